Context: an optimization exercise on an open-source flow, tuned for small area and a short achievable clock period. The choices shown serve that exercise and are no tape-out recipe. At most, simulation tests tie the RTL to the original design; equivalence was not proved. The runs stand in the order in which they began. Some may have run side by side, so a run need not build on the results above it, and the first need not be the original design. Some runs may be left out. An edit can pass the tests and still lose a function that they never use. No functional check of the RTL was part of runs 4, 5 and 7.

[config.mk]
export PLATFORM = sky130hd
export DESIGN_NAME = cpu_z80
export DESIGN_NICKNAME = cpu_z80
export VERILOG_FILES = /design/flow/design.v
export SDC_FILE = /design/flow/constraint.sdc
export NUM_CORES = 4
export LEC_CHECK = 0
export CAP_MARGIN = 30
export CORE_MARGIN = 2
export CORE_UTILIZATION = 40
export SLEW_MARGIN = 30
[design.v]
module tv80_reg ( 
  DOBH, DOAL, DOCL, DOBL, DOCH, DOAH, 
  AddrC, AddrA, AddrB, DIH, DIL, clk, CEN, WEH, WEL
  );
    input  [2:0] AddrC;
    output [7:0] DOBH;
    input  [2:0] AddrA;
    input  [2:0] AddrB;
    input  [7:0] DIH;
    output [7:0] DOAL;
    output [7:0] DOCL;
    input  [7:0] DIL;
    output [7:0] DOBL;
    output [7:0] DOCH;
    output [7:0] DOAH;
    input  clk, CEN, WEH, WEL;
  reg [7:0] RegsH [0:7];
  reg [7:0] RegsL [0:7];
  always @(posedge clk)
    begin
      if (CEN)
        begin
          if (WEH) RegsH[AddrA] <= DIH;
          if (WEL) RegsL[AddrA] <= DIL;
        end
    end
  assign DOAH = RegsH[AddrA];
  assign DOAL = RegsL[AddrA];
  assign DOBH = RegsH[AddrB];
  assign DOBL = RegsL[AddrB];
  assign DOCH = RegsH[AddrC];
  assign DOCL = RegsL[AddrC];
  wire [7:0] B = RegsH[0];
  wire [7:0] C = RegsL[0];
  wire [7:0] D = RegsH[1];
  wire [7:0] E = RegsL[1];
  wire [7:0] H = RegsH[2];
  wire [7:0] L = RegsL[2];
  wire [15:0] IX = { RegsH[3], RegsL[3] };
  wire [15:0] IY = { RegsH[7], RegsL[7] };
endmodule
module tv80_alu ( 
  Q, F_Out, 
  Arith16, Z16, ALU_Op, IR, ISet, BusA, BusB, F_In
  );
  parameter		Mode   = 0;
  parameter		Flag_C = 0;
  parameter		Flag_N = 1;
  parameter		Flag_P = 2;
  parameter		Flag_X = 3;
  parameter		Flag_H = 4;
  parameter		Flag_Y = 5;
  parameter		Flag_Z = 6;
  parameter		Flag_S = 7;
  input 		Arith16;
  input 		Z16;
  input [3:0]           ALU_Op ;
  input [5:0]           IR;
  input [1:0]           ISet;
  input [7:0]           BusA;
  input [7:0]           BusB;
  input [7:0]           F_In;
  output [7:0]          Q;
  output [7:0]          F_Out;
  reg [7:0]             Q;
  reg [7:0]             F_Out;
  function [4:0] AddSub4;
    input [3:0] A;
    input [3:0] B;
    input Sub;
    input Carry_In;
    begin
      AddSub4 = { 1'b0, A } + { 1'b0, (Sub)?~B:B } + {4'h0,Carry_In};
    end
  endfunction  
  function [3:0] AddSub3;
    input [2:0] A;
    input [2:0] B;
    input Sub;
    input Carry_In;
    begin
      AddSub3 = { 1'b0, A } + { 1'b0, (Sub)?~B:B } + {3'h0,Carry_In};
    end
  endfunction  
  function [1:0] AddSub1;
    input A;
    input B;
    input Sub;
    input Carry_In;
    begin
      AddSub1 = { 1'b0, A } + { 1'b0, (Sub)?~B:B } + {1'h0,Carry_In};
    end
  endfunction  
  reg UseCarry;
  reg Carry7_v;
  reg OverFlow_v;
  reg HalfCarry_v;
  reg Carry_v;
  reg [7:0] Q_v;
  reg [7:0] BitMask;
  always @( ALU_Op or BusA or BusB or F_In or IR)
    begin
      case (IR[5:3])
        3'b000 : BitMask = 8'b00000001;
        3'b001 : BitMask = 8'b00000010;
        3'b010 : BitMask = 8'b00000100; 
        3'b011 : BitMask = 8'b00001000; 
        3'b100 : BitMask = 8'b00010000; 
        3'b101 : BitMask = 8'b00100000; 
        3'b110 : BitMask = 8'b01000000; 
        default: BitMask = 8'b10000000; 
      endcase  
      UseCarry = ~ ALU_Op[2] && ALU_Op[0];
      { HalfCarry_v, Q_v[3:0] } = AddSub4(BusA[3:0], BusB[3:0], ALU_Op[1], ALU_Op[1] ^ (UseCarry && F_In[Flag_C]) );
      { Carry7_v, Q_v[6:4]  } = AddSub3(BusA[6:4], BusB[6:4], ALU_Op[1], HalfCarry_v);
      { Carry_v, Q_v[7] } = AddSub1(BusA[7], BusB[7], ALU_Op[1], Carry7_v);
      OverFlow_v = Carry_v ^ Carry7_v;
    end  
  reg [7:0] Q_t;
  reg [8:0] DAA_Q;
  always @ ( ALU_Op or Arith16 or BitMask or BusA or BusB
	    or Carry_v or F_In or HalfCarry_v or IR or ISet
	    or OverFlow_v or Q_v or Z16)
    begin
      Q_t = 8'hxx;
      DAA_Q = {9{1'bx}};
      F_Out = F_In;
      case (ALU_Op)
	4'b0000, 4'b0001,  4'b0010, 4'b0011, 4'b0100, 4'b0101, 4'b0110, 4'b0111 :
          begin
	    F_Out[Flag_N] = 1'b0;
	    F_Out[Flag_C] = 1'b0;
	    case (ALU_Op[2:0])
	      3'b000, 3'b001 :  
                begin
		  Q_t = Q_v;
		  F_Out[Flag_C] = Carry_v;
		  F_Out[Flag_H] = HalfCarry_v;
		  F_Out[Flag_P] = OverFlow_v;
                end
	      3'b010, 3'b011, 3'b111 :  
                begin
		  Q_t = Q_v;
		  F_Out[Flag_N] = 1'b1;
		  F_Out[Flag_C] = ~ Carry_v;
		  F_Out[Flag_H] = ~ HalfCarry_v;
		  F_Out[Flag_P] = OverFlow_v;
                end
	      3'b100 :  
                begin
		  Q_t[7:0] = BusA & BusB;
		  F_Out[Flag_H] = 1'b1;
                end
	      3'b101 :  
                begin
		  Q_t[7:0] = BusA ^ BusB;
		  F_Out[Flag_H] = 1'b0;
                end
	      default :  
                begin
		  Q_t[7:0] = BusA | BusB;
		  F_Out[Flag_H] = 1'b0;
                end
	    endcase  
	    if (ALU_Op[2:0] == 3'b111 ) 
              begin  
		F_Out[Flag_X] = BusB[3];
		F_Out[Flag_Y] = BusB[5];
	      end 
            else 
              begin
		F_Out[Flag_X] = Q_t[3];
		F_Out[Flag_Y] = Q_t[5];
	      end
	    if (Q_t[7:0] == 8'b00000000 ) 
              begin
		F_Out[Flag_Z] = 1'b1;
		if (Z16 == 1'b1 ) 
                  begin
		    F_Out[Flag_Z] = F_In[Flag_Z];	 
		  end
	      end 
            else 
              begin
		F_Out[Flag_Z] = 1'b0;
	      end  
	    F_Out[Flag_S] = Q_t[7];
	    case (ALU_Op[2:0])
	      3'b000, 3'b001, 3'b010, 3'b011, 3'b111 :  
                ;
	      default :
	        F_Out[Flag_P] = ~(^Q_t);                    
	    endcase  
	    if (Arith16 == 1'b1 ) 
              begin
		F_Out[Flag_S] = F_In[Flag_S];
		F_Out[Flag_Z] = F_In[Flag_Z];
		F_Out[Flag_P] = F_In[Flag_P];
	      end
          end  
	4'b1100 :
          begin
	    F_Out[Flag_H] = F_In[Flag_H];
	    F_Out[Flag_C] = F_In[Flag_C];
	    DAA_Q[7:0] = BusA;
	    DAA_Q[8] = 1'b0;
	    if (F_In[Flag_N] == 1'b0 ) 
              begin
		if (DAA_Q[3:0] > 9 || F_In[Flag_H] == 1'b1 ) 
                  begin
		    if ((DAA_Q[3:0] > 9) ) 
                      begin
			F_Out[Flag_H] = 1'b1;
		      end 
                    else 
                      begin
			F_Out[Flag_H] = 1'b0;
		      end
		    DAA_Q = DAA_Q + 6;
		  end  
		if (DAA_Q[8:4] > 9 || F_In[Flag_C] == 1'b1 ) 
                  begin
		    DAA_Q = DAA_Q + 96;  
		  end
	      end 
            else 
              begin
		if (DAA_Q[3:0] > 9 || F_In[Flag_H] == 1'b1 ) 
                  begin
		    if (DAA_Q[3:0] > 5 ) 
                      begin
			F_Out[Flag_H] = 1'b0;
		      end
		    DAA_Q[7:0] = DAA_Q[7:0] - 6;
		  end
		if (BusA > 153 || F_In[Flag_C] == 1'b1 ) 
                  begin
		    DAA_Q = DAA_Q - 352;  
		  end
	      end  
	    F_Out[Flag_X] = DAA_Q[3];
	    F_Out[Flag_Y] = DAA_Q[5];
	    F_Out[Flag_C] = F_In[Flag_C] || DAA_Q[8];
	    Q_t = DAA_Q[7:0];
	    if (DAA_Q[7:0] == 8'b00000000 ) 
              begin
		F_Out[Flag_Z] = 1'b1;
	      end 
            else 
              begin
		F_Out[Flag_Z] = 1'b0;
	      end
	    F_Out[Flag_S] = DAA_Q[7];
	    F_Out[Flag_P] = ~ (^DAA_Q);
          end  
	4'b1101, 4'b1110 :
          begin
	    Q_t[7:4] = BusA[7:4];
	    if (ALU_Op[0] == 1'b1 ) 
              begin
		Q_t[3:0] = BusB[7:4];
	      end 
            else 
              begin
		Q_t[3:0] = BusB[3:0];
	      end
	    F_Out[Flag_H] = 1'b0;
	    F_Out[Flag_N] = 1'b0;
	    F_Out[Flag_X] = Q_t[3];
	    F_Out[Flag_Y] = Q_t[5];
	    if (Q_t[7:0] == 8'b00000000 ) 
              begin
		F_Out[Flag_Z] = 1'b1;
	      end 
            else 
              begin
		F_Out[Flag_Z] = 1'b0;
	      end
	    F_Out[Flag_S] = Q_t[7];
            F_Out[Flag_P] = ~(^Q_t);
          end  
	4'b1001 :
          begin
	    Q_t[7:0] = BusB & BitMask;
	    F_Out[Flag_S] = Q_t[7];
	    if (Q_t[7:0] == 8'b00000000 ) 
              begin
		F_Out[Flag_Z] = 1'b1;
		F_Out[Flag_P] = 1'b1;
	      end 
            else 
              begin
		F_Out[Flag_Z] = 1'b0;
		F_Out[Flag_P] = 1'b0;
	      end
	    F_Out[Flag_H] = 1'b1;
	    F_Out[Flag_N] = 1'b0;
	    F_Out[Flag_X] = 1'b0;
	    F_Out[Flag_Y] = 1'b0;
	    if (IR[2:0] != 3'b110 ) 
              begin
		F_Out[Flag_X] = BusB[3];
		F_Out[Flag_Y] = BusB[5];
	      end
          end  
	4'b1010 :
	  Q_t[7:0] = BusB | BitMask;
	4'b1011 :
	  Q_t[7:0] = BusB & ~ BitMask;
	4'b1000 :
          begin
	    case (IR[5:3])
	      3'b000 :  
                begin
		  Q_t[7:1] = BusA[6:0];
		  Q_t[0] = BusA[7];
		  F_Out[Flag_C] = BusA[7];
                end
	      3'b010 :  
                begin
		  Q_t[7:1] = BusA[6:0];
		  Q_t[0] = F_In[Flag_C];
		  F_Out[Flag_C] = BusA[7];
                end
	      3'b001 :  
                begin
		  Q_t[6:0] = BusA[7:1];
		  Q_t[7] = BusA[0];
		  F_Out[Flag_C] = BusA[0];
                end
	      3'b011 :  
                begin                        
		  Q_t[6:0] = BusA[7:1];
		  Q_t[7] = F_In[Flag_C];
		  F_Out[Flag_C] = BusA[0];
                end
	      3'b100 :  
                begin
		  Q_t[7:1] = BusA[6:0];
		  Q_t[0] = 1'b0;
		  F_Out[Flag_C] = BusA[7];
                end
	      3'b110 :  
                begin
		  if (Mode == 3 ) 
                    begin
		      Q_t[7:4] = BusA[3:0];
		      Q_t[3:0] = BusA[7:4];
		      F_Out[Flag_C] = 1'b0;                            
		    end 
                  else 
                    begin
		      Q_t[7:1] = BusA[6:0];
		      Q_t[0] = 1'b1;
		      F_Out[Flag_C] = BusA[7];
		    end  
                end  
	      3'b101 :  
                begin
		  Q_t[6:0] = BusA[7:1];
		  Q_t[7] = BusA[7];
		  F_Out[Flag_C] = BusA[0];
                end
	      default :  
                begin
		  Q_t[6:0] = BusA[7:1];
		  Q_t[7] = 1'b0;
		  F_Out[Flag_C] = BusA[0];
                end
	    endcase  
	    F_Out[Flag_H] = 1'b0;
	    F_Out[Flag_N] = 1'b0;
	    F_Out[Flag_X] = Q_t[3];
	    F_Out[Flag_Y] = Q_t[5];
	    F_Out[Flag_S] = Q_t[7];
	    if (Q_t[7:0] == 8'b00000000 ) 
              begin
		F_Out[Flag_Z] = 1'b1;
	      end 
            else 
              begin
		F_Out[Flag_Z] = 1'b0;
	      end
            F_Out[Flag_P] = ~(^Q_t);
	    if (ISet == 2'b00 ) 
              begin
		F_Out[Flag_P] = F_In[Flag_P];
		F_Out[Flag_S] = F_In[Flag_S];
		F_Out[Flag_Z] = F_In[Flag_Z];
	      end
          end  
	default :
	  ;
      endcase  
      Q = Q_t;
    end  
endmodule  
module tv80_mcode 
  ( 
  MCycles, TStates, Prefix, Inc_PC, Inc_WZ, IncDec_16, Read_To_Reg, 
  Read_To_Acc, Set_BusA_To, Set_BusB_To, ALU_Op, Save_ALU, PreserveC, 
  Arith16, Set_Addr_To, IORQ, Jump, JumpE, JumpXY, Call, RstP, LDZ, 
  LDW, LDSPHL, Special_LD, ExchangeDH, ExchangeRp, ExchangeAF, 
  ExchangeRS, I_DJNZ, I_CPL, I_CCF, I_SCF, I_RETN, I_BT, I_BC, I_BTR, 
  I_RLD, I_RRD, I_INRC, SetDI, SetEI, IMode, Halt, NoRead, Write, 
  IR, ISet, MCycle, F, NMICycle, IntCycle
  );
  parameter             Mode   = 0;
  parameter             Flag_C = 0;
  parameter             Flag_N = 1;
  parameter             Flag_P = 2;
  parameter             Flag_X = 3;
  parameter             Flag_H = 4;
  parameter             Flag_Y = 5;
  parameter             Flag_Z = 6;
  parameter             Flag_S = 7;
  input [7:0]           IR;
  input [1:0]           ISet                    ;
  input [6:0]           MCycle                  ;
  input [7:0]           F                       ;
  input                 NMICycle                ;
  input                 IntCycle                ;
  output [2:0]          MCycles                 ;
  output [2:0]          TStates                 ;
  output [1:0]          Prefix                  ;  
  output                Inc_PC                  ;
  output                Inc_WZ                  ;
  output [3:0]          IncDec_16               ;  
  output                Read_To_Reg             ;
  output                Read_To_Acc             ;
  output [3:0]          Set_BusA_To     ;  
  output [3:0]          Set_BusB_To     ;  
  output [3:0]          ALU_Op                  ;
  output                Save_ALU                ;
  output                PreserveC               ;
  output                Arith16                 ;
  output [2:0]          Set_Addr_To             ;  
  output                IORQ                    ;
  output                Jump                    ;
  output                JumpE                   ;
  output                JumpXY                  ;
  output                Call                    ;
  output                RstP                    ;
  output                LDZ                     ;
  output                LDW                     ;
  output                LDSPHL                  ;
  output [2:0]          Special_LD              ;  
  output                ExchangeDH              ;
  output                ExchangeRp              ;
  output                ExchangeAF              ;
  output                ExchangeRS              ;
  output                I_DJNZ                  ;
  output                I_CPL                   ;
  output                I_CCF                   ;
  output                I_SCF                   ;
  output                I_RETN                  ;
  output                I_BT                    ;
  output                I_BC                    ;
  output                I_BTR                   ;
  output                I_RLD                   ;
  output                I_RRD                   ;
  output                I_INRC                  ;
  output                SetDI                   ;
  output                SetEI                   ;
  output [1:0]          IMode                   ;
  output                Halt                    ;
  output                NoRead                  ;
  output                Write   ;                
  reg [2:0]             MCycles                 ;
  reg [2:0]             TStates                 ;
  reg [1:0]             Prefix                  ;  
  reg                   Inc_PC                  ;
  reg                   Inc_WZ                  ;
  reg [3:0]             IncDec_16               ;  
  reg                   Read_To_Reg             ;
  reg                   Read_To_Acc             ;
  reg [3:0]             Set_BusA_To     ;  
  reg [3:0]             Set_BusB_To     ;  
  reg [3:0]             ALU_Op                  ;
  reg                   Save_ALU                ;
  reg                   PreserveC               ;
  reg                   Arith16                 ;
  reg [2:0]             Set_Addr_To             ;  
  reg                   IORQ                    ;
  reg                   Jump                    ;
  reg                   JumpE                   ;
  reg                   JumpXY                  ;
  reg                   Call                    ;
  reg                   RstP                    ;
  reg                   LDZ                     ;
  reg                   LDW                     ;
  reg                   LDSPHL                  ;
  reg [2:0]             Special_LD              ;  
  reg                   ExchangeDH              ;
  reg                   ExchangeRp              ;
  reg                   ExchangeAF              ;
  reg                   ExchangeRS              ;
  reg                   I_DJNZ                  ;
  reg                   I_CPL                   ;
  reg                   I_CCF                   ;
  reg                   I_SCF                   ;
  reg                   I_RETN                  ;
  reg                   I_BT                    ;
  reg                   I_BC                    ;
  reg                   I_BTR                   ;
  reg                   I_RLD                   ;
  reg                   I_RRD                   ;
  reg                   I_INRC                  ;
  reg                   SetDI                   ;
  reg                   SetEI                   ;
  reg [1:0]             IMode                   ;
  reg                   Halt                    ;
  reg                   NoRead                  ;
  reg                   Write   ;                
  parameter             aNone   = 3'b111;
  parameter             aBC     = 3'b000;
  parameter             aDE     = 3'b001;
  parameter             aXY     = 3'b010;
  parameter             aIOA    = 3'b100;
  parameter             aSP     = 3'b101;
  parameter             aZI     = 3'b110;
  function is_cc_true;
    input [7:0] FF;
    input [2:0] cc;
    begin
      if (Mode == 3 ) 
        begin
          case (cc)
            3'b000  : is_cc_true = FF[7] == 1'b0;  
            3'b001  : is_cc_true = FF[7] == 1'b1;  
            3'b010  : is_cc_true = FF[4] == 1'b0;  
            3'b011  : is_cc_true = FF[4] == 1'b1;  
            3'b100  : is_cc_true = 0;
            3'b101  : is_cc_true = 0;
            3'b110  : is_cc_true = 0;
            3'b111  : is_cc_true = 0;
          endcase
        end 
      else 
        begin
          case (cc)
            3'b000  : is_cc_true = FF[6] == 1'b0;  
            3'b001  : is_cc_true = FF[6] == 1'b1;  
            3'b010  : is_cc_true = FF[0] == 1'b0;  
            3'b011  : is_cc_true = FF[0] == 1'b1;  
            3'b100  : is_cc_true = FF[2] == 1'b0;  
            3'b101  : is_cc_true = FF[2] == 1'b1;  
            3'b110  : is_cc_true = FF[7] == 1'b0;  
            3'b111  : is_cc_true = FF[7] == 1'b1;  
          endcase
        end
    end
  endfunction  
  reg [2:0] DDD;
  reg [2:0] SSS;
  reg [1:0] DPAIR;
  always @ ( F or IR or ISet or IntCycle or MCycle
            or NMICycle)
    begin
      DDD = IR[5:3];
      SSS = IR[2:0];
      DPAIR = IR[5:4];
      MCycles = 3'b001;
      if (MCycle[0] ) 
        begin
          TStates = 3'b100;
        end 
      else 
        begin
          TStates = 3'b011;
        end
      Prefix = 2'b00;
      Inc_PC = 1'b0;
      Inc_WZ = 1'b0;
      IncDec_16 = 4'b0000;
      Read_To_Acc = 1'b0;
      Read_To_Reg = 1'b0;
      Set_BusB_To = 4'b0000;
      Set_BusA_To = 4'b0000;
      ALU_Op = { 1'b0, IR[5:3] };
      Save_ALU = 1'b0;
      PreserveC = 1'b0;
      Arith16 = 1'b0;
      IORQ = 1'b0;
      Set_Addr_To = aNone;
      Jump = 1'b0;
      JumpE = 1'b0;
      JumpXY = 1'b0;
      Call = 1'b0;
      RstP = 1'b0;
      LDZ = 1'b0;
      LDW = 1'b0;
      LDSPHL = 1'b0;
      Special_LD = 3'b000;
      ExchangeDH = 1'b0;
      ExchangeRp = 1'b0;
      ExchangeAF = 1'b0;
      ExchangeRS = 1'b0;
      I_DJNZ = 1'b0;
      I_CPL = 1'b0;
      I_CCF = 1'b0;
      I_SCF = 1'b0;
      I_RETN = 1'b0;
      I_BT = 1'b0;
      I_BC = 1'b0;
      I_BTR = 1'b0;
      I_RLD = 1'b0;
      I_RRD = 1'b0;
      I_INRC = 1'b0;
      SetDI = 1'b0;
      SetEI = 1'b0;
      IMode = 2'b11;
      Halt = 1'b0;
      NoRead = 1'b0;
      Write = 1'b0;
      case (ISet)
        2'b00  :
          begin
            casez (IR)
              8'b01zzzzzz :
                begin
                  if (IR[5:0] == 6'b110110)
                    Halt = 1'b1;
                  else if (IR[2:0] == 3'b110)
                    begin
                      MCycles = 3'b010;
                      if (MCycle[0])
                        Set_Addr_To = aXY;
                      if (MCycle[1])
                        begin
                          Set_BusA_To[2:0] = DDD;
                          Read_To_Reg = 1'b1;
                        end
                    end  
                  else if (IR[5:3] == 3'b110)
                    begin
                      MCycles = 3'b010;
                      if (MCycle[0])
                        begin
                          Set_Addr_To = aXY;
                          Set_BusB_To[2:0] = SSS;
                          Set_BusB_To[3] = 1'b0;
                        end
                      if (MCycle[1])
                        Write = 1'b1;
                    end  
                  else
                    begin
                      Set_BusB_To[2:0] = SSS;
                      ExchangeRp = 1'b1;
                      Set_BusA_To[2:0] = DDD;
                      Read_To_Reg = 1'b1;
                    end  
                end  
              8'b00zzz110 :
                begin
                  if (IR[5:3] == 3'b110)
                    begin
                      MCycles = 3'b011;
                      if (MCycle[1])
                        begin
                          Inc_PC = 1'b1;
                          Set_Addr_To = aXY;
                          Set_BusB_To[2:0] = SSS;
                          Set_BusB_To[3] = 1'b0;
                        end
                      if (MCycle[2])
                        Write = 1'b1;
                    end  
                  else
                    begin
                      MCycles = 3'b010;
                      if (MCycle[1])
                        begin
                          Inc_PC = 1'b1;
                          Set_BusA_To[2:0] = DDD;
                          Read_To_Reg = 1'b1;
                        end
                    end
                end
              8'b00001010  :
                begin
                  MCycles = 3'b010;
                  if (MCycle[0])
                    Set_Addr_To = aBC;
                  if (MCycle[1])
                    Read_To_Acc = 1'b1;
                end  
              8'b00011010  :
                begin
                  MCycles = 3'b010;
                  if (MCycle[0])
                    Set_Addr_To = aDE;
                  if (MCycle[1])
                    Read_To_Acc = 1'b1;
                end  
              8'b00111010  :
                begin
                  if (Mode == 3 ) 
                    begin
                      MCycles = 3'b010;
                      if (MCycle[0])
                        Set_Addr_To = aXY;
                      if (MCycle[1])
                        begin
                          Read_To_Acc = 1'b1;
                          IncDec_16 = 4'b1110;
                        end
                    end 
                  else 
                    begin
                      MCycles = 3'b100;
                      if (MCycle[1])
                        begin
                          Inc_PC = 1'b1;
                          LDZ = 1'b1;
                        end
                      if (MCycle[2])
                        begin
                          Set_Addr_To = aZI;
                          Inc_PC = 1'b1;
                        end
                      if (MCycle[3])
                        begin
                          Read_To_Acc = 1'b1;
                        end
                    end  
                end  
              8'b00000010  :
                begin
                  MCycles = 3'b010;
                  if (MCycle[0])
                    begin
                      Set_Addr_To = aBC;
                      Set_BusB_To = 4'b0111;
                    end
                  if (MCycle[1])
                    begin
                      Write = 1'b1;
                    end
                end  
              8'b00010010  :
                begin
                  MCycles = 3'b010;
                  case (1'b1)  
                    MCycle[0] :
                      begin
                        Set_Addr_To = aDE;
                        Set_BusB_To = 4'b0111;
                      end
                    MCycle[1] :
                      Write = 1'b1;
                    default :;
                  endcase  
                end  
              8'b00110010  :
                begin
                  if (Mode == 3 ) 
                    begin
                      MCycles = 3'b010;
                      case (1'b1)  
                        MCycle[0] :
                          begin
                            Set_Addr_To = aXY;
                            Set_BusB_To = 4'b0111;
                          end
                        MCycle[1] :
                          begin
                            Write = 1'b1;
                            IncDec_16 = 4'b1110;
                          end
                        default :;
                      endcase  
                    end 
                  else 
                    begin
                      MCycles = 3'b100;
                      case (1'b1)  
                        MCycle[1] :
                          begin
                            Inc_PC = 1'b1;
                            LDZ = 1'b1;
                          end
                        MCycle[2] :
                          begin
                            Set_Addr_To = aZI;
                            Inc_PC = 1'b1;
                            Set_BusB_To = 4'b0111;
                          end
                        MCycle[3] :
                          begin
                            Write = 1'b1;
                          end
                        default :;
                      endcase
                    end  
                end  
              8'b00000001,8'b00010001,8'b00100001,8'b00110001  :
                begin
                  MCycles = 3'b011;
                  case (1'b1)  
                    MCycle[1] :
                      begin
                        Inc_PC = 1'b1;
                        Read_To_Reg = 1'b1;
                        if (DPAIR == 2'b11 ) 
                          begin
                            Set_BusA_To[3:0] = 4'b1000;
                          end 
                        else 
                          begin
                            Set_BusA_To[2:1] = DPAIR;
                            Set_BusA_To[0] = 1'b1;
                          end
                      end  
                    MCycle[2] :
                      begin
                        Inc_PC = 1'b1;
                        Read_To_Reg = 1'b1;
                        if (DPAIR == 2'b11 ) 
                          begin
                            Set_BusA_To[3:0] = 4'b1001;
                          end 
                        else 
                          begin
                            Set_BusA_To[2:1] = DPAIR;
                            Set_BusA_To[0] = 1'b0;
                          end
                      end  
                    default :;
                  endcase  
                end  
              8'b00101010  :
                begin
                  if (Mode == 3 ) 
                    begin
                      MCycles = 3'b010;
                      case (1'b1)  
                        MCycle[0] :
                          Set_Addr_To = aXY;
                        MCycle[1] :
                          begin
                            Read_To_Acc = 1'b1;
                            IncDec_16 = 4'b0110;
                          end
                        default :;
                      endcase
                    end 
                  else 
                    begin
                      MCycles = 3'b101;
                      case (1'b1)  
                        MCycle[1] :
                          begin
                            Inc_PC = 1'b1;
                            LDZ = 1'b1;
                          end
                        MCycle[2] :
                          begin
                            Set_Addr_To = aZI;
                            Inc_PC = 1'b1;
                            LDW = 1'b1;
                          end
                        MCycle[3] :
                          begin
                            Set_BusA_To[2:0] = 3'b101;  
                            Read_To_Reg = 1'b1;
                            Inc_WZ = 1'b1;
                            Set_Addr_To = aZI;
                          end
                        MCycle[4] :
                          begin
                            Set_BusA_To[2:0] = 3'b100;  
                            Read_To_Reg = 1'b1;
                          end
                        default :;
                      endcase
                    end  
                end  
              8'b00100010  :
                begin
                  if (Mode == 3 ) 
                    begin
                      MCycles = 3'b010;
                      case (1'b1)  
                        MCycle[0] :
                          begin
                            Set_Addr_To = aXY;
                            Set_BusB_To = 4'b0111;
                          end
                        MCycle[1] :
                          begin
                            Write = 1'b1;
                            IncDec_16 = 4'b0110;
                          end
                        default :;
                      endcase
                    end 
                  else 
                    begin
                      MCycles = 3'b101;
                      case (1'b1)  
                        MCycle[1] :
                          begin
                            Inc_PC = 1'b1;
                            LDZ = 1'b1;
                          end
                        MCycle[2] :
                          begin
                            Set_Addr_To = aZI;
                            Inc_PC = 1'b1;
                            LDW = 1'b1;
                            Set_BusB_To = 4'b0101;  
                          end
                        MCycle[3] :
                          begin
                            Inc_WZ = 1'b1;
                            Set_Addr_To = aZI;
                            Write = 1'b1;
                            Set_BusB_To = 4'b0100;  
                          end
                        MCycle[4] :                          
                          Write = 1'b1;
                        default :;
                      endcase
                    end  
                end  
              8'b11111001  :
                begin
                  TStates = 3'b110;
                  LDSPHL = 1'b1;
                end
              8'b11zz0101 :
                begin
                  MCycles = 3'b011;
                  case (1'b1)  
                    MCycle[0] :
                      begin
                        TStates = 3'b101;
                        IncDec_16 = 4'b1111;
                        Set_Addr_To = aSP;
                        if (DPAIR == 2'b11 ) 
                          begin
                            Set_BusB_To = 4'b0111;
                          end 
                        else
                          begin
                            Set_BusB_To[2:1] = DPAIR;
                            Set_BusB_To[0] = 1'b0;
                            Set_BusB_To[3] = 1'b0;
                          end
                      end  
                    MCycle[1] :
                      begin
                        IncDec_16 = 4'b1111;
                        Set_Addr_To = aSP;
                        if (DPAIR == 2'b11 ) 
                          begin
                            Set_BusB_To = 4'b1011;
                          end 
                        else 
                          begin
                            Set_BusB_To[2:1] = DPAIR;
                            Set_BusB_To[0] = 1'b1;
                            Set_BusB_To[3] = 1'b0;
                          end
                        Write = 1'b1;
                      end  
                    MCycle[2] :
                      Write = 1'b1;
                    default :;
                  endcase  
                end  
              8'b11zz0001 :
                begin
                  MCycles = 3'b011;
                  case (1'b1)  
                    MCycle[0] :
                      Set_Addr_To = aSP;
                    MCycle[1] :
                      begin
                        IncDec_16 = 4'b0111;
                        Set_Addr_To = aSP;
                        Read_To_Reg = 1'b1;
                        if (DPAIR == 2'b11 ) 
                          begin
                            Set_BusA_To[3:0] = 4'b1011;
                          end 
                        else 
                          begin
                            Set_BusA_To[2:1] = DPAIR;
                            Set_BusA_To[0] = 1'b1;
                          end
                      end  
                    MCycle[2] :
                      begin
                        IncDec_16 = 4'b0111;
                        Read_To_Reg = 1'b1;
                        if (DPAIR == 2'b11 ) 
                          begin
                            Set_BusA_To[3:0] = 4'b0111;
                          end 
                        else 
                          begin
                            Set_BusA_To[2:1] = DPAIR;
                            Set_BusA_To[0] = 1'b0;
                          end
                      end  
                    default :;
                  endcase  
                end  
              8'b11101011  :
                begin
                  if (Mode != 3 ) 
                    begin
                      ExchangeDH = 1'b1;
                    end
                end
              8'b00001000  :
                begin
                  if (Mode == 3 ) 
                    begin
                      MCycles = 3'b101;
                      case (1'b1)  
                        MCycle[1] :
                          begin
                            Inc_PC = 1'b1;
                            LDZ = 1'b1;
                          end
                        MCycle[2] :
                          begin
                            Set_Addr_To = aZI;
                            Inc_PC = 1'b1;
                            LDW = 1'b1;
                            Set_BusB_To = 4'b1000;
                          end
                        MCycle[3] :
                          begin
                            Inc_WZ = 1'b1;
                            Set_Addr_To = aZI;
                            Write = 1'b1;
                            Set_BusB_To = 4'b1001;
                          end
                        MCycle[4] :
                          Write = 1'b1;
                        default :;
                      endcase
                    end 
                  else if (Mode < 2 ) 
                    begin
                      ExchangeAF = 1'b1;
                    end
                end  
              8'b11011001  :
                begin
                  if (Mode == 3 ) 
                    begin
                      MCycles = 3'b011;
                      case (1'b1)  
                        MCycle[0] :
                          Set_Addr_To = aSP;
                        MCycle[1] :
                          begin
                            IncDec_16 = 4'b0111;
                            Set_Addr_To = aSP;
                            LDZ = 1'b1;
                          end
                        MCycle[2] :
                          begin
                            Jump = 1'b1;
                            IncDec_16 = 4'b0111;
                            I_RETN = 1'b1;
                            SetEI = 1'b1;
                          end
                        default :;
                      endcase
                    end 
                  else if (Mode < 2 ) 
                    begin
                      ExchangeRS = 1'b1;
                    end
                end  
              8'b11100011  :
                begin
                  if (Mode != 3 ) 
                    begin
                      MCycles = 3'b101;
                      case (1'b1)  
                        MCycle[0] :
                          Set_Addr_To = aSP;
                        MCycle[1] :
                          begin
                            Read_To_Reg = 1'b1;
                            Set_BusA_To = 4'b0101;
                            Set_BusB_To = 4'b0101;
                            Set_Addr_To = aSP;
                          end
                        MCycle[2] :
                          begin
                            IncDec_16 = 4'b0111;
                            Set_Addr_To = aSP;
                            TStates = 3'b100;
                            Write = 1'b1;
                          end
                        MCycle[3] :
                          begin
                            Read_To_Reg = 1'b1;
                            Set_BusA_To = 4'b0100;
                            Set_BusB_To = 4'b0100;
                            Set_Addr_To = aSP;
                          end
                        MCycle[4] :
                          begin
                            IncDec_16 = 4'b1111;
                            TStates = 3'b101;
                            Write = 1'b1;
                          end
                        default :;
                      endcase
                    end  
                end  
              8'b10zzzzzz :
                begin
                  if (IR[2:0] == 3'b110)
                    begin
                      MCycles = 3'b010;
                      case (1'b1)  
                        MCycle[0] :
                          Set_Addr_To = aXY;
                        MCycle[1] :
                          begin
                            Read_To_Reg = 1'b1;
                            Save_ALU = 1'b1;
                            Set_BusB_To[2:0] = SSS;
                            Set_BusA_To[2:0] = 3'b111;
                          end
                        default :;
                      endcase  
                    end  
                  else
                    begin
                      Set_BusB_To[2:0] = SSS;
                      Set_BusA_To[2:0] = 3'b111;
                      Read_To_Reg = 1'b1;
                      Save_ALU = 1'b1;
                    end  
                end  
              8'b11zzz110 :
                begin
                  MCycles = 3'b010;
                  if (MCycle[1] ) 
                    begin
                      Inc_PC = 1'b1;
                      Read_To_Reg = 1'b1;
                      Save_ALU = 1'b1;
                      Set_BusB_To[2:0] = SSS;
                      Set_BusA_To[2:0] = 3'b111;
                    end
                end
              8'b00zzz100 :
                begin
                  if (IR[5:3] == 3'b110)
                    begin
                      MCycles = 3'b011;
                      case (1'b1)  
                        MCycle[0] :
                          Set_Addr_To = aXY;
                        MCycle[1] :
                          begin
                            TStates = 3'b100;
                            Set_Addr_To = aXY;
                            Read_To_Reg = 1'b1;
                            Save_ALU = 1'b1;
                            PreserveC = 1'b1;
                            ALU_Op = 4'b0000;
                            Set_BusB_To = 4'b1010;
                            Set_BusA_To[2:0] = DDD;
                          end  
                        MCycle[2] :
                          Write = 1'b1;
                        default :;
                      endcase  
                    end  
                  else
                    begin
                      Set_BusB_To = 4'b1010;
                      Set_BusA_To[2:0] = DDD;
                      Read_To_Reg = 1'b1;
                      Save_ALU = 1'b1;
                      PreserveC = 1'b1;
                      ALU_Op = 4'b0000;
                    end
                end
              8'b00zzz101 :
                begin               
                  if (IR[5:3] == 3'b110)
                    begin
                      MCycles = 3'b011;
                      case (1'b1)  
                        MCycle[0] :
                          Set_Addr_To = aXY;
                        MCycle[1] :
                          begin
                            TStates = 3'b100;
                            Set_Addr_To = aXY;
                            ALU_Op = 4'b0010;
                            Read_To_Reg = 1'b1;
                            Save_ALU = 1'b1;
                            PreserveC = 1'b1;
                            Set_BusB_To = 4'b1010;
                            Set_BusA_To[2:0] = DDD;
                          end  
                        MCycle[2] :
                          Write = 1'b1;
                        default :;
                      endcase  
                    end
                  else
                    begin
                      Set_BusB_To = 4'b1010;
                      Set_BusA_To[2:0] = DDD;
                      Read_To_Reg = 1'b1;
                      Save_ALU = 1'b1;
                      PreserveC = 1'b1;
                      ALU_Op = 4'b0010;
                    end
                end
              8'b00100111  :
                begin
                  Set_BusA_To[2:0] = 3'b111;
                  Read_To_Reg = 1'b1;
                  ALU_Op = 4'b1100;
                  Save_ALU = 1'b1;
                end
              8'b00101111  :
                I_CPL = 1'b1;
              8'b00111111  :
                I_CCF = 1'b1;
              8'b00110111  :
                I_SCF = 1'b1;
              8'b00000000  :
                begin
                  if (NMICycle == 1'b1 ) 
                    begin
                      MCycles = 3'b011;
                      case (1'b1)  
                        MCycle[0] :
                          begin
                            TStates = 3'b101;
                            IncDec_16 = 4'b1111;
                            Set_Addr_To = aSP;
                            Set_BusB_To = 4'b1101;
                          end
                        MCycle[1] :
                          begin
                            TStates = 3'b100;
                            Write = 1'b1;
                            IncDec_16 = 4'b1111;
                            Set_Addr_To = aSP;
                            Set_BusB_To = 4'b1100;
                          end
                        MCycle[2] :
                          begin
                            TStates = 3'b100;
                            Write = 1'b1;
                          end
                        default :;
                      endcase  
                    end 
                  else if (IntCycle == 1'b1 ) 
                    begin
                      MCycles = 3'b101;
                      case (1'b1)  
                        MCycle[0] :
                          begin
                            LDZ = 1'b1;
                            TStates = 3'b101;
                            IncDec_16 = 4'b1111;
                            Set_Addr_To = aSP;
                            Set_BusB_To = 4'b1101;
                          end
                        MCycle[1] :
                          begin
                            TStates = 3'b100;
                            Write = 1'b1;
                            IncDec_16 = 4'b1111;
                            Set_Addr_To = aSP;
                            Set_BusB_To = 4'b1100;
                          end
                        MCycle[2] :
                          begin
                            TStates = 3'b100;
                            Write = 1'b1;
                          end
                        MCycle[3] :
                          begin
                            Inc_PC = 1'b1;
                            LDZ = 1'b1;
                          end
                        MCycle[4] :
                          Jump = 1'b1;
                        default :;
                      endcase
                    end
                end  
              8'b11110011  :
                SetDI = 1'b1;
              8'b11111011  :
                SetEI = 1'b1;
              8'b00zz1001  :
                begin
                  MCycles = 3'b011;
                  case (1'b1)  
                    MCycle[1] :
                      begin
                        NoRead = 1'b1;
                        ALU_Op = 4'b0000;
                        Read_To_Reg = 1'b1;
                        Save_ALU = 1'b1;
                        Set_BusA_To[2:0] = 3'b101;
                        case (IR[5:4])
                          0,1,2  :
                            begin
                              Set_BusB_To[2:1] = IR[5:4];
                              Set_BusB_To[0] = 1'b1;
                            end
                          default :
                            Set_BusB_To = 4'b1000;
                        endcase  
                        TStates = 3'b100;
                        Arith16 = 1'b1;
                      end  
                    MCycle[2] :
                      begin
                        NoRead = 1'b1;
                        Read_To_Reg = 1'b1;
                        Save_ALU = 1'b1;
                        ALU_Op = 4'b0001;
                        Set_BusA_To[2:0] = 3'b100;
                        case (IR[5:4])
                          0,1,2  :
                            Set_BusB_To[2:1] = IR[5:4];
                          default :
                            Set_BusB_To = 4'b1001;
                        endcase
                        Arith16 = 1'b1;
                      end  
                    default :;
                  endcase  
                end  
              8'b00zz0011 :
                begin
                  TStates = 3'b110;
                  IncDec_16[3:2] = 2'b01;
                  IncDec_16[1:0] = DPAIR;
                end
              8'b00zz1011 :
                begin
                  TStates = 3'b110;
                  IncDec_16[3:2] = 2'b11;
                  IncDec_16[1:0] = DPAIR;
                end
              8'b00000111,
                  8'b00010111,
                  8'b00001111,
                  8'b00011111 :
                    begin
                      Set_BusA_To[2:0] = 3'b111;
                      ALU_Op = 4'b1000;
                      Read_To_Reg = 1'b1;
                      Save_ALU = 1'b1;
                    end  
              8'b11000011  :
                begin
                  MCycles = 3'b011;
                  if (MCycle[1])
                    begin
                      Inc_PC = 1'b1;
                      LDZ = 1'b1;
                    end
                  if (MCycle[2])
                    begin
                      Inc_PC = 1'b1;
                      Jump = 1'b1;
                    end
                end  
              8'b11zzz010  :
                begin
                  if (IR[5] == 1'b1 && Mode == 3 ) 
                    begin
                      case (IR[4:3])
                        2'b00  :
                          begin
                            MCycles = 3'b010;
                            case (1'b1)  
                              MCycle[0] :
                                begin
                                  Set_Addr_To = aBC;
                                  Set_BusB_To   = 4'b0111;
                                end
                              MCycle[1] :
                                begin
                                  Write = 1'b1;
                                  IORQ = 1'b1;
                                end
                              default :;
                            endcase  
                          end  
                        2'b01  :
                          begin
                            MCycles = 3'b100;
                            case (1'b1)  
                              MCycle[1] :
                                begin
                                  Inc_PC = 1'b1;
                                  LDZ = 1'b1;
                                end
                              MCycle[2] :
                                begin
                                  Set_Addr_To = aZI;
                                  Inc_PC = 1'b1;
                                  Set_BusB_To = 4'b0111;
                                end
                              MCycle[3] :
                                Write = 1'b1;
                              default :;
                            endcase  
                          end  
                        2'b10  :
                          begin
                            MCycles = 3'b010;
                            case (1'b1)  
                              MCycle[0] :
                                Set_Addr_To = aBC;
                              MCycle[1] :
                                begin
                                  Read_To_Acc = 1'b1;
                                  IORQ = 1'b1;
                                end
                              default :;
                            endcase  
                          end  
                        2'b11  :
                          begin
                            MCycles = 3'b100;
                            case (1'b1)  
                              MCycle[1] :
                                begin
                                  Inc_PC = 1'b1;
                                  LDZ = 1'b1;
                                end
                              MCycle[2] :
                                begin
                                  Set_Addr_To = aZI;
                                  Inc_PC = 1'b1;
                                end
                              MCycle[3] :
                                Read_To_Acc = 1'b1;
                              default :;
                            endcase  
                          end
                      endcase
                    end 
                  else 
                    begin
                      MCycles = 3'b011;
                      case (1'b1)  
                        MCycle[1] :
                          begin
                            Inc_PC = 1'b1;
                            LDZ = 1'b1;
                          end
                        MCycle[2] :
                          begin
                            Inc_PC = 1'b1;
                            if (is_cc_true(F, IR[5:3]) ) 
                              begin
                                Jump = 1'b1;
                              end
                          end
                        default :;
                      endcase
                    end  
                end  
              8'b00011000  :
                begin
                  if (Mode != 2 ) 
                    begin
                      MCycles = 3'b011;
                      case (1'b1)  
                        MCycle[1] :
                          Inc_PC = 1'b1;
                        MCycle[2] :
                          begin
                            NoRead = 1'b1;
                            JumpE = 1'b1;
                            TStates = 3'b101;
                          end
                        default :;
                      endcase
                    end  
                end  
              8'b001zz000  :
                begin
                  if (Mode != 2 ) 
                    begin
                      MCycles = 3'd3;
                      case (1'b1)  
                        MCycle[1] :
                          begin
                            Inc_PC = 1'b1;
                            case (IR[4:3])
                              0 : MCycles = (F[Flag_Z]) ? 3'd2 : 3'd3;
                              1 : MCycles = (!F[Flag_Z]) ? 3'd2 : 3'd3;
                              2 : MCycles = (F[Flag_C]) ? 3'd2 : 3'd3;
                              3 : MCycles = (!F[Flag_C]) ? 3'd2 : 3'd3;
                            endcase
                          end
                        MCycle[2] :
                          begin
                            NoRead = 1'b1;
                            JumpE = 1'b1;
                            TStates = 3'd5;
                          end
                        default :;
                      endcase
                    end  
                end  
              8'b11101001  :
                JumpXY = 1'b1;
              8'b00010000  :
                begin
                  if (Mode == 3 ) 
                    begin
                      I_DJNZ = 1'b1;
                    end 
                  else if (Mode < 2 ) 
                    begin
                      MCycles = 3'b011;
                      case (1'b1)  
                        MCycle[0] :
                          begin
                            TStates = 3'b101;
                            I_DJNZ = 1'b1;
                            Set_BusB_To = 4'b1010;
                            Set_BusA_To[2:0] = 3'b000;
                            Read_To_Reg = 1'b1;
                            Save_ALU = 1'b1;
                            ALU_Op = 4'b0010;
                          end
                        MCycle[1] :
                          begin
                            I_DJNZ = 1'b1;
                            Inc_PC = 1'b1;
                          end
                        MCycle[2] :
                          begin
                            NoRead = 1'b1;
                            JumpE = 1'b1;
                            TStates = 3'b101;
                          end
                        default :;
                      endcase
                    end  
                end  
              8'b11001101  :
                begin
                  MCycles = 3'b101;
                  case (1'b1)  
                    MCycle[1] :
                      begin
                        Inc_PC = 1'b1;
                        LDZ = 1'b1;
                      end
                    MCycle[2] :
                      begin
                        IncDec_16 = 4'b1111;
                        Inc_PC = 1'b1;
                        TStates = 3'b100;
                        Set_Addr_To = aSP;
                        LDW = 1'b1;
                        Set_BusB_To = 4'b1101;
                      end
                    MCycle[3] :
                      begin
                        Write = 1'b1;
                        IncDec_16 = 4'b1111;
                        Set_Addr_To = aSP;
                        Set_BusB_To = 4'b1100;
                      end
                    MCycle[4] :
                      begin
                        Write = 1'b1;
                        Call = 1'b1;
                      end
                    default :;
                  endcase  
                end  
              8'b11zzz100  :
                begin
                  if (IR[5] == 1'b0 || Mode != 3 ) 
                    begin
                      MCycles = 3'b101;
                      case (1'b1)  
                        MCycle[1] :
                          begin
                            Inc_PC = 1'b1;
                            LDZ = 1'b1;
                          end
                        MCycle[2] :
                          begin
                            Inc_PC = 1'b1;
                            LDW = 1'b1;
                            if (is_cc_true(F, IR[5:3]) ) 
                              begin
                                IncDec_16 = 4'b1111;
                                Set_Addr_To = aSP;
                                TStates = 3'b100;
                                Set_BusB_To = 4'b1101;
                              end 
                            else 
                              begin
                                MCycles = 3'b011;
                              end  
                          end  
                        MCycle[3] :
                          begin
                            Write = 1'b1;
                            IncDec_16 = 4'b1111;
                            Set_Addr_To = aSP;
                            Set_BusB_To = 4'b1100;
                          end
                        MCycle[4] :
                          begin
                            Write = 1'b1;
                            Call = 1'b1;
                          end
                        default :;
                      endcase
                    end  
                end  
              8'b11001001  :
                begin
                  MCycles = 3'b011;
                  case (1'b1)  
                    MCycle[0] :
                      begin
                        TStates = 3'b101;
                        Set_Addr_To = aSP;
                      end
                    MCycle[1] :
                      begin
                        IncDec_16 = 4'b0111;
                        Set_Addr_To = aSP;
                        LDZ = 1'b1;
                      end
                    MCycle[2] :
                      begin
                        Jump = 1'b1;
                        IncDec_16 = 4'b0111;
                      end
                    default :;
                  endcase  
                end  
              8'b11000000,8'b11001000,8'b11010000,8'b11011000,8'b11100000,8'b11101000,8'b11110000,8'b11111000  :
                begin                  
                  if (IR[5] == 1'b1 && Mode == 3 ) 
                    begin
                      case (IR[4:3])
                        2'b00  :
                          begin
                            MCycles = 3'b011;
                            case (1'b1)  
                              MCycle[1] :
                                begin
                                  Inc_PC = 1'b1;
                                  Set_Addr_To = aIOA;
                                  Set_BusB_To   = 4'b0111;
                                end
                              MCycle[2] :
                                Write = 1'b1;
                              default :;
                            endcase  
                          end  
                        2'b01  :
                          begin
                            MCycles = 3'b011;
                            case (1'b1)  
                              MCycle[1] :
                                begin
                                  ALU_Op = 4'b0000;
                                  Inc_PC = 1'b1;
                                  Read_To_Reg = 1'b1;
                                  Save_ALU = 1'b1;
                                  Set_BusA_To = 4'b1000;
                                  Set_BusB_To = 4'b0110;
                                end
                              MCycle[2] :
                                begin
                                  NoRead = 1'b1;
                                  Read_To_Reg = 1'b1;
                                  Save_ALU = 1'b1;
                                  ALU_Op = 4'b0001;
                                  Set_BusA_To = 4'b1001;
                                  Set_BusB_To = 4'b1110;         
                                end
                              default :;
                            endcase  
                          end  
                        2'b10  :
                          begin
                            MCycles = 3'b011;
                            case (1'b1)  
                              MCycle[1] :
                                begin
                                  Inc_PC = 1'b1;
                                  Set_Addr_To = aIOA;
                                end
                              MCycle[2] :
                                Read_To_Acc = 1'b1;
                              default :;
                            endcase  
                          end  
                        2'b11  :
                          begin
                            MCycles = 3'b101;
                            case (1'b1)  
                              MCycle[1] :
                                begin
                                  Inc_PC = 1'b1;
                                  LDZ = 1'b1;
                                end
                              MCycle[2] :
                                begin
                                  Set_Addr_To = aZI;
                                  Inc_PC = 1'b1;
                                  LDW = 1'b1;
                                end
                              MCycle[3] :
                                begin
                                  Set_BusA_To[2:0] = 3'b101;  
                                  Read_To_Reg = 1'b1;
                                  Inc_WZ = 1'b1;
                                  Set_Addr_To = aZI;
                                end
                              MCycle[4] :
                                begin
                                  Set_BusA_To[2:0] = 3'b100;  
                                  Read_To_Reg = 1'b1;
                                end
                              default :;
                            endcase  
                          end  
                      endcase  
                    end 
                  else 
                    begin
                      MCycles = 3'b011;
                      case (1'b1)  
                        MCycle[0] :
                          begin
                            if (is_cc_true(F, IR[5:3]) )                              
                              begin
                                Set_Addr_To = aSP;
                              end 
                            else 
                              begin
                                MCycles = 3'b001;
                              end
                            TStates = 3'b101;
                          end  
                        MCycle[1] :
                          begin
                            IncDec_16 = 4'b0111;
                            Set_Addr_To = aSP;
                            LDZ = 1'b1;
                          end
                        MCycle[2] :
                          begin
                            Jump = 1'b1;
                            IncDec_16 = 4'b0111;
                          end
                        default :;
                      endcase
                    end  
                end  
              8'b11000111,8'b11001111,8'b11010111,8'b11011111,8'b11100111,8'b11101111,8'b11110111,8'b11111111  :
                begin
                  MCycles = 3'b011;
                  case (1'b1)  
                    MCycle[0] :
                      begin
                        TStates = 3'b101;
                        IncDec_16 = 4'b1111;
                        Set_Addr_To = aSP;
                        Set_BusB_To = 4'b1101;
                      end
                    MCycle[1] :
                      begin
                        Write = 1'b1;
                        IncDec_16 = 4'b1111;
                        Set_Addr_To = aSP;
                        Set_BusB_To = 4'b1100;
                      end
                    MCycle[2] :
                      begin
                        Write = 1'b1;
                        RstP = 1'b1;
                      end
                    default :;
                  endcase  
                end  
              8'b11011011  :
                begin
                  if (Mode != 3 ) 
                    begin
                      MCycles = 3'b011;
                      case (1'b1)  
                        MCycle[1] :
                          begin
                            Inc_PC = 1'b1;
                            Set_Addr_To = aIOA;
                          end
                        MCycle[2] :
                          begin
                            Read_To_Acc = 1'b1;
                            IORQ = 1'b1;
                          end
                        default :;
                      endcase
                    end  
                end  
              8'b11010011  :
                begin
                  if (Mode != 3 ) 
                    begin
                      MCycles = 3'b011;
                      case (1'b1)  
                        MCycle[1] :
                          begin
                            Inc_PC = 1'b1;
                            Set_Addr_To = aIOA;
                            Set_BusB_To = 4'b0111;
                          end
                        MCycle[2] :
                          begin
                            Write = 1'b1;
                            IORQ = 1'b1;
                          end
                        default :;
                      endcase
                    end  
                end  
              8'b11001011  :
                begin
                  if (Mode != 2 ) 
                    begin
                      Prefix = 2'b01;
                    end
                end              
              8'b11101101  :
                begin
                  if (Mode < 2 ) 
                    begin
                      Prefix = 2'b10;
                    end
                end
              8'b11011101,8'b11111101  :
                begin
                  if (Mode < 2 ) 
                    begin
                      Prefix = 2'b11;
                    end
                end
            endcase  
          end  
        2'b01  :
          begin
            Set_BusA_To[2:0] = IR[2:0];
            Set_BusB_To[2:0] = IR[2:0];
            casez (IR)
              8'b00000000,8'b00000001,8'b00000010,8'b00000011,8'b00000100,8'b00000101,8'b00000111,
              8'b00010000,8'b00010001,8'b00010010,8'b00010011,8'b00010100,8'b00010101,8'b00010111,
              8'b00001000,8'b00001001,8'b00001010,8'b00001011,8'b00001100,8'b00001101,8'b00001111,
              8'b00011000,8'b00011001,8'b00011010,8'b00011011,8'b00011100,8'b00011101,8'b00011111,
              8'b00100000,8'b00100001,8'b00100010,8'b00100011,8'b00100100,8'b00100101,8'b00100111,
              8'b00101000,8'b00101001,8'b00101010,8'b00101011,8'b00101100,8'b00101101,8'b00101111,
              8'b00110000,8'b00110001,8'b00110010,8'b00110011,8'b00110100,8'b00110101,8'b00110111,
              8'b00111000,8'b00111001,8'b00111010,8'b00111011,8'b00111100,8'b00111101,8'b00111111 :
                begin
                  if (MCycle[0] ) begin
                    ALU_Op = 4'b1000;
                    Read_To_Reg = 1'b1;
                    Save_ALU = 1'b1;
                  end
                end  
              8'b00zzz110  :
                begin
                  MCycles = 3'b011;
                  case (1'b1)  
                    MCycle[0], MCycle[6] :
                      Set_Addr_To = aXY;
                    MCycle[1] :
                      begin
                        ALU_Op = 4'b1000;
                        Read_To_Reg = 1'b1;
                        Save_ALU = 1'b1;
                        Set_Addr_To = aXY;
                        TStates = 3'b100;
                      end
                    MCycle[2] :
                      Write = 1'b1;
                    default :;
                  endcase  
                end  
              8'b01000000,8'b01000001,8'b01000010,8'b01000011,8'b01000100,8'b01000101,8'b01000111,
                  8'b01001000,8'b01001001,8'b01001010,8'b01001011,8'b01001100,8'b01001101,8'b01001111,
                  8'b01010000,8'b01010001,8'b01010010,8'b01010011,8'b01010100,8'b01010101,8'b01010111,
                  8'b01011000,8'b01011001,8'b01011010,8'b01011011,8'b01011100,8'b01011101,8'b01011111,
                  8'b01100000,8'b01100001,8'b01100010,8'b01100011,8'b01100100,8'b01100101,8'b01100111,
                  8'b01101000,8'b01101001,8'b01101010,8'b01101011,8'b01101100,8'b01101101,8'b01101111,
                  8'b01110000,8'b01110001,8'b01110010,8'b01110011,8'b01110100,8'b01110101,8'b01110111,
                  8'b01111000,8'b01111001,8'b01111010,8'b01111011,8'b01111100,8'b01111101,8'b01111111 :
                    begin
                      if (MCycle[0] )
                        begin
                          Set_BusB_To[2:0] = IR[2:0];
                          ALU_Op = 4'b1001;
                        end
                    end  
              8'b01000110,8'b01001110,8'b01010110,8'b01011110,8'b01100110,8'b01101110,8'b01110110,8'b01111110  :
                begin
                  MCycles = 3'b010;
                  case (1'b1)  
                    MCycle[0], MCycle[6] :
                      Set_Addr_To = aXY;
                    MCycle[1] :
                      begin
                        ALU_Op = 4'b1001;
                        TStates = 3'b100;
                      end
                    default :;
                  endcase  
                end  
              8'b11000000,8'b11000001,8'b11000010,8'b11000011,8'b11000100,8'b11000101,8'b11000111,
                  8'b11001000,8'b11001001,8'b11001010,8'b11001011,8'b11001100,8'b11001101,8'b11001111,
                  8'b11010000,8'b11010001,8'b11010010,8'b11010011,8'b11010100,8'b11010101,8'b11010111,
                  8'b11011000,8'b11011001,8'b11011010,8'b11011011,8'b11011100,8'b11011101,8'b11011111,
                  8'b11100000,8'b11100001,8'b11100010,8'b11100011,8'b11100100,8'b11100101,8'b11100111,
                  8'b11101000,8'b11101001,8'b11101010,8'b11101011,8'b11101100,8'b11101101,8'b11101111,
                  8'b11110000,8'b11110001,8'b11110010,8'b11110011,8'b11110100,8'b11110101,8'b11110111,
                  8'b11111000,8'b11111001,8'b11111010,8'b11111011,8'b11111100,8'b11111101,8'b11111111 :
                    begin
                      if (MCycle[0] ) 
                        begin
                          ALU_Op = 4'b1010;
                          Read_To_Reg = 1'b1;
                          Save_ALU = 1'b1;
                        end
                    end  
              8'b11000110,8'b11001110,8'b11010110,8'b11011110,8'b11100110,8'b11101110,8'b11110110,8'b11111110  :
                begin
                  MCycles = 3'b011;
                  case (1'b1)  
                    MCycle[0], MCycle[6] :
                      Set_Addr_To = aXY;
                    MCycle[1] :
                      begin
                        ALU_Op = 4'b1010;
                        Read_To_Reg = 1'b1;
                        Save_ALU = 1'b1;
                        Set_Addr_To = aXY;
                        TStates = 3'b100;
                      end
                    MCycle[2] :
                      Write = 1'b1;
                    default :;
                  endcase  
                end  
              8'b10000000,8'b10000001,8'b10000010,8'b10000011,8'b10000100,8'b10000101,8'b10000111,
                  8'b10001000,8'b10001001,8'b10001010,8'b10001011,8'b10001100,8'b10001101,8'b10001111,
                  8'b10010000,8'b10010001,8'b10010010,8'b10010011,8'b10010100,8'b10010101,8'b10010111,
                  8'b10011000,8'b10011001,8'b10011010,8'b10011011,8'b10011100,8'b10011101,8'b10011111,
                  8'b10100000,8'b10100001,8'b10100010,8'b10100011,8'b10100100,8'b10100101,8'b10100111,
                  8'b10101000,8'b10101001,8'b10101010,8'b10101011,8'b10101100,8'b10101101,8'b10101111,
                  8'b10110000,8'b10110001,8'b10110010,8'b10110011,8'b10110100,8'b10110101,8'b10110111,
                  8'b10111000,8'b10111001,8'b10111010,8'b10111011,8'b10111100,8'b10111101,8'b10111111 :
                    begin
                      if (MCycle[0] ) 
                        begin
                          ALU_Op = 4'b1011;
                          Read_To_Reg = 1'b1;
                          Save_ALU = 1'b1;
                        end
                    end  
              8'b10000110,8'b10001110,8'b10010110,8'b10011110,8'b10100110,8'b10101110,8'b10110110,8'b10111110  :
                begin
                  MCycles = 3'b011;
                  case (1'b1)  
                    MCycle[0], MCycle[6] :
                      Set_Addr_To = aXY;
                    MCycle[1] :
                      begin
                        ALU_Op = 4'b1011;
                        Read_To_Reg = 1'b1;
                        Save_ALU = 1'b1;
                        Set_Addr_To = aXY;
                        TStates = 3'b100;
                      end
                    MCycle[2] :
                      Write = 1'b1;
                    default :;
                  endcase  
                end  
            endcase  
          end  
        default :
          begin : default_ed_block
            casez (IR)
              8'b01010111  :
                begin
                  Special_LD = 3'b100;
                  TStates = 3'b101;
                end
              8'b01011111  :
                begin
                  Special_LD = 3'b101;
                  TStates = 3'b101;
                end
              8'b01000111  :
                begin
                  Special_LD = 3'b110;
                  TStates = 3'b101;
                end
              8'b01001111  :
                begin
                  Special_LD = 3'b111;
                  TStates = 3'b101;
                end
              8'b01001011,8'b01011011,8'b01101011,8'b01111011  :
                begin
                  MCycles = 3'b101;
                  case (1'b1)  
                    MCycle[1] :
                      begin
                        Inc_PC = 1'b1;
                        LDZ = 1'b1;
                      end
                    MCycle[2] :
                      begin
                        Set_Addr_To = aZI;
                        Inc_PC = 1'b1;
                        LDW = 1'b1;
                      end
                    MCycle[3] :
                      begin
                        Read_To_Reg = 1'b1;
                        if (IR[5:4] == 2'b11 ) 
                          begin
                            Set_BusA_To = 4'b1000;
                          end 
                        else 
                          begin
                            Set_BusA_To[2:1] = IR[5:4];
                            Set_BusA_To[0] = 1'b1;
                          end
                        Inc_WZ = 1'b1;
                        Set_Addr_To = aZI;
                      end  
                    MCycle[4] :
                      begin
                        Read_To_Reg = 1'b1;
                        if (IR[5:4] == 2'b11 ) 
                          begin
                            Set_BusA_To = 4'b1001;
                          end 
                        else 
                          begin
                            Set_BusA_To[2:1] = IR[5:4];
                            Set_BusA_To[0] = 1'b0;
                          end
                      end  
                    default :;
                  endcase  
                end  
              8'b01000011,8'b01010011,8'b01100011,8'b01110011  :
                begin
                  MCycles = 3'b101;
                  case (1'b1)  
                    MCycle[1] :
                      begin
                        Inc_PC = 1'b1;
                        LDZ = 1'b1;
                      end
                    MCycle[2] :
                      begin
                        Set_Addr_To = aZI;
                        Inc_PC = 1'b1;
                        LDW = 1'b1;
                        if (IR[5:4] == 2'b11 ) 
                          begin
                            Set_BusB_To = 4'b1000;
                          end 
                        else 
                          begin
                            Set_BusB_To[2:1] = IR[5:4];
                            Set_BusB_To[0] = 1'b1;
                            Set_BusB_To[3] = 1'b0;
                          end
                      end  
                    MCycle[3] :
                      begin
                        Inc_WZ = 1'b1;
                        Set_Addr_To = aZI;
                        Write = 1'b1;
                        if (IR[5:4] == 2'b11 ) 
                          begin
                            Set_BusB_To = 4'b1001;
                          end 
                        else 
                          begin
                            Set_BusB_To[2:1] = IR[5:4];
                            Set_BusB_To[0] = 1'b0;
                            Set_BusB_To[3] = 1'b0;
                          end
                      end  
                    MCycle[4] :
                      begin
                        Write = 1'b1;
                      end
                    default :;
                  endcase  
                end  
              8'b10100000 , 8'b10101000 , 8'b10110000 , 8'b10111000  :
                begin
                  MCycles = 3'b100;
                  case (1'b1)  
                    MCycle[0] :
                      begin
                        Set_Addr_To = aXY;
                        IncDec_16 = 4'b1100;  
                      end
                    MCycle[1] :
                      begin
                        Set_BusB_To = 4'b0110;
                        Set_BusA_To[2:0] = 3'b111;
                        ALU_Op = 4'b0000;
                        Set_Addr_To = aDE;
                        if (IR[3] == 1'b0 ) 
                          begin
                            IncDec_16 = 4'b0110;  
                          end 
                        else 
                          begin
                            IncDec_16 = 4'b1110;
                          end
                      end  
                    MCycle[2] :
                      begin
                        I_BT = 1'b1;
                        TStates = 3'b101;
                        Write = 1'b1;
                        if (IR[3] == 1'b0 ) 
                          begin
                            IncDec_16 = 4'b0101;  
                          end 
                        else 
                          begin
                            IncDec_16 = 4'b1101;
                          end
                      end  
                    MCycle[3] :
                      begin
                        NoRead = 1'b1;
                        TStates = 3'b101;
                      end
                    default :;
                  endcase  
                end  
              8'b10100001 , 8'b10101001 , 8'b10110001 , 8'b10111001  :
                begin
                  MCycles = 3'b100;
                  case (1'b1)  
                    MCycle[0] :
                      begin
                        Set_Addr_To = aXY;
                        IncDec_16 = 4'b1100;  
                      end
                    MCycle[1] :
                      begin
                        Set_BusB_To = 4'b0110;
                        Set_BusA_To[2:0] = 3'b111;
                        ALU_Op = 4'b0111;
                        Save_ALU = 1'b1;
                        PreserveC = 1'b1;
                        if (IR[3] == 1'b0 ) 
                          begin
                            IncDec_16 = 4'b0110;
                          end 
                        else 
                          begin
                            IncDec_16 = 4'b1110;
                          end
                      end  
                    MCycle[2] :
                      begin
                        NoRead = 1'b1;
                        I_BC = 1'b1;
                        TStates = 3'b101;
                      end
                    MCycle[3] :
                      begin
                        NoRead = 1'b1;
                        TStates = 3'b101;
                      end
                    default :;
                  endcase  
                end  
              8'b01000100,8'b01001100,8'b01010100,8'b01011100,8'b01100100,8'b01101100,8'b01110100,8'b01111100  :
                begin
                  ALU_Op = 4'b0010;
                  Set_BusB_To = 4'b0111;
                  Set_BusA_To = 4'b1010;
                  Read_To_Acc = 1'b1;
                  Save_ALU = 1'b1;
                end
              8'b01000110,8'b01001110,8'b01100110,8'b01101110  :
                begin
                  IMode = 2'b00;
                end
              8'b01010110,8'b01110110  :
                IMode = 2'b01;
              8'b01011110,8'b01110111  :
                IMode = 2'b10;
              8'b01001010,8'b01011010,8'b01101010,8'b01111010  :
                begin
                  MCycles = 3'b011;
                  case (1'b1)  
                    MCycle[1] :
                      begin
                        NoRead = 1'b1;
                        ALU_Op = 4'b0001;
                        Read_To_Reg = 1'b1;
                        Save_ALU = 1'b1;
                        Set_BusA_To[2:0] = 3'b101;
                        case (IR[5:4])
                          0,1,2  :
                            begin
                              Set_BusB_To[2:1] = IR[5:4];
                              Set_BusB_To[0] = 1'b1;
                            end
                          default :
                            Set_BusB_To = 4'b1000;
                        endcase
                        TStates = 3'b100;
                      end  
                    MCycle[2] :
                      begin
                        NoRead = 1'b1;
                        Read_To_Reg = 1'b1;
                        Save_ALU = 1'b1;
                        ALU_Op = 4'b0001;
                        Set_BusA_To[2:0] = 3'b100;
                        case (IR[5:4])
                          0,1,2  :
                            begin
                              Set_BusB_To[2:1] = IR[5:4];
                              Set_BusB_To[0] = 1'b0;
                            end
                          default :
                            Set_BusB_To = 4'b1001;
                        endcase  
                      end  
                    default :;
                  endcase  
                end  
              8'b01000010,8'b01010010,8'b01100010,8'b01110010  :
                begin
                  MCycles = 3'b011;
                  case (1'b1)  
                    MCycle[1] :
                      begin
                        NoRead = 1'b1;
                        ALU_Op = 4'b0011;
                        Read_To_Reg = 1'b1;
                        Save_ALU = 1'b1;
                        Set_BusA_To[2:0] = 3'b101;
                        case (IR[5:4])
                          0,1,2  :
                            begin
                              Set_BusB_To[2:1] = IR[5:4];
                              Set_BusB_To[0] = 1'b1;
                            end
                          default :
                            Set_BusB_To = 4'b1000;
                        endcase
                        TStates = 3'b100;
                      end  
                    MCycle[2] :
                      begin
                        NoRead = 1'b1;
                        ALU_Op = 4'b0011;
                        Read_To_Reg = 1'b1;
                        Save_ALU = 1'b1;
                        Set_BusA_To[2:0] = 3'b100;
                        case (IR[5:4])
                          0,1,2  :
                            Set_BusB_To[2:1] = IR[5:4];
                          default :
                            Set_BusB_To = 4'b1001;
                        endcase
                      end  
                    default :;
                  endcase  
                end  
              8'b01101111  :
                begin
                  MCycles = 3'b100;
                  case (1'b1)  
                    MCycle[1] :
                      begin
                        NoRead = 1'b1;
                        Set_Addr_To = aXY;
                      end
                    MCycle[2] :
                      begin
                        Read_To_Reg = 1'b1;
                        Set_BusB_To[2:0] = 3'b110;
                        Set_BusA_To[2:0] = 3'b111;
                        ALU_Op = 4'b1101;
                        TStates = 3'b100;
                        Set_Addr_To = aXY;
                        Save_ALU = 1'b1;
                      end
                    MCycle[3] :
                      begin
                        I_RLD = 1'b1;
                        Write = 1'b1;
                      end
                    default :;
                  endcase  
                end  
              8'b01100111  :
                begin
                  MCycles = 3'b100;
                  case (1'b1)  
                    MCycle[1] :
                      Set_Addr_To = aXY;
                    MCycle[2] :
                      begin
                        Read_To_Reg = 1'b1;
                        Set_BusB_To[2:0] = 3'b110;
                        Set_BusA_To[2:0] = 3'b111;
                        ALU_Op = 4'b1110;
                        TStates = 3'b100;
                        Set_Addr_To = aXY;
                        Save_ALU = 1'b1;
                      end
                    MCycle[3] :
                      begin
                        I_RRD = 1'b1;
                        Write = 1'b1;
                      end
                    default :;
                  endcase  
                end  
              8'b01000101,8'b01001101,8'b01010101,8'b01011101,8'b01100101,8'b01101101,8'b01110101,8'b01111101  :
                begin
                  MCycles = 3'b011;
                  case (1'b1)  
                    MCycle[0] :
                      Set_Addr_To = aSP;
                    MCycle[1] :
                      begin
                        IncDec_16 = 4'b0111;
                        Set_Addr_To = aSP;
                        LDZ = 1'b1;
                      end
                    MCycle[2] :
                      begin
                        Jump = 1'b1;
                        IncDec_16 = 4'b0111;
                        I_RETN = 1'b1;
                      end
                    default :;
                  endcase  
                end  
              8'b01000000,8'b01001000,8'b01010000,8'b01011000,8'b01100000,8'b01101000,8'b01110000,8'b01111000  :
                begin
                  MCycles = 3'b010;
                  case (1'b1)  
                    MCycle[0] :
                      Set_Addr_To = aBC;
                    MCycle[1] :
                      begin
                        IORQ = 1'b1;
                        if (IR[5:3] != 3'b110 ) 
                          begin
                            Read_To_Reg = 1'b1;
                            Set_BusA_To[2:0] = IR[5:3];
                          end
                        I_INRC = 1'b1;
                      end
                    default :;
                  endcase  
                end  
              8'b01000001,8'b01001001,8'b01010001,8'b01011001,8'b01100001,8'b01101001,8'b01110001,8'b01111001  :
                begin
                  MCycles = 3'b010;
                  case (1'b1)  
                    MCycle[0] :
                      begin
                        Set_Addr_To = aBC;
                        Set_BusB_To[2:0]        = IR[5:3];
                        if (IR[5:3] == 3'b110 ) 
                          begin
                            Set_BusB_To[3] = 1'b1;
                          end
                      end
                    MCycle[1] :
                      begin
                        Write = 1'b1;
                        IORQ = 1'b1;
                      end
                    default :;
                  endcase  
                end  
              8'b10100010 , 8'b10101010 , 8'b10110010 , 8'b10111010  :
                begin
                  MCycles = 3'b100;
                  case (1'b1)  
                    MCycle[0] :
                      begin
                        Set_Addr_To = aBC;
                        Set_BusB_To = 4'b1010;
                        Set_BusA_To = 4'b0000;
                        Read_To_Reg = 1'b1;
                        Save_ALU = 1'b1;
                        ALU_Op = 4'b0010;
                      end
                    MCycle[1] :
                      begin
                        IORQ = 1'b1;
                        Set_BusB_To = 4'b0110;
                        Set_Addr_To = aXY;
                      end
                    MCycle[2] :
                      begin
                        if (IR[3] == 1'b0 ) 
                          begin
			    IncDec_16 = 4'b0110;
                          end 
                        else 
                          begin
			    IncDec_16 = 4'b1110;
                          end
                        TStates = 3'b100;
                        Write = 1'b1;
                        I_BTR = 1'b1;
                      end  
                    MCycle[3] :
                      begin
                        NoRead = 1'b1;
                        TStates = 3'b101;
                      end
                    default :;
                  endcase  
                end  
              8'b10100011 , 8'b10101011 , 8'b10110011 , 8'b10111011  :
                begin
                  MCycles = 3'b100;
                  case (1'b1)  
                    MCycle[0] :
                      begin
                        TStates = 3'b101;
                        Set_Addr_To = aXY;
                        Set_BusB_To = 4'b1010;
                        Set_BusA_To = 4'b0000;
                        Read_To_Reg = 1'b1;
                        Save_ALU = 1'b1;
                        ALU_Op = 4'b0010;
                      end
                    MCycle[1] :
                      begin
                        Set_BusB_To = 4'b0110;
                        Set_Addr_To = aBC;
                        if (IR[3] == 1'b0 ) 
                          begin
                            IncDec_16 = 4'b0110;
                          end 
                        else 
                          begin
                            IncDec_16 = 4'b1110;
                          end
                      end
                    MCycle[2] :
                      begin
                        if (IR[3] == 1'b0 ) 
                          begin
                            IncDec_16 = 4'b0010;
                          end 
                        else 
                          begin
                            IncDec_16 = 4'b1010;
                          end
                        IORQ = 1'b1;
                        Write = 1'b1;
                        I_BTR = 1'b1;
                      end  
                    MCycle[3] :
                      begin
                        NoRead = 1'b1;
                        TStates = 3'b101;
                      end
                    default :;
                  endcase  
                end  
              default : ;
            endcase  
          end  
      endcase  
      if (Mode == 1 ) 
        begin
          if (MCycle[0] ) 
            begin
            end 
          else 
            begin
              TStates = 3'b011;
            end
        end
      if (Mode == 3 ) 
        begin
          if (MCycle[0] ) 
            begin
            end 
          else 
            begin
              TStates = 3'b100;
            end
        end
      if (Mode < 2 ) 
        begin
          if (MCycle[5] ) 
            begin
              Inc_PC = 1'b1;
              if (Mode == 1 ) 
                begin
                  Set_Addr_To = aXY;
                  TStates = 3'b100;
                  Set_BusB_To[2:0] = SSS;
                  Set_BusB_To[3] = 1'b0;
                end
              if (IR == 8'b00110110 || IR == 8'b11001011 ) 
                begin
                  Set_Addr_To = aNone;
                end
            end
          if (MCycle[6] ) 
            begin
              if (Mode == 0 ) 
                begin
                  TStates = 3'b101;
                end
              if (ISet != 2'b01 ) 
                begin
                  Set_Addr_To = aXY;
                end
              Set_BusB_To[2:0] = SSS;
              Set_BusB_To[3] = 1'b0;
              if (IR == 8'b00110110 || ISet == 2'b01 ) 
                begin
                  Inc_PC = 1'b1;
                end 
              else 
                begin
                  NoRead = 1'b1;
                end
            end
        end  
    end  
endmodule  
module tv80_core ( 
  m1_n, iorq, no_read, write, rfsh_n, halt_n, busak_n, A, dout, mc,
  ts, intcycle_n, IntE, stop,
  reset_n, clk, cen, wait_n, int_n, nmi_n, busrq_n, dinst, di
  );
  parameter Mode = 0;    
  parameter IOWait = 1;  
  parameter Flag_C = 0;
  parameter Flag_N = 1;
  parameter Flag_P = 2;
  parameter Flag_X = 3;
  parameter Flag_H = 4;
  parameter Flag_Y = 5;
  parameter Flag_Z = 6;
  parameter Flag_S = 7;
  input     reset_n;            
  input     clk;                
  input     cen;                
  input     wait_n;             
  input     int_n;              
  input     nmi_n;              
  input     busrq_n;            
  output    m1_n;               
  output    iorq;               
  output    no_read;            
  output    write;
  output    rfsh_n;
  output    halt_n;
  output    busak_n;
  output [15:0] A;
  input [7:0]   dinst;
  input [7:0]   di;
  output [7:0]  dout;
  output [6:0]  mc;
  output [6:0]  ts;
  output        intcycle_n;     
  output        IntE;           
  output        stop;           
  reg    m1_n;          
  reg    iorq; 
  reg    halt_n;                
  reg    busak_n;               
  reg [15:0] A; 
  reg [7:0]  dout;        
  reg [6:0]  mc;        
  reg [6:0]  ts;        
  reg   intcycle_n;     
  reg   IntE;           
  reg   stop;           
  parameter     aNone    = 3'b111;
  parameter     aBC      = 3'b000;
  parameter     aDE      = 3'b001;
  parameter     aXY      = 3'b010;
  parameter     aIOA     = 3'b100;
  parameter     aSP      = 3'b101;
  parameter     aZI      = 3'b110;
  reg [7:0]     ACC, F;
  reg [7:0]     Ap, Fp;
  reg [7:0]     I;
  reg [15:0]    SP, PC;
  reg [7:0]     RegDIH;
  reg [7:0]     RegDIL;
  wire [15:0]   RegBusA;
  wire [15:0]   RegBusB;
  wire [15:0]   RegBusC;
  reg [2:0]     RegAddrA_r;
  reg [2:0]     RegAddrA;
  reg [2:0]     RegAddrB_r;
  reg [2:0]     RegAddrB;
  reg [2:0]     RegAddrC;
  reg           RegWEH;
  reg           RegWEL;
  reg           Alternate;
  reg [15:0]    TmpAddr;         
  reg [7:0]     IR;              
  reg [1:0]     ISet;            
  reg [15:0]    RegBusA_r;
  reg [15:0]    ID16;
  reg [7:0]     Save_Mux;
  reg [6:0]     tstate;
  reg [6:0]     mcycle;
  reg           last_mcycle, last_tstate;
  reg           IntE_FF1;
  reg           IntE_FF2;
  reg           Halt_FF;
  reg           BusReq_s;
  reg           BusAck;
  reg           ClkEn;
  reg           NMI_s;
  reg           INT_s;
  reg [1:0]     IStatus;
  reg [7:0]     DI_Reg;
  reg           T_Res;
  reg [1:0]     XY_State;
  reg [2:0]     Pre_XY_F_M;
  reg           NextIs_XY_Fetch;
  reg           XY_Ind;
  reg           No_BTR;
  reg           BTR_r;
  reg           Auto_Wait;
  reg           Auto_Wait_t1;
  reg           Auto_Wait_t2;
  reg           IncDecZ;
  reg [7:0]     BusB;
  reg [7:0]     BusA;
  wire [7:0]    ALU_Q;
  wire [7:0]    F_Out;
  reg [4:0]     Read_To_Reg_r;
  reg           Arith16_r;
  reg           Z16_r;
  reg [3:0]     ALU_Op_r;
  reg           Save_ALU_r;
  reg           PreserveC_r;
  reg [2:0]     mcycles;
  wire [2:0]    mcycles_d;
  wire [2:0]    tstates;
  reg           IntCycle;
  reg           NMICycle;
  wire          Inc_PC;
  wire          Inc_WZ;
  wire [3:0]    IncDec_16;
  wire [1:0]    Prefix;
  wire          Read_To_Acc;
  wire          Read_To_Reg;
  wire [3:0]     Set_BusB_To;
  wire [3:0]     Set_BusA_To;
  wire [3:0]     ALU_Op;
  wire           Save_ALU;
  wire           PreserveC;
  wire           Arith16;
  wire [2:0]     Set_Addr_To;
  wire           Jump;
  wire           JumpE;
  wire           JumpXY;
  wire           Call;
  wire           RstP;
  wire           LDZ;
  wire           LDW;
  wire           LDSPHL;
  wire           iorq_i;
  wire [2:0]     Special_LD;
  wire           ExchangeDH;
  wire           ExchangeRp;
  wire           ExchangeAF;
  wire           ExchangeRS;
  wire           I_DJNZ;
  wire           I_CPL;
  wire           I_CCF;
  wire           I_SCF;
  wire           I_RETN;
  wire           I_BT;
  wire           I_BC;
  wire           I_BTR;
  wire           I_RLD;
  wire           I_RRD;
  wire           I_INRC;
  wire           SetDI;
  wire           SetEI;
  wire [1:0]     IMode;
  wire           Halt;
  reg [15:0]     PC16;
  reg [15:0]     PC16_B;
  reg [15:0]     SP16, SP16_A, SP16_B;
  reg [15:0]     ID16_B;
  reg            Oldnmi_n;
  tv80_mcode #(Mode, Flag_C, Flag_N, Flag_P, Flag_X, Flag_H, Flag_Y, Flag_Z, Flag_S) i_mcode
    (
     .IR                   (IR),
     .ISet                 (ISet),
     .MCycle               (mcycle),
     .F                    (F),
     .NMICycle             (NMICycle),
     .IntCycle             (IntCycle),
     .MCycles              (mcycles_d),
     .TStates              (tstates),
     .Prefix               (Prefix),
     .Inc_PC               (Inc_PC),
     .Inc_WZ               (Inc_WZ),
     .IncDec_16            (IncDec_16),
     .Read_To_Acc          (Read_To_Acc),
     .Read_To_Reg          (Read_To_Reg),
     .Set_BusB_To          (Set_BusB_To),
     .Set_BusA_To          (Set_BusA_To),
     .ALU_Op               (ALU_Op),
     .Save_ALU             (Save_ALU),
     .PreserveC            (PreserveC),
     .Arith16              (Arith16),
     .Set_Addr_To          (Set_Addr_To),
     .IORQ                 (iorq_i),
     .Jump                 (Jump),
     .JumpE                (JumpE),
     .JumpXY               (JumpXY),
     .Call                 (Call),
     .RstP                 (RstP),
     .LDZ                  (LDZ),
     .LDW                  (LDW),
     .LDSPHL               (LDSPHL),
     .Special_LD           (Special_LD),
     .ExchangeDH           (ExchangeDH),
     .ExchangeRp           (ExchangeRp),
     .ExchangeAF           (ExchangeAF),
     .ExchangeRS           (ExchangeRS),
     .I_DJNZ               (I_DJNZ),
     .I_CPL                (I_CPL),
     .I_CCF                (I_CCF),
     .I_SCF                (I_SCF),
     .I_RETN               (I_RETN),
     .I_BT                 (I_BT),
     .I_BC                 (I_BC),
     .I_BTR                (I_BTR),
     .I_RLD                (I_RLD),
     .I_RRD                (I_RRD),
     .I_INRC               (I_INRC),
     .SetDI                (SetDI),
     .SetEI                (SetEI),
     .IMode                (IMode),
     .Halt                 (Halt),
     .NoRead               (no_read),
     .Write                (write)
     );
  tv80_alu #(Mode, Flag_C, Flag_N, Flag_P, Flag_X, Flag_H, Flag_Y, Flag_Z, Flag_S) i_alu
    (
     .Arith16              (Arith16_r),
     .Z16                  (Z16_r),
     .ALU_Op               (ALU_Op_r),
     .IR                   (IR[5:0]),
     .ISet                 (ISet),
     .BusA                 (BusA),
     .BusB                 (BusB),
     .F_In                 (F),
     .Q                    (ALU_Q),
     .F_Out                (F_Out)
     );
  function [6:0] number_to_bitvec;
    input [2:0] num;
    begin
      case (num)
        1 : number_to_bitvec = 7'b0000001;
        2 : number_to_bitvec = 7'b0000010;
        3 : number_to_bitvec = 7'b0000100;
        4 : number_to_bitvec = 7'b0001000;
        5 : number_to_bitvec = 7'b0010000;
        6 : number_to_bitvec = 7'b0100000;
        7 : number_to_bitvec = 7'b1000000;
        default : number_to_bitvec = 7'bx;
      endcase  
    end
  endfunction  
  function [2:0] mcyc_to_number;
    input [6:0] mcyc;
    begin
      casez (mcyc)
        7'b1zzzzzz : mcyc_to_number = 3'h7;
        7'b01zzzzz : mcyc_to_number = 3'h6;
        7'b001zzzz : mcyc_to_number = 3'h5;
        7'b0001zzz : mcyc_to_number = 3'h4;
        7'b00001zz : mcyc_to_number = 3'h3;
        7'b000001z : mcyc_to_number = 3'h2;
        7'b0000001 : mcyc_to_number = 3'h1;
        default : mcyc_to_number = 3'h1;
      endcase
    end
  endfunction
  always @( mcycle or mcycles or tstate or tstates)
    begin
      case (mcycles)
        1 : last_mcycle = mcycle[0];
        2 : last_mcycle = mcycle[1];
        3 : last_mcycle = mcycle[2];
        4 : last_mcycle = mcycle[3];
        5 : last_mcycle = mcycle[4];
        6 : last_mcycle = mcycle[5];
        7 : last_mcycle = mcycle[6];
        default : last_mcycle = 1'bx;
      endcase  
      case (tstates)
        0 : last_tstate = tstate[0];
        1 : last_tstate = tstate[1];
        2 : last_tstate = tstate[2];
        3 : last_tstate = tstate[3];
        4 : last_tstate = tstate[4];
        5 : last_tstate = tstate[5];
        6 : last_tstate = tstate[6];
        default : last_tstate = 1'bx;
      endcase
    end  
  always @( ALU_Q or BusAck or BusB or DI_Reg
	   or ExchangeRp or IR or Save_ALU_r or Set_Addr_To or XY_Ind
	   or XY_State or cen or last_tstate or mcycle)
    begin
      ClkEn = cen && ~ BusAck;
      if (last_tstate)
        T_Res = 1'b1;
      else T_Res = 1'b0;
      if (XY_State != 2'b00 && XY_Ind == 1'b0 &&
          ((Set_Addr_To == aXY) ||
           (mcycle[0] && IR == 8'b11001011) ||
           (mcycle[0] && IR == 8'b00110110)))
        NextIs_XY_Fetch = 1'b1;
      else 
        NextIs_XY_Fetch = 1'b0;
      if (ExchangeRp)
        Save_Mux = BusB;
      else if (!Save_ALU_r)
        Save_Mux = DI_Reg;
      else
        Save_Mux = ALU_Q;
    end  
  always @ (posedge clk or negedge reset_n)
    begin
      if (reset_n == 1'b0 ) 
        begin
          PC <= 0;   
          A <= 0;
          TmpAddr <= 0;
          IR <= 8'b00000000;
          ISet <= 2'b00;
          XY_State <= 2'b00;
          IStatus <= 2'b00;
          mcycles <= 3'b000;
          dout <= 8'b00000000;
          ACC <= 8'hFF;
          F <= 8'hFF;
          Ap <= 8'hFF;
          Fp <= 8'hFF;
          I <= 0;
          SP <= 16'hFFFF;
          Alternate <= 1'b0;
          Read_To_Reg_r <= 5'b00000;
          Arith16_r <= 1'b0;
          BTR_r <= 1'b0;
          Z16_r <= 1'b0;
          ALU_Op_r <= 4'b0000;
          Save_ALU_r <= 1'b0;
          PreserveC_r <= 1'b0;
          XY_Ind <= 1'b0;
        end 
      else 
        begin
          if (ClkEn == 1'b1 ) 
            begin
              ALU_Op_r <= 4'b0000;
              Save_ALU_r <= 1'b0;
              Read_To_Reg_r <= 5'b00000;
              mcycles <= mcycles_d;
              if (IMode != 2'b11 ) 
                begin
                  IStatus <= IMode;
                end
              Arith16_r <= Arith16;
              PreserveC_r <= PreserveC;
              if (ISet == 2'b10 && ALU_Op[2] == 1'b0 && ALU_Op[0] == 1'b1 && mcycle[2] ) 
                begin
                  Z16_r <= 1'b1;
                end 
              else 
                begin
                  Z16_r <= 1'b0;
                end
              if (mcycle[0] && (tstate[1] | tstate[2] | tstate[3] )) 
                begin
                  if (tstate[2] && wait_n == 1'b1 ) 
                    begin
                      if (Jump == 1'b0 && Call == 1'b0 && NMICycle == 1'b0 && IntCycle == 1'b0 && ~ (Halt_FF == 1'b1 || Halt == 1'b1) ) 
                        begin
                          PC <= PC16;
                        end
                      if (IntCycle == 1'b1 && IStatus == 2'b01 ) 
                        begin
                          IR <= 8'b11111111;
                        end 
                      else if (Halt_FF == 1'b1 || (IntCycle == 1'b1 && IStatus == 2'b10) || NMICycle == 1'b1 ) 
                        begin
                          IR <= 8'b00000000;
			  TmpAddr[7:0] <= dinst;  
                        end 
                      else 
                        begin
                          IR <= dinst;
                        end
                      ISet <= 2'b00;
                      if (Prefix != 2'b00 ) 
                        begin
                          if (Prefix == 2'b11 ) 
                            begin
                              if (IR[5] == 1'b1 ) 
                                begin
                                  XY_State <= 2'b10;
                                end 
                              else 
                                begin
                                  XY_State <= 2'b01;
                                end
                            end 
                          else 
                            begin
                              if (Prefix == 2'b10 ) 
                                begin
                                  XY_State <= 2'b00;
                                  XY_Ind <= 1'b0;
                                end
                              ISet <= Prefix;
                            end
                        end 
                      else 
                        begin
                          XY_State <= 2'b00;
                          XY_Ind <= 1'b0;
                        end
                    end  
                end 
              else 
                begin
                  if (mcycle[5] ) 
                    begin
                      XY_Ind <= 1'b1;
                      if (Prefix == 2'b01 ) 
                        begin
                          ISet <= 2'b01;
                        end
                    end
                  if (T_Res == 1'b1 ) 
                    begin
                      BTR_r <= (I_BT || I_BC || I_BTR) && ~ No_BTR;
                      if (Jump == 1'b1 ) 
                        begin
                          A[15:8] <= DI_Reg;
                          A[7:0] <= TmpAddr[7:0];
                          PC[15:8] <= DI_Reg;
                          PC[7:0] <= TmpAddr[7:0];
                        end 
                      else if (JumpXY == 1'b1 ) 
                        begin
                          A <= RegBusC;
                          PC <= RegBusC;
                        end else if (Call == 1'b1 || RstP == 1'b1 ) 
                          begin
                            A <= TmpAddr;
                            PC <= TmpAddr;
                          end 
                        else if (last_mcycle && NMICycle == 1'b1 ) 
                          begin
                            A <= 16'b0000000001100110;
                            PC <= 16'b0000000001100110;
                          end 
                        else if (mcycle[2] && IntCycle == 1'b1 && IStatus == 2'b10 ) 
                          begin
                            A[15:8] <= I;
                            A[7:0] <= TmpAddr[7:0];
                            PC[15:8] <= I;
                            PC[7:0] <= TmpAddr[7:0];
                          end 
                        else 
                          begin
                            case (Set_Addr_To)
                              aXY :
                                begin
                                  if (XY_State == 2'b00 ) 
                                    begin
                                      A <= RegBusC;
                                    end 
                                  else 
                                    begin
                                      if (NextIs_XY_Fetch == 1'b1 )
                                        begin
                                          A <= PC;
                                        end 
                                      else 
                                        begin
                                          A <= TmpAddr;
                                        end
                                    end  
                                end  
                              aIOA :
                                begin
                                  if (Mode == 3 ) 
                                    begin
                                      A[15:8] <= 8'hFF;
                                    end 
                                  else if (Mode == 2 ) 
                                    begin
                                      A[15:8] <= DI_Reg;
                                    end 
                                  else 
                                    begin
                                      A[15:8] <= ACC;
                                    end
                                  A[7:0] <= DI_Reg;
                                end  
                              aSP :
                                begin
                                  A <= SP;
                                end
                              aBC :
                                begin
                                  if (Mode == 3 && iorq_i == 1'b1 ) 
                                    begin
                                      A[15:8] <= 8'hFF;
                                      A[7:0] <= RegBusC[7:0];
                                    end 
                                  else 
                                    begin
                                      A <= RegBusC;
                                    end
                                end  
                              aDE :
                                begin
                                  A <= RegBusC;
                                end
                              aZI :
                                begin                                  
                                  if (Inc_WZ == 1'b1 ) 
                                    begin
                                      A <= TmpAddr + 1;
                                    end 
                                  else 
                                    begin
                                      A[15:8] <= DI_Reg;
                                      A[7:0] <= TmpAddr[7:0];
                                    end
                                end  
                              default   :
                                begin                                    
                                  A <= PC;
                                end
                            endcase  
                          end  
                      Save_ALU_r <= Save_ALU;
                      ALU_Op_r <= ALU_Op;
                      if (I_CPL == 1'b1 ) 
                        begin
                          ACC <= ~ ACC;
                          F[Flag_Y] <= ~ ACC[5];
                          F[Flag_H] <= 1'b1;
                          F[Flag_X] <= ~ ACC[3];
                          F[Flag_N] <= 1'b1;
                        end
                      if (I_CCF == 1'b1 ) 
                        begin
                          F[Flag_C] <= ~ F[Flag_C];
                          F[Flag_Y] <= ACC[5];
                          F[Flag_H] <= F[Flag_C];
                          F[Flag_X] <= ACC[3];
                          F[Flag_N] <= 1'b0;
                        end
                      if (I_SCF == 1'b1 ) 
                        begin
                          F[Flag_C] <= 1'b1;
                          F[Flag_Y] <= ACC[5];
                          F[Flag_H] <= 1'b0;
                          F[Flag_X] <= ACC[3];
                          F[Flag_N] <= 1'b0;
                        end
                    end  
                  if (tstate[2] && wait_n == 1'b1 ) 
                    begin
                      if (ISet == 2'b01 && mcycle[6] ) 
                        begin
                          IR <= dinst;
                        end
                      if (JumpE == 1'b1 ) 
                        begin
                          PC <= PC16;
                        end 
                      else if (Inc_PC == 1'b1 ) 
                        begin
                          PC <= PC16;
                        end
                      if (BTR_r == 1'b1 ) 
                        begin
                          PC <= PC16;
                        end
                      if (RstP == 1'b1 ) 
                        begin
                          TmpAddr <= { 10'h0, IR[5:3], 3'h0 };
                        end
                    end
                  if (tstate[3] && mcycle[5] ) 
                    begin
                      TmpAddr <= SP16;
                    end
                  if ((tstate[2] && wait_n == 1'b1) || (tstate[4] && mcycle[0]) ) 
                    begin
                      if (IncDec_16[2:0] == 3'b111 ) 
                        begin
                          SP <= SP16;
                        end
                    end
                  if (LDSPHL == 1'b1 ) 
                    begin
                      SP <= RegBusC;
                    end
                  if (ExchangeAF == 1'b1 ) 
                    begin
                      Ap <= ACC;
                      ACC <= Ap;
                      Fp <= F;
                      F <= Fp;
                    end
                  if (ExchangeRS == 1'b1 ) 
                    begin
                      Alternate <= ~ Alternate;
                    end
                end  
              if (tstate[3] ) 
                begin
                  if (LDZ == 1'b1 ) 
                    begin
                      TmpAddr[7:0] <= DI_Reg;
                    end
                  if (LDW == 1'b1 ) 
                    begin
                      TmpAddr[15:8] <= DI_Reg;
                    end
                  if (Special_LD[2] == 1'b1 ) 
                    begin
                      case (Special_LD[1:0])
                        2'b00 :
                          begin
                            ACC <= I;
                            F[Flag_P] <= IntE_FF2;
			    F[Flag_Z] <= (I == 0);
			    F[Flag_S] <= I[7];
			    F[Flag_H] <= 0;
			    F[Flag_N] <= 0; 
                          end
                        2'b01 :
                          begin
                            ACC <= 0;
                            F[Flag_P] <= IntE_FF2;
			    F[Flag_Z] <= (I == 0);
			    F[Flag_S] <= I[7];
			    F[Flag_H] <= 0;
			    F[Flag_N] <= 0; 
                          end
                        2'b10 :
                          I <= ACC;
                        default : ;
                      endcase
                    end
                end  
              if ((I_DJNZ == 1'b0 && Save_ALU_r == 1'b1) || ALU_Op_r == 4'b1001 ) 
                begin
                  if (Mode == 3 ) 
                    begin
                      F[6] <= F_Out[6];
                      F[5] <= F_Out[5];
                      F[7] <= F_Out[7];
                      if (PreserveC_r == 1'b0 ) 
                        begin
                          F[4] <= F_Out[4];
                        end
                    end 
                  else 
                    begin
                      F[7:1] <= F_Out[7:1];
                      if (PreserveC_r == 1'b0 ) 
                        begin
                          F[Flag_C] <= F_Out[0];
                        end
                    end
                end  
              if (T_Res == 1'b1 && I_INRC == 1'b1 ) 
                begin
                  F[Flag_H] <= 1'b0;
                  F[Flag_N] <= 1'b0;
                  if (DI_Reg[7:0] == 8'b00000000 ) 
                    begin
                      F[Flag_Z] <= 1'b1;
                    end 
                  else 
                    begin
                      F[Flag_Z] <= 1'b0;
                    end
                  F[Flag_S] <= DI_Reg[7];
                  F[Flag_P] <= ~ (^DI_Reg[7:0]);
                end  
              if (tstate[1] && Auto_Wait_t1 == 1'b0 ) 
                begin
                  dout <= BusB;
                  if (I_RLD == 1'b1 ) 
                    begin
                      dout[3:0] <= BusA[3:0];
                      dout[7:4] <= BusB[3:0];
                    end
                  if (I_RRD == 1'b1 ) 
                    begin
                      dout[3:0] <= BusB[7:4];
                      dout[7:4] <= BusA[3:0];
                    end
                end
              if (T_Res == 1'b1 ) 
                begin
                  Read_To_Reg_r[3:0] <= Set_BusA_To;
                  Read_To_Reg_r[4] <= Read_To_Reg;
                  if (Read_To_Acc == 1'b1 ) 
                    begin
                      Read_To_Reg_r[3:0] <= 4'b0111;
                      Read_To_Reg_r[4] <= 1'b1;
                    end
                end
              if (tstate[1] && I_BT == 1'b1 ) 
                begin
                  F[Flag_X] <= ALU_Q[3];
                  F[Flag_Y] <= ALU_Q[1];
                  F[Flag_H] <= 1'b0;
                  F[Flag_N] <= 1'b0;
                end
              if (I_BC == 1'b1 || I_BT == 1'b1 ) 
                begin
                  F[Flag_P] <= IncDecZ;
                end
              if ((tstate[1] && Save_ALU_r == 1'b0 && Auto_Wait_t1 == 1'b0) ||
                  (Save_ALU_r == 1'b1 && ALU_Op_r != 4'b0111) ) 
                begin
                  case (Read_To_Reg_r)
                    5'b10111 :
                      ACC <= Save_Mux;
                    5'b10110 :
                      dout <= Save_Mux;
                    5'b11000 :
                      SP[7:0] <= Save_Mux;
                    5'b11001 :
                      SP[15:8] <= Save_Mux;
                    5'b11011 :
                      F <= Save_Mux;
                    default : ;
                  endcase
                end  
            end  
        end  
    end
  always @ (posedge clk)
    begin
      if (ClkEn == 1'b1 ) 
        begin
          RegAddrA_r <=  { Alternate, Set_BusA_To[2:1] };
          if (XY_Ind == 1'b0 && XY_State != 2'b00 && Set_BusA_To[2:1] == 2'b10 ) 
            begin
              RegAddrA_r <= { XY_State[1],  2'b11 };
            end
          RegAddrB_r <= { Alternate, Set_BusB_To[2:1] };
          if (XY_Ind == 1'b0 && XY_State != 2'b00 && Set_BusB_To[2:1] == 2'b10 ) 
            begin
              RegAddrB_r <= { XY_State[1],  2'b11 };
            end
          RegAddrC <= { Alternate,  Set_Addr_To[1:0] };
          if ((JumpXY == 1'b1 || LDSPHL == 1'b1) ) 
            begin
              RegAddrC <= { Alternate, 2'b10 };
            end
          if (((JumpXY == 1'b1 || LDSPHL == 1'b1) && XY_State != 2'b00) || (mcycle[5]) ) 
            begin
              RegAddrC <= { XY_State[1],  2'b11 };
            end
          if (I_DJNZ == 1'b1 && Save_ALU_r == 1'b1 && Mode < 2 ) 
            begin
              IncDecZ <= F_Out[Flag_Z];
            end
          if ((tstate[2] || (tstate[3] && mcycle[0])) && IncDec_16[2:0] == 3'b100 ) 
            begin
              if (ID16 == 0 ) 
                begin
                  IncDecZ <= 1'b0;
                end 
              else 
                begin
                  IncDecZ <= 1'b1;
                end
            end
          RegBusA_r <= RegBusA;
        end
    end  
  always @( Alternate or ExchangeDH or IncDec_16
	   or RegAddrA_r or RegAddrB_r or XY_State or mcycle or tstate)
    begin
      if ((tstate[2] || (tstate[3] && mcycle[0] && IncDec_16[2] == 1'b1)) && XY_State == 2'b00)
        RegAddrA = { Alternate, IncDec_16[1:0] };
      else if ((tstate[2] || (tstate[3] && mcycle[0] && IncDec_16[2] == 1'b1)) && IncDec_16[1:0] == 2'b10)
        RegAddrA = { XY_State[1], 2'b11 };
      else if (ExchangeDH == 1'b1 && tstate[3])
        RegAddrA = { Alternate, 2'b10 };
      else if (ExchangeDH == 1'b1 && tstate[4])
        RegAddrA = { Alternate, 2'b01 };
      else
        RegAddrA = RegAddrA_r;
      if (ExchangeDH == 1'b1 && tstate[3])
        RegAddrB = { Alternate, 2'b01 };
      else
        RegAddrB = RegAddrB_r;
    end  
  always @( ALU_Op_r or Auto_Wait_t1 or ExchangeDH
	   or IncDec_16 or Read_To_Reg_r or Save_ALU_r or mcycle
	   or tstate or wait_n)
    begin
      RegWEH = 1'b0;
      RegWEL = 1'b0;
      if ((tstate[1] && ~Save_ALU_r && ~Auto_Wait_t1) ||
          (Save_ALU_r && (ALU_Op_r != 4'b0111)) ) 
        begin
          case (Read_To_Reg_r)
            5'b10000 , 5'b10001 , 5'b10010 , 5'b10011 , 5'b10100 , 5'b10101 :
              begin
                RegWEH = ~ Read_To_Reg_r[0];
                RegWEL = Read_To_Reg_r[0];
              end  
            default : ;
          endcase  
        end  
      if (ExchangeDH && (tstate[3] || tstate[4]) ) 
        begin
          RegWEH = 1'b1;
          RegWEL = 1'b1;
        end
      if (IncDec_16[2] && ((tstate[2] && wait_n && ~mcycle[0]) || (tstate[3] && mcycle[0])) ) 
        begin
          case (IncDec_16[1:0])
            2'b00 , 2'b01 , 2'b10 :
              begin
                RegWEH = 1'b1;
                RegWEL = 1'b1;
              end  
            default : ;
          endcase
        end
    end  
  always @( ExchangeDH or ID16 or IncDec_16 or RegBusA_r
	   or RegBusB or Save_Mux or mcycle or tstate)
    begin
      RegDIH = Save_Mux;
      RegDIL = Save_Mux;
      if (ExchangeDH == 1'b1 && tstate[3] ) 
        begin
          RegDIH = RegBusB[15:8];
          RegDIL = RegBusB[7:0];
        end
      else if (ExchangeDH == 1'b1 && tstate[4] ) 
        begin
          RegDIH = RegBusA_r[15:8];
          RegDIL = RegBusA_r[7:0];
        end
      else if (IncDec_16[2] == 1'b1 && ((tstate[2] && ~mcycle[0]) || (tstate[3] && mcycle[0])) ) 
        begin
          RegDIH = ID16[15:8];
          RegDIL = ID16[7:0];
        end
    end
  tv80_reg i_reg
    (
     .clk                  (clk),
     .CEN                  (ClkEn),
     .WEH                  (RegWEH),
     .WEL                  (RegWEL),
     .AddrA                (RegAddrA),
     .AddrB                (RegAddrB),
     .AddrC                (RegAddrC),
     .DIH                  (RegDIH),
     .DIL                  (RegDIL),
     .DOAH                 (RegBusA[15:8]),
     .DOAL                 (RegBusA[7:0]),
     .DOBH                 (RegBusB[15:8]),
     .DOBL                 (RegBusB[7:0]),
     .DOCH                 (RegBusC[15:8]),
     .DOCL                 (RegBusC[7:0])
     );
  always @ (posedge clk)
    begin
      if (ClkEn == 1'b1 ) 
        begin
          case (Set_BusB_To)
            4'b0111 :
              BusB <= ACC;
            4'b0000 , 4'b0001 , 4'b0010 , 4'b0011 , 4'b0100 , 4'b0101 :
              begin
                if (Set_BusB_To[0] == 1'b1 ) 
                  begin
                    BusB <= RegBusB[7:0];
                  end 
                else 
                  begin
                    BusB <= RegBusB[15:8];
                  end
              end
            4'b0110 :
              BusB <= DI_Reg;
            4'b1000 :
              BusB <= SP[7:0];
            4'b1001 :
              BusB <= SP[15:8];
            4'b1010 :
              BusB <= 8'b00000001;
            4'b1011 :
              BusB <= F;
            4'b1100 :
              BusB <= PC[7:0];
            4'b1101 :
              BusB <= PC[15:8];
            4'b1110 :
              BusB <= 8'b00000000;
            default :
              BusB <= 8'h0;
          endcase
          case (Set_BusA_To)
            4'b0111 :
              BusA <= ACC;
            4'b0000 , 4'b0001 , 4'b0010 , 4'b0011 , 4'b0100 , 4'b0101 :
              begin
                if (Set_BusA_To[0] == 1'b1 )
                  begin
                    BusA <= RegBusA[7:0];
                  end 
                else 
                  begin
                    BusA <= RegBusA[15:8];
                  end
              end
            4'b0110 :
              BusA <= DI_Reg;
            4'b1000 :
              BusA <= SP[7:0];
            4'b1001 :
              BusA <= SP[15:8];
            4'b1010 :
              BusA <= 8'b00000000;
            default :
              BusA <=  8'h0;
          endcase
        end
    end
  assign rfsh_n = 1'b1;
  always @( BusAck or Halt_FF or I_DJNZ or IntCycle
	   or IntE_FF1 or di or iorq_i or mcycle or tstate)
    begin
      mc = mcycle;
      ts = tstate;
      DI_Reg = di;
      halt_n = ~ Halt_FF;
      busak_n = ~ BusAck;
      intcycle_n = ~ IntCycle;
      IntE = IntE_FF1;
      iorq = iorq_i;
      stop = I_DJNZ;
    end
  always @ (posedge clk or negedge reset_n)
    begin : sync_inputs
      if (~reset_n) 
        begin
          BusReq_s <= 1'b0;
          INT_s <= 1'b0;
          NMI_s <= 1'b0;
          Oldnmi_n <= 1'b0;
        end 
      else
        begin
          if (cen == 1'b1 ) 
            begin
              BusReq_s <= ~ busrq_n;
              INT_s <= ~ int_n;
              if (NMICycle == 1'b1 ) 
                begin
                  NMI_s <= 1'b0;
                end 
              else if (nmi_n == 1'b0 && Oldnmi_n == 1'b1 ) 
                begin
                  NMI_s <= 1'b1;
                end
              Oldnmi_n <= nmi_n;
            end
        end
    end
  always @ (posedge clk or negedge reset_n)
    begin
      if (reset_n == 1'b0 ) 
        begin
          mcycle <= 7'b0000001;
          tstate <= 7'b0000001;
          Pre_XY_F_M <= 3'b000;
          Halt_FF <= 1'b0;
          BusAck <= 1'b0;
          NMICycle <= 1'b0;
          IntCycle <= 1'b0;
          IntE_FF1 <= 1'b0;
          IntE_FF2 <= 1'b0;
          No_BTR <= 1'b0;
          Auto_Wait_t1 <= 1'b0;
          Auto_Wait_t2 <= 1'b0;
          m1_n <= 1'b1;
        end 
      else
        begin
          if (cen == 1'b1 ) 
            begin
              if (T_Res == 1'b1 ) 
                begin
                  Auto_Wait_t1 <= 1'b0;
                end 
              else 
                begin
		  Auto_Wait_t1 <= Auto_Wait || (iorq_i & ~Auto_Wait_t2);
                end
              Auto_Wait_t2 <= Auto_Wait_t1 & !T_Res;
              No_BTR <= (I_BT && (~ IR[4] || ~ F[Flag_P])) ||
                        (I_BC && (~ IR[4] || F[Flag_Z] || ~ F[Flag_P])) ||
                        (I_BTR && (~ IR[4] || F[Flag_Z]));
              if (tstate[2] ) 
                begin
                  if (SetEI == 1'b1 ) 
                    begin
                      if (!NMICycle)
                        IntE_FF1 <= 1'b1;
                      IntE_FF2 <= 1'b1;
                    end
                  if (I_RETN == 1'b1 ) 
                    begin
                      IntE_FF1 <= IntE_FF2;
                    end
                end
              if (tstate[3] ) 
                begin
                  if (SetDI == 1'b1 ) 
                    begin
                      IntE_FF1 <= 1'b0;
                      IntE_FF2 <= 1'b0;
                    end
                end
              if (IntCycle == 1'b1 || NMICycle == 1'b1 ) 
                begin
                  Halt_FF <= 1'b0;
                end
              if (mcycle[0] && tstate[2] && wait_n == 1'b1 ) 
                begin
                  m1_n <= 1'b1;
                end
              if (BusReq_s == 1'b1 && BusAck == 1'b1 ) 
                begin
                end 
              else 
                begin
                  BusAck <= 1'b0;
                  if (tstate[2] && wait_n == 1'b0 ) 
                    begin
                    end 
                  else if (T_Res == 1'b1 ) 
                    begin
                      if (Halt == 1'b1 ) 
                        begin
                          Halt_FF <= 1'b1;
                        end
                      if (BusReq_s == 1'b1 ) 
                        begin
                          BusAck <= 1'b1;
                        end 
                      else 
                        begin
                          tstate <= 7'b0000010;
                          if (NextIs_XY_Fetch == 1'b1 ) 
                            begin
                              mcycle <= 7'b0100000;
                              Pre_XY_F_M <= mcyc_to_number(mcycle);
                              if (IR == 8'b00110110 && Mode == 0 ) 
                                begin
                                  Pre_XY_F_M <= 3'b010;
                                end
                            end 
                          else if ((mcycle[6]) || (mcycle[5] && Mode == 1 && ISet != 2'b01) ) 
                            begin
                              mcycle <= number_to_bitvec(Pre_XY_F_M + 1);
                            end 
                          else if ((last_mcycle) ||
                                   No_BTR == 1'b1 ||
                                   (mcycle[1] && I_DJNZ == 1'b1 && IncDecZ == 1'b1) ) 
                            begin
                              m1_n <= 1'b0;
                              mcycle <= 7'b0000001;
                              IntCycle <= 1'b0;
                              NMICycle <= 1'b0;
                              if (NMI_s == 1'b1 && Prefix == 2'b00 ) 
                                begin
                                  NMICycle <= 1'b1;
                                  IntE_FF1 <= 1'b0;
                                end 
                              else if ((IntE_FF1 == 1'b1 && INT_s == 1'b1) && Prefix == 2'b00 && SetEI == 1'b0 ) 
                                begin
                                  IntCycle <= 1'b1;
                                  IntE_FF1 <= 1'b0;
                                  IntE_FF2 <= 1'b0;
                                end
                            end 
                          else 
                            begin
                              mcycle <= { mcycle[5:0], mcycle[6] };
                            end
                        end
                    end 
                  else 
                    begin    
                      if ( ~(Auto_Wait == 1'b1 && Auto_Wait_t2 == 1'b0) &&
                           ~(IOWait == 1 && iorq_i == 1'b1 && Auto_Wait_t1 == 1'b0) ) 
                        begin
                          tstate <= { tstate[5:0], tstate[6] };
                        end
                    end
                end
              if (tstate[0]) 
                begin
                  m1_n <= 1'b0;
                end
            end
        end
    end
  always @( BTR_r or DI_Reg or IncDec_16 or JumpE or PC
	   or RegBusA or RegBusC or SP or tstate)
    begin
      if (JumpE == 1'b1 ) 
        begin
          PC16_B = { {8{DI_Reg[7]}}, DI_Reg };
        end 
      else if (BTR_r == 1'b1 ) 
        begin
          PC16_B = -2;
        end
      else
        begin
          PC16_B = 1;
        end
      if (tstate[3])
        begin
          SP16_A = RegBusC;
          SP16_B = { {8{DI_Reg[7]}}, DI_Reg };
        end
      else
        begin
          SP16_A = SP;
          if (IncDec_16[3] == 1'b1)
            SP16_B = -1;
          else
            SP16_B = 1;
        end
      if (IncDec_16[3])  
        ID16_B = -1;
      else
        ID16_B = 1;
      ID16 = RegBusA + ID16_B;
      PC16 = PC + PC16_B;
      SP16 = SP16_A + SP16_B;
    end  
  always @( IntCycle or NMICycle or mcycle)
    begin
      Auto_Wait = 1'b0;
      if (IntCycle == 1'b1 || NMICycle == 1'b1 ) 
        begin
          if (mcycle[0] ) 
            begin
              Auto_Wait = 1'b1;
            end
        end
    end  
endmodule  
module cpu_z80(
	input CLK,
	input nRESET,
	input wire [7:0] DATA_IN,
	output wire [7:0] DATA_OUT,
	output [15:0] ADDRESS,
	output reg nIORQ, nMREQ,
	output reg nRD, nWR,
	input nINT, nNMI
);
	reg [7:0] DATA_IN_REG;
	wire [6:0] T_STATE;
	wire [6:0] M_CYCLE;
	wire nINTCYCLE;
	wire NO_READ;
	wire WRITE;
	wire IORQ;
	tv80_core TV80( , IORQ, NO_READ, WRITE, , , , ADDRESS, DATA_OUT, M_CYCLE,
							T_STATE, nINTCYCLE, , , nRESET, CLK, 1'b1, 1'b1,
							nINT, nNMI, 1'b1, DATA_IN, DATA_IN_REG);
	always @(posedge CLK)
	begin
		if (!nRESET)
		begin
			nRD <= 1'b1;
			nWR <= 1'b1;
			nIORQ <= 1'b1;
			nMREQ <= 1'b1;
			DATA_IN_REG <= 8'b00000000;
		end
		else
		begin
			nRD <= 1'b1;
			nWR <= 1'b1;
			nIORQ <= 1'b1;
			nMREQ <= 1'b1;
			if (M_CYCLE[0])
			begin
				if (T_STATE[1])
				begin
					nRD <= ~nINTCYCLE;
					nMREQ <= ~nINTCYCLE;
					nIORQ <= nINTCYCLE;
				end
			end
			else
			begin
				if ((T_STATE[1]) && NO_READ == 1'b0 && WRITE == 1'b0)
				begin
					nRD <= 1'b0;
					nIORQ <= ~IORQ;
					nMREQ <= IORQ;
				end
				if ((T_STATE[1]) && WRITE == 1'b1)
				begin
					nWR <= 1'b0;
					nIORQ <= ~IORQ;
					nMREQ <= IORQ;
				end
			end
			if (T_STATE[2]) DATA_IN_REG <= DATA_IN;
		end
	end
endmodule
[constraint.sdc]
create_clock -name core_clock -period 11.0 [get_ports {CLK}]
set_input_delay 2.2000 -clock core_clock [delete_from_list [all_inputs] [get_ports {CLK}]]
set_output_delay 2.2000 -clock core_clock [all_outputs]
set_load 0.01 [all_outputs]
[run.sh]
#!/bin/bash
# synth_recipe.tcl (not shown) runs the flow's synth.tcl, then flattens the netlist and writes it again
# the make line also repeats each setting of config.mk as NAME=value (left out here)
make -C /OpenROAD-flow-scripts/flow DESIGN_CONFIG=/design/flow/config.mk WORK_HOME=/design/flow/orfs CLKGATE_MAP_FILE= SYNTH_SCRIPT=/design/flow/synth_recipe.tcl finish
==> results of run 1 <==
-- worst min-delay path by stage --
stage	slack, ps	end	from
2_1_floorplan	450	TV80.Pre_XY_F_M[2]$_DFFE_PN0P_	TV80.Pre_XY_F_M[2]$_DFFE_PN0P_
3_3_place_gp	470	TV80.Ap[5]$_DFFE_PN1P_	TV80.Ap[5]$_DFFE_PN1P_
3_5_place_dp	470	TV80.Ap[5]$_DFFE_PN1P_	TV80.Ap[5]$_DFFE_PN1P_
4_1_cts	480	TV80.Ap[5]$_DFFE_PN1P_	TV80.Ap[5]$_DFFE_PN1P_
5_1_grt	490	TV80.Ap[5]$_DFFE_PN1P_	TV80.Ap[5]$_DFFE_PN1P_
6_report	480	TV80.Ap[5]$_DFFE_PN1P_	TV80.Ap[5]$_DFFE_PN1P_
-- worst min-delay path, delay by kind of cell, from the launching register on --
| kind | cells | cell delay (ps) |
|---|---|---|
| DFF | 1 | 370 |
| AOI/OAI and AO/OA | 1 | 70 |
| and+or+nand+nor | 1 | 40 |
-- registers in the layout (all words and copies together) (netlist names), 4 cells and up --
name	flops
TV80.i_reg.RegsH	64
TV80.mcycle	7
TV80.I	8
TV80.BusB	8
TV80.Read_To_Reg_r	5
TV80.ALU_Op_r	4
TV80.TmpAddr	16
TV80.i_reg.RegsL	64
TV80.RegBusA_r	16
TV80.Ap	8
TV80.tstate	7
TV80.IR	8
TV80.SP	16
TV80.ACC	8
TV80.A	16
TV80.F	8
TV80.PC	16
TV80.dout	8
DATA_IN_REG	8
TV80.BusA	8
TV80.Fp	8
-- through the flow --
stage | instance area, sq um | utilization [%]
CTS | 37300 | 44.5
finish | 37300 | 44.6
detailed placement | 35800 | 42.8
floorplan | 33800 | -
global placement | 35700 | 42.7
global route | 37300 | 44.6
-- routing by layer --
layer	wire, microns	track usage (%)
met5	93	0
met2	75900	59.5
met1	74800	56.3
met4	10600	19.1
met3	28000	16.8
-- logic make-up (layout without fill, tap and decap cells) --
| kind of cell | count (synthesis) | count (layout) | share of synthesized area, % |
|---|---|---|---|
| AOI/OAI and AO/OA | 1460 | 1460 | 28.4 |
| and+or+nand+nor | 1610 | 1610 | 23.1 |
| xor gates and xnor gates | 104 | 104 | 2.69 |
| adders and majority gates | 110 | 110 | 4.25 |
| DFF | 355 | 355 | 27.6 |
| muxes | 222 | 222 | 8.11 |
| buffers and inverters | 488 | 440 | 5.80 |
| other | 0 | 7 | 0 |
-- cell type report --
class                   instances  area [sq um]
fillers                      8374         46400
multi-input cells            3506         22800
flip-flops and latches        355          9340
repair buffers                226          1800
well taps                    1134          1420
clock buffers                  50          1110
inverters                     137           514
clock inverters                27           355
diodes                          7          17.5
-- Yosys cell counts (50+ instances only) --
cell type	number
clkbuf_1	272
ha_1	102
o21ai_0	312
xnor2_1	79
nand2_1	471
nor3_1	110
mux2i_1	139
a31oi_1	54
inv_1	132
nand3_1	141
a21oi_1	393
dfxtp_1	53
dfstp_2	50
a211oi_1	89
edfxtp_1	129
dfrtp_1	123
nor2_1	456
a22oi_1	61
nor2b_1	57
o22ai_1	65
==> impl_metrics.tcl, run 1 <==
set metrics [dict create \
    rsz0062_at_grt "no" \
    ys_seq_elements 355 \
    layout.nets 4390 \
    syn_inst 4349 \
    core_area_sq_um 83700 \
    rows 106 \
    min_period_ps 9010 \
    wl_microns 189000 \
    drcViolationCount 0 \
    clock_latency_ps 630 \
    die_h_microns 295 \
    ys_seq_area_share_pct 27.6 \
    dpl.hpwl_microns 142000 \
    crit_top_cell "nand2_1" \
    max_slew.worst_pin.slew_ps 1170 \
    antenna_found_initial 14 \
    cp_top_family "compound AO/OA/AOI/OAI gates" \
    drv_cap 0 \
    yosysWarnings 5 \
    rr_worst_depth 23 \
    cp.required_ps 11280 \
    drt_iter0_drc 6314 \
    first_pass_iters 9 \
    critical_path_depth 23 \
    cts_sinks 355 \
    via_per_inst 7.11 \
    critPathBufInv 2 \
    grt_pass1_wl_microns 266000 \
    slew_headroom_pct 21.1 \
    synth_edf_count 129 \
    wire_per_inst_microns 34.8 \
    timing.rr.end "TV80.i_reg.RegsH[5][5]$_DFFE_PP_" \
    clockRootBuffer "clkbuf_16" \
    cts_max_level 2 \
    cpPeakStageDelay_ps 790 \
    synth_top_area_share_pct 11.5 \
    final_common_cell "nand2_1" \
    portBuffers 39 \
    grtUsageTotal_pct 42.2 \
    skew_ps 52.6 \
    cts_tree "yes" \
    syn_area_sq_um 33800 \
    cp.arrival_ps 9290 \
    io_pins 40 \
    path_cells "buf_4 > nand2_1 > nor3_1 > a211o_1 > nor4_4 > a221oi_1 > a2bb2oi_1 > nand2_1 > nand2_1 > nor2_1 > a22oi_1 > o22ai_1 > a21oi_1 > inv_1 > ha_1 > nand4_1 > nand2_1 > o2111ai_1 > nand3_1 > a2111oi_0 > nor3_1 > o21a_1 > o21ai_0" \
    vias 38671 \
    start_util_pct 40.4 \
    place_ws_ps 2260 \
    synth.distinct_cells 109 \
    r2r_slack_ps 1990 \
    drive_gt1_share_pct 12.0 \
    start_kind "register" \
    final_cells 5442 \
    report.final.slew_viol_count 0 \
    finalSetupViolCount 0 \
    crit_path_end "TV80.i_reg.RegsH[5][5]$_DFFE_PP_" \
    yosysTopAreaCell "edfxtp_1" \
    ys_top_cells_by_area "edfxtp_1 (11%), dfrtp_1 (9.1%), a21oi_1 (5.8%), nand2_1 (5.2%), nor2_1 (5.1%)" \
    syn2layout_area_growth_pct 10.4 \
    layout_common_cells "nand2_1 (471), nor2_1 (439), a21oi_1 (390), o21ai_0 (308), buf_4 (186)" \
    critPathLaunch "TV80.IR[0]$_DFFE_PN0P_" \
    r2r-start "TV80.IR[0]$_DFFE_PN0P_" \
    hold_ws_ps 482 \
    tns_ps 0 \
    final_hold_viol_count 0 \
    cts_setup_buffers 0 \
    cts_buffer_depth 3 \
    fin_crit_sh_pct 81.9 \
    numCtsBuffers 42 \
    dp.cells 5357 \
    synth_async_sr_flop_share_pct 48.7 \
    mappedNetlistNets 4471 \
    ys.flop_type "edfxtp_1" \
    grt_remaining_overflow 0 \
    setup.worst_path.end_class "register" \
    avgSynthCellArea_sq_um 7.77 \
    die_area_sq_um 86800 \
    status "timing/DRC/antenna clean" \
    grt_pass1_vias 35320 \
    fmax_mhz 111 \
    fin_ws_ps 1990 \
    clk_pin_slew_worst_paths_ps 60 \
    path_class "reg2reg" \
    hold_depth 2 \
    critical_path.max_fanout 44 \
    fp.dieW_microns 295 \
    finalWeightedCongestion 1.10 \
    hp-class "reg2reg" \
    grt_max_degree 80 \
    postCtsHoldBufs 0 \
    slowest_stage "nor3_1" \
    ant_nets 0 \
    cts_resized 0 \
]
Power of run 1 is not shown: the default activity estimate is doubtful for this run.
==> run 2, diff against run 1 <==
--- a/config.mk
+++ b/config.mk
@@ -5,6 +5,7 @@
 export SDC_FILE = /design/flow/constraint.sdc
 export NUM_CORES = 4
 export LEC_CHECK = 0
+export ABC_AREA = 1
 export CAP_MARGIN = 30
 export CORE_MARGIN = 2
 export CORE_UTILIZATION = 40
==> run 2 against run 1 <==
  * Clock-buffer cell count grew 7
  * Register-to-register slack gained 20 ps
  * Synthesized cell count grew 18%
  * Worst hold slack gained 6.4 ps
  * Critical path depth grew 7
  * Global-route usage grew 3.4 points
  * Critical endpoint unchanged
  * Largest cell class unchanged
  * Highest routed layer unchanged
==> impl_metrics.tcl, run 2 <==
set metrics [dict create \
    status "timing/DRC/antenna clean" \
    synthAdderAreaFrac_pct 4.31 \
    cts_setup_buffers 0 \
    synth_async_sr_flop_share_pct 48.7 \
    cp_top_family "simple AND/OR/NAND/NOR gates" \
    cts_sinks 355 \
    drive_gt1_share_pct 7.40 \
    yosysTopAreaCell "nand2_1" \
    numCtsBuffers 45 \
    layout.nets 5232 \
    fin_crit_sh_pct 81.7 \
    max_slew.worst_pin.slew_ps 1120 \
    ys_seq_area_share_pct 28.0 \
    first_pass_iters 7 \
    final_hold_viol_count 0 \
    grt_use_met1_pct 59.2 \
    ys_seq_elements 355 \
    finalSetupViolCount 0 \
    skew_ps 49.1 \
    cp.arrival_ps 9290 \
    die_area_sq_um 85600 \
    cts_max_level 2 \
    ys_top_cells_by_area "nand2_1 (12%), edfxtp_1 (12%), dfrtp_1 (9.2%), o21ai_0 (7.8%), inv_1 (6.6%)" \
    syn_area_sq_um 33300 \
    synth_most_common_cell "nand2_1" \
    grt_pass1_vias 38387 \
    largest_registers "TV80.i_reg.RegsH: 64 flops, TV80.i_reg.RegsL: 64 flops" \
    fp.dieW_microns 293 \
    min_period_ps 8990 \
    avgSynthCellArea_sq_um 6.47 \
    cts_buffer_depth 3 \
    grtUsageTotal_pct 45.7 \
    start_kind "register" \
    fillerInstances 8739 \
    postCtsHoldBufs 0 \
    drcViolationCount 0 \
    slew_headroom_pct 25.1 \
    synth_edf_count 129 \
    io_pins 40 \
    hp-class "reg2reg" \
    grt_busiest_layer "met2" \
    synth.distinct_cells 80 \
    vias 41169 \
    wire_per_inst_microns 32.3 \
    via_per_inst 6.62 \
    grt_max_degree 88 \
    dpl.hpwl_microns 158000 \
    start_util_pct 40.5 \
    die_h_microns 293 \
    cts_tree "yes" \
    mappedNetlistNets 5272 \
    synth_top_area_share_pct 12.1 \
    critical_path.max_fanout 23 \
    clockRootBuffer "clkbuf_16" \
    met2_usage_pct 67.5 \
    finalWeightedCongestion 1.07 \
    path_class "reg2reg" \
    yosysWarnings 5 \
    core_area_sq_um 82200 \
    antenna_found_initial 12 \
    layout_common_cells "nand2_1 (1,073), inv_1 (582), nor2_1 (560), o21ai_0 (518), a21oi_1 (349)" \
    drt_iter0_drc 6589 \
    synthMuxAreaShare_pct 0.124 \
    grt_pass1_wl_microns 284000 \
    setup.worst_path.end_class "register" \
    drv_cap 0 \
    slowest_stage "nand2_1" \
    ant_nets 0 \
    critPathBufInv 5 \
    clock_latency_ps 640 \
    grt_remaining_overflow 0 \
    rsz0062_at_grt "no" \
    syn2layout_area_growth_pct 9.59 \
    cpPeakStageDelay_ps 640 \
    yosys-top-cells-count "nand2_1 (1,074), inv_1 (585), nor2_1 (578), o21ai_0 (520), a21oi_1 (350)" \
    yosys.area_share.simple_pct 29.5 \
    clk_pin_slew_worst_paths_ps 60 \
    cp.required_ps 11310 \
    final_common_cell "nand2_1" \
    rows 105 \
    fmax_mhz 111 \
    cts_resized 0 \
    wl_microns 201000 \
    portBuffers 39 \
    synth_top_family_by_area "simple AND/OR/NAND/NOR gates" \
    syn_inst 5150 \
    crit_top_cell "nand2_1" \
    tns_ps 0 \
    synth-xor-area-share_pct 2.05 \
    ys.flop_type "edfxtp_1" \
    synth-compound-area-share_pct 26.1 \
    gr-usage-met3_pct 13.4 \
    report.final.slew_viol_count 0 \
]
## run 2: changes by cell type after synthesis, moves of 122 or more
| cell | before | now |
|---|---|---|
| nand2_1 | 471 | 1074 |
| inv_1 | 132 | 585 |
| nand3_1 | 141 | 313 |
| mux2i_1 | 139 | 3 |
| nor2_1 | 456 | 578 |
| o21ai_0 | 312 | 520 |
## run 2: tightest hold or removal path: stages, from the launching register on
cell and delay [ps]:
dfrtp_1 340, nand2_1 50, o21ai_1 60
## run 2: layer usage
| metal | routed length (microns) | part of all wire, % |
|---|---|---|
| met5 | 82 | 0.041 |
| met3 | 26200 | 13 |
| met4 | 13800 | 6.9 |
| met2 | 83400 | 42 |
| met1 | 77200 | 38 |
## run 2: cell type report
class	instances	area [sq um]	share of cell area [%]
tap	1070	1340	3.67
antenna	4	10.0	0.0274
timing repair buffer	134	1120	3.06
multi-input combinational	3924	20800	57.0
clock inverter	27	294	0.805
sequential	355	9330	25.6
clock buffer	57	1180	3.24
inverter	650	2440	6.69
## run 2: final timing paths
path	cells past startpoint	start	slack (ps)	to
min in group asynchronous	1	nRESET	1620	TV80.dout[2]$_DFF_PN0_
worst min register to register	2	TV80.A[3]$_DFFE_PN0P_	490	TV80.A[3]$_DFFE_PN0P_
worst max register to register	30	TV80.IR[4]$_DFFE_PN0P_	2010	TV80.i_reg.RegsH[5][5]$_DFFE_PP_
worst max-delay path	30	TV80.IR[4]$_DFFE_PN0P_	2010	TV80.i_reg.RegsH[5][5]$_DFFE_PP_
max in group asynchronous	2	nRESET	8080	TV80.IR[2]$_DFFE_PN0P_
worst min-delay path	2	TV80.A[3]$_DFFE_PN0P_	490	TV80.A[3]$_DFFE_PN0P_
## run 2: cells by family (layout without fill, tap and decap cells)
logic type / Yosys count / in the layout
XOR/XNOR: 78 / 78
adder cells (fa/ha/maj): 110 / 110
multiplexers: 4 / 4
other: 0 / 4
AO/OA/AOI/OAI: 1439 / 1439
flip-flops: 355 / 355
buffers and inverters: 871 / 868
AND/OR/NAND/NOR: 2293 / 2293
## run 2: metrics by stage
stage / hold WS [ps] / util [%] / cell area [sq um] / std cells / setup WS (ps)
floorplan: 434 / - / 33300 / 5150 / 5560
global placement: 469 / 42.5 / 34900 / 6132 / 2410
detailed placement: 478 / 42.6 / 35000 / 6132 / 2440
CTS: 493 / 44.3 / 36500 / 6216 / 2430
global route: 505 / 44.4 / 36500 / 6217 / 1560
finish: 488 / 44.4 / 36500 / 6221 / 2010
Power of run 2 is not shown: the default activity estimate is doubtful for this run.
==> run 3, diff against run 2 <==
--- a/config.mk
+++ b/config.mk
@@ -5,8 +5,8 @@
 export SDC_FILE = /design/flow/constraint.sdc
 export NUM_CORES = 4
 export LEC_CHECK = 0
-export ABC_AREA = 1
 export CAP_MARGIN = 30
 export CORE_MARGIN = 2
 export CORE_UTILIZATION = 40
+export SETUP_SLACK_MARGIN = 3
 export SLEW_MARGIN = 30
==> run 3 against run 2 <==
  * Global-route usage down 3.3 points
  * Non-clock buffer count is 98 higher
  * Register-to-register slack improved by 990 ps
  * Wire length down 5.3%
  * Clock-buffer cell count decreased by 7
  * Largest cell class unchanged
  * Still clean
  * Critical path depth shrank 11
  * Fmax grew 12%
  * Core utilization is 0.49 points higher
  * Highest routed layer unchanged
  * Die area increased by 1.5%
  * First-iteration DRC count is 1.2% lower
  * Design area up 2.9%
  * Cell count shrank 12%
==> impl_metrics.tcl, run 3 <==
set metrics [dict create \
    grt_busiest_layer "met2" \
    fillerInstances 8358 \
    grt_pass1_vias 35310 \
    slew_headroom_pct 26.7 \
    critPathBufInv 3 \
    grt_max_degree 80 \
    numCtsBuffers 42 \
    grt_pass1_wl_microns 266000 \
    final_common_cell "nand2_1" \
    cts_sinks 355 \
    ant_nets 0 \
    grtUsageTotal_pct 42.4 \
    fin_crit_sh_pct 72.7 \
    synth_top_family_by_area "compound AO/OA/AOI/OAI gates" \
    skew_ps 53.7 \
    yosys-top-cells-count "nand2_1 (471), nor2_1 (456), a21oi_1 (393), o21ai_0 (312), clkbuf_1 (272)" \
    slowest_stage "nor2b_1" \
    mappedNetlistNets 4471 \
    fp.dieW_microns 295 \
    yosys.area_share.simple_pct 23.1 \
    rows 106 \
    hp-class "reg2reg" \
    min_period_ps 8000 \
    wl_microns 190000 \
    finalSetupViolCount 0 \
    synth.distinct_cells 109 \
    drv_cap 0 \
    cpPeakStageDelay_ps 830 \
    fmax_mhz 125 \
    synth_top_area_share_pct 11.5 \
    tns_ps 0 \
    rsz0062_at_grt "no" \
    avgSynthCellArea_sq_um 7.77 \
    ys_seq_area_share_pct 27.6 \
    die_area_sq_um 86800 \
    syn_inst 4349 \
    antenna_found_initial 14 \
    clk_pin_slew_worst_paths_ps 70 \
    via_per_inst 7.13 \
    drcViolationCount 0 \
    cp.required_ps 11510 \
    critical_path.max_fanout 27 \
    synth_async_sr_flop_share_pct 48.7 \
    synth_most_common_cell "nand2_1" \
    grt_use_met1_pct 56.9 \
    syn2layout_area_growth_pct 11.1 \
    grt_remaining_overflow 0 \
    start_kind "register" \
    portBuffers 39 \
    final_hold_viol_count 0 \
    synthMuxAreaShare_pct 8.11 \
    ys_top_cells_by_area "edfxtp_1 (11%), dfrtp_1 (9.1%), a21oi_1 (5.8%), nand2_1 (5.2%), nor2_1 (5.1%)" \
    largest_registers "TV80.i_reg.RegsH: 64 flops, TV80.i_reg.RegsL: 64 flops" \
    die_h_microns 295 \
    clockRootBuffer "clkbuf_16" \
    yosysWarnings 5 \
    synth-xor-area-share_pct 2.69 \
    dpl.hpwl_microns 142000 \
    status "timing/DRC/antenna clean" \
    cts_max_level 2 \
    cts_tree "yes" \
    crit_top_cell "o21ai_0" \
    report.final.slew_viol_count 0 \
    wire_per_inst_microns 34.9 \
    io_pins 40 \
    cp_top_family "compound AO/OA/AOI/OAI gates" \
    first_pass_iters 10 \
    clock_latency_ps 630 \
    max_slew.worst_pin.slew_ps 1090 \
    setup.worst_path.end_class "register" \
    start_util_pct 40.4 \
    vias 38864 \
    yosysTopAreaCell "edfxtp_1" \
    synth-compound-area-share_pct 28.4 \
    layout_common_cells "nand2_1 (470), nor2_1 (436), a21oi_1 (388), o21ai_0 (306), buf_4 (189)" \
    cts_buffer_depth 3 \
    utilization_pct 44.9 \
    path_class "reg2reg" \
    finalWeightedCongestion 1.10 \
    synth_edf_count 129 \
    gr-usage-met3_pct 15.9 \
    drt_iter0_drc 6509 \
    layout.nets 4397 \
    ys.flop_type "edfxtp_1" \
    syn_area_sq_um 33800 \
    met2_usage_pct 59.9 \
    drive_gt1_share_pct 12.7 \
    synthAdderAreaFrac_pct 4.25 \
    path_cells "buf_4 > and4b_1 > a311o_1 > nor4_1 > o2111ai_1 > nor3_1 > buf_4 > o21ai_0 > a21oi_1 > o21ai_0 > a311o_1 > a21boi_0 > inv_1 > and2_1 > nor2b_1 > a221oi_1 > a32oi_1 > o21ai_0 > nand3_1" \
    ys_seq_elements 355 \
    cp.arrival_ps 8510 \
    core_area_sq_um 83700 \
]
run 3: logic make-up (layout without fill, tap and decap cells):
kind of cell	count (synthesis)	count (layout)
adder cells (fa/ha/maj)	110	110
flip-flops	355	355
buffers and inverters	488	446
XOR/XNOR	104	104
other	0	6
AO/OA/AOI/OAI	1460	1460
AND/OR/NAND/NOR	1610	1611
multiplexers	222	222
run 3: worst paths after layout:
| path | slack (ps) | cells past startpoint | start | to |
|---|---|---|---|---|
| setup / recovery | 3000 | 19 | TV80.IR[2]$_DFFE_PN0P_ | TV80.BusB[1]$_DFF_P_ |
| hold / removal | 480 | 2 | TV80.Ap[5]$_DFFE_PN1P_ | TV80.Ap[5]$_DFFE_PN1P_ |
| setup reg to reg | 3000 | 19 | TV80.IR[2]$_DFFE_PN0P_ | TV80.BusB[1]$_DFF_P_ |
| hold reg to reg | 480 | 2 | TV80.Ap[5]$_DFFE_PN1P_ | TV80.Ap[5]$_DFFE_PN1P_ |
| max in group asynchronous | 7960 | 2 | nRESET | TV80.dout[4]$_DFF_PN0_ |
| min in group asynchronous | 1610 | 1 | nRESET | TV80.INT_s$_DFF_PN0_ |
run 3: stage by stage:
step,worst slack (ps),cell area (sq um),std cells,hold slack [ps]
floorplan,3900,33800,4349,449
global placement,2400,35700,5356,468
detailed placement,2260,35800,5357,474
CTS,2970,37300,5435,483
global route,3010,37500,5443,494
finish,3000,37600,5448,481
run 3: area by class of cell:
| class | instances | area (sq um) | share of cell area [%] |
|---|---|---|---|
| multi-input cells | 3507 | 22900 | 61.0 |
| flip-flops and latches | 355 | 9350 | 24.9 |
| repair buffers | 232 | 1890 | 5.03 |
| well taps | 1134 | 1420 | 3.78 |
| clock buffers | 50 | 1110 | 2.96 |
| inverters | 137 | 520 | 1.39 |
| clock inverters | 27 | 355 | 0.946 |
| diodes | 6 | 15.0 | 0.0400 |
run 3: routing by layer:
layer,wire length (microns),share of wire (%),up-vias
li1,-,-,16207
met1,74700,39,18787
met2,76400,40,3173
met3,28100,15,687
met4,10800,5.7,10
met5,68,0.036,-
run 3: repair_timing:
item,CTS,global route
cloned,1,0
setup buffers,0,7
resized for setup,15,25
hold buffers,0,0
pin swaps,1,4
endpoints found under the setup margin,94,110
run 3: worst reg2reg max path: stages (launching register included):
cell       delay [ps]
dfrtp_2           690
buf_4             430
and4b_1           400
a311o_1           410
nor4_1            630
o2111ai_1         440
nor3_1            290
buf_4             270
o21ai_0           290
a21oi_1           220
o21ai_0           120
a311o_1           520
a21boi_0          210
inv_1             190
and2_1            700
nor2b_1           840
a221oi_1          390
a32oi_1           250
o21ai_0           380
nand3_1           240
Power of run 3 is not shown: the default activity estimate is doubtful for this run.
==> run 4, diff against run 3 <==
--- a/design.v
+++ b/design.v
@@ -403,7 +403,7 @@
   LDW, LDSPHL, Special_LD, ExchangeDH, ExchangeRp, ExchangeAF, 
   ExchangeRS, I_DJNZ, I_CPL, I_CCF, I_SCF, I_RETN, I_BT, I_BC, I_BTR, 
   I_RLD, I_RRD, I_INRC, SetDI, SetEI, IMode, Halt, NoRead, Write, 
-  IR, ISet, MCycle, F, NMICycle, IntCycle
+  IR, ISet, MCycle, cc, NMICycle, IntCycle
   );
   parameter             Mode   = 0;
   parameter             Flag_C = 0;
@@ -417,7 +417,7 @@
   input [7:0]           IR;
   input [1:0]           ISet                    ;
   input [6:0]           MCycle                  ;
-  input [7:0]           F                       ;
+  input                 cc                      ;
   input                 NMICycle                ;
   input                 IntCycle                ;
   output [2:0]          MCycles                 ;
@@ -519,42 +519,10 @@
   parameter             aIOA    = 3'b100;
   parameter             aSP     = 3'b101;
   parameter             aZI     = 3'b110;
-  function is_cc_true;
-    input [7:0] FF;
-    input [2:0] cc;
-    begin
-      if (Mode == 3 ) 
-        begin
-          case (cc)
-            3'b000  : is_cc_true = FF[7] == 1'b0;  
-            3'b001  : is_cc_true = FF[7] == 1'b1;  
-            3'b010  : is_cc_true = FF[4] == 1'b0;  
-            3'b011  : is_cc_true = FF[4] == 1'b1;  
-            3'b100  : is_cc_true = 0;
-            3'b101  : is_cc_true = 0;
-            3'b110  : is_cc_true = 0;
-            3'b111  : is_cc_true = 0;
-          endcase
-        end 
-      else 
-        begin
-          case (cc)
-            3'b000  : is_cc_true = FF[6] == 1'b0;  
-            3'b001  : is_cc_true = FF[6] == 1'b1;  
-            3'b010  : is_cc_true = FF[0] == 1'b0;  
-            3'b011  : is_cc_true = FF[0] == 1'b1;  
-            3'b100  : is_cc_true = FF[2] == 1'b0;  
-            3'b101  : is_cc_true = FF[2] == 1'b1;  
-            3'b110  : is_cc_true = FF[7] == 1'b0;  
-            3'b111  : is_cc_true = FF[7] == 1'b1;  
-          endcase
-        end
-    end
-  endfunction  
   reg [2:0] DDD;
   reg [2:0] SSS;
   reg [1:0] DPAIR;
-  always @ ( F or IR or ISet or IntCycle or MCycle
+  always @ ( cc or IR or ISet or IntCycle or MCycle
             or NMICycle)
     begin
       DDD = IR[5:3];
@@ -1473,7 +1441,7 @@
                         MCycle[2] :
                           begin
                             Inc_PC = 1'b1;
-                            if (is_cc_true(F, IR[5:3]) ) 
+                            if (cc ) 
                               begin
                                 Jump = 1'b1;
                               end
@@ -1509,12 +1477,7 @@
                         MCycle[1] :
                           begin
                             Inc_PC = 1'b1;
-                            case (IR[4:3])
-                              0 : MCycles = (F[Flag_Z]) ? 3'd2 : 3'd3;
-                              1 : MCycles = (!F[Flag_Z]) ? 3'd2 : 3'd3;
-                              2 : MCycles = (F[Flag_C]) ? 3'd2 : 3'd3;
-                              3 : MCycles = (!F[Flag_C]) ? 3'd2 : 3'd3;
-                            endcase
+                            MCycles = cc ? 3'd3 : 3'd2;
                           end
                         MCycle[2] :
                           begin
@@ -1611,7 +1574,7 @@
                           begin
                             Inc_PC = 1'b1;
                             LDW = 1'b1;
-                            if (is_cc_true(F, IR[5:3]) ) 
+                            if (cc ) 
                               begin
                                 IncDec_16 = 4'b1111;
                                 Set_Addr_To = aSP;
@@ -1759,7 +1722,7 @@
                       case (1'b1)  
                         MCycle[0] :
                           begin
-                            if (is_cc_true(F, IR[5:3]) )                              
+                            if (cc )                              
                               begin
                                 Set_Addr_To = aSP;
                               end 
@@ -2745,61 +2708,6 @@
   reg [15:0]     SP16, SP16_A, SP16_B;
   reg [15:0]     ID16_B;
   reg            Oldnmi_n;
-  tv80_mcode #(Mode, Flag_C, Flag_N, Flag_P, Flag_X, Flag_H, Flag_Y, Flag_Z, Flag_S) i_mcode
-    (
-     .IR                   (IR),
-     .ISet                 (ISet),
-     .MCycle               (mcycle),
-     .F                    (F),
-     .NMICycle             (NMICycle),
-     .IntCycle             (IntCycle),
-     .MCycles              (mcycles_d),
-     .TStates              (tstates),
-     .Prefix               (Prefix),
-     .Inc_PC               (Inc_PC),
-     .Inc_WZ               (Inc_WZ),
-     .IncDec_16            (IncDec_16),
-     .Read_To_Acc          (Read_To_Acc),
-     .Read_To_Reg          (Read_To_Reg),
-     .Set_BusB_To          (Set_BusB_To),
-     .Set_BusA_To          (Set_BusA_To),
-     .ALU_Op               (ALU_Op),
-     .Save_ALU             (Save_ALU),
-     .PreserveC            (PreserveC),
-     .Arith16              (Arith16),
-     .Set_Addr_To          (Set_Addr_To),
-     .IORQ                 (iorq_i),
-     .Jump                 (Jump),
-     .JumpE                (JumpE),
-     .JumpXY               (JumpXY),
-     .Call                 (Call),
-     .RstP                 (RstP),
-     .LDZ                  (LDZ),
-     .LDW                  (LDW),
-     .LDSPHL               (LDSPHL),
-     .Special_LD           (Special_LD),
-     .ExchangeDH           (ExchangeDH),
-     .ExchangeRp           (ExchangeRp),
-     .ExchangeAF           (ExchangeAF),
-     .ExchangeRS           (ExchangeRS),
-     .I_DJNZ               (I_DJNZ),
-     .I_CPL                (I_CPL),
-     .I_CCF                (I_CCF),
-     .I_SCF                (I_SCF),
-     .I_RETN               (I_RETN),
-     .I_BT                 (I_BT),
-     .I_BC                 (I_BC),
-     .I_BTR                (I_BTR),
-     .I_RLD                (I_RLD),
-     .I_RRD                (I_RRD),
-     .I_INRC               (I_INRC),
-     .SetDI                (SetDI),
-     .SetEI                (SetEI),
-     .IMode                (IMode),
-     .Halt                 (Halt),
-     .NoRead               (no_read),
-     .Write                (write)
-     );
   tv80_alu #(Mode, Flag_C, Flag_N, Flag_P, Flag_X, Flag_H, Flag_Y, Flag_Z, Flag_S) i_alu
     (
      .Arith16              (Arith16_r),
@@ -2843,6 +2751,219 @@
       endcase
     end
   endfunction
+  reg [7:0]     IR_n;
+  reg [1:0]     ISet_n;
+  reg [6:0]     mcycle_n;
+  reg           NMICycle_n, IntCycle_n;
+  always @*
+    begin
+      IR_n = IR;
+      ISet_n = ISet;
+      if (ClkEn)
+        begin
+          if (mcycle[0] && (tstate[1] | tstate[2] | tstate[3]))
+            begin
+              if (tstate[2] && wait_n)
+                begin
+                  if (IntCycle && IStatus == 2'b01)
+                    IR_n = 8'b11111111;
+                  else if (Halt_FF || (IntCycle && IStatus == 2'b10) || NMICycle)
+                    IR_n = 8'b00000000;
+                  else
+                    IR_n = dinst;
+                  ISet_n = 2'b00;
+                  if (Prefix != 2'b00 && Prefix != 2'b11)
+                    ISet_n = Prefix;
+                end
+            end
+          else
+            begin
+              if (mcycle[5] && Prefix == 2'b01)
+                ISet_n = 2'b01;
+              if (tstate[2] && wait_n && ISet == 2'b01 && mcycle[6])
+                IR_n = dinst;
+            end
+        end
+    end
+  always @*
+    begin
+      mcycle_n = mcycle;
+      NMICycle_n = NMICycle;
+      IntCycle_n = IntCycle;
+      if (cen && !(BusReq_s && BusAck) && !(tstate[2] && !wait_n) && T_Res && !BusReq_s)
+        begin
+          if (NextIs_XY_Fetch)
+            mcycle_n = 7'b0100000;
+          else if ((mcycle[6]) || (mcycle[5] && Mode == 1 && ISet != 2'b01))
+            mcycle_n = number_to_bitvec(Pre_XY_F_M + 1);
+          else if (last_mcycle || No_BTR || (mcycle[1] && I_DJNZ && IncDecZ))
+            begin
+              mcycle_n = 7'b0000001;
+              IntCycle_n = 1'b0;
+              NMICycle_n = 1'b0;
+              if (NMI_s && Prefix == 2'b00)
+                NMICycle_n = 1'b1;
+              else if (IntE_FF1 && INT_s && Prefix == 2'b00 && !SetEI)
+                IntCycle_n = 1'b1;
+            end
+          else
+            mcycle_n = { mcycle[5:0], mcycle[6] };
+        end
+    end
+  always @ (posedge clk or negedge reset_n)
+    begin
+      if (reset_n == 1'b0)
+        begin
+          IR <= 8'b00000000;
+          ISet <= 2'b00;
+          mcycle <= 7'b0000001;
+          NMICycle <= 1'b0;
+          IntCycle <= 1'b0;
+        end
+      else
+        begin
+          IR <= IR_n;
+          ISet <= ISet_n;
+          mcycle <= mcycle_n;
+          NMICycle <= NMICycle_n;
+          IntCycle <= IntCycle_n;
+        end
+    end
+  wire [67:0]  dec0, dec1;
+  reg  [67:0]  dec0_r, dec1_r;
+  localparam [67:0] DEC_RST = 68'h30000001c00000018;
+  always @ (posedge clk or negedge reset_n)
+    begin
+      if (reset_n == 1'b0)
+        begin
+          dec0_r <= DEC_RST;
+          dec1_r <= DEC_RST;
+        end
+      else
+        begin
+          dec0_r <= dec0;
+          dec1_r <= dec1;
+        end
+    end
+  function cc_true;
+    input [7:0] FF;
+    input [2:0] c;
+    begin
+      case (c)
+        3'b000  : cc_true = FF[6] == 1'b0;  
+        3'b001  : cc_true = FF[6] == 1'b1;  
+        3'b010  : cc_true = FF[0] == 1'b0;  
+        3'b011  : cc_true = FF[0] == 1'b1;  
+        3'b100  : cc_true = FF[2] == 1'b0;  
+        3'b101  : cc_true = FF[2] == 1'b1;  
+        3'b110  : cc_true = FF[7] == 1'b0;  
+        default : cc_true = FF[7] == 1'b1;  
+      endcase
+    end
+  endfunction
+  wire cc_now = cc_true(F, { IR[5] & ~(IR[7:5] == 3'b001), IR[4:3] });
+  wire [67:0]  dec = cc_now ? dec1_r : dec0_r;
+  tv80_mcode #(Mode, Flag_C, Flag_N, Flag_P, Flag_X, Flag_H, Flag_Y, Flag_Z, Flag_S) i_mcode0
+    (
+     .IR(IR_n), .ISet(ISet_n), .MCycle(mcycle_n), .cc(1'b0), .NMICycle(NMICycle_n), .IntCycle(IntCycle_n),
+     .MCycles(dec0[67:65]),
+     .TStates(dec0[64:62]),
+     .Prefix(dec0[61:60]),
+     .Inc_PC(dec0[59:59]),
+     .Inc_WZ(dec0[58:58]),
+     .IncDec_16(dec0[57:54]),
+     .Read_To_Acc(dec0[53:53]),
+     .Read_To_Reg(dec0[52:52]),
+     .Set_BusB_To(dec0[51:48]),
+     .Set_BusA_To(dec0[47:44]),
+     .ALU_Op(dec0[43:40]),
+     .Save_ALU(dec0[39:39]),
+     .PreserveC(dec0[38:38]),
+     .Arith16(dec0[37:37]),
+     .Set_Addr_To(dec0[36:34]),
+     .IORQ(dec0[33:33]),
+     .Jump(dec0[32:32]),
+     .JumpE(dec0[31:31]),
+     .JumpXY(dec0[30:30]),
+     .Call(dec0[29:29]),
+     .RstP(dec0[28:28]),
+     .LDZ(dec0[27:27]),
+     .LDW(dec0[26:26]),
+     .LDSPHL(dec0[25:25]),
+     .Special_LD(dec0[24:22]),
+     .ExchangeDH(dec0[21:21]),
+     .ExchangeRp(dec0[20:20]),
+     .ExchangeAF(dec0[19:19]),
+     .ExchangeRS(dec0[18:18]),
+     .I_DJNZ(dec0[17:17]),
+     .I_CPL(dec0[16:16]),
+     .I_CCF(dec0[15:15]),
+     .I_SCF(dec0[14:14]),
+     .I_RETN(dec0[13:13]),
+     .I_BT(dec0[12:12]),
+     .I_BC(dec0[11:11]),
+     .I_BTR(dec0[10:10]),
+     .I_RLD(dec0[9:9]),
+     .I_RRD(dec0[8:8]),
+     .I_INRC(dec0[7:7]),
+     .SetDI(dec0[6:6]),
+     .SetEI(dec0[5:5]),
+     .IMode(dec0[4:3]),
+     .Halt(dec0[2:2]),
+     .NoRead(dec0[1:1]),
+     .Write(dec0[0:0])
+    );
+  tv80_mcode #(Mode, Flag_C, Flag_N, Flag_P, Flag_X, Flag_H, Flag_Y, Flag_Z, Flag_S) i_mcode1
+    (
+     .IR(IR_n), .ISet(ISet_n), .MCycle(mcycle_n), .cc(1'b1), .NMICycle(NMICycle_n), .IntCycle(IntCycle_n),
+     .MCycles(dec1[67:65]),
+     .TStates(dec1[64:62]),
+     .Prefix(dec1[61:60]),
+     .Inc_PC(dec1[59:59]),
+     .Inc_WZ(dec1[58:58]),
+     .IncDec_16(dec1[57:54]),
+     .Read_To_Acc(dec1[53:53]),
+     .Read_To_Reg(dec1[52:52]),
+     .Set_BusB_To(dec1[51:48]),
+     .Set_BusA_To(dec1[47:44]),
+     .ALU_Op(dec1[43:40]),
+     .Save_ALU(dec1[39:39]),
+     .PreserveC(dec1[38:38]),
+     .Arith16(dec1[37:37]),
+     .Set_Addr_To(dec1[36:34]),
+     .IORQ(dec1[33:33]),
+     .Jump(dec1[32:32]),
+     .JumpE(dec1[31:31]),
+     .JumpXY(dec1[30:30]),
+     .Call(dec1[29:29]),
+     .RstP(dec1[28:28]),
+     .LDZ(dec1[27:27]),
+     .LDW(dec1[26:26]),
+     .LDSPHL(dec1[25:25]),
+     .Special_LD(dec1[24:22]),
+     .ExchangeDH(dec1[21:21]),
+     .ExchangeRp(dec1[20:20]),
+     .ExchangeAF(dec1[19:19]),
+     .ExchangeRS(dec1[18:18]),
+     .I_DJNZ(dec1[17:17]),
+     .I_CPL(dec1[16:16]),
+     .I_CCF(dec1[15:15]),
+     .I_SCF(dec1[14:14]),
+     .I_RETN(dec1[13:13]),
+     .I_BT(dec1[12:12]),
+     .I_BC(dec1[11:11]),
+     .I_BTR(dec1[10:10]),
+     .I_RLD(dec1[9:9]),
+     .I_RRD(dec1[8:8]),
+     .I_INRC(dec1[7:7]),
+     .SetDI(dec1[6:6]),
+     .SetEI(dec1[5:5]),
+     .IMode(dec1[4:3]),
+     .Halt(dec1[2:2]),
+     .NoRead(dec1[1:1]),
+     .Write(dec1[0:0])
+    );
+  assign {mcycles_d, tstates, Prefix, Inc_PC, Inc_WZ, IncDec_16, Read_To_Acc, Read_To_Reg, Set_BusB_To, Set_BusA_To, ALU_Op, Save_ALU, PreserveC, Arith16, Set_Addr_To, iorq_i, Jump, JumpE, JumpXY, Call, RstP, LDZ, LDW, LDSPHL, Special_LD, ExchangeDH, ExchangeRp, ExchangeAF, ExchangeRS, I_DJNZ, I_CPL, I_CCF, I_SCF, I_RETN, I_BT, I_BC, I_BTR, I_RLD, I_RRD, I_INRC, SetDI, SetEI, IMode, Halt, no_read, write} = dec;
   always @( mcycle or mcycles or tstate or tstates)
     begin
       case (mcycles)
@@ -2895,8 +3016,6 @@
           PC <= 0;   
           A <= 0;
           TmpAddr <= 0;
-          IR <= 8'b00000000;
-          ISet <= 2'b00;
           XY_State <= 2'b00;
           IStatus <= 2'b00;
           mcycles <= 3'b000;
@@ -2949,18 +3068,11 @@
                         end
                       if (IntCycle == 1'b1 && IStatus == 2'b01 ) 
                         begin
-                          IR <= 8'b11111111;
                         end 
                       else if (Halt_FF == 1'b1 || (IntCycle == 1'b1 && IStatus == 2'b10) || NMICycle == 1'b1 ) 
                         begin
-                          IR <= 8'b00000000;
 			  TmpAddr[7:0] <= dinst;  
                         end 
-                      else 
-                        begin
-                          IR <= dinst;
-                        end
-                      ISet <= 2'b00;
                       if (Prefix != 2'b00 ) 
                         begin
                           if (Prefix == 2'b11 ) 
@@ -2981,7 +3093,6 @@
                                   XY_State <= 2'b00;
                                   XY_Ind <= 1'b0;
                                 end
-                              ISet <= Prefix;
                             end
                         end 
                       else 
@@ -2996,10 +3107,6 @@
                   if (mcycle[5] ) 
                     begin
                       XY_Ind <= 1'b1;
-                      if (Prefix == 2'b01 ) 
-                        begin
-                          ISet <= 2'b01;
-                        end
                     end
                   if (T_Res == 1'b1 ) 
                     begin
@@ -3136,10 +3243,6 @@
                     end  
                   if (tstate[2] && wait_n == 1'b1 ) 
                     begin
-                      if (ISet == 2'b01 && mcycle[6] ) 
-                        begin
-                          IR <= dinst;
-                        end
                       if (JumpE == 1'b1 ) 
                         begin
                           PC <= PC16;
@@ -3554,13 +3657,10 @@
     begin
       if (reset_n == 1'b0 ) 
         begin
-          mcycle <= 7'b0000001;
           tstate <= 7'b0000001;
           Pre_XY_F_M <= 3'b000;
           Halt_FF <= 1'b0;
           BusAck <= 1'b0;
-          NMICycle <= 1'b0;
-          IntCycle <= 1'b0;
           IntE_FF1 <= 1'b0;
           IntE_FF2 <= 1'b0;
           No_BTR <= 1'b0;
@@ -3637,7 +3737,6 @@
                           tstate <= 7'b0000010;
                           if (NextIs_XY_Fetch == 1'b1 ) 
                             begin
-                              mcycle <= 7'b0100000;
                               Pre_XY_F_M <= mcyc_to_number(mcycle);
                               if (IR == 8'b00110110 && Mode == 0 ) 
                                 begin
@@ -3646,32 +3745,22 @@
                             end 
                           else if ((mcycle[6]) || (mcycle[5] && Mode == 1 && ISet != 2'b01) ) 
                             begin
-                              mcycle <= number_to_bitvec(Pre_XY_F_M + 1);
                             end 
                           else if ((last_mcycle) ||
                                    No_BTR == 1'b1 ||
                                    (mcycle[1] && I_DJNZ == 1'b1 && IncDecZ == 1'b1) ) 
                             begin
                               m1_n <= 1'b0;
-                              mcycle <= 7'b0000001;
-                              IntCycle <= 1'b0;
-                              NMICycle <= 1'b0;
                               if (NMI_s == 1'b1 && Prefix == 2'b00 ) 
                                 begin
-                                  NMICycle <= 1'b1;
                                   IntE_FF1 <= 1'b0;
                                 end 
                               else if ((IntE_FF1 == 1'b1 && INT_s == 1'b1) && Prefix == 2'b00 && SetEI == 1'b0 ) 
                                 begin
-                                  IntCycle <= 1'b1;
                                   IntE_FF1 <= 1'b0;
                                   IntE_FF2 <= 1'b0;
                                 end
                             end 
-                          else 
-                            begin
-                              mcycle <= { mcycle[5:0], mcycle[6] };
-                            end
                         end
                     end 
                   else 
--- a/config.mk
+++ b/config.mk
@@ -8,5 +8,4 @@
 export CAP_MARGIN = 30
 export CORE_MARGIN = 2
 export CORE_UTILIZATION = 40
-export SETUP_SLACK_MARGIN = 3
 export SLEW_MARGIN = 30
==> run 4 against run 3 <==
  * Still clean on timing, DRC and antenna
  * Global-route usage down 3.3 points
  * Clock-buffer cell count up 18
  * Cell count about the same
  * Fmax down 6.1%
  * Clock skew down 20 ps
  * Worst hold slack worse by 120 ps
  * Worst setup slack worse by 520 ps
  * Critical path type unchanged
  * Largest cell class unchanged
==> impl_metrics.tcl, run 4 <==
set metrics [dict create \
    fmax_mhz 117 \
    synth_edf_count 129 \
    layout.nets 4364 \
    largest_reg_flops 68 \
    max_slew.worst_pin.slew_ps 1090 \
    critical_path.max_fanout 20 \
    drive_gt1_share_pct 11.1 \
    ys_seq_area_share_pct 33.1 \
    synth.distinct_cells 93 \
    cts_tree "yes" \
    io_pins 40 \
    path_class "reg2reg" \
    cts_setup_buffers 0 \
    synth_top_area_share_pct 14.2 \
    grtUsageTotal_pct 39.0 \
    largest_registers "TV80.dec0_r: 68 flops, TV80.i_reg.RegsH: 64 flops, TV80.i_reg.RegsL: 64 flops" \
    avgSynthCellArea_sq_um 8.01 \
    yosysWarnings 5 \
    cts_sinks 441 \
    status "timing/DRC/antenna clean" \
    via_per_inst 6.95 \
    wire_per_inst_microns 33.1 \
    final_hold_viol_count 0 \
    numCtsBuffers 50 \
    finalWeightedCongestion 1.10 \
    drv_cap 0 \
    ant_nets 0 \
    grt_max_degree 78 \
    die_h_microns 299 \
    cts_buffer_depth 3 \
    layout_common_cells "nand2_1 (580), nor2_1 (435), a21oi_1 (404), o21ai_0 (362), dfrtp_1 (196)" \
    finalSetupViolCount 0 \
    ys.flop_type "dfrtp_1" \
    cp.arrival_ps 8850 \
    die_area_sq_um 89300 \
    report.final.slew_viol_count 0 \
    start_util_pct 40.2 \
    dpl.hpwl_microns 131000 \
    syn_inst 4338 \
    yosysTopAreaCell "dfrtp_1" \
    core_area_sq_um 86500 \
    mappedNetlistNets 4456 \
    ys_top_cells_by_area "dfrtp_1 (14%), edfxtp_1 (11%), nand2_1 (6.3%), a21oi_1 (5.8%), o21ai_0 (5.3%)" \
    clockRootBuffer "clkbuf_16" \
    path_cells "mux4_2 > xor2_4 > mux2i_1 > o22ai_2 > a211oi_4 > o21ai_1 > o22a_1 > and2_4 > fa_1 > a21o_1 > a21oi_1 > o21bai_1 > a21o_1 > a21oi_1 > o21ai_0 > a21o_1 > a21boi_0 > o21bai_1 > a21oi_1 > xnor2_1 > a21boi_0 > o21ai_0" \
    min_period_ps 8520 \
    rows 108 \
    slew_headroom_pct 26.9 \
    top_register "TV80.dec0_r" \
    portBuffers 39 \
    drt_iter0_drc 5857 \
    setup.worst_path.end_class "register" \
    grt_pass1_vias 34831 \
    synth_most_common_cell "nand2_1" \
    skew_ps 33.5 \
    fp.dieW_microns 299 \
    hp-class "reg2reg" \
    tns_ps 0 \
    cp.required_ps 11330 \
    synth_async_sr_flop_share_pct 58.7 \
    rsz0062_at_grt "no" \
    first_pass_iters 8 \
    cts_resized 0 \
    start_kind "register" \
    fin_ws_ps 2480 \
    place_ws_ps 2680 \
    grt_pass1_wl_microns 256000 \
    wl_microns 180000 \
    utilization_pct 44.3 \
    final_common_cell "nand2_1" \
    syn2layout_area_growth_pct 10.3 \
    cpPeakStageDelay_ps 940 \
    yosys-top-cells-count "nand2_1 (581), nor2_1 (455), a21oi_1 (405), o21ai_0 (365), clkbuf_1 (280)" \
    clock_latency_ps 650 \
    fin_crit_sh_pct 77.4 \
    postCtsHoldBufs 0 \
    drcViolationCount 0 \
    grt_remaining_overflow 0 \
    slowest_stage "a211oi_4" \
    ys_seq_elements 441 \
    syn_area_sq_um 34800 \
    cts_max_level 2 \
    antenna_found_initial 6 \
    clk_pin_slew_worst_paths_ps 60 \
    vias 37831 \
]
## run 4: cell count changes in the layout (fill, tap and decap cells not counted), moves of 17 or more
cell	before	now
dfrtp_1	114	196
a22oi_1	60	87
inv_1	131	102
o22ai_1	63	88
a211oi_1	84	101
o21ai_0	306	362
buf_4	189	138
a311oi_1	28	6
xnor2_1	79	59
a221oi_1	36	55
and3_1	49	21
nand2_1	470	580
nor2b_1	57	30
## run 4: path summary, 6_finish.rpt
path,end,depth (start not counted),from,slack [ps]
setup / recovery,TV80.i_reg.RegsH[5][6]$_DFFE_PP_,22,TV80.IR[4]$_DFF_PN0_,2480
hold / removal,TV80.PreserveC_r$_DFF_PN0_,0,TV80.dec0_r[38]$_DFF_PN0_,360
setup reg to reg,TV80.i_reg.RegsH[5][6]$_DFFE_PP_,22,TV80.IR[4]$_DFF_PN0_,2480
hold reg to reg,TV80.PreserveC_r$_DFF_PN0_,0,TV80.dec0_r[38]$_DFF_PN0_,360
max in group asynchronous,TV80.dec0_r[37]$_DFF_PN0_,3,nRESET,7590
min in group asynchronous,TV80.TmpAddr[15]$_DFF_PN0_,1,nRESET,1540
## run 4: final cells by class
| class | count | area, sq um |
|---|---|---|
| diodes | 1 | 2.50 |
| clock buffers | 68 | 1410 |
| clock inverters | 26 | 264 |
| fillers | 8601 | 48200 |
| inverters | 108 | 405 |
| multi-input cells | 3466 | 21800 |
| flip-flops and latches | 441 | 11500 |
| well taps | 1155 | 1450 |
| repair buffers | 179 | 1450 |
## run 4: cell families after synthesis
| group | after synthesis | synth area share [%] |
|---|---|---|
| and+or+nand+nor | 1525 | 19.3 |
| buffers and inverters | 431 | 4.77 |
| AOI/OAI and AO/OA | 1504 | 27.5 |
| muxes | 233 | 8.72 |
| xor gates and xnor gates | 97 | 2.55 |
| adders and majority gates | 107 | 4.02 |
| DFF | 441 | 33.1 |
## run 4: worst max-delay path, delay by kind of cell (launching register included)
family,cells,cell delay (ps)
AOI/OAI and AO/OA,16,4760
muxes,2,1240
xor gates and xnor gates,2,830
DFF,1,740
adders and majority gates,1,460
and+or+nand+nor,1,190
## run 4: metrics by stage
step	instance area, sq um	hold slack [ps]	std cells
floorplan	34800	399	4338
global placement	36600	336	5349
detailed placement	36600	340	5349
CTS	38300	349	5443
global route	38300	374	5443
finish	38300	357	5444
## run 4: per-layer routing
layer | up-vias | part of all wire, % | global-route usage (%)
met5 | - | 0.038 | 0
met4 | 8 | 7.5 | 23.4
met3 | 688 | 12 | 9.71
met2 | 2853 | 42 | 57.4
met1 | 18291 | 39 | 51.7
li1 | 15991 | - | -
Power of run 4 is not shown: the default activity estimate is doubtful for this run.
==> run 5, diff against run 4 <==
--- a/design.v
+++ b/design.v
@@ -97,6 +97,8 @@
   reg HalfCarry_v;
   reg Carry_v;
   reg [7:0] Q_v;
+  reg [7:0] BusB_x;
+  reg [8:0] Sum_v;
   reg [7:0] BitMask;
   always @( ALU_Op or BusA or BusB or F_In or IR)
     begin
@@ -111,9 +113,12 @@
         default: BitMask = 8'b10000000; 
       endcase  
       UseCarry = ~ ALU_Op[2] && ALU_Op[0];
-      { HalfCarry_v, Q_v[3:0] } = AddSub4(BusA[3:0], BusB[3:0], ALU_Op[1], ALU_Op[1] ^ (UseCarry && F_In[Flag_C]) );
-      { Carry7_v, Q_v[6:4]  } = AddSub3(BusA[6:4], BusB[6:4], ALU_Op[1], HalfCarry_v);
-      { Carry_v, Q_v[7] } = AddSub1(BusA[7], BusB[7], ALU_Op[1], Carry7_v);
+      BusB_x = ALU_Op[1] ? ~BusB : BusB;
+      Sum_v = { 1'b0, BusA } + { 1'b0, BusB_x } + { 8'h00, ALU_Op[1] ^ (UseCarry && F_In[Flag_C]) };
+      Q_v = Sum_v[7:0];
+      Carry_v = Sum_v[8];
+      HalfCarry_v = Sum_v[4] ^ BusA[4] ^ BusB_x[4];
+      Carry7_v = Sum_v[7] ^ BusA[7] ^ BusB_x[7];
       OverFlow_v = Carry_v ^ Carry7_v;
     end  
   reg [7:0] Q_t;
@@ -2704,9 +2709,7 @@
   wire [1:0]     IMode;
   wire           Halt;
   reg [15:0]     PC16;
-  reg [15:0]     PC16_B;
-  reg [15:0]     SP16, SP16_A, SP16_B;
-  reg [15:0]     ID16_B;
+  reg [15:0]     SP16, SP16_A;
   reg            Oldnmi_n;
   tv80_alu #(Mode, Flag_C, Flag_N, Flag_P, Flag_X, Flag_H, Flag_Y, Flag_Z, Flag_S) i_alu
     (
@@ -3200,7 +3203,7 @@
                                 begin                                  
                                   if (Inc_WZ == 1'b1 ) 
                                     begin
-                                      A <= TmpAddr + 1;
+                                      A <= incdec16(TmpAddr, 1'b0);
                                     end 
                                   else 
                                     begin
@@ -3779,42 +3782,71 @@
             end
         end
     end
-  always @( BTR_r or DI_Reg or IncDec_16 or JumpE or PC
-	   or RegBusA or RegBusC or SP or tstate)
+  function [7:0] adj8;
+    input [7:0] x;
+    input       c;
+    input       s;
+    reg [7:0]   t, m;
+    integer     i;
+    begin
+      t = s ? ~x : x;
+      m[0] = 1'b1;
+      for (i = 1; i < 8; i = i + 1)
+        m[i] = m[i-1] & t[i-1];
+      adj8 = (c ^ s) ? (x ^ m) : x;
+    end
+  endfunction
+  function [15:0] incdec16;
+    input [15:0] x;
+    input        d;
+    reg [15:0]   t, m;
+    integer      i;
+    begin
+      t = d ? ~x : x;
+      m[0] = 1'b1;
+      for (i = 1; i < 16; i = i + 1)
+        m[i] = m[i-1] & t[i-1];
+      incdec16 = x ^ m;
+    end
+  endfunction
+  reg [7:0] PC16_BL, SP16_BL;
+  reg       PC16_S, SP16_S;
+  reg [8:0] PC16_L, SP16_L;
+  always @*
     begin
-      if (JumpE == 1'b1 ) 
+      if (JumpE == 1'b1 )
         begin
-          PC16_B = { {8{DI_Reg[7]}}, DI_Reg };
-        end 
-      else if (BTR_r == 1'b1 ) 
+          PC16_BL = DI_Reg;
+          PC16_S = DI_Reg[7];
+        end
+      else if (BTR_r == 1'b1 )
         begin
-          PC16_B = -2;
+          PC16_BL = 8'hFE;
+          PC16_S = 1'b1;
         end
       else
         begin
-          PC16_B = 1;
+          PC16_BL = 8'h01;
+          PC16_S = 1'b0;
         end
       if (tstate[3])
         begin
           SP16_A = RegBusC;
-          SP16_B = { {8{DI_Reg[7]}}, DI_Reg };
+          SP16_BL = DI_Reg;
+          SP16_S = DI_Reg[7];
         end
       else
         begin
           SP16_A = SP;
-          if (IncDec_16[3] == 1'b1)
-            SP16_B = -1;
-          else
-            SP16_B = 1;
+          SP16_BL = IncDec_16[3] ? 8'hFF : 8'h01;
+          SP16_S = IncDec_16[3];
         end
-      if (IncDec_16[3])  
-        ID16_B = -1;
-      else
-        ID16_B = 1;
-      ID16 = RegBusA + ID16_B;
-      PC16 = PC + PC16_B;
-      SP16 = SP16_A + SP16_B;
-    end  
+      ID16 = incdec16(RegBusA, IncDec_16[3]);
+      PC16_L = PC[7:0] + PC16_BL;
+      PC16 = { adj8(PC[15:8], PC16_L[8], PC16_S), PC16_L[7:0] };
+      SP16_L = SP16_A[7:0] + SP16_BL;
+      SP16 = { adj8(SP16_A[15:8], SP16_L[8], SP16_S), SP16_L[7:0] };
+    end
   always @( IntCycle or NMICycle or mcycle)
     begin
       Auto_Wait = 1'b0;
--- a/config.mk
+++ b/config.mk
@@ -8,4 +8,5 @@
 export CAP_MARGIN = 30
 export CORE_MARGIN = 2
 export CORE_UTILIZATION = 40
+export SETUP_SLACK_MARGIN = 5
 export SLEW_MARGIN = 30
==> run 5 against run 4 <==
  * Wire length grew 8.9%
  * Design area grew 7.7%
  * Register-to-register slack gained 2500 ps
  * Sequential cell count is the same
  * Die area grew 4.2%
  * Via count grew 6.3%
  * Fmax grew 39%
  * Worst setup slack gained 2400 ps
  * Synthesized cell count grew 3.1%
  * Global-route usage grew 1.6 points
  * Largest cell class unchanged
==> impl_metrics.tcl, run 5 <==
set metrics [dict create \
    status "timing/DRC/antenna clean" \
    report.final.slew_viol_count 0 \
    grt_remaining_overflow 0 \
    start_kind "input pin" \
    min_from "TV80.Fp[7]$_DFFE_PN1P_" \
    numCtsBuffers 53 \
    wire_per_inst_microns 34.6 \
    hold_ws_ps 458 \
    rows 110 \
    tns_ps 0 \
    core_area_sq_um 89900 \
    min_period_ps 6120 \
    start_util_pct 40.3 \
    cts_buffer_depth 3 \
    syn_area_sq_um 36200 \
    clock_latency_ps 640 \
    cp_top_family "simple AND/OR/NAND/NOR gates" \
    avgSynthCellArea_sq_um 8.11 \
    r2r_slack_ps 5020 \
    synth_async_sr_flop_share_pct 58.7 \
    wl_microns 196000 \
    synth.distinct_cells 115 \
    rr_worst_depth 16 \
    hp-class "reg2reg" \
    ant_nets 0 \
    timing.rr.end "TV80.dec0_r[11]$_DFF_PN0_" \
    drt_iter0_drc 6510 \
    path_cells "clkdlybuf4s50_1 > inv_1 > mux2i_1 > nor3_1 > a31oi_1 > or2_2 > o21ai_0 > o21ai_0 > nand2_1 > nand4b_1 > nor3_1 > nand4_1 > nor4_1" \
    die_area_sq_um 93000 \
    yosys-top-cells-count "nand2_1 (554), nor2_1 (422), a21oi_1 (386), o21ai_0 (317), clkbuf_1 (255)" \
    die_h_microns 305 \
    seqCellArea_sq_um 11500 \
    largest_registers "TV80.dec0_r: 68 flops, TV80.i_reg.RegsH: 64 flops, TV80.i_reg.RegsL: 64 flops" \
    syn2layout_area_growth_pct 13.8 \
    drv_cap 0 \
    drcViolationCount 0 \
    yosysWarnings 5 \
    clockRootBuffer "clkbuf_16" \
    setup.worst_path.end_class "register" \
    vias 40200 \
    multiInputGateArea_sq_um 23700 \
    final_hold_viol_count 0 \
    r2r-start "TV80.IR[4]$_DFF_PN0_" \
    grt_pass1_vias 37457 \
    path_class "in2reg" \
    cts_sinks 441 \
    grtUsageTotal_pct 40.6 \
    io_pins 40 \
    cpPeakStageDelay_ps 670 \
    fp.dieW_microns 305 \
    synth_most_common_cell "nand2_1" \
    largest_reg_flops 68 \
    finalSetupViolCount 0 \
    final_common_cell "nand2_1" \
    yosysTopAreaCell "dfrtp_1" \
    critPathBufInv 2 \
    ys_seq_elements 441 \
    layout.nets 4544 \
    max_slew.worst_pin.slew_ps 1210 \
    synth_top_area_share_pct 13.6 \
    first_pass_iters 7 \
    mappedNetlistNets 4572 \
    min_to "TV80.Fp[7]$_DFFE_PN1P_" \
    slew_headroom_pct 16.7 \
    cts_max_level 2 \
    hold_depth 2 \
    layout_common_cells "nand2_1 (547), nor2_1 (399), a21oi_1 (374), o21ai_0 (311), buf_4 (203)" \
    clk_pin_slew_worst_paths_ps 60 \
    dp.cells 5511 \
    fin_crit_sh_pct 55.6 \
    via_per_inst 7.09 \
    grt_max_degree 160 \
    syn_inst 4472 \
    rsz0062_at_grt "yes" \
    skew_ps 22.4 \
    cp.required_ps 11520 \
    ys_top_cells_by_area "dfrtp_1 (14%), edfxtp_1 (11%), nand2_1 (5.7%), a21oi_1 (5.3%), dfstp_2 (4.5%)" \
    antenna_found_initial 7 \
    cp.arrival_ps 6630 \
    ys_seq_area_share_pct 31.7 \
    cts_tree "yes" \
    critical_path.max_fanout 7 \
    finalWeightedCongestion 1.11 \
    grt_pass1_wl_microns 277000 \
    top_register "TV80.dec0_r" \
    fmax_mhz 163 \
    ys.flop_type "dfrtp_1" \
    final_cells 5667 \
    synth_edf_count 129 \
    slowest_stage "nor3_1" \
    drive_gt1_share_pct 15.0 \
    dpl.hpwl_microns 142000 \
    portBuffers 39 \
    fillerInstances 8883 \
]
run 5: changes by cell type in the layout (fill, tap and decap cells not counted), sizes merged, moves of 22 or more:
| cell | before | now |
|---|---|---|
| and3 | 21 | 44 |
| buf | 141 | 223 |
| nand2 | 581 | 554 |
| nor2 | 455 | 426 |
| nor3 | 114 | 138 |
| o211ai | 34 | 56 |
| o21ai | 372 | 343 |
| o22ai | 90 | 68 |
run 5: worst max-delay path by stage:
stage                           startpoint                   endpoint  slack (ps)  depth (start not counted)
2_1_floorplan  TV80.RegAddrC[0]$_SDFF_PP1_      TV80.SP[15]$_DFF_PN1_        5250                         20
3_3_place_gp                    DATA_IN[7]  TV80.dec0_r[17]$_DFF_PN0_        3120                         16
3_5_place_dp                    DATA_IN[7]  TV80.dec0_r[17]$_DFF_PN0_        3030                         16
4_1_cts                         DATA_IN[6]  TV80.dec0_r[46]$_DFF_PN0_        4930                         15
5_1_grt                         DATA_IN[3]  TV80.dec0_r[46]$_DFF_PN0_        4920                         15
6_report                        DATA_IN[3]  TV80.dec0_r[28]$_DFF_PN0_        4880                         13
run 5: per-stage QoR:
step                worst slack, ps  area [sq um]  util (%)
finish                         4880         41300      45.9
CTS                            4930         40500      45.1
global placement               3120         38100      42.4
floorplan                      5250         36200         -
detailed placement             3030         38100      42.4
global route                   4920         41300      45.9
run 5: final cells by class:
type                    count  share of cell area (%)
well taps                1176                    3.57
inverters                 122                    1.16
flip-flops and latches    441                    27.9
repair buffers            263                    5.53
clock inverters            27                   0.710
multi-input cells        3563                    57.4
diodes                      2                  0.0121
clock buffers              73                    3.75
run 5: worst reg2reg max path, delay by kind of cell (launching register included):
kind	cells	cell delay (ps)
xor+xnor	1	190
compound gates	1	350
flops	1	350
simple gates	6	2310
buf+inv	6	1590
mux	2	1020
run 5: logic make-up after synthesis:
logic type | count (synthesis) | synth area share [%]
compound gates | 1599 | 29.3
simple gates | 1540 | 19.5
flops | 441 | 31.7
buf+inv | 469 | 5.25
xor+xnor | 94 | 2.37
fa+ha+maj | 88 | 3.12
mux | 241 | 8.72
run 5: timing repair:
item	CTS	global route
endpoints found under the setup margin	179	155
pin swaps	11	7
hold buffers	0	0
buffers inserted	28	20
cloned	0	2
gates resized for setup	69	90
run 5: routing by layer:
metal | track usage (%) | wire length [microns] | up-vias
met2 | 58.5 | 80400 | 3103
met4 | 30.3 | 17800 | 10
met1 | 52.3 | 74100 | 19388
met3 | 10.4 | 23700 | 855
li1 | - | - | 16844
met5 | 0 | 73 | -
Power of run 5 is not shown: default switching activity piles up to over one toggle a cycle in this logic, so the estimate is an artifact.
==> run 6, diff against run 5 <==
==> design.v: back to that of run 1 <==
==> run 6 against run 5 <==
  * Clock skew increased by 7.8 ps
  * First-iteration DRC count increased by 6.5%
  * Global-route usage rose by 6.3 points
  * Sequential share of layout area decreased by 5.4 points
  * Highest routed layer unchanged
==> impl_metrics.tcl, run 6 <==
set metrics [dict create \
    start_util_pct 40.4 \
    mappedNetlistNets 4471 \
    grt_max_degree 69 \
    stdcell_area_sq_um 41600 \
    layout.nets 4600 \
    grt_pass1_vias 36864 \
    syn_inst 4349 \
    syn_area_sq_um 33800 \
    clock_latency_ps 620 \
    timing.rr.end "TV80.i_reg.RegsH[0][6]$_DFFE_PP_" \
    cts_max_level 2 \
    start_kind "register" \
    synth.distinct_cells 109 \
    min_to "TV80.Pre_XY_F_M[2]$_DFFE_PN0P_" \
    max_slew.worst_pin.slew_ps 1230 \
    crit_top_cell "buf_6" \
    vias 40657 \
    status "timing/DRC/antenna clean" \
    dpl_cell_area_sq_um 35900 \
    tns_ps 0 \
    setup.worst_path.end_class "register" \
    critical_path_depth 27 \
    critPathBufInv 6 \
    slew_headroom_pct 17.2 \
    drt_iter0_drc 6933 \
    wl_microns 211000 \
    synth_most_common_cell "nand2_1" \
    ant_nets 0 \
    final_hold_viol_count 0 \
    die_h_microns 295 \
    antenna_found_initial 15 \
    die_area_sq_um 86800 \
    wire_per_inst_microns 37.3 \
    synth_top_area_share_pct 11.5 \
    critical_path.max_fanout 8 \
    rsz0062_at_grt "yes" \
    yosysTopAreaCell "edfxtp_1" \
    fp.dieW_microns 295 \
    finalWeightedCongestion 1.05 \
    rows 106 \
    grt_remaining_overflow 0 \
    grtUsageTotal_pct 46.9 \
    min_period_ps 6430 \
    synth_async_sr_flop_share_pct 48.7 \
    via_per_inst 7.19 \
    r2r-start "TV80.IR[1]$_DFFE_PN0P_" \
    ys.flop_type "edfxtp_1" \
    portBuffers 39 \
    finalSetupViolCount 0 \
    clockRootBuffer "clkbuf_16" \
    skew_ps 30.3 \
    dpl.hpwl_microns 153000 \
    ys_seq_elements 355 \
    drive_gt1_share_pct 22.8 \
    syn2layout_area_growth_pct 23.0 \
    largest_registers "TV80.i_reg.RegsH: 64 flops, TV80.i_reg.RegsL: 64 flops" \
    io_pins 40 \
    clk_pin_slew_worst_paths_ps 70 \
    fin_crit_sh_pct 58.5 \
    slowest_stage "or4_4" \
    cts_buffer_depth 3 \
    synth_edf_count 129 \
    path_class "reg2reg" \
    report.final.slew_viol_count 0 \
    drcViolationCount 0 \
    numCtsBuffers 45 \
    r2r_slack_ps 4570 \
    ys_top_cells_by_area "edfxtp_1 (11%), dfrtp_1 (9.1%), a21oi_1 (5.8%), nand2_1 (5.2%), nor2_1 (5.1%)" \
    fillerInstances 8119 \
    cpPeakStageDelay_ps 640 \
    yosysWarnings 5 \
    hp-class "reg2reg" \
    core_area_sq_um 83700 \
    cts_tree "yes" \
    first_pass_iters 10 \
    utilization_pct 49.7 \
    hold_depth 2 \
    ys_seq_area_share_pct 27.6 \
    min_from "TV80.Pre_XY_F_M[2]$_DFFE_PN0P_" \
    grt_pass1_wl_microns 290000 \
    yosys-top-cells-count "nand2_1 (471), nor2_1 (456), a21oi_1 (393), o21ai_0 (312), clkbuf_1 (272)" \
    drv_cap 0 \
    final_common_cell "nand2_1" \
    avgSynthCellArea_sq_um 7.77 \
    fmax_mhz 155 \
    rr_worst_depth 27 \
    cp.required_ps 11320 \
    cts_sinks 355 \
    layout_common_cells "nand2_1 (449), nor2_1 (413), a21oi_1 (356), buf_4 (318), o21ai_0 (276)" \
    cp.arrival_ps 6750 \
    cp_top_family "compound AO/OA/AOI/OAI gates" \
]
==> run 6: changes by cell type after synthesis, sizes merged, moves of 18 or more <==
cell,previous run,this run
nor3,138,111
a31oi,73,54
nor2b,33,57
a221oi,66,39
dfrtp,197,123
nand3,112,141
a211oi,111,92
nor2,426,458
ha,84,102
a311oi,11,29
clkbuf,256,274
a22oi,87,61
o21ai,343,321
nand2,554,471
==> run 6: final cells by class <==
cell class                      count  area, sq um  area share (%)
Timing Repair Buffer              431         4000            9.62
Antenna cell                       10         25.0          0.0602
Tap cell                         1134         1420            3.41
Clock buffer                       57         1240            2.99
Sequential cell                   355         9370            22.5
Multi-Input combinational cell   3508        24700            59.5
Inverter                          137          527            1.27
Clock inverter                     26          275           0.662
==> run 6: worst register-to-register path, cell delays in order (launching register included) <==
cell and delay (ps):
dfrtp_4 470, buf_12 180, buf_12 120, or3b_1 340, a2111o_1 420, nand4_4 180, nor4_4 70, buf_6 140
a31o_4 270, buf_6 130, buf_6 110, o31ai_4 290, a211oi_4 110, or4_4 640, buf_6 160, nor2_4 110
a221oi_2 80, a21oi_1 190, nor2_2 110, ha_4 260, a21oi_2 140, o21bai_2 90, or2_4 230, o311a_4 400
a21o_4 240, a311oi_4 320, o21ba_4 250, o22ai_4 110
==> run 6: layer usage <==
metal | track usage (%) | vias to the layer above | share of wire, %
met3 | 20.3 | 806 | 16
met5 | 0 | - | 0.069
met4 | 22.2 | 16 | 6.3
met1 | 63.1 | 19740 | 39
met2 | 63.7 | 3448 | 39
li1 | - | 16647 | -
==> run 6: cell families after synthesis <==
logic type	synth area share [%]
AO/OA/AOI/OAI	28.4
XOR/XNOR	2.69
adder cells (fa/ha/maj)	4.25
buffers and inverters	5.80
flip-flops	27.6
multiplexers	8.11
AND/OR/NAND/NOR	23.1
==> run 6: worst max path at each step <==
stage	startpoint	endpoint	slack, ps
after floorplan	TV80.IR[6]$_DFFE_PN0P_	TV80.TmpAddr[15]$_DFF_PN0_	5000
after CTS	TV80.IR[1]$_DFFE_PN0P_	TV80.i_reg.RegsH[0][6]$_DFFE_PP_	4780
final	TV80.IR[1]$_DFFE_PN0P_	TV80.i_reg.RegsH[0][6]$_DFFE_PP_	4570
after global routing	TV80.IR[7]$_DFFE_PN0P_	TV80.i_reg.RegsH[2][4]$_DFFE_PP_	4470
after global placement	TV80.IR[1]$_DFFE_PN0P_	TV80.i_reg.RegsH[1][3]$_DFFE_PP_	2770
after detailed placement	TV80.IR[1]$_DFFE_PN0P_	TV80.i_reg.RegsH[5][3]$_DFFE_PP_	2680
==> run 6: through the flow <==
| stage | hold slack (ps) | std cells | setup WS (ps) |
|---|---|---|---|
| CTS | 487 | 5594 | 4780 |
| global route | 516 | 5648 | 4470 |
| finish | 487 | 5658 | 4570 |
| floorplan | 449 | 4349 | 5000 |
| detailed placement | 475 | 5349 | 2680 |
| global placement | 467 | 5348 | 2770 |
==> run 6: what timing repair did <==
item                                   in CTS  in global routing
pin swaps                                  77                 70
gates resized for setup                   304                181
endpoints found under the hold margin       0                  0
setup endpoints to repair                 343                194
hold buffers                                0                  0
gates cloned                                7                  4
buffers inserted                          155                 48
Power of run 6 is not shown: the default activity estimate is doubtful for this run.
==> run 7, diff against run 6 <==
--- a/design.v
+++ b/design.v
@@ -97,6 +97,8 @@
   reg HalfCarry_v;
   reg Carry_v;
   reg [7:0] Q_v;
+  reg [7:0] BusB_x;
+  reg [8:0] Sum_v;
   reg [7:0] BitMask;
   always @( ALU_Op or BusA or BusB or F_In or IR)
     begin
@@ -111,19 +113,29 @@
         default: BitMask = 8'b10000000; 
       endcase  
       UseCarry = ~ ALU_Op[2] && ALU_Op[0];
-      { HalfCarry_v, Q_v[3:0] } = AddSub4(BusA[3:0], BusB[3:0], ALU_Op[1], ALU_Op[1] ^ (UseCarry && F_In[Flag_C]) );
-      { Carry7_v, Q_v[6:4]  } = AddSub3(BusA[6:4], BusB[6:4], ALU_Op[1], HalfCarry_v);
-      { Carry_v, Q_v[7] } = AddSub1(BusA[7], BusB[7], ALU_Op[1], Carry7_v);
+      BusB_x = ALU_Op[1] ? ~BusB : BusB;
+      Sum_v = { 1'b0, BusA } + { 1'b0, BusB_x } + { 8'h00, ALU_Op[1] ^ (UseCarry && F_In[Flag_C]) };
+      Q_v = Sum_v[7:0];
+      Carry_v = Sum_v[8];
+      HalfCarry_v = Sum_v[4] ^ BusA[4] ^ BusB_x[4];
+      Carry7_v = Sum_v[7] ^ BusA[7] ^ BusB_x[7];
       OverFlow_v = Carry_v ^ Carry7_v;
     end  
   reg [7:0] Q_t;
   reg [8:0] DAA_Q;
+  reg [7:0] DAA_Q1;
+  reg [7:0] DAA_c;
+  reg       DAA_lo, DAA_hi;
   always @ ( ALU_Op or Arith16 or BitMask or BusA or BusB
 	    or Carry_v or F_In or HalfCarry_v or IR or ISet
 	    or OverFlow_v or Q_v or Z16)
     begin
       Q_t = 8'hxx;
       DAA_Q = {9{1'bx}};
+      DAA_lo = (BusA[3:0] > 9) || F_In[Flag_H];
+      DAA_hi = (BusA > 153) || F_In[Flag_C];
+      DAA_c = { 1'b0, DAA_hi, DAA_hi, 2'b00, DAA_lo, DAA_lo, 1'b0 };
+      DAA_Q1 = BusA - { 5'b00000, DAA_lo, DAA_lo, 1'b0 };
       F_Out = F_In;
       case (ALU_Op)
 	4'b0000, 4'b0001,  4'b0010, 4'b0011, 4'b0100, 4'b0101, 4'b0110, 4'b0111 :
@@ -202,42 +214,18 @@
           begin
 	    F_Out[Flag_H] = F_In[Flag_H];
 	    F_Out[Flag_C] = F_In[Flag_C];
-	    DAA_Q[7:0] = BusA;
-	    DAA_Q[8] = 1'b0;
-	    if (F_In[Flag_N] == 1'b0 ) 
+	    if (F_In[Flag_N] == 1'b0 )
               begin
-		if (DAA_Q[3:0] > 9 || F_In[Flag_H] == 1'b1 ) 
-                  begin
-		    if ((DAA_Q[3:0] > 9) ) 
-                      begin
-			F_Out[Flag_H] = 1'b1;
-		      end 
-                    else 
-                      begin
-			F_Out[Flag_H] = 1'b0;
-		      end
-		    DAA_Q = DAA_Q + 6;
-		  end  
-		if (DAA_Q[8:4] > 9 || F_In[Flag_C] == 1'b1 ) 
-                  begin
-		    DAA_Q = DAA_Q + 96;  
-		  end
-	      end 
-            else 
+		F_Out[Flag_H] = (BusA[3:0] > 9);
+		DAA_Q = { 1'b0, BusA } + { 1'b0, DAA_c };
+	      end
+            else
               begin
-		if (DAA_Q[3:0] > 9 || F_In[Flag_H] == 1'b1 ) 
-                  begin
-		    if (DAA_Q[3:0] > 5 ) 
-                      begin
-			F_Out[Flag_H] = 1'b0;
-		      end
-		    DAA_Q[7:0] = DAA_Q[7:0] - 6;
-		  end
-		if (BusA > 153 || F_In[Flag_C] == 1'b1 ) 
-                  begin
-		    DAA_Q = DAA_Q - 352;  
-		  end
-	      end  
+		if (BusA[3:0] > 5 )
+		  F_Out[Flag_H] = 1'b0;
+		DAA_Q[7:0] = BusA - DAA_c;
+		DAA_Q[8] = DAA_hi && (DAA_Q1 >= 8'h60);
+	      end
 	    F_Out[Flag_X] = DAA_Q[3];
 	    F_Out[Flag_Y] = DAA_Q[5];
 	    F_Out[Flag_C] = F_In[Flag_C] || DAA_Q[8];
@@ -403,7 +391,7 @@
   LDW, LDSPHL, Special_LD, ExchangeDH, ExchangeRp, ExchangeAF, 
   ExchangeRS, I_DJNZ, I_CPL, I_CCF, I_SCF, I_RETN, I_BT, I_BC, I_BTR, 
   I_RLD, I_RRD, I_INRC, SetDI, SetEI, IMode, Halt, NoRead, Write, 
-  IR, ISet, MCycle, F, NMICycle, IntCycle
+  IR, ISet, MCycle, cc, NMICycle, IntCycle
   );
   parameter             Mode   = 0;
   parameter             Flag_C = 0;
@@ -417,7 +405,7 @@
   input [7:0]           IR;
   input [1:0]           ISet                    ;
   input [6:0]           MCycle                  ;
-  input [7:0]           F                       ;
+  input                 cc                      ;
   input                 NMICycle                ;
   input                 IntCycle                ;
   output [2:0]          MCycles                 ;
@@ -519,42 +507,10 @@
   parameter             aIOA    = 3'b100;
   parameter             aSP     = 3'b101;
   parameter             aZI     = 3'b110;
-  function is_cc_true;
-    input [7:0] FF;
-    input [2:0] cc;
-    begin
-      if (Mode == 3 ) 
-        begin
-          case (cc)
-            3'b000  : is_cc_true = FF[7] == 1'b0;  
-            3'b001  : is_cc_true = FF[7] == 1'b1;  
-            3'b010  : is_cc_true = FF[4] == 1'b0;  
-            3'b011  : is_cc_true = FF[4] == 1'b1;  
-            3'b100  : is_cc_true = 0;
-            3'b101  : is_cc_true = 0;
-            3'b110  : is_cc_true = 0;
-            3'b111  : is_cc_true = 0;
-          endcase
-        end 
-      else 
-        begin
-          case (cc)
-            3'b000  : is_cc_true = FF[6] == 1'b0;  
-            3'b001  : is_cc_true = FF[6] == 1'b1;  
-            3'b010  : is_cc_true = FF[0] == 1'b0;  
-            3'b011  : is_cc_true = FF[0] == 1'b1;  
-            3'b100  : is_cc_true = FF[2] == 1'b0;  
-            3'b101  : is_cc_true = FF[2] == 1'b1;  
-            3'b110  : is_cc_true = FF[7] == 1'b0;  
-            3'b111  : is_cc_true = FF[7] == 1'b1;  
-          endcase
-        end
-    end
-  endfunction  
   reg [2:0] DDD;
   reg [2:0] SSS;
   reg [1:0] DPAIR;
-  always @ ( F or IR or ISet or IntCycle or MCycle
+  always @ ( cc or IR or ISet or IntCycle or MCycle
             or NMICycle)
     begin
       DDD = IR[5:3];
@@ -1473,7 +1429,7 @@
                         MCycle[2] :
                           begin
                             Inc_PC = 1'b1;
-                            if (is_cc_true(F, IR[5:3]) ) 
+                            if (cc ) 
                               begin
                                 Jump = 1'b1;
                               end
@@ -1509,12 +1465,7 @@
                         MCycle[1] :
                           begin
                             Inc_PC = 1'b1;
-                            case (IR[4:3])
-                              0 : MCycles = (F[Flag_Z]) ? 3'd2 : 3'd3;
-                              1 : MCycles = (!F[Flag_Z]) ? 3'd2 : 3'd3;
-                              2 : MCycles = (F[Flag_C]) ? 3'd2 : 3'd3;
-                              3 : MCycles = (!F[Flag_C]) ? 3'd2 : 3'd3;
-                            endcase
+                            MCycles = cc ? 3'd3 : 3'd2;
                           end
                         MCycle[2] :
                           begin
@@ -1611,7 +1562,7 @@
                           begin
                             Inc_PC = 1'b1;
                             LDW = 1'b1;
-                            if (is_cc_true(F, IR[5:3]) ) 
+                            if (cc ) 
                               begin
                                 IncDec_16 = 4'b1111;
                                 Set_Addr_To = aSP;
@@ -1759,7 +1710,7 @@
                       case (1'b1)  
                         MCycle[0] :
                           begin
-                            if (is_cc_true(F, IR[5:3]) )                              
+                            if (cc )                              
                               begin
                                 Set_Addr_To = aSP;
                               end 
@@ -2741,65 +2692,8 @@
   wire [1:0]     IMode;
   wire           Halt;
   reg [15:0]     PC16;
-  reg [15:0]     PC16_B;
-  reg [15:0]     SP16, SP16_A, SP16_B;
-  reg [15:0]     ID16_B;
+  reg [15:0]     SP16, SP16_A;
   reg            Oldnmi_n;
-  tv80_mcode #(Mode, Flag_C, Flag_N, Flag_P, Flag_X, Flag_H, Flag_Y, Flag_Z, Flag_S) i_mcode
-    (
-     .IR                   (IR),
-     .ISet                 (ISet),
-     .MCycle               (mcycle),
-     .F                    (F),
-     .NMICycle             (NMICycle),
-     .IntCycle             (IntCycle),
-     .MCycles              (mcycles_d),
-     .TStates              (tstates),
-     .Prefix               (Prefix),
-     .Inc_PC               (Inc_PC),
-     .Inc_WZ               (Inc_WZ),
-     .IncDec_16            (IncDec_16),
-     .Read_To_Acc          (Read_To_Acc),
-     .Read_To_Reg          (Read_To_Reg),
-     .Set_BusB_To          (Set_BusB_To),
-     .Set_BusA_To          (Set_BusA_To),
-     .ALU_Op               (ALU_Op),
-     .Save_ALU             (Save_ALU),
-     .PreserveC            (PreserveC),
-     .Arith16              (Arith16),
-     .Set_Addr_To          (Set_Addr_To),
-     .IORQ                 (iorq_i),
-     .Jump                 (Jump),
-     .JumpE                (JumpE),
-     .JumpXY               (JumpXY),
-     .Call                 (Call),
-     .RstP                 (RstP),
-     .LDZ                  (LDZ),
-     .LDW                  (LDW),
-     .LDSPHL               (LDSPHL),
-     .Special_LD           (Special_LD),
-     .ExchangeDH           (ExchangeDH),
-     .ExchangeRp           (ExchangeRp),
-     .ExchangeAF           (ExchangeAF),
-     .ExchangeRS           (ExchangeRS),
-     .I_DJNZ               (I_DJNZ),
-     .I_CPL                (I_CPL),
-     .I_CCF                (I_CCF),
-     .I_SCF                (I_SCF),
-     .I_RETN               (I_RETN),
-     .I_BT                 (I_BT),
-     .I_BC                 (I_BC),
-     .I_BTR                (I_BTR),
-     .I_RLD                (I_RLD),
-     .I_RRD                (I_RRD),
-     .I_INRC               (I_INRC),
-     .SetDI                (SetDI),
-     .SetEI                (SetEI),
-     .IMode                (IMode),
-     .Halt                 (Halt),
-     .NoRead               (no_read),
-     .Write                (write)
-     );
   tv80_alu #(Mode, Flag_C, Flag_N, Flag_P, Flag_X, Flag_H, Flag_Y, Flag_Z, Flag_S) i_alu
     (
      .Arith16              (Arith16_r),
@@ -2843,6 +2737,237 @@
       endcase
     end
   endfunction
+  reg [7:0]     IR_n;
+  reg [1:0]     ISet_n;
+  reg [6:0]     mcycle_n;
+  reg           NMICycle_n, IntCycle_n;
+  always @*
+    begin
+      IR_n = IR;
+      ISet_n = ISet;
+      if (ClkEn)
+        begin
+          if (mcycle[0] && (tstate[1] | tstate[2] | tstate[3]))
+            begin
+              if (tstate[2] && wait_n)
+                begin
+                  if (IntCycle && IStatus == 2'b01)
+                    IR_n = 8'b11111111;
+                  else if (Halt_FF || (IntCycle && IStatus == 2'b10) || NMICycle)
+                    IR_n = 8'b00000000;
+                  else
+                    IR_n = dinst;
+                  ISet_n = 2'b00;
+                  if (Prefix != 2'b00 && Prefix != 2'b11)
+                    ISet_n = Prefix;
+                end
+            end
+          else
+            begin
+              if (mcycle[5] && Prefix == 2'b01)
+                ISet_n = 2'b01;
+              if (tstate[2] && wait_n && ISet == 2'b01 && mcycle[6])
+                IR_n = dinst;
+            end
+        end
+    end
+  always @*
+    begin
+      mcycle_n = mcycle;
+      NMICycle_n = NMICycle;
+      IntCycle_n = IntCycle;
+      if (cen && !(BusReq_s && BusAck) && !(tstate[2] && !wait_n) && T_Res && !BusReq_s)
+        begin
+          if (NextIs_XY_Fetch)
+            mcycle_n = 7'b0100000;
+          else if ((mcycle[6]) || (mcycle[5] && Mode == 1 && ISet != 2'b01))
+            mcycle_n = number_to_bitvec(Pre_XY_F_M + 1);
+          else if (last_mcycle || No_BTR || (mcycle[1] && I_DJNZ && IncDecZ))
+            begin
+              mcycle_n = 7'b0000001;
+              IntCycle_n = 1'b0;
+              NMICycle_n = 1'b0;
+              if (NMI_s && Prefix == 2'b00)
+                NMICycle_n = 1'b1;
+              else if (IntE_FF1 && INT_s && Prefix == 2'b00 && !SetEI)
+                IntCycle_n = 1'b1;
+            end
+          else
+            mcycle_n = { mcycle[5:0], mcycle[6] };
+        end
+    end
+  always @ (posedge clk or negedge reset_n)
+    begin
+      if (reset_n == 1'b0)
+        begin
+          IR <= 8'b00000000;
+          ISet <= 2'b00;
+          mcycle <= 7'b0000001;
+          NMICycle <= 1'b0;
+          IntCycle <= 1'b0;
+        end
+      else
+        begin
+          IR <= IR_n;
+          ISet <= ISet_n;
+          mcycle <= mcycle_n;
+          NMICycle <= NMICycle_n;
+          IntCycle <= IntCycle_n;
+        end
+    end
+  wire [67:0]  dec0, dec1;
+  reg  [67:0]  dec0_r, dec1_r;
+  localparam [67:0] DEC_RST = 68'h30000001c00000018;
+  always @ (posedge clk or negedge reset_n)
+    begin
+      if (reset_n == 1'b0)
+        begin
+          dec0_r <= DEC_RST;
+          dec1_r <= DEC_RST;
+        end
+      else
+        begin
+          dec0_r <= dec0;
+          dec1_r <= dec1;
+        end
+    end
+  function cc_true;
+    input [7:0] FF;
+    input [2:0] c;
+    begin
+      case (c)
+        3'b000  : cc_true = FF[6] == 1'b0;  
+        3'b001  : cc_true = FF[6] == 1'b1;  
+        3'b010  : cc_true = FF[0] == 1'b0;  
+        3'b011  : cc_true = FF[0] == 1'b1;  
+        3'b100  : cc_true = FF[2] == 1'b0;  
+        3'b101  : cc_true = FF[2] == 1'b1;  
+        3'b110  : cc_true = FF[7] == 1'b0;  
+        default : cc_true = FF[7] == 1'b1;  
+      endcase
+    end
+  endfunction
+  wire [2:0] csel_n = { IR_n[5] & ~(IR_n[7:5] == 3'b001), IR_n[4:3] };
+  reg  [3:0] cflag_r;
+  reg        cpol_r;
+  always @ (posedge clk or negedge reset_n)
+    begin
+      if (reset_n == 1'b0)
+        begin
+          cflag_r <= 4'b0001;
+          cpol_r <= 1'b0;
+        end
+      else
+        begin
+          cflag_r <= { csel_n[2:1] == 2'b11, csel_n[2:1] == 2'b10,
+                       csel_n[2:1] == 2'b01, csel_n[2:1] == 2'b00 };
+          cpol_r <= csel_n[0];
+        end
+    end
+  wire cc_now = ~(cpol_r ^ ((cflag_r[0] & F[Flag_Z]) | (cflag_r[1] & F[Flag_C]) |
+                            (cflag_r[2] & F[Flag_P]) | (cflag_r[3] & F[Flag_S])));
+  wire [67:0]  dec = cc_now ? dec1_r : dec0_r;
+  tv80_mcode #(Mode, Flag_C, Flag_N, Flag_P, Flag_X, Flag_H, Flag_Y, Flag_Z, Flag_S) i_mcode0
+    (
+     .IR(IR_n), .ISet(ISet_n), .MCycle(mcycle_n), .cc(1'b0), .NMICycle(NMICycle_n), .IntCycle(IntCycle_n),
+     .MCycles(dec0[67:65]),
+     .TStates(dec0[64:62]),
+     .Prefix(dec0[61:60]),
+     .Inc_PC(dec0[59:59]),
+     .Inc_WZ(dec0[58:58]),
+     .IncDec_16(dec0[57:54]),
+     .Read_To_Acc(dec0[53:53]),
+     .Read_To_Reg(dec0[52:52]),
+     .Set_BusB_To(dec0[51:48]),
+     .Set_BusA_To(dec0[47:44]),
+     .ALU_Op(dec0[43:40]),
+     .Save_ALU(dec0[39:39]),
+     .PreserveC(dec0[38:38]),
+     .Arith16(dec0[37:37]),
+     .Set_Addr_To(dec0[36:34]),
+     .IORQ(dec0[33:33]),
+     .Jump(dec0[32:32]),
+     .JumpE(dec0[31:31]),
+     .JumpXY(dec0[30:30]),
+     .Call(dec0[29:29]),
+     .RstP(dec0[28:28]),
+     .LDZ(dec0[27:27]),
+     .LDW(dec0[26:26]),
+     .LDSPHL(dec0[25:25]),
+     .Special_LD(dec0[24:22]),
+     .ExchangeDH(dec0[21:21]),
+     .ExchangeRp(dec0[20:20]),
+     .ExchangeAF(dec0[19:19]),
+     .ExchangeRS(dec0[18:18]),
+     .I_DJNZ(dec0[17:17]),
+     .I_CPL(dec0[16:16]),
+     .I_CCF(dec0[15:15]),
+     .I_SCF(dec0[14:14]),
+     .I_RETN(dec0[13:13]),
+     .I_BT(dec0[12:12]),
+     .I_BC(dec0[11:11]),
+     .I_BTR(dec0[10:10]),
+     .I_RLD(dec0[9:9]),
+     .I_RRD(dec0[8:8]),
+     .I_INRC(dec0[7:7]),
+     .SetDI(dec0[6:6]),
+     .SetEI(dec0[5:5]),
+     .IMode(dec0[4:3]),
+     .Halt(dec0[2:2]),
+     .NoRead(dec0[1:1]),
+     .Write(dec0[0:0])
+    );
+  tv80_mcode #(Mode, Flag_C, Flag_N, Flag_P, Flag_X, Flag_H, Flag_Y, Flag_Z, Flag_S) i_mcode1
+    (
+     .IR(IR_n), .ISet(ISet_n), .MCycle(mcycle_n), .cc(1'b1), .NMICycle(NMICycle_n), .IntCycle(IntCycle_n),
+     .MCycles(dec1[67:65]),
+     .TStates(dec1[64:62]),
+     .Prefix(dec1[61:60]),
+     .Inc_PC(dec1[59:59]),
+     .Inc_WZ(dec1[58:58]),
+     .IncDec_16(dec1[57:54]),
+     .Read_To_Acc(dec1[53:53]),
+     .Read_To_Reg(dec1[52:52]),
+     .Set_BusB_To(dec1[51:48]),
+     .Set_BusA_To(dec1[47:44]),
+     .ALU_Op(dec1[43:40]),
+     .Save_ALU(dec1[39:39]),
+     .PreserveC(dec1[38:38]),
+     .Arith16(dec1[37:37]),
+     .Set_Addr_To(dec1[36:34]),
+     .IORQ(dec1[33:33]),
+     .Jump(dec1[32:32]),
+     .JumpE(dec1[31:31]),
+     .JumpXY(dec1[30:30]),
+     .Call(dec1[29:29]),
+     .RstP(dec1[28:28]),
+     .LDZ(dec1[27:27]),
+     .LDW(dec1[26:26]),
+     .LDSPHL(dec1[25:25]),
+     .Special_LD(dec1[24:22]),
+     .ExchangeDH(dec1[21:21]),
+     .ExchangeRp(dec1[20:20]),
+     .ExchangeAF(dec1[19:19]),
+     .ExchangeRS(dec1[18:18]),
+     .I_DJNZ(dec1[17:17]),
+     .I_CPL(dec1[16:16]),
+     .I_CCF(dec1[15:15]),
+     .I_SCF(dec1[14:14]),
+     .I_RETN(dec1[13:13]),
+     .I_BT(dec1[12:12]),
+     .I_BC(dec1[11:11]),
+     .I_BTR(dec1[10:10]),
+     .I_RLD(dec1[9:9]),
+     .I_RRD(dec1[8:8]),
+     .I_INRC(dec1[7:7]),
+     .SetDI(dec1[6:6]),
+     .SetEI(dec1[5:5]),
+     .IMode(dec1[4:3]),
+     .Halt(dec1[2:2]),
+     .NoRead(dec1[1:1]),
+     .Write(dec1[0:0])
+    );
+  assign {mcycles_d, tstates, Prefix, Inc_PC, Inc_WZ, IncDec_16, Read_To_Acc, Read_To_Reg, Set_BusB_To, Set_BusA_To, ALU_Op, Save_ALU, PreserveC, Arith16, Set_Addr_To, iorq_i, Jump, JumpE, JumpXY, Call, RstP, LDZ, LDW, LDSPHL, Special_LD, ExchangeDH, ExchangeRp, ExchangeAF, ExchangeRS, I_DJNZ, I_CPL, I_CCF, I_SCF, I_RETN, I_BT, I_BC, I_BTR, I_RLD, I_RRD, I_INRC, SetDI, SetEI, IMode, Halt, no_read, write} = dec;
   always @( mcycle or mcycles or tstate or tstates)
     begin
       case (mcycles)
@@ -2895,8 +3020,6 @@
           PC <= 0;   
           A <= 0;
           TmpAddr <= 0;
-          IR <= 8'b00000000;
-          ISet <= 2'b00;
           XY_State <= 2'b00;
           IStatus <= 2'b00;
           mcycles <= 3'b000;
@@ -2949,18 +3072,11 @@
                         end
                       if (IntCycle == 1'b1 && IStatus == 2'b01 ) 
                         begin
-                          IR <= 8'b11111111;
                         end 
                       else if (Halt_FF == 1'b1 || (IntCycle == 1'b1 && IStatus == 2'b10) || NMICycle == 1'b1 ) 
                         begin
-                          IR <= 8'b00000000;
 			  TmpAddr[7:0] <= dinst;  
                         end 
-                      else 
-                        begin
-                          IR <= dinst;
-                        end
-                      ISet <= 2'b00;
                       if (Prefix != 2'b00 ) 
                         begin
                           if (Prefix == 2'b11 ) 
@@ -2981,7 +3097,6 @@
                                   XY_State <= 2'b00;
                                   XY_Ind <= 1'b0;
                                 end
-                              ISet <= Prefix;
                             end
                         end 
                       else 
@@ -2996,10 +3111,6 @@
                   if (mcycle[5] ) 
                     begin
                       XY_Ind <= 1'b1;
-                      if (Prefix == 2'b01 ) 
-                        begin
-                          ISet <= 2'b01;
-                        end
                     end
                   if (T_Res == 1'b1 ) 
                     begin
@@ -3093,7 +3204,7 @@
                                 begin                                  
                                   if (Inc_WZ == 1'b1 ) 
                                     begin
-                                      A <= TmpAddr + 1;
+                                      A <= incdec16(TmpAddr, 1'b0);
                                     end 
                                   else 
                                     begin
@@ -3136,10 +3247,6 @@
                     end  
                   if (tstate[2] && wait_n == 1'b1 ) 
                     begin
-                      if (ISet == 2'b01 && mcycle[6] ) 
-                        begin
-                          IR <= dinst;
-                        end
                       if (JumpE == 1'b1 ) 
                         begin
                           PC <= PC16;
@@ -3554,13 +3661,10 @@
     begin
       if (reset_n == 1'b0 ) 
         begin
-          mcycle <= 7'b0000001;
           tstate <= 7'b0000001;
           Pre_XY_F_M <= 3'b000;
           Halt_FF <= 1'b0;
           BusAck <= 1'b0;
-          NMICycle <= 1'b0;
-          IntCycle <= 1'b0;
           IntE_FF1 <= 1'b0;
           IntE_FF2 <= 1'b0;
           No_BTR <= 1'b0;
@@ -3637,7 +3741,6 @@
                           tstate <= 7'b0000010;
                           if (NextIs_XY_Fetch == 1'b1 ) 
                             begin
-                              mcycle <= 7'b0100000;
                               Pre_XY_F_M <= mcyc_to_number(mcycle);
                               if (IR == 8'b00110110 && Mode == 0 ) 
                                 begin
@@ -3646,32 +3749,22 @@
                             end 
                           else if ((mcycle[6]) || (mcycle[5] && Mode == 1 && ISet != 2'b01) ) 
                             begin
-                              mcycle <= number_to_bitvec(Pre_XY_F_M + 1);
                             end 
                           else if ((last_mcycle) ||
                                    No_BTR == 1'b1 ||
                                    (mcycle[1] && I_DJNZ == 1'b1 && IncDecZ == 1'b1) ) 
                             begin
                               m1_n <= 1'b0;
-                              mcycle <= 7'b0000001;
-                              IntCycle <= 1'b0;
-                              NMICycle <= 1'b0;
                               if (NMI_s == 1'b1 && Prefix == 2'b00 ) 
                                 begin
-                                  NMICycle <= 1'b1;
                                   IntE_FF1 <= 1'b0;
                                 end 
                               else if ((IntE_FF1 == 1'b1 && INT_s == 1'b1) && Prefix == 2'b00 && SetEI == 1'b0 ) 
                                 begin
-                                  IntCycle <= 1'b1;
                                   IntE_FF1 <= 1'b0;
                                   IntE_FF2 <= 1'b0;
                                 end
                             end 
-                          else 
-                            begin
-                              mcycle <= { mcycle[5:0], mcycle[6] };
-                            end
                         end
                     end 
                   else 
@@ -3690,42 +3783,71 @@
             end
         end
     end
-  always @( BTR_r or DI_Reg or IncDec_16 or JumpE or PC
-	   or RegBusA or RegBusC or SP or tstate)
+  function [7:0] adj8;
+    input [7:0] x;
+    input       c;
+    input       s;
+    reg [7:0]   t, m;
+    integer     i;
+    begin
+      t = s ? ~x : x;
+      m[0] = 1'b1;
+      for (i = 1; i < 8; i = i + 1)
+        m[i] = m[i-1] & t[i-1];
+      adj8 = (c ^ s) ? (x ^ m) : x;
+    end
+  endfunction
+  function [15:0] incdec16;
+    input [15:0] x;
+    input        d;
+    reg [15:0]   t, m;
+    integer      i;
+    begin
+      t = d ? ~x : x;
+      m[0] = 1'b1;
+      for (i = 1; i < 16; i = i + 1)
+        m[i] = m[i-1] & t[i-1];
+      incdec16 = x ^ m;
+    end
+  endfunction
+  reg [7:0] PC16_BL, SP16_BL;
+  reg       PC16_S, SP16_S;
+  reg [8:0] PC16_L, SP16_L;
+  always @*
     begin
-      if (JumpE == 1'b1 ) 
+      if (JumpE == 1'b1 )
         begin
-          PC16_B = { {8{DI_Reg[7]}}, DI_Reg };
-        end 
-      else if (BTR_r == 1'b1 ) 
+          PC16_BL = DI_Reg;
+          PC16_S = DI_Reg[7];
+        end
+      else if (BTR_r == 1'b1 )
         begin
-          PC16_B = -2;
+          PC16_BL = 8'hFE;
+          PC16_S = 1'b1;
         end
       else
         begin
-          PC16_B = 1;
+          PC16_BL = 8'h01;
+          PC16_S = 1'b0;
         end
       if (tstate[3])
         begin
           SP16_A = RegBusC;
-          SP16_B = { {8{DI_Reg[7]}}, DI_Reg };
+          SP16_BL = DI_Reg;
+          SP16_S = DI_Reg[7];
         end
       else
         begin
           SP16_A = SP;
-          if (IncDec_16[3] == 1'b1)
-            SP16_B = -1;
-          else
-            SP16_B = 1;
+          SP16_BL = IncDec_16[3] ? 8'hFF : 8'h01;
+          SP16_S = IncDec_16[3];
         end
-      if (IncDec_16[3])  
-        ID16_B = -1;
-      else
-        ID16_B = 1;
-      ID16 = RegBusA + ID16_B;
-      PC16 = PC + PC16_B;
-      SP16 = SP16_A + SP16_B;
-    end  
+      ID16 = incdec16(RegBusA, IncDec_16[3]);
+      PC16_L = PC[7:0] + PC16_BL;
+      PC16 = { adj8(PC[15:8], PC16_L[8], PC16_S), PC16_L[7:0] };
+      SP16_L = SP16_A[7:0] + SP16_BL;
+      SP16 = { adj8(SP16_A[15:8], SP16_L[8], SP16_S), SP16_L[7:0] };
+    end
   always @( IntCycle or NMICycle or mcycle)
     begin
       Auto_Wait = 1'b0;
==> run 7 against run 6 <==
  * Die area is 2.9% higher
  * Core utilization down 4.3 points
  * Sequential cell count up 90
  * Global-route usage decreased by 8.0 points
  * Critical path depth is 9 lower
  * Fmax up 5.3%
  * Clock-buffer cell count rose by 13
  * Critical endpoint is now TV80.dec0_r[35]$_DFF_PN1_
  * Worst hold slack lost 110 ps
  * Synthesized cell count is 2.5% lower
  * Cell count decreased by 5.2%
  * Via count is 8.0% lower
  * Still clean
  * Design area shrank 5.6%
==> impl_metrics.tcl, run 7 <==
set metrics [dict create \
    cts_tree "yes" \
    cts_sinks 445 \
    syn_area_sq_um 34800 \
    ys.flop_type "dfrtp_1" \
    place_ws_ps 3290 \
    cp.arrival_ps 6640 \
    synth_async_sr_flop_share_pct 59.1 \
    via_per_inst 6.98 \
    grt_remaining_overflow 0 \
    synth_edf_count 129 \
    path_class "reg2reg" \
    drcViolationCount 0 \
    wl_microns 181000 \
    start_kind "register" \
    start_util_pct 40.2 \
    multiInputGateArea_sq_um 22200 \
    clockRootBuffer "clkbuf_16" \
    ys_seq_elements 445 \
    yosysTopAreaCell "dfrtp_1" \
    cpPeakStageDelay_ps 750 \
    vias 37416 \
    status "timing/DRC/antenna clean" \
    r2r_slack_ps 4890 \
    setup.worst_path.end_class "register" \
    tns_ps 0 \
    fmax_mhz 164 \
    largest_registers "TV80.dec1_r: 68 flops, TV80.i_reg.RegsH: 64 flops, TV80.i_reg.RegsL: 64 flops" \
    fin_crit_sh_pct 55.5 \
    top_register "TV80.dec1_r" \
    io_pins 40 \
    clock_latency_ps 650 \
    synth_most_common_cell "nand2_1" \
    utilization_pct 45.4 \
    slowest_stage "dfstp_2" \
    fillerInstances 8644 \
    final_common_cell "nand2_1" \
    finalWeightedCongestion 1.05 \
    synth.distinct_cells 116 \
    fin_ws_ps 4890 \
    layout.nets 4266 \
    yosysWarnings 5 \
    grt_pass1_vias 34516 \
    syn2layout_area_growth_pct 12.8 \
    rows 108 \
    drt_iter0_drc 5763 \
    ant_nets 0 \
    critical_path.max_fanout 45 \
    die_area_sq_um 89400 \
    wire_per_inst_microns 33.7 \
    cp.required_ps 11530 \
    cts_max_level 2 \
    ys_top_cells_by_area "dfrtp_1 (14%), edfxtp_1 (11%), a21oi_1 (5.9%), nand2_1 (5.2%), o21ai_0 (4.8%)" \
    dpl.hpwl_microns 133000 \
    slew_headroom_pct 29.9 \
    report.final.slew_viol_count 0 \
    hp-class "reg2reg" \
    min_period_ps 6110 \
    numCtsBuffers 54 \
    grt_pass1_wl_microns 256000 \
    yosys-top-cells-count "nand2_1 (485), nor2_1 (445), a21oi_1 (411), o21ai_0 (337), clkbuf_1 (248)" \
    finalSetupViolCount 0 \
    syn_inst 4239 \
    fp.dieW_microns 299 \
    grt_max_degree 150 \
    rsz0062_at_grt "yes" \
    ys_seq_area_share_pct 33.3 \
    portBuffers 39 \
    grtUsageTotal_pct 39.0 \
    antenna_found_initial 8 \
    critPathBufInv 4 \
    path_cells "a22oi_1 > a21boi_2 > nor2_2 > a21o_1 > a31o_1 > a211o_1 > a21oi_4 > buf_12 > mux2i_4 > clkbuf_8 > inv_4 > buf_4 > nand2_1 > o32a_1 > o21ai_0 > o21ai_0 > a211o_1 > o21bai_1" \
    max_slew.worst_pin.slew_ps 1050 \
    cp_top_family "compound AO/OA/AOI/OAI gates" \
    antenna_cells 0 \
    final_hold_viol_count 0 \
    mappedNetlistNets 4344 \
    die_h_microns 299 \
    core_area_sq_um 86500 \
    clk_pin_slew_worst_paths_ps 60 \
    skew_ps 47.4 \
    drv_cap 0 \
    cts_buffer_depth 3 \
    drive_gt1_share_pct 15.1 \
    synth_top_area_share_pct 14.4 \
    largest_reg_flops 68 \
    avgSynthCellArea_sq_um 8.21 \
    seqCellArea_sq_um 11600 \
    first_pass_iters 11 \
    layout_common_cells "nand2_1 (469), nor2_1 (410), a21oi_1 (403), o21ai_0 (320), dfrtp_1 (200)" \
]
run 7: cell types whose count changed after synthesis, moves of 17 or more:
cell / before / now
dfrtp_1: 123 / 200
nand3_1: 141 / 92
inv_1: 132 / 88
a211oi_1: 89 / 118
and3_1: 49 / 21
o21ai_0: 312 / 337
clkbuf_1: 272 / 248
a221oi_1: 37 / 57
a21oi_1: 393 / 411
a22oi_1: 61 / 79
nor2b_1: 57 / 39
nand2b_1: 39 / 22
run 7: metal layers:
| metal | global-route usage (%) | vias to the layer above | routed length, microns |
|---|---|---|---|
| met4 | 23.5 | 12 | 13400 |
| li1 | - | 15776 | - |
| met2 | 56.8 | 2669 | 75100 |
| met3 | 9.47 | 653 | 20800 |
| met5 | 0 | - | 80 |
| met1 | 52.2 | 18306 | 71400 |
run 7: final timing paths:
path                            cells past startpoint                 startpoint                    endpoint
max in group asynchronous                           3                     nRESET   TV80.dec1_r[35]$_DFF_PN1_
min in group asynchronous                           1                     nRESET  TV80.TmpAddr[13]$_DFF_PN0_
worst min register to register                      0  TV80.dec1_r[37]$_DFF_PN0_    TV80.Arith16_r$_DFF_PN0_
worst max register to register                     18        TV80.F[6]$_DFF_PN1_   TV80.dec0_r[35]$_DFF_PN1_
worst max-delay path                               18        TV80.F[6]$_DFF_PN1_   TV80.dec0_r[35]$_DFF_PN1_
worst min-delay path                                0  TV80.dec1_r[37]$_DFF_PN0_    TV80.Arith16_r$_DFF_PN0_
run 7: cell type report:
cell class	count	area share (%)
flip-flops and latches	445	29.6
clock inverters	32	0.946
repair buffers	199	4.38
well taps	1155	3.68
inverters	102	1.08
multi-input cells	3359	56.5
clock buffers	70	3.83
run 7: logic make-up (layout without fill, tap and decap cells):
group	Yosys count	in the layout	share of synthesized area, %
xor+xnor	90	90	2.26
buf+inv	437	403	5.06
flops	445	445	33.3
compound gates	1505	1505	27.9
mux	256	256	9.38
fa+ha+maj	93	93	3.47
simple gates	1413	1415	18.6
run 7: repair_timing:
action,in CTS,in global routing
setup buffers,7,10
endpoints found under the setup margin,141,129
pin swaps,9,13
cloned,0,2
hold buffers,0,0
resized for setup,95,83
run 7: metrics by stage:
| step | cells | hold slack, ps | cell area, sq um |
|---|---|---|---|
| 6_report | 5362 | 375 | 39300 |
| 5_1_grt | 5362 | 388 | 39300 |
| 4_1_cts | 5350 | 372 | 38800 |
| 3_5_place_dp | 5241 | 360 | 36500 |
| 3_3_place_gp | 5240 | 363 | 36500 |
| 2_1_floorplan | 4239 | 405 | 34800 |
Power of run 7 is not shown: default switching activity piles up to over one toggle a cycle in this logic, so the estimate is an artifact.
==> run 8, diff against run 7 <==
--- a/design.v
+++ b/design.v
@@ -123,19 +123,12 @@
     end  
   reg [7:0] Q_t;
   reg [8:0] DAA_Q;
-  reg [7:0] DAA_Q1;
-  reg [7:0] DAA_c;
-  reg       DAA_lo, DAA_hi;
   always @ ( ALU_Op or Arith16 or BitMask or BusA or BusB
 	    or Carry_v or F_In or HalfCarry_v or IR or ISet
 	    or OverFlow_v or Q_v or Z16)
     begin
       Q_t = 8'hxx;
       DAA_Q = {9{1'bx}};
-      DAA_lo = (BusA[3:0] > 9) || F_In[Flag_H];
-      DAA_hi = (BusA > 153) || F_In[Flag_C];
-      DAA_c = { 1'b0, DAA_hi, DAA_hi, 2'b00, DAA_lo, DAA_lo, 1'b0 };
-      DAA_Q1 = BusA - { 5'b00000, DAA_lo, DAA_lo, 1'b0 };
       F_Out = F_In;
       case (ALU_Op)
 	4'b0000, 4'b0001,  4'b0010, 4'b0011, 4'b0100, 4'b0101, 4'b0110, 4'b0111 :
@@ -214,18 +207,42 @@
           begin
 	    F_Out[Flag_H] = F_In[Flag_H];
 	    F_Out[Flag_C] = F_In[Flag_C];
-	    if (F_In[Flag_N] == 1'b0 )
+	    DAA_Q[7:0] = BusA;
+	    DAA_Q[8] = 1'b0;
+	    if (F_In[Flag_N] == 1'b0 ) 
               begin
-		F_Out[Flag_H] = (BusA[3:0] > 9);
-		DAA_Q = { 1'b0, BusA } + { 1'b0, DAA_c };
-	      end
-            else
+		if (DAA_Q[3:0] > 9 || F_In[Flag_H] == 1'b1 ) 
+                  begin
+		    if ((DAA_Q[3:0] > 9) ) 
+                      begin
+			F_Out[Flag_H] = 1'b1;
+		      end 
+                    else 
+                      begin
+			F_Out[Flag_H] = 1'b0;
+		      end
+		    DAA_Q = DAA_Q + 6;
+		  end  
+		if (DAA_Q[8:4] > 9 || F_In[Flag_C] == 1'b1 ) 
+                  begin
+		    DAA_Q = DAA_Q + 96;  
+		  end
+	      end 
+            else 
               begin
-		if (BusA[3:0] > 5 )
-		  F_Out[Flag_H] = 1'b0;
-		DAA_Q[7:0] = BusA - DAA_c;
-		DAA_Q[8] = DAA_hi && (DAA_Q1 >= 8'h60);
-	      end
+		if (DAA_Q[3:0] > 9 || F_In[Flag_H] == 1'b1 ) 
+                  begin
+		    if (DAA_Q[3:0] > 5 ) 
+                      begin
+			F_Out[Flag_H] = 1'b0;
+		      end
+		    DAA_Q[7:0] = DAA_Q[7:0] - 6;
+		  end
+		if (BusA > 153 || F_In[Flag_C] == 1'b1 ) 
+                  begin
+		    DAA_Q = DAA_Q - 352;  
+		  end
+	      end  
 	    F_Out[Flag_X] = DAA_Q[3];
 	    F_Out[Flag_Y] = DAA_Q[5];
 	    F_Out[Flag_C] = F_In[Flag_C] || DAA_Q[8];
==> run 8 against run 7 <==
  * Die area rose by 0.63%
  * Design area fell by 0.76%
  * Synthesized cell count rose by 0.54%
  * Register-to-register slack improved by 200 ps
  * Worst hold slack improved by 5.2 ps
  * Critical path depth did not move
  * Sequential share of layout area rose by 0.21 points
  * Highest routed layer unchanged
  * Largest cell class unchanged
==> impl_metrics.tcl, run 8 <==
set metrics [dict create \
    ys_top_cells_by_area "dfrtp_1 (14%), edfxtp_1 (11%), a21oi_1 (5.4%), nand2_1 (5.1%), o21ai_0 (4.7%)" \
    fin_crit_sh_pct 55.0 \
    grt_pass1_wl_microns 258000 \
    top_layer_used "met5" \
    io_pins 40 \
    largest_registers "TV80.dec1_r: 68 flops, TV80.i_reg.RegsH: 64 flops, TV80.i_reg.RegsL: 64 flops" \
    layout.nets 4269 \
    ys.flop_type "dfrtp_1" \
    numCtsBuffers 52 \
    utilization_pct 44.9 \
    fp.dieW_microns 300 \
    mappedNetlistNets 4362 \
    synth_most_common_cell "nand2_1" \
    grt_max_degree 76 \
    rsz0062_at_grt "yes" \
    path_class "in2reg" \
    report.final.slew_viol_count 0 \
    min_period_ps 6050 \
    drt_iter0_drc 5894 \
    via_per_inst 7.01 \
    synth_top_area_share_pct 14.3 \
    antenna_cells 0 \
    layout_common_cells "nand2_1 (466), nor2_1 (398), a21oi_1 (375), o21ai_0 (324), dfrtp_1 (199)" \
    syn_area_sq_um 35000 \
    yosysTopAreaCell "dfrtp_1" \
    die_area_sq_um 89900 \
    ys_seq_elements 445 \
    largest_reg_flops 68 \
    finalSetupViolCount 0 \
    antenna_found_initial 7 \
    rows 108 \
    clk_pin_slew_worst_paths_ps 60 \
    routedLengthMet1_microns 70900 \
    start_util_pct 40.4 \
    tns_ps 0 \
    start_kind "input pin" \
    clock_latency_ps 660 \
    final_common_cell "nand2_1" \
    yosys-top-cells-count "nand2_1 (474), nor2_1 (432), a21oi_1 (378), o21ai_0 (331), clkbuf_1 (266)" \
    dpl.hpwl_microns 133000 \
    final_hold_viol_count 0 \
    cts_buffer_depth 3 \
    finalWeightedCongestion 1.04 \
    drcViolationCount 0 \
    skew_ps 65.0 \
    portBuffers 39 \
    core_area_sq_um 86800 \
    grt_remaining_overflow 0 \
    cts_sinks 445 \
    synth.distinct_cells 115 \
    clockRootBuffer "clkbuf_16" \
    fmax_mhz 165 \
    slew_headroom_pct 28.8 \
    cts_max_level 2 \
    ys_seq_area_share_pct 33.1 \
    yosysWarnings 5 \
    wl_met2_microns 74200 \
    synth_async_sr_flop_share_pct 59.1 \
    hp-class "reg2reg" \
    wire_per_inst_microns 33.7 \
    ant_nets 0 \
    grt_pass1_vias 34374 \
    cts_tree "yes" \
    wl_met3_microns 22200 \
    cp.required_ps 11510 \
    fillerInstances 8617 \
    setup.worst_path.end_class "register" \
    avgSynthCellArea_sq_um 8.22 \
    drv_cap 0 \
    grtUsageTotal_pct 39.1 \
    max_slew.worst_pin.slew_ps 1050 \
    synth_edf_count 129 \
    critical_path.max_fanout 31 \
    vias 37629 \
    syn2layout_area_growth_pct 11.3 \
    die_h_microns 300 \
    syn_inst 4262 \
    top_register "TV80.dec1_r" \
    cp.arrival_ps 6570 \
    postCtsHoldBufs 0 \
    wl_microns 181000 \
    first_pass_iters 6 \
    status "timing/DRC/antenna clean" \
    drive_gt1_share_pct 13.3 \
]
run 8: path summary, 6_finish.rpt:
kind | startpoint | to | slack, ps | cells past startpoint
setup / recovery | DATA_IN[5] | TV80.dec0_r[65]$_DFF_PN1_ | 4950 | 18
hold / removal | TV80.dec1_r[37]$_DFF_PN0_ | TV80.Arith16_r$_DFF_PN0_ | 380 | 0
setup reg to reg | TV80.F[0]$_DFF_PN1_ | TV80.dec1_r[0]$_DFF_PN0_ | 5090 | 17
hold reg to reg | TV80.dec1_r[37]$_DFF_PN0_ | TV80.Arith16_r$_DFF_PN0_ | 380 | 0
max in group asynchronous | nRESET | TV80.dec0_r[63]$_DFF_PN0_ | 8090 | 2
min in group asynchronous | nRESET | TV80.TmpAddr[0]$_DFF_PN0_ | 1560 | 1
run 8: worst max-delay path, cell delays in order:
cell,delay (ps)
clkdlybuf4s50_1,500
or3b_2,240
a21oi_1,70
o21ai_0,240
a21o_1,160
buf_4,400
inv_1,100
buf_6,220
nand2_4,220
nor2_1,70
buf_4,190
nand2_1,330
nand2_1,170
nor2_1,310
o2111a_1,240
nand3_1,90
nor4_1,590
o21ai_0,210
run 8: layout make-up:
type | count | area, sq um | share of cell area [%]
Timing Repair Buffer | 186 | 1560 | 4.00
Clock inverter | 25 | 269 | 0.690
Inverter | 108 | 424 | 1.09
Sequential cell | 445 | 11600 | 29.8
Multi-Input combinational cell | 3376 | 22200 | 57.0
Clock buffer | 73 | 1440 | 3.70
Tap cell | 1155 | 1450 | 3.71
run 8: kinds of logic after synthesis:
group,Yosys count,synth area share (%)
multiplexers,241,8.97
adder cells (fa/ha/maj),88,3.23
XOR/XNOR,92,2.30
AO/OA/AOI/OAI,1541,28.9
AND/OR/NAND/NOR,1413,18.5
buffers and inverters,442,4.98
flip-flops,445,33.1
run 8: metrics by stage:
| stage | cells | worst slack (ps) | instance area, sq um | hold WS (ps) |
|---|---|---|---|---|
| 2_1_floorplan | 4262 | 5280 | 35000 | 405 |
| 3_3_place_gp | 5255 | 3360 | 36600 | 370 |
| 3_5_place_dp | 5256 | 3290 | 36700 | 360 |
| 4_1_cts | 5361 | 4950 | 38700 | 376 |
| 5_1_grt | 5368 | 4950 | 39000 | 383 |
| 6_report | 5368 | 4950 | 39000 | 380 |
run 8: what timing repair did:
| action | in CTS | in global routing |
|---|---|---|
| endpoints found under the setup margin | 99 | 115 |
| gates cloned | 0 | 1 |
| pin swaps | 6 | 8 |
| setup buffers | 7 | 5 |
| gates resized for setup | 48 | 63 |
run 8: layer usage:
metal	vias to the layer above	track usage, %
met5	-	0
met4	6	23.8
met3	662	9.12
met2	2789	56.1
met1	18268	53.4
li1	15904	-
Power of run 8 is not shown: the default activity estimate is doubtful for this run.
==> run 9, diff against run 8 <==
--- a/design.v
+++ b/design.v
@@ -123,12 +123,19 @@
     end  
   reg [7:0] Q_t;
   reg [8:0] DAA_Q;
+  reg [7:0] DAA_Q1;
+  reg [7:0] DAA_c;
+  reg       DAA_lo, DAA_hi;
   always @ ( ALU_Op or Arith16 or BitMask or BusA or BusB
 	    or Carry_v or F_In or HalfCarry_v or IR or ISet
 	    or OverFlow_v or Q_v or Z16)
     begin
       Q_t = 8'hxx;
       DAA_Q = {9{1'bx}};
+      DAA_lo = (BusA[3:0] > 9) || F_In[Flag_H];
+      DAA_hi = (BusA > 153) || F_In[Flag_C];
+      DAA_c = { 1'b0, DAA_hi, DAA_hi, 2'b00, DAA_lo, DAA_lo, 1'b0 };
+      DAA_Q1 = BusA - { 5'b00000, DAA_lo, DAA_lo, 1'b0 };
       F_Out = F_In;
       case (ALU_Op)
 	4'b0000, 4'b0001,  4'b0010, 4'b0011, 4'b0100, 4'b0101, 4'b0110, 4'b0111 :
@@ -207,42 +214,18 @@
           begin
 	    F_Out[Flag_H] = F_In[Flag_H];
 	    F_Out[Flag_C] = F_In[Flag_C];
-	    DAA_Q[7:0] = BusA;
-	    DAA_Q[8] = 1'b0;
-	    if (F_In[Flag_N] == 1'b0 ) 
+	    if (F_In[Flag_N] == 1'b0 )
               begin
-		if (DAA_Q[3:0] > 9 || F_In[Flag_H] == 1'b1 ) 
-                  begin
-		    if ((DAA_Q[3:0] > 9) ) 
-                      begin
-			F_Out[Flag_H] = 1'b1;
-		      end 
-                    else 
-                      begin
-			F_Out[Flag_H] = 1'b0;
-		      end
-		    DAA_Q = DAA_Q + 6;
-		  end  
-		if (DAA_Q[8:4] > 9 || F_In[Flag_C] == 1'b1 ) 
-                  begin
-		    DAA_Q = DAA_Q + 96;  
-		  end
-	      end 
-            else 
+		F_Out[Flag_H] = (BusA[3:0] > 9);
+		DAA_Q = { 1'b0, BusA } + { 1'b0, DAA_c };
+	      end
+            else
               begin
-		if (DAA_Q[3:0] > 9 || F_In[Flag_H] == 1'b1 ) 
-                  begin
-		    if (DAA_Q[3:0] > 5 ) 
-                      begin
-			F_Out[Flag_H] = 1'b0;
-		      end
-		    DAA_Q[7:0] = DAA_Q[7:0] - 6;
-		  end
-		if (BusA > 153 || F_In[Flag_C] == 1'b1 ) 
-                  begin
-		    DAA_Q = DAA_Q - 352;  
-		  end
-	      end  
+		if (BusA[3:0] > 5 )
+		  F_Out[Flag_H] = 1'b0;
+		DAA_Q[7:0] = BusA - DAA_c;
+		DAA_Q[8] = DAA_hi && (DAA_Q1 >= 8'h60);
+	      end
 	    F_Out[Flag_X] = DAA_Q[3];
 	    F_Out[Flag_Y] = DAA_Q[5];
 	    F_Out[Flag_C] = F_In[Flag_C] || DAA_Q[8];
@@ -2865,24 +2848,15 @@
     end
   endfunction
   wire [2:0] csel_n = { IR_n[5] & ~(IR_n[7:5] == 3'b001), IR_n[4:3] };
-  reg  [3:0] cflag_r;
-  reg        cpol_r;
+  reg        cc_r;
   always @ (posedge clk or negedge reset_n)
     begin
       if (reset_n == 1'b0)
-        begin
-          cflag_r <= 4'b0001;
-          cpol_r <= 1'b0;
-        end
+        cc_r <= 1'b0;
       else
-        begin
-          cflag_r <= { csel_n[2:1] == 2'b11, csel_n[2:1] == 2'b10,
-                       csel_n[2:1] == 2'b01, csel_n[2:1] == 2'b00 };
-          cpol_r <= csel_n[0];
-        end
+        cc_r <= cc_true(F_n, csel_n);
     end
-  wire cc_now = ~(cpol_r ^ ((cflag_r[0] & F[Flag_Z]) | (cflag_r[1] & F[Flag_C]) |
-                            (cflag_r[2] & F[Flag_P]) | (cflag_r[3] & F[Flag_S])));
+  wire cc_now = cc_r;
   wire [67:0]  dec = cc_now ? dec1_r : dec0_r;
   tv80_mcode #(Mode, Flag_C, Flag_N, Flag_P, Flag_X, Flag_H, Flag_Y, Flag_Z, Flag_S) i_mcode0
     (
@@ -3030,6 +3004,79 @@
       else
         Save_Mux = ALU_Q;
     end  
+  reg [7:0] F_n;
+  always @*
+    begin
+      F_n = F;
+      if (ClkEn == 1'b1 )
+        begin
+          if (!(mcycle[0] && (tstate[1] | tstate[2] | tstate[3] )))
+            begin
+              if (T_Res == 1'b1 )
+                begin
+                  if (I_CPL == 1'b1 )
+                    begin
+                      F_n[Flag_Y] = ~ ACC[5];
+                      F_n[Flag_H] = 1'b1;
+                      F_n[Flag_X] = ~ ACC[3];
+                      F_n[Flag_N] = 1'b1;
+                    end
+                  if (I_CCF == 1'b1 )
+                    begin
+                      F_n[Flag_C] = ~ F[Flag_C];
+                      F_n[Flag_Y] = ACC[5];
+                      F_n[Flag_H] = F[Flag_C];
+                      F_n[Flag_X] = ACC[3];
+                      F_n[Flag_N] = 1'b0;
+                    end
+                  if (I_SCF == 1'b1 )
+                    begin
+                      F_n[Flag_C] = 1'b1;
+                      F_n[Flag_Y] = ACC[5];
+                      F_n[Flag_H] = 1'b0;
+                      F_n[Flag_X] = ACC[3];
+                      F_n[Flag_N] = 1'b0;
+                    end
+                end
+              if (ExchangeAF == 1'b1 )
+                F_n = Fp;
+            end
+          if (tstate[3] && Special_LD[2] == 1'b1 && Special_LD[1] == 1'b0 )
+            begin
+              F_n[Flag_P] = IntE_FF2;
+              F_n[Flag_Z] = (I == 0);
+              F_n[Flag_S] = I[7];
+              F_n[Flag_H] = 1'b0;
+              F_n[Flag_N] = 1'b0;
+            end
+          if ((I_DJNZ == 1'b0 && Save_ALU_r == 1'b1) || ALU_Op_r == 4'b1001 )
+            begin
+              F_n[7:1] = F_Out[7:1];
+              if (PreserveC_r == 1'b0 )
+                F_n[Flag_C] = F_Out[0];
+            end
+          if (T_Res == 1'b1 && I_INRC == 1'b1 )
+            begin
+              F_n[Flag_H] = 1'b0;
+              F_n[Flag_N] = 1'b0;
+              F_n[Flag_Z] = (DI_Reg[7:0] == 8'b00000000);
+              F_n[Flag_S] = DI_Reg[7];
+              F_n[Flag_P] = ~ (^DI_Reg[7:0]);
+            end
+          if (tstate[1] && I_BT == 1'b1 )
+            begin
+              F_n[Flag_X] = ALU_Q[3];
+              F_n[Flag_Y] = ALU_Q[1];
+              F_n[Flag_H] = 1'b0;
+              F_n[Flag_N] = 1'b0;
+            end
+          if (I_BC == 1'b1 || I_BT == 1'b1 )
+            F_n[Flag_P] = IncDecZ;
+          if (((tstate[1] && Save_ALU_r == 1'b0 && Auto_Wait_t1 == 1'b0) ||
+               (Save_ALU_r == 1'b1 && ALU_Op_r != 4'b0111)) && Read_To_Reg_r == 5'b11011 )
+            F_n = Save_Mux;
+        end
+    end
   always @ (posedge clk or negedge reset_n)
     begin
       if (reset_n == 1'b0 ) 
@@ -3061,6 +3108,7 @@
         begin
           if (ClkEn == 1'b1 ) 
             begin
+              F <= F_n;
               ALU_Op_r <= 4'b0000;
               Save_ALU_r <= 1'b0;
               Read_To_Reg_r <= 5'b00000;
@@ -3240,26 +3288,26 @@
                       if (I_CPL == 1'b1 ) 
                         begin
                           ACC <= ~ ACC;
-                          F[Flag_Y] <= ~ ACC[5];
-                          F[Flag_H] <= 1'b1;
-                          F[Flag_X] <= ~ ACC[3];
-                          F[Flag_N] <= 1'b1;
+                          ;
+                          ;
+                          ;
+                          ;
                         end
                       if (I_CCF == 1'b1 ) 
                         begin
-                          F[Flag_C] <= ~ F[Flag_C];
-                          F[Flag_Y] <= ACC[5];
-                          F[Flag_H] <= F[Flag_C];
-                          F[Flag_X] <= ACC[3];
-                          F[Flag_N] <= 1'b0;
+                          ;
+                          ;
+                          ;
+                          ;
+                          ;
                         end
                       if (I_SCF == 1'b1 ) 
                         begin
-                          F[Flag_C] <= 1'b1;
-                          F[Flag_Y] <= ACC[5];
-                          F[Flag_H] <= 1'b0;
-                          F[Flag_X] <= ACC[3];
-                          F[Flag_N] <= 1'b0;
+                          ;
+                          ;
+                          ;
+                          ;
+                          ;
                         end
                     end  
                   if (tstate[2] && wait_n == 1'b1 ) 
@@ -3301,7 +3349,7 @@
                       Ap <= ACC;
                       ACC <= Ap;
                       Fp <= F;
-                      F <= Fp;
+                      ;
                     end
                   if (ExchangeRS == 1'b1 ) 
                     begin
@@ -3324,20 +3372,20 @@
                         2'b00 :
                           begin
                             ACC <= I;
-                            F[Flag_P] <= IntE_FF2;
-			    F[Flag_Z] <= (I == 0);
-			    F[Flag_S] <= I[7];
-			    F[Flag_H] <= 0;
-			    F[Flag_N] <= 0; 
+                            ;
+			    ;
+			    ;
+			    ;
+			    ; 
                           end
                         2'b01 :
                           begin
                             ACC <= 0;
-                            F[Flag_P] <= IntE_FF2;
-			    F[Flag_Z] <= (I == 0);
-			    F[Flag_S] <= I[7];
-			    F[Flag_H] <= 0;
-			    F[Flag_N] <= 0; 
+                            ;
+			    ;
+			    ;
+			    ;
+			    ; 
                           end
                         2'b10 :
                           I <= ACC;
@@ -3349,37 +3397,37 @@
                 begin
                   if (Mode == 3 ) 
                     begin
-                      F[6] <= F_Out[6];
-                      F[5] <= F_Out[5];
-                      F[7] <= F_Out[7];
+                      ;
+                      ;
+                      ;
                       if (PreserveC_r == 1'b0 ) 
                         begin
-                          F[4] <= F_Out[4];
+                          ;
                         end
                     end 
                   else 
                     begin
-                      F[7:1] <= F_Out[7:1];
+                      ;
                       if (PreserveC_r == 1'b0 ) 
                         begin
-                          F[Flag_C] <= F_Out[0];
+                          ;
                         end
                     end
                 end  
               if (T_Res == 1'b1 && I_INRC == 1'b1 ) 
                 begin
-                  F[Flag_H] <= 1'b0;
-                  F[Flag_N] <= 1'b0;
+                  ;
+                  ;
                   if (DI_Reg[7:0] == 8'b00000000 ) 
                     begin
-                      F[Flag_Z] <= 1'b1;
+                      ;
                     end 
                   else 
                     begin
-                      F[Flag_Z] <= 1'b0;
+                      ;
                     end
-                  F[Flag_S] <= DI_Reg[7];
-                  F[Flag_P] <= ~ (^DI_Reg[7:0]);
+                  ;
+                  ;
                 end  
               if (tstate[1] && Auto_Wait_t1 == 1'b0 ) 
                 begin
@@ -3407,14 +3455,14 @@
                 end
               if (tstate[1] && I_BT == 1'b1 ) 
                 begin
-                  F[Flag_X] <= ALU_Q[3];
-                  F[Flag_Y] <= ALU_Q[1];
-                  F[Flag_H] <= 1'b0;
-                  F[Flag_N] <= 1'b0;
+                  ;
+                  ;
+                  ;
+                  ;
                 end
               if (I_BC == 1'b1 || I_BT == 1'b1 ) 
                 begin
-                  F[Flag_P] <= IncDecZ;
+                  ;
                 end
               if ((tstate[1] && Save_ALU_r == 1'b0 && Auto_Wait_t1 == 1'b0) ||
                   (Save_ALU_r == 1'b1 && ALU_Op_r != 4'b0111) ) 
@@ -3429,7 +3477,7 @@
                     5'b11001 :
                       SP[15:8] <= Save_Mux;
                     5'b11011 :
-                      F <= Save_Mux;
+                      ;
                     default : ;
                   endcase
                 end  
==> flow/run.sh (new file) <==
#!/bin/bash
set -euo pipefail
bash standard.sh SETUP_SLACK_MARGIN=6 "BUFFER_PORTS_ARGS=-buffer_cell sky130_fd_sc_hd__buf_4" finish > make.log 2>&1
==> standard.sh (new file) <==
#!/bin/bash
# synth_recipe.tcl (not shown) runs the flow's synth.tcl, then flattens the netlist and writes it again
# the make line also repeats each setting of config.mk as NAME=value (left out here)
make -C /OpenROAD-flow-scripts/flow DESIGN_CONFIG=/design/flow/config.mk WORK_HOME=/design/flow/orfs CLKGATE_MAP_FILE= SYNTH_SCRIPT=/design/flow/synth_recipe.tcl "${@:-finish}"
--- a/config.mk
+++ b/config.mk
@@ -8,5 +8,4 @@
 export CAP_MARGIN = 30
 export CORE_MARGIN = 2
 export CORE_UTILIZATION = 40
-export SETUP_SLACK_MARGIN = 5
 export SLEW_MARGIN = 30
removed: run.sh
==> run 9 against run 8 <==
  * Die area rose by 0.30%
  * Sequential share of layout area down 1.6 points
  * Via count increased by 2.7%
  * First-iteration DRC count grew 3.1%
  * Global-route usage grew 2.1 points
==> impl_metrics.tcl, run 9 <==
set metrics [dict create \
    status "timing/DRC/antenna clean" \
    wl_microns 192000 \
    synth_async_sr_flop_share_pct 58.8 \
    die_h_microns 300 \
    postCtsHoldBufs 0 \
    drv_cap 0 \
    path_class "in2reg" \
    clock_latency_ps 690 \
    layout_common_cells "nand2_1 (431), a21oi_1 (330), nor2_1 (326), o21ai_0 (296), buf_4 (246)" \
    grtUsageTotal_pct 41.3 \
    skew_ps 80.5 \
    drcViolationCount 0 \
    min_period_ps 5140 \
    crit_top_cell "o21ai_0" \
    rsz0062_at_grt "yes" \
    rows 108 \
    setup.worst_path.end_class "register" \
    critical_path.max_fanout 24 \
    ys.flop_type "dfrtp_1" \
    io_pins 40 \
    core_area_sq_um 86900 \
    cp.arrival_ps 5670 \
    start_kind "input pin" \
    ys_seq_area_share_pct 32.8 \
    cts_sinks 442 \
    drive_gt1_share_pct 19.4 \
    place_ws_ps 3950 \
    final_common_cell "nand2_1" \
    synth.distinct_cells 109 \
    cts_tree "yes" \
    vias 38647 \
    report.final.slew_viol_count 0 \
    cts_max_level 2 \
    synth_most_common_cell "nand2_1" \
    portBuffers 39 \
    ant_nets 0 \
    start_util_pct 40.4 \
    fin_crit_sh_pct 46.7 \
    top_register "TV80.dec1_r" \
    wire_per_inst_microns 35.6 \
    clockRootBuffer "clkbuf_16" \
    final_hold_viol_count 0 \
    first_pass_iters 9 \
    slowest_stage "nor3_2" \
    via_per_inst 7.15 \
    grt_remaining_overflow 0 \
    hp-class "reg2reg" \
    yosysTopAreaCell "dfrtp_1" \
    finalWeightedCongestion 1.05 \
    largest_registers "TV80.dec1_r: 68 flops, TV80.i_reg.RegsH: 64 flops, TV80.i_reg.RegsL: 64 flops" \
    fmax_mhz 195 \
    final_cells 5403 \
    slew_headroom_pct 27.8 \
    max_slew.worst_pin.slew_ps 1070 \
    yosysWarnings 5 \
    path_cells "buf_4 > o21ai_0 > and2_1 > buf_12 > clkinvlp_4 > buf_8 > nor2_2 > nor3_1 > a221o_1 > nor3_2 > o21ai_0 > a221oi_1 > o21ai_0" \
    synth_top_area_share_pct 14.1 \
    syn_inst 4199 \
    dp.cells 5220 \
    cpPeakStageDelay_ps 530 \
    avgSynthCellArea_sq_um 8.37 \
    antenna_found_initial 8 \
    grt_max_degree 117 \
    drt_iter0_drc 6078 \
    largest_reg_flops 68 \
    finalSetupViolCount 0 \
    synth_edf_count 129 \
    syn2layout_area_growth_pct 16.4 \
    tns_ps 0 \
    mappedNetlistNets 4305 \
    cts_buffer_depth 3 \
    die_area_sq_um 90200 \
    yosys-top-cells-count "nand2_1 (439), nor2_1 (355), a21oi_1 (348), o21ai_0 (314), clkbuf_1 (271)" \
    syn_area_sq_um 35100 \
    cp.required_ps 11530 \
    layout.nets 4304 \
    fin_ws_ps 5860 \
    clk_pin_slew_worst_paths_ps 60 \
    grt_pass1_vias 35644 \
    numCtsBuffers 54 \
    grt_pass1_wl_microns 270000 \
    ys_seq_elements 442 \
    fp.dieW_microns 300 \
    dpl.hpwl_microns 139000 \
    ys_top_cells_by_area "dfrtp_1 (14%), edfxtp_1 (11%), a21oi_1 (5.0%), nand2_1 (4.7%), dfstp_2 (4.6%)" \
]
[run 9: cell types whose count changed after synthesis, sizes merged, moves of 11 or more]
cell    change
nor2       -78
nand2      -34
a21oi      -28
a221oi     +24
mux2i      -23
a22oi      -22
mux2       +17
nor3       +17
o21ai      -17
a21o       +12
a311oi     -11
nor4       -11
[run 9: worst max-delay path: cells and delay by family]
family	cells	cell delay (ps)
AO/OA/AOI/OAI	5	1270
buffers and inverters	4	820
AND/OR/NAND/NOR	4	1360
[run 9: cells by family (layout without fill, tap and decap cells)]
group,after synthesis,after routing,share of synthesized area (%)
AOI/OAI and AO/OA,1567,1568,29.8
and+or+nand+nor,1305,1307,17.2
buffers and inverters,456,498,5.19
DFF,442,442,32.8
muxes,243,243,9.26
adders and majority gates,94,94,3.48
xor gates and xnor gates,92,92,2.29
other,0,4,0
[run 9: final cells by class]
type                            instances  area [sq um]
Timing Repair Buffer                  289          2520
Sequential cell                       442         11500
Tap cell                             1155          1450
Multi-Input combinational cell       3304         23000
Antenna cell                            4          10.0
Clock buffer                           65          1460
Fill cell                            8417         46000
Clock inverter                         37           515
Inverter                              107           435
[run 9: worst paths after layout]
kind                                       startpoint                          to  slack [ps]  cells after the start
max in group asynchronous                      nRESET  TV80.ALU_Op_r[0]$_DFF_PN0_        8010                      2
min                         TV80.dec1_r[38]$_DFF_PN0_  TV80.PreserveC_r$_DFF_PN0_         350                      0
min reg2reg                 TV80.dec1_r[38]$_DFF_PN0_  TV80.PreserveC_r$_DFF_PN0_         350                      0
max                                        DATA_IN[0]   TV80.dec1_r[62]$_DFF_PN0_        5860                     13
min in group asynchronous                      nRESET      TV80.A[11]$_DFFE_PN0P_        1510                      1
max reg2reg                TV80.tstate[2]$_DFFE_PN0P_   TV80.dec1_r[20]$_DFF_PN0_        5920                     13
[run 9: per-layer routing]
metal	up-vias	share of wire, %	wire [microns]	track usage, %
met5	-	0.020	38	0
met4	6	8.5	16300	27.8
met3	696	12	23100	10.3
met2	2957	41	78000	58.1
met1	18916	39	74700	55.6
li1	16072	-	-	-
[run 9: stage by stage]
step | utilization (%) | area, sq um | hold slack, ps
after global routing | 47.1 | 40900 | 359
after global placement | 42.6 | 37000 | 333
final | 47.1 | 40900 | 351
after CTS | 46.1 | 40000 | 353
after detailed placement | 42.6 | 37000 | 342
after floorplan | - | 35200 | 405
[run 9: repair_timing]
action / 4_1_cts / 5_1_grt
resized for setup: 174 / 112
gates cloned: 5 / 2
buffers inserted: 24 / 44
endpoints found under the setup margin: 205 / 185
pin swaps: 10 / 20
Power of run 9 is left out: the tool's default activity adds up to more than one toggle a clock period on the data nets, which glitch-free logic cannot reach.
==> run 10, diff against run 9 <==
--- a/config.mk
+++ b/config.mk
@@ -8,4 +8,5 @@
 export CAP_MARGIN = 30
 export CORE_MARGIN = 2
 export CORE_UTILIZATION = 40
+export CTS_BUF_LIST = sky130_fd_sc_hd__clkbuf_4
 export SLEW_MARGIN = 30
==> run 10 against run 9 <==
  * Still clean
  * Wire length is 1.1% higher
  * Worst setup slack better by 83 ps
  * Design area is 0.91% lower
  * First-iteration DRC count is 5.0% higher
  * Clock skew is 19 ps higher
  * Non-clock buffer count is 3 lower
  * Worst hold slack worse by 18 ps
  * Clock-buffer cell count is 125 higher
  * Via count is 1.9% higher
  * Largest cell class unchanged
==> impl_metrics.tcl, run 10 <==
set metrics [dict create \
    status "timing/DRC/antenna clean" \
    clock_latency_ps 1110 \
    ys_top_cells_by_area "dfrtp_1 (14%), edfxtp_1 (11%), a21oi_1 (5.0%), nand2_1 (4.7%), dfstp_2 (4.6%)" \
    final_hold_viol_count 0 \
    via_per_inst 7.10 \
    layout.nets 4380 \
    die_h_microns 300 \
    dpl.hpwl_microns 139000 \
    finalSetupViolCount 0 \
    layout_common_cells "nand2_1 (433), nor2_1 (330), a21oi_1 (329), o21ai_0 (301), buf_4 (252)" \
    tns_ps 0 \
    grt_pass1_vias 36265 \
    max_slew.worst_pin.slew_ps 1050 \
    cp.required_ps 11930 \
    fmax_mhz 198 \
    largest_registers "TV80.dec1_r: 68 flops, TV80.i_reg.RegsH: 64 flops, TV80.i_reg.RegsL: 64 flops" \
    wire_per_inst_microns 35.0 \
    slew_headroom_pct 27.8 \
    portBuffers 39 \
    min_period_ps 5060 \
    drive_gt1_share_pct 21.1 \
    rows 108 \
    fp.dieW_microns 300 \
    grt_pass1_wl_microns 273000 \
    top_register "TV80.dec1_r" \
    io_pins 40 \
    synth_async_sr_flop_share_pct 58.8 \
    clk_pin_slew_worst_paths_ps 60 \
    mappedNetlistNets 4305 \
    grt_max_degree 117 \
    yosys-top-cells-count "nand2_1 (439), nor2_1 (355), a21oi_1 (348), o21ai_0 (314), clkbuf_1 (271)" \
    cts_buffer_depth 3 \
    grtUsageTotal_pct 41.9 \
    grt_remaining_overflow 0 \
    vias 39389 \
    final_common_cell "nand2_1" \
    rsz0062_at_grt "yes" \
    synth_top_area_share_pct 14.1 \
    yosysTopAreaCell "dfrtp_1" \
    syn_area_sq_um 35100 \
    fillerInstances 8570 \
    cp.arrival_ps 5990 \
    ys_seq_area_share_pct 32.8 \
    first_pass_iters 9 \
    postCtsHoldBufs 0 \
    ys.flop_type "dfrtp_1" \
    largest_reg_flops 68 \
    syn_inst 4199 \
    clockRootBuffer "clkbuf_4" \
    report.final.slew_viol_count 0 \
    setup.worst_path.end_class "register" \
    wl_microns 194000 \
    core_area_sq_um 86900 \
    ys_seq_elements 442 \
    antenna_found_initial 10 \
    start_util_pct 40.4 \
    fin_crit_sh_pct 46.0 \
    die_area_sq_um 90200 \
    finalWeightedCongestion 1.05 \
    skew_ps 99.7 \
    synth_edf_count 129 \
    numCtsBuffers 133 \
    synth.distinct_cells 109 \
    cts_max_level 4 \
    hp-class "reg2reg" \
    yosysWarnings 5 \
    start_kind "input pin" \
    synth_most_common_cell "nand2_1" \
    syn2layout_area_growth_pct 15.4 \
    avgSynthCellArea_sq_um 8.37 \
    path_class "in2reg" \
    drt_iter0_drc 6381 \
    drv_cap 0 \
    cts_sinks 442 \
    critical_path.max_fanout 31 \
    ant_nets 0 \
    cts_tree "yes" \
    drcViolationCount 0 \
]
run 10: area by class of cell:
class | count | area [sq um] | share of cell area, %
diodes | 7 | 17.5 | 0.0432
clock buffers | 190 | 1430 | 3.52
clock inverters | 53 | 413 | 1.02
inverters | 107 | 433 | 1.07
multi-input cells | 3304 | 22800 | 56.3
flip-flops and latches | 442 | 11500 | 28.5
well taps | 1155 | 1450 | 3.57
repair buffers | 286 | 2450 | 6.04
run 10: cell families (layout without fill, tap and decap cells):
| family | after synthesis | count (layout) | share of synthesized area, % |
|---|---|---|---|
| AO/OA/AOI/OAI | 1567 | 1568 | 29.8 |
| adder cells (fa/ha/maj) | 94 | 94 | 3.48 |
| other | 0 | 7 | 0 |
| flip-flops | 442 | 442 | 32.8 |
| multiplexers | 243 | 243 | 9.26 |
| AND/OR/NAND/NOR | 1305 | 1307 | 17.2 |
| XOR/XNOR | 92 | 92 | 2.29 |
| buffers and inverters | 456 | 636 | 5.19 |
run 10: per-stage QoR:
| step | hold WS [ps] | util (%) | worst slack [ps] | std cells | instance area [sq um] |
|---|---|---|---|---|---|
| after detailed placement | 342 | 42.6 | 3950 | 5220 | 37000 |
| after global routing | 367 | 46.6 | 5910 | 5542 | 40500 |
| after global placement | 333 | 42.6 | 3740 | 5218 | 37000 |
| after floorplan | 405 | - | 6020 | 4199 | 35200 |
| after CTS | 339 | 45.7 | 6000 | 5491 | 39700 |
| final | 333 | 46.7 | 5940 | 5544 | 40500 |
run 10: worst max-delay path: stages:
cell and delay (ps):
buf_4 110, inv_1 50, a31oi_1 270, a31oi_4 110, buf_4 270, inv_4 260, buf_4 480, nor2_1 210
nand3_1 530, o311ai_0 290, nor4_1 330, buf_4 230, nor2b_1 160, o211ai_1 120, a221oi_1 260, nor3_1 80
run 10: worst paths after layout:
path | startpoint | end | slack (ps) | cells after the start
min reg2reg | TV80.dec1_r[37]$_DFF_PN0_ | TV80.Arith16_r$_DFF_PN0_ | 330 | 0
max | DATA_IN[3] | TV80.dec1_r[63]$_DFF_PN0_ | 5940 | 16
max reg2reg | TV80.tstate[1]$_DFFE_PN0P_ | TV80.dec1_r[62]$_DFF_PN0_ | 5970 | 16
min | TV80.dec1_r[37]$_DFF_PN0_ | TV80.Arith16_r$_DFF_PN0_ | 330 | 0
min in group asynchronous | nRESET | TV80.A[11]$_DFFE_PN0P_ | 1100 | 1
max in group asynchronous | nRESET | TV80.IR[5]$_DFF_PN0_ | 8370 | 2
run 10: layer usage:
| metal | up-vias | GRT usage (%) | wire (microns) |
|---|---|---|---|
| li1 | 16319 | - | - |
| met1 | 19198 | 55.9 | 75000 |
| met2 | 3163 | 59.7 | 79700 |
| met3 | 705 | 11.3 | 24300 |
| met4 | 4 | 26.6 | 15100 |
| met5 | - | 0 | 28 |
run 10: repair_timing:
action	in CTS	in global routing
gates resized for setup	145	93
cloned	6	1
pin swaps	8	16
setup buffers	22	44
endpoints found under the setup margin	200	180
Power of run 10 is left out for the same reason.
==> run 11, diff against run 10 <==
--- a/config.mk
+++ b/config.mk
@@ -5,8 +5,8 @@
 export SDC_FILE = /design/flow/constraint.sdc
 export NUM_CORES = 4
 export LEC_CHECK = 0
-export CAP_MARGIN = 30
+export CAP_MARGIN = 10
 export CORE_MARGIN = 2
 export CORE_UTILIZATION = 40
 export CTS_BUF_LIST = sky130_fd_sc_hd__clkbuf_4
-export SLEW_MARGIN = 30
+export SLEW_MARGIN = 10
==> run 11 against run 10 <==
  * Non-clock buffer count decreased by 13
  * Worst hold slack got worse by 23 ps
  * Critical path depth decreased by 3
  * Sequential share of layout area increased by 0.23 points
  * Via count decreased by 0.55%
  * Highest routed layer unchanged
  * Design area decreased by 0.78%
==> impl_metrics.tcl, run 11 <==
set metrics [dict create \
    status "timing/DRC/antenna clean" \
    drcViolationCount 0 \
    finalSetupViolCount 0 \
    start_kind "register" \
    dpl_cell_area_sq_um 37000 \
    wl_microns 193000 \
    grt_pass1_vias 36115 \
    multiInputGateArea_sq_um 22700 \
    ys.flop_type "dfrtp_1" \
    hp-class "reg2reg" \
    critical_path.max_fanout 60 \
    yosysTopAreaCell "dfrtp_1" \
    synth_edf_count 129 \
    antenna_found_initial 10 \
    ys_top_cells_by_area "dfrtp_1 (14%), edfxtp_1 (11%), a21oi_1 (5.0%), nand2_1 (4.7%), dfstp_2 (4.6%)" \
    rows 108 \
    clock_latency_ps 1060 \
    clk_pin_slew_worst_paths_ps 60 \
    synth_async_sr_flop_share_pct 58.8 \
    cpPeakStageDelay_ps 670 \
    largest_registers "TV80.dec1_r: 68 flops, TV80.i_reg.RegsH: 64 flops, TV80.i_reg.RegsL: 64 flops" \
    cts_max_level 4 \
    mappedNetlistNets 4305 \
    postCtsHoldBufs 0 \
    grt_remaining_overflow 0 \
    syn_area_sq_um 35100 \
    top_register "TV80.dec1_r" \
    synth.distinct_cells 109 \
    crit_top_cell "o21ai_0" \
    report.final.slew_viol_count 0 \
    critical_path_depth 13 \
    grt_pass1_wl_microns 270000 \
    drt_iter0_drc 5724 \
    rsz0062_at_grt "yes" \
    numCtsBuffers 131 \
    syn2layout_area_growth_pct 14.5 \
    synthMuxAreaShare_pct 9.26 \
    layout.nets 4365 \
    finalWeightedCongestion 1.05 \
    syn_inst 4199 \
    path_class "reg2reg" \
    avgSynthCellArea_sq_um 8.37 \
    grtUsageTotal_pct 41.4 \
    min_period_ps 5170 \
    hold_ws_ps 311 \
    ys_seq_elements 442 \
    wire_per_inst_microns 34.9 \
    final_common_cell "nand2_1" \
    dpl.hpwl_microns 139000 \
    cts_tree "yes" \
    seqCellArea_sq_um 11500 \
    portBuffers 39 \
    first_pass_iters 6 \
    yosys-top-cells-count "nand2_1 (439), nor2_1 (355), a21oi_1 (348), o21ai_0 (314), clkbuf_1 (271)" \
    setup.worst_path.end_class "register" \
    ant_nets 0 \
    fmax_mhz 193 \
    start_util_pct 40.4 \
    die_h_microns 300 \
    max_slew.worst_pin.slew_ps 1280 \
    slowest_stage "nor3_1" \
    rr_worst_depth 13 \
    skew_ps 84.4 \
    final_hold_viol_count 0 \
    cp.required_ps 11850 \
    via_per_inst 7.09 \
    tns_ps 0 \
    hold_depth 0 \
    yosysWarnings 5 \
    synth_most_common_cell "nand2_1" \
    slew_headroom_pct 14.2 \
    cp.arrival_ps 6030 \
    die_area_sq_um 90200 \
    critPathBufInv 4 \
    stdcell_area_sq_um 40200 \
    ys_seq_area_share_pct 32.8 \
    fillerInstances 8654 \
    synth_top_family_by_area "compound AO/OA/AOI/OAI gates" \
    cp_top_family "simple AND/OR/NAND/NOR gates" \
    vias 39174 \
    synth-xor-area-share_pct 2.29 \
    utilization_pct 46.3 \
    cts_buffer_depth 3 \
    yosys.area_share.simple_pct 17.2 \
    core_area_sq_um 86900 \
    clockRootBuffer "clkbuf_4" \
    path_cells "buf_12 > o31ai_4 > buf_6 > nand2_1 > o21ai_0 > a21o_2 > inv_2 > nor2_4 > buf_4 > nand4_1 > nor2_1 > o21ai_0 > nor3_1" \
    synth_top_area_share_pct 14.1 \
    fin_crit_sh_pct 47.0 \
    fp.dieW_microns 300 \
    largest_reg_flops 68 \
    drv_cap 0 \
    cts_sinks 442 \
    io_pins 40 \
    synth-compound-area-share_pct 29.8 \
    synthAdderAreaFrac_pct 3.48 \
    drive_gt1_share_pct 20.4 \
    grt_max_degree 117 \
    layout_common_cells "nand2_1 (434), nor2_1 (339), a21oi_1 (330), o21ai_0 (300), buf_4 (240)" \
]
==> run 11: final cells by class <==
class                   instances  area share [%]
clock inverters                39           0.656
clock buffers                 199            3.71
inverters                     107            1.08
repair buffers                273            5.79
well taps                    1155            3.59
multi-input cells            3304            56.4
diodes                          9          0.0560
flip-flops and latches        442            28.7
==> run 11: what timing repair did <==
item | CTS | global route
pin swaps | 11 | 18
setup endpoints to repair | 200 | 162
gates cloned | 4 | 2
resized for setup | 158 | 75
setup buffers | 24 | 33
==> run 11: logic make-up (layout without fill, tap and decap cells) <==
logic type,count (synthesis),count (layout)
AND/OR/NAND/NOR,1305,1307
multiplexers,243,243
XOR/XNOR,92,92
buffers and inverters,456,618
other,0,9
adder cells (fa/ha/maj),94,94
AO/OA/AOI/OAI,1567,1568
flip-flops,442,442
==> run 11: metrics by stage <==
step,std cells,setup slack (ps)
6_report,5528,5830
2_1_floorplan,4199,6020
3_3_place_gp,5218,3740
3_5_place_dp,5218,3760
4_1_cts,5484,5990
5_1_grt,5526,5920
==> run 11: path summary, 6_finish.rpt <==
check	startpoint	to	slack (ps)
worst max-delay path	TV80.tstate[3]$_DFFE_PN0P_	TV80.dec1_r[28]$_DFF_PN0_	5830
worst min-delay path	TV80.dec1_r[37]$_DFF_PN0_	TV80.Arith16_r$_DFF_PN0_	310
worst max register to register	TV80.tstate[3]$_DFFE_PN0P_	TV80.dec1_r[28]$_DFF_PN0_	5830
worst min register to register	TV80.dec1_r[37]$_DFF_PN0_	TV80.Arith16_r$_DFF_PN0_	310
max in group asynchronous	nRESET	TV80.IR[5]$_DFF_PN0_	8340
min in group asynchronous	nRESET	TV80.A[11]$_DFFE_PN0P_	1180
==> run 11: per-layer routing <==
layer,routed length [microns],share of wire [%],GRT usage [%],vias to the layer above
met5,153,0.079,0.741,-
met4,15200,7.9,27.4,8
met3,23900,12,11.1,744
met2,78900,41,58.8,3160
met1,74500,39,55.0,18975
li1,-,-,-,16287
Power of run 11 is left out for the same reason.
==> run 12, diff against run 11 <==
==> flow/run.sh (replaced) <==
#!/bin/bash
set -euo pipefail
bash standard.sh SETUP_SLACK_MARGIN=6.25 "BUFFER_PORTS_ARGS=-buffer_cell sky130_fd_sc_hd__buf_4" finish > make.log 2>&1
--- a/config.mk
+++ b/config.mk
@@ -5,8 +5,8 @@
 export SDC_FILE = /design/flow/constraint.sdc
 export NUM_CORES = 4
 export LEC_CHECK = 0
-export CAP_MARGIN = 10
+export CAP_MARGIN = 30
 export CORE_MARGIN = 2
 export CORE_UTILIZATION = 40
 export CTS_BUF_LIST = sky130_fd_sc_hd__clkbuf_4
-export SLEW_MARGIN = 10
+export SLEW_MARGIN = 30
==> run 12 against run 11 <==
  * First-iteration DRC count is 22% higher
  * Global-route usage is 0.24 points lower
  * Largest cell class unchanged
  * Wire length is 0.35% lower
  * Highest routed layer unchanged
  * Design area is 3.3% higher
  * Clock-buffer cell count is 13 lower
==> impl_metrics.tcl, run 12 <==
set metrics [dict create \
    clk_pin_slew_worst_paths_ps 70 \
    layout.nets 4432 \
    setup.worst_path.end_class "register" \
    grt_pass1_vias 36515 \
    layout_common_cells "nand2_1 (428), a21oi_1 (325), nor2_1 (321), o21ai_0 (295), buf_4 (281)" \
    io_pins 40 \
    finalSetupViolCount 0 \
    cp.arrival_ps 5770 \
    wire_per_inst_microns 34.3 \
    hold_ws_ps 374 \
    top_register "TV80.dec1_r" \
    syn_inst 4199 \
    rsz0062_at_grt "yes" \
    yosysTopAreaCell "dfrtp_1" \
    place_ws_ps 3820 \
    ant_nets 0 \
    ys_top_cells_by_area "dfrtp_1 (14%), edfxtp_1 (11%), a21oi_1 (5.0%), nand2_1 (4.7%), dfstp_2 (4.6%)" \
    final_hold_viol_count 0 \
    antenna_found_initial 9 \
    drive_gt1_share_pct 23.3 \
    grt_use_met1_pct 54.2 \
    fmax_mhz 207 \
    yosys-top-cells-count "nand2_1 (439), nor2_1 (355), a21oi_1 (348), o21ai_0 (314), clkbuf_1 (271)" \
    ys_seq_elements 442 \
    first_pass_iters 7 \
    yosysWarnings 5 \
    cts_sinks 442 \
    portBuffers 39 \
    dpl_cell_area_sq_um 37100 \
    wl_microns 192000 \
    status "timing/DRC/antenna clean" \
    syn2layout_area_growth_pct 18.3 \
    dpl.hpwl_microns 134000 \
    synth.distinct_cells 109 \
    cp.required_ps 11930 \
    die_area_sq_um 90200 \
    hold_depth 0 \
    fin_ws_ps 6160 \
    fillerInstances 8522 \
    synth_most_common_cell "nand2_1" \
    core_area_sq_um 86900 \
    via_per_inst 7.06 \
    die_h_microns 300 \
    cts_buffer_depth 3 \
    grt_remaining_overflow 0 \
    clock_latency_ps 1120 \
    drcViolationCount 0 \
    rows 108 \
    avgSynthCellArea_sq_um 8.37 \
    max_slew.worst_pin.slew_ps 1120 \
    start_util_pct 40.4 \
    postCtsHoldBufs 0 \
    grt_pass1_wl_microns 270000 \
    drv_cap 0 \
    ys_seq_area_share_pct 32.8 \
    clockRootBuffer "clkbuf_4" \
    grt_busiest_layer "met2" \
    slew_headroom_pct 23.1 \
    fp.dieW_microns 300 \
    cts_tree "yes" \
    path_class "reg2reg" \
    start_kind "register" \
    gr-usage-met3_pct 11.6 \
    min_period_ps 4840 \
    largest_registers "TV80.dec1_r: 68 flops, TV80.i_reg.RegsH: 64 flops, TV80.i_reg.RegsL: 64 flops" \
    stdcell_area_sq_um 41600 \
    fin_crit_sh_pct 44.0 \
    numCtsBuffers 132 \
    met2_usage_pct 58.6 \
    grt_max_degree 102 \
    critical_path.max_fanout 3 \
    synth_top_area_share_pct 14.1 \
    tns_ps 0 \
    report.final.slew_viol_count 0 \
    final_common_cell "nand2_1" \
    ys.flop_type "dfrtp_1" \
    grtUsageTotal_pct 41.2 \
    rr_worst_depth 21 \
    vias 39506 \
    skew_ps 123 \
    cts_max_level 4 \
    synth_edf_count 129 \
    mappedNetlistNets 4305 \
    finalWeightedCongestion 1.08 \
    largest_reg_flops 68 \
    syn_area_sq_um 35100 \
    drt_iter0_drc 6974 \
    synth_async_sr_flop_share_pct 58.8 \
    hp-class "reg2reg" \
]
[run 12: critical path, stage by stage (launching register included)]
cell and delay, ps:
dfstp_2 570, clkinvlp_4 120, or3_4 350, xnor2_2 140
fa_2 390, fa_2 350, a21o_1 170, a21oi_2 210
o21bai_1 120, a21oi_2 170, or3_1 130, a32o_2 240
ha_2 190, a41oi_2 150, or3_4 370, a31oi_4 170
a21oi_2 70, a211o_1 310, o21ai_2 80, mux2i_1 140
xnor2_1 180, o21ai_1 70
[run 12: logic make-up (layout without fill, tap and decap cells)]
| kind of cell | count (synthesis) | in the layout | synth area share [%] |
|---|---|---|---|
| compound gates | 1567 | 1568 | 29.8 |
| xor+xnor | 92 | 92 | 2.29 |
| fa+ha+maj | 94 | 94 | 3.48 |
| buf+inv | 456 | 688 | 5.19 |
| flops | 442 | 442 | 32.8 |
| mux | 243 | 243 | 9.26 |
| other cells | 0 | 3 | 0 |
| simple gates | 1305 | 1307 | 17.2 |
[run 12: cell type report]
type / count / area [sq um] / area share (%)
Sequential cell: 442 / 11600 / 27.8
Tap cell: 1155 / 1450 / 3.48
Antenna cell: 3 / 7.51 / 0.0181
Clock buffer: 186 / 1400 / 3.36
Multi-Input combinational cell: 3304 / 23200 / 55.8
Clock inverter: 56 / 342 / 0.822
Timing Repair Buffer: 339 / 3200 / 7.69
Inverter: 107 / 439 / 1.06
[run 12: path summary, 6_finish.rpt]
| kind | to | start | slack [ps] |
|---|---|---|---|
| max | TV80.cc_r$_DFF_PN0_ | TV80.F[0]$_DFF_PN1_ | 6160 |
| min | TV80.PreserveC_r$_DFF_PN0_ | TV80.dec1_r[38]$_DFF_PN0_ | 370 |
| max reg2reg | TV80.cc_r$_DFF_PN0_ | TV80.F[0]$_DFF_PN1_ | 6160 |
| min reg2reg | TV80.PreserveC_r$_DFF_PN0_ | TV80.dec1_r[38]$_DFF_PN0_ | 370 |
| max in group asynchronous | TV80.dec1_r[21]$_DFF_PN0_ | nRESET | 8250 |
| min in group asynchronous | TV80.PC[14]$_DFFE_PN0P_ | nRESET | 1120 |
[run 12: what timing repair did]
item / CTS / global route
setup endpoints to repair: 216 / 185
gates cloned: 9 / 8
setup buffers: 56 / 54
resized for setup: 198 / 141
pin swaps: 34 / 43
[run 12: layer usage]
metal  wire length (microns)  vias up
met2                   77800     3280
met1                   72700    18972
met4                   16500       10
li1                        -    16411
met5                      58        -
met3                   24900      833
[run 12: metrics by stage]
stage | cells | util [%]
2_1_floorplan | 4199 | -
3_3_place_gp | 5218 | 42.6
3_5_place_dp | 5219 | 42.7
4_1_cts | 5526 | 46.4
5_1_grt | 5591 | 47.8
6_report | 5592 | 47.8
Power of run 12 is left out for the same reason.
==> run 13, diff against run 12 <==
==> config.mk (replaced) <==
export PLATFORM = sky130hd
export DESIGN_NAME = cpu_z80
export DESIGN_NICKNAME = cpu_z80
export VERILOG_FILES = /design/flow/design.v
export SDC_FILE = /design/flow/constraint.sdc
export NUM_CORES = 4
export LEC_CHECK = 0
export CAP_MARGIN = 10
export CORE_MARGIN = 2
export CORE_UTILIZATION = 50
export CTS_BUF_LIST = sky130_fd_sc_hd__clkbuf_4
export SLEW_MARGIN = 10
==> run 13 against run 12 <==
  * Still clean
  * Worst setup slack worse by 35 ps
  * Cell count decreased by 4.7%
  * Synthesized cell count unchanged
  * Sequential share of layout area up 0.74 points
  * Die area is 20% lower
  * Fmax down 0.71%
  * Critical path type unchanged
==> impl_metrics.tcl, run 13 <==
set metrics [dict create \
    die_area_sq_um 72400 \
    status "timing/DRC/antenna clean" \
    die_h_microns 269 \
    path_cells "clkinvlp_4 > or3_4 > xnor2_2 > fa_2 > fa_2 > a21o_1 > a21oi_2 > o21bai_1 > a21oi_2 > or3_1 > a32o_2 > ha_2 > a41oi_2 > or3_4 > a31oi_4 > a21oi_1 > a211o_1 > o21ai_2 > mux2i_2 > xnor2_1 > o21ai_1" \
    max_slew.worst_pin.slew_ps 1250 \
    drive_gt1_share_pct 21.5 \
    finalSetupViolCount 0 \
    critical_path.max_fanout 3 \
    fillerInstances 6482 \
    critPathBufInv 1 \
    r2r-start "TV80.F[0]$_DFF_PN1_" \
    finalWeightedCongestion 1.10 \
    cp.arrival_ps 5710 \
    synth_edf_count 129 \
    ys_seq_elements 442 \
    hp-class "reg2reg" \
    yosysWarnings 5 \
    yosysTopAreaCell "dfrtp_1" \
    cts_max_level 3 \
    avgSynthCellArea_sq_um 8.37 \
    skew_ps 48.8 \
    final_hold_viol_count 0 \
    cts_tree "yes" \
    ys_top_cells_by_area "dfrtp_1 (14%), edfxtp_1 (11%), a21oi_1 (5.0%), nand2_1 (4.7%), dfstp_2 (4.6%)" \
    grt_remaining_overflow 0 \
    postCtsHoldBufs 0 \
    clock_latency_ps 980 \
    numCtsBuffers 120 \
    ys_seq_area_share_pct 32.8 \
    rsz0062_at_grt "yes" \
    cts_sinks 442 \
    via_per_inst 7.51 \
    dp.cells 4994 \
    stdcell_area_sq_um 40500 \
    mappedNetlistNets 4305 \
    rows 97 \
    wire_per_inst_microns 34.6 \
    fin_crit_sh_pct 44.3 \
    setup.worst_path.end_class "register" \
    ant_nets 0 \
    grt_max_degree 99 \
    first_pass_iters 10 \
    syn_inst 4199 \
    largest_reg_flops 68 \
    layout.nets 4379 \
    ys.flop_type "dfrtp_1" \
    dpl_cell_area_sq_um 36700 \
    start_kind "register" \
    clockRootBuffer "clkbuf_4" \
    fmax_mhz 205 \
    syn_area_sq_um 35100 \
    drcViolationCount 0 \
    critPathLaunch "TV80.F[0]$_DFF_PN1_" \
    syn2layout_area_growth_pct 15.3 \
    layout_common_cells "nand2_1 (431), nor2_1 (334), a21oi_1 (326), o21ai_0 (289), buf_4 (253)" \
    cts_buffer_depth 3 \
    grtUsageTotal_pct 49.6 \
    yosys-top-cells-count "nand2_1 (439), nor2_1 (355), a21oi_1 (348), o21ai_0 (314), clkbuf_1 (271)" \
    grt_pass1_vias 36169 \
    synth_async_sr_flop_share_pct 58.8 \
    grt_pass1_wl_microns 259000 \
    portBuffers 39 \
    tns_ps 0 \
    path_class "reg2reg" \
    min_from "TV80.dec1_r[38]$_DFF_PN0_" \
    cp.required_ps 11830 \
    core_area_sq_um 69800 \
    final_cells 5329 \
    fp.dieW_microns 269 \
    antenna_found_initial 13 \
    io_pins 40 \
    slowest_stage "dfstp_2" \
    clk_pin_slew_worst_paths_ps 80 \
    start_util_pct 50.3 \
    r2r_slack_ps 6120 \
    synth_most_common_cell "nand2_1" \
    wl_microns 184000 \
    drt_iter0_drc 7087 \
    synth_top_area_share_pct 14.1 \
    slew_headroom_pct 14.1 \
    synth.distinct_cells 109 \
    drv_cap 0 \
    report.final.slew_viol_count 0 \
    dpl.hpwl_microns 128000 \
    cp_top_family "compound AO/OA/AOI/OAI gates" \
    vias 40015 \
    top_register "TV80.dec1_r" \
    cpPeakStageDelay_ps 570 \
    final_common_cell "nand2_1" \
    min_period_ps 4880 \
    largest_registers "TV80.dec1_r: 68 flops, TV80.i_reg.RegsH: 64 flops, TV80.i_reg.RegsL: 64 flops" \
]
==> run 13: path summary, 6_finish.rpt <==
path | to | depth (start not counted)
max | TV80.cc_r$_DFF_PN0_ | 21
min | TV80.PreserveC_r$_DFF_PN0_ | 0
max reg2reg | TV80.cc_r$_DFF_PN0_ | 21
min reg2reg | TV80.PreserveC_r$_DFF_PN0_ | 0
max in group asynchronous | TV80.tstate[2]$_DFFE_PN0P_ | 2
min in group asynchronous | TV80.A[10]$_DFFE_PN0P_ | 1
==> run 13: worst register-to-register path, stage by stage (launching register included) <==
cell and delay [ps]:
dfstp_2 570, clkinvlp_4 130, or3_4 350, xnor2_2 150, fa_2 410, fa_2 360
a21o_1 190, a21oi_2 160, o21bai_1 100, a21oi_2 190, or3_1 140, a32o_2 190
ha_2 180, a41oi_2 130, or3_4 370, a31oi_4 200, a21oi_1 100, a211o_1 300
o21ai_2 100, mux2i_2 150, xnor2_1 200, o21ai_1 80
==> run 13: repair_timing <==
| item | CTS | global route |
|---|---|---|
| buffers inserted | 57 | 32 |
| setup endpoints to repair | 214 | 175 |
| endpoints found under the hold margin | 0 | 0 |
| pin swaps | 36 | 25 |
| cloned | 8 | 0 |
| gates resized for setup | 196 | 138 |
==> run 13: stage by stage <==
step / setup slack, ps / hold WS [ps] / utilization, %
finish: 6120 / 353 / 58.0
global route: 6070 / 361 / 58.0
CTS: 6190 / 346 / 56.9
detailed placement: 3690 / 343 / 52.6
global placement: 3730 / 337 / 52.6
floorplan: 6180 / 405 / -
==> run 13: kinds of logic (layout without fill, tap and decap cells) <==
| kind of cell | Yosys count | after routing | share of synthesized area, % |
|---|---|---|---|
| AO/OA/AOI/OAI | 1567 | 1568 | 29.8 |
| AND/OR/NAND/NOR | 1305 | 1308 | 17.2 |
| buffers and inverters | 456 | 632 | 5.19 |
| flip-flops | 442 | 442 | 32.8 |
| multiplexers | 243 | 243 | 9.26 |
| adder cells (fa/ha/maj) | 94 | 94 | 3.48 |
| XOR/XNOR | 92 | 92 | 2.29 |
| other | 0 | 10 | 0 |
==> run 13: metal layers <==
layer | part of all wire (%) | global-route usage, % | routed length [microns]
met4 | 9.2 | 36.0 | 16900
met5 | 0.041 | 0.338 | 75
met3 | 15 | 19.9 | 28100
met2 | 40 | 69.1 | 73400
met1 | 36 | 61.7 | 65700
==> run 13: cell type report <==
cell class / count / area, sq um / area share [%]
clock buffers: 174 / 1310 / 3.23
well taps: 940 / 1180 / 2.90
diodes: 10 / 25.0 / 0.0618
flip-flops and latches: 442 / 11600 / 28.5
inverters: 107 / 438 / 1.08
clock inverters: 54 / 312 / 0.769
multi-input cells: 3305 / 23100 / 57.0
repair buffers: 297 / 2620 / 6.46
Power of run 13 is left out for the same reason.

re-timing with driven ports:
In the flow no input, the clock included, has a driving cell. The finished layouts below were timed again as built, in two steps.
Step 1 (the two cells are an assumption about what drives the block):
set clk [get_ports {CLK}]
set_driving_cell -lib_cell sky130_fd_sc_hd__clkbuf_16 $clk
set_driving_cell -lib_cell sky130_fd_sc_hd__buf_2 [delete_from_list [all_inputs] $clk]
Step 2 adds t to the input delays and takes it off the output delays; t is the mean of the earliest and latest rising clock arrival at the registers after step 1. Input paths then give back, and output paths get back, about the clock's delay inside the block.
Slacks: no drivers / after step 1 / after step 2; pairs: no drivers / after step 1.
run	t, ns	setup slack, ns	hold slack, ns	worst data-port slew with drivers (ns)
run 1	0.672	1.991 / 1.991 / 1.991	0.482 / 0.482 / 0.482	0.08
run 2	0.686	2.014 / 2.014 / 2.014	0.488 / 0.488 / 0.488	0.05
run 3	0.670	3.001 / 3.001 / 3.001	0.481 / 0.481 / 0.481	0.09
run 4	0.697	2.483 / 2.483 / 2.483	0.357 / 0.357 / 0.357	0.05
run 5	0.704	4.882 / 4.929 / 4.225	0.458 / 0.458 / 0.458	0.05
run 6	0.667	4.567 / 4.567 / 4.567	0.487 / 0.487 / 0.487	0.04
run 7	0.699	4.890 / 4.890 / 4.398	0.375 / 0.375 / 0.375	0.05
run 8	0.694	4.946 / 4.984 / 4.291	0.380 / 0.380 / 0.380	0.06
run 9	0.718	5.859 / 5.905 / 5.187	0.351 / 0.351 / 0.351	0.08
run 10	1.127	5.942 / 5.966 / 4.844	0.333 / 0.333 / 0.333	0.08
run 11	1.091	5.828 / 5.828 / 4.856	0.311 / 0.311 / 0.311	0.07
run 12	1.126	6.159 / 6.159 / 5.084	0.374 / 0.374 / 0.374	0.07
run 13	1.026	6.124 / 6.124 / 5.127	0.353 / 0.353 / 0.353	0.05
After both steps every run listed still meets setup and hold. The setup slack of run 10, which loses most, moves by +0.024 ns with the drivers and by -1.098 ns with both steps.
